This is an optimization exercise on Yosys and OpenROAD, whose aim is small area, not a production implementation. At most, simulation tests tie the RTL to the original design; equivalence was not proved. Runs are listed by start time; runs that overlapped did not see each other's results, and the first one shown may already differ from the original design. The series may have gaps, and a smaller design here may also do less where the tests do not look. The RTL of runs 1 and 3 to 6 was laid out without a check of its function. Power and IR drop assume default switching activity.

$ cat design/flow/constraint.sdc
create_clock -name core_clock -period 10.0 [get_ports {CLK}]
set_input_delay 2.0000 -clock core_clock [delete_from_list [all_inputs] [get_ports {CLK}]]
set_output_delay 2.0000 -clock core_clock [all_outputs]
set_load 0.01 [all_outputs]
$ cat design/flow/design.v
`timescale 10 ps / 1ps
`timescale 1ps / 1ps
`timescale 10 ps / 1ps
module WROM64 ( WI ,WR ,ADDR );
	parameter nw=15;	
	input [5:0] ADDR ;
	wire [5:0] ADDR ;
	output [nw-1:0] WI ;
	wire [nw-1:0] WI ;
	output [nw-1:0] WR ;
	wire [nw-1:0] WR ;
	parameter signed  [15:0] c0 = 16'h7fff;  
	parameter signed  [15:0] s0 = 16'h0000;   
	parameter signed  [15:0] c1 = 16'h7f62;   
	parameter signed  [15:0] s1 = 16'h0c8c;   
	parameter signed  [15:0] c2 = 16'h7d8a;   
	parameter signed  [15:0] s2 = 16'h18f9 ;   
	parameter signed  [15:0] c3 = 16'h7a7d;   
	parameter signed  [15:0] s3 = 16'h2528;   
	parameter signed  [15:0] c4 = 16'h7642;   
	parameter signed  [15:0] s4 = 16'h30fc;   
	parameter signed  [15:0] c5 = 16'h70e3;   
	parameter signed  [15:0] s5 = 16'h3c57;   
	parameter signed  [15:0] c6 = 16'h6a6e;   
	parameter signed  [15:0] s6 = 16'h471d ;   
	parameter signed  [15:0] c7 = 16'h62f2;   
	parameter signed  [15:0] s7 = 16'h5134;   
	parameter signed  [15:0] c8 = 16'h5a82;   
	parameter[31:0] w0= {c0,-s0};   
	parameter[31:0] w1= {c1,-s1};
	parameter[31:0] w2= {c2,-s2};
	parameter[31:0] w3= {c3,-s3};
	parameter[31:0] w4= {c4,-s4};
	parameter[31:0] w5= {c5,-s5};
	parameter[31:0] w6= {c6,-s6};
	parameter[31:0] w7= {c7,-s7};
	parameter[31:0] w8= {c8,-c8};
	parameter[31:0] w9= {s7,-c7};
	parameter[31:0] w10= {s6,-c6};
	parameter[31:0] w12= {s4,-c4};
	parameter[31:0] w14= {s2,-c2};
	parameter[31:0] w15= {s1,-c1};
	parameter[31:0] w16= {s0,-c0};
	parameter[31:0] w18= {-s2, -c2};
	parameter[31:0] w20= {-s4, -c4};
	parameter[31:0] w21= {-s5, -c5};
	parameter[31:0] w24= {-c8, -c8};
	parameter[31:0] w25= {-c7, -s7};
	parameter[31:0] w28= {-c4, -s4};
	parameter[31:0] w30= {-c2, -s2};
	parameter[31:0] w35= {-c3, s3};
	parameter[31:0] w36= {-c4, s4};
	parameter[31:0] w42= {-s6, c6};
	parameter[31:0] w49= {s1, c1};
	reg [31:0] wf [0:63] ;	 
	integer	i;
	always@(ADDR) begin
			for( i =0; i<8; i=i+1) 	 wf[i] =w0;					
			for( i =8; i<63; i=i+8)  wf[i] =w0;					
			wf[9] =w1 ; wf[10] =w2 ;    wf[11] =w3 ;wf[12] =w4 ;
			wf[13] =w5 ;wf[14] =w6 ;   wf[15] =w7 ;
			wf[17] =w2 ;wf[18] =w4 ;   wf[19] =w6 ;wf[20] =w8 ;
			wf[21] =w10 ;wf[22] =w12 ;wf[23] =w14;
			wf[25] =w3 ;wf[26] =w6 ;   wf[27] =w9 ;wf[28] =w12 ;
			wf[29] =w15 ;wf[30] =w18 ;wf[31] =w21;
			wf[33] =w4 ;wf[34] =w8 ;	wf[35] =w12 ;wf[36] =w16 ;
			wf[37] =w20 ;wf[38] =w24 ;wf[39] =w28;
			wf[41] =w5 ;wf[42] =w10 ;	wf[43] =w15 ;wf[44] =w20 ;
			wf[45] =w25 ;wf[46] =w30 ;wf[47] =w35;
			wf[49] =w6 ;wf[50] =w12 ;	wf[51] =w18 ;wf[52] =w24 ;
			wf[53] =w30 ;wf[54] =w36 ;wf[55] =w42;
			wf[57] =w7 ;wf[58] =w14 ;	wf[59] =w21 ;wf[60] =w28 ;
			wf[61] =w35 ;wf[62] =w42 ;wf[63] =w49;
		end
	parameter[31:0] wi0= {c0,s0};   
	parameter[31:0] wi1= {c1,s1};
	parameter[31:0] wi2= {c2,s2};
	parameter[31:0] wi3= {c3,s3};
	parameter[31:0] wi4= {c4,s4};
	parameter[31:0] wi5= {c5,s5};
	parameter[31:0] wi6= {c6,s6};
	parameter[31:0] wi7= {c7,s7};
	parameter[31:0] wi8= {c8,c8};
	parameter[31:0] wi9= {s7,c7};
	parameter[31:0] wi10= {s6,c6};
	parameter[31:0] wi12= {s4,c4};
	parameter[31:0] wi14= {s2,c2};
	parameter[31:0] wi15= {s1,c1};
	parameter[31:0] wi16= {s0,c0};
	parameter[31:0] wi18= {-s2, c2};
	parameter[31:0] wi20= {-s4, c4};
	parameter[31:0] wi21= {-s5, c5};
	parameter[31:0] wi24= {-c8, c8};
	parameter[31:0] wi25= {-c7, s7};
	parameter[31:0] wi28= {-c4, s4};
	parameter[31:0] wi30= {-c2, s2};
	parameter[31:0] wi35= {-c3, -s3};
	parameter[31:0] wi36= {-c4, -s4};
	parameter[31:0] wi42= {-s6, -c6};
	parameter[31:0] wi49= {s1, -c1};		 
	reg [31:0] wb [0:63] ;	 
	always@(ADDR) begin
			for( i =0; i<8; i=i+1) 	 wb[i] =wi0;					
			for( i =8; i<63; i=i+8)  wb[i] =wi0;					
			wb[9] =wi1 ; wb[10] =wi2 ;    wb[11] =wi3 ;wb[12] =wi4 ;
			wb[13] =wi5 ;wb[14] =wi6 ;   wb[15] =wi7 ;
			wb[17] =wi2 ;wb[18] =wi4 ;   wb[19] =wi6 ;wb[20] =wi8 ;
			wb[21] =wi10 ;wb[22] =wi12 ;wb[23] =wi14;
			wb[25] =wi3 ;wb[26] =wi6 ;   wb[27] =wi9 ;wb[28] =wi12 ;
			wb[29] =wi15 ;wb[30] =wi18 ;wb[31] =wi21;
			wb[33] =wi4 ;wb[34] =wi8 ;	wb[35] =wi12 ;wb[36] =wi16 ;
			wb[37] =wi20 ;wb[38] =wi24 ;wb[39] =wi28;
			wb[41] =wi5 ;wb[42] =wi10 ;	wb[43] =wi15 ;wb[44] =wi20 ;
			wb[45] =wi25 ;wb[46] =wi30 ;wb[47] =wi35;
			wb[49] =wi6 ;wb[50] =wi12 ;	wb[51] =wi18 ;wb[52] =wi24 ;
			wb[53] =wi30 ;wb[54] =wi36 ;wb[55] =wi42;
			wb[57] =wi7 ;wb[58] =wi14 ;	wb[59] =wi21 ;wb[60] =wi28 ;
			wb[61] =wi35 ;wb[62] =wi42 ;wb[63] =wi49;
		end	  
	wire[31:0] reim;		
	assign reim = wb[ADDR];
	assign WR =reim[31:32-nw];
	assign WI=reim[15 :16-nw];
endmodule
`timescale 1 ns / 1 ps
`timescale 10 ps / 1ps
module RAM2x64C_1 ( CLK ,ED ,WE ,ODD ,ADDRW ,ADDRR ,DR ,DI ,DOR ,DOI );
	parameter nb=13;	
	output [nb-1:0] DOR ;
	wire [nb-1:0] DOR ;
	output [nb-1:0] DOI ;
	wire [nb-1:0] DOI ;
	input CLK ;
	wire CLK ;
	input ED ;
	wire ED ;
	input WE ;	      
	wire WE ;
	input ODD ;	   
	wire ODD ;
	input [5:0] ADDRW ;
	wire [5:0] ADDRW ;
	input [5:0] ADDRR ;
	wire [5:0] ADDRR ;
	input [nb-1:0] DR ;
	wire [nb-1:0] DR ;
	input [nb-1:0] DI ;
	wire [nb-1:0] DI ;	
	reg	oddd,odd2;
	always @( posedge CLK) begin  
			if (ED)	begin
					oddd<=ODD;
					odd2<=oddd;
				end
		end 
	wire [6:0] addrr2 = {ODD,ADDRR};
	wire [6:0] addrw2 = {~ODD,ADDRW};
	wire [2*nb-1:0] di= {DR,DI} ;	
	wire [2*nb-1:0] doi;	
	reg [2*nb-1:0] ram [127:0];
	reg [6:0] read_addra;
	always @(posedge CLK) begin
			if (ED)
				begin
					if (WE)
						ram[addrw2] <= di;
					read_addra <= addrr2;
				end
		end
	assign doi = ram[read_addra];				 
	assign	DOR=doi[2*nb-1:nb];		  
	assign	DOI=doi[nb-1:0];		  
endmodule
`timescale 1 ns / 1 ps
`timescale 10 ps / 1ps
module BUFRAM64C1 ( CLK ,RST ,ED ,START ,DR ,DI ,RDY ,DOR ,DOI );
	parameter nb=13;
	output RDY ;
	reg RDY ;
	output [nb-1:0] DOR ;
	wire [nb-1:0] DOR ;
	output [nb-1:0] DOI ;
	wire [nb-1:0] DOI ;
	input CLK ;
	wire CLK ;
	input RST ;
	wire RST ;
	input ED ;
	wire ED ;
	input START ;
	wire START ;
	input [nb-1:0] DR ;
	wire [nb-1:0] DR ;
	input [nb-1:0] DI ;
	wire [nb-1:0] DI ;
	wire odd, we;
	wire [5:0] addrw,addrr;
	reg [6:0] addr;
	reg [7:0] ct2;		 
	always @(posedge CLK)	 
		begin
			if (RST) begin
					addr<=6'b000000;
					ct2<= 7'b1000001;  
				RDY<=1'b0; end
			else if (START) begin 
					addr<=6'b000000;
					ct2<= 6'b000000;  
				RDY<=1'b0;end
			else if (ED)	begin
					RDY<=1'b0;
					addr<=addr+1; 
					if (ct2!=65) 
					ct2<=ct2+1;
					if (ct2==64) 
					RDY<=1'b1;
				end 
		end
assign	addrw=	addr[5:0];
assign	odd=addr[6];	   			 
assign	addrr={addr[2 : 0], addr[5 : 3]};	   
assign	we = ED;	  
	RAM2x64C_1 #(nb)	URAM(.CLK(CLK),.ED(ED),.WE(we),.ODD(odd),
	.ADDRW(addrw),	.ADDRR(addrr),
	.DR(DR),.DI(DI),
	.DOR(DOR),	.DOI(DOI));	   
endmodule
`timescale 1ps / 1ps  
`timescale 10 ps / 1ps
module FFT8 ( DOR ,DII ,RST ,ED ,CLK ,DOI ,START ,DIR ,RDY );
	parameter nb=13;	
	input ED ;
	wire ED ;
	input RST ;
	wire RST ;
	input CLK ;
	wire CLK ;
	input [nb-1:0] DII ;
	wire [nb-1:0] DII ;
	input START ;
	wire START ;
	input [nb-1:0] DIR ;
	wire [nb-1:0] DIR ;
	output [nb+2:0] DOI ;
	wire [nb+2:0] DOI ;
	output [nb+2:0] DOR ;
	wire [nb+2:0] DOR ;
	output RDY ;
	reg RDY ;		   
	reg [2:0] ct;  
	reg [3:0] ctd;  
	always @(   posedge CLK) begin	 
			if (RST)	begin
					ct<=0; 
					ctd<=15; 
				RDY<=0;  end
			else if (START)	  begin
					ct<=0; 
					ctd<=0;	
				RDY<=0;   end
			else if (ED) begin	
					RDY<=0; 
					ct<=ct+1;	
					if (ctd !=4'b1111)
						ctd<=ctd+1;		
					if (ctd==12 ) 
						RDY<=1;
				end 
		end	   
	reg signed	[nb-1: 0] dr,d1r,d2r,d3r,d4r,di,d1i,d2i,d3i,d4i;
	always @(posedge CLK)	   
		begin
			if (ED) 	begin
					dr<=DIR;  
					d1r<=dr;  
					d2r<=d1r;
					d3r<=d2r;
					d4r<=d3r;				
					di<=DII;  
					d1i<=di;  
					d2i<=d1i;
					d3i<=d2i;
					d4i<=d3i;				
				end
		end 	
	reg signed	[nb:0]	s1r,s2r,s1d1r,s1d2r,s1d3r,s2d1r,s2d2r,s2d3r;
	reg signed	[nb:0]	s1i,s2i,s1d1i,s1d2i,s1d3i,s2d1i,s2d2i,s2d3i;
	always @(posedge CLK)	begin		    
			if (ED && ((ct==5) || (ct==6) || (ct==7) || (ct==0))) begin
					s1r<=d4r + dr ;
					s1i<=d4i + di ;
					s2r<=d4r - dr ;
					s2i<= d4i - di;
				end	
			if	(ED)   begin
					s1d1r<=s1r;
					s1d2r<=s1d1r;	  
					s1d1i<=s1i;
					s1d2i<=s1d1i;	  
					if (ct==0 || ct==1)	 begin	   
							s1d3r<=s1d2r;
							s1d3i<=s1d2i;
						end
					if (ct==6 || ct==7 || ct==0) begin
							s2d1r<=s2r;
							s2d2r<=s2d1r;
							s2d1i<=s2i;
							s2d2i<=s2d1i;
						end		  
					if (ct==0) begin
							s2d3r<=s2d2r;
							s2d3i<=s2d2i;
						end 
				end
		end			  
	reg signed [nb+1:0]	s3r,s4r,s3d1r,s3d2r,s3d3r;
	reg signed [nb+1:0]	s3i,s4i,s3d1i,s3d2i,s3d3i;
	always @(posedge CLK)	begin		   
			if (ED)  
				case (ct) 
					0: begin s3r<=  s1d2r+s1r;	 	    
						s3i<= s1d2i+ s1i ;end  
					1: begin s3r<=  s1d3r - s1d1r;	 	  
						s3i<= s1d3i - s1d1i; end 
					2: begin s3r<= s1d3r +s1r;	 	  
						s3i<= s1d3i+ s1i ; end
					3: begin s3r<=  s1d3r - s1r;	 	 
						s3i<= s1d3i - s1i ; end
				endcase
			if	(ED) begin
					if (ct==1 || ct==2 || ct==3) begin
							s3d1r<=s3r;						 
							s3d1i<=s3i;
						end 
					if ( ct==2 || ct==3) begin
							s3d2r<=s3d1r;	  				 
							s3d3r<=s3d2r;				    
							s3d2i<=s3d1i;	  
							s3d3i<=s3d2i;
						end 
				end 		  
		end 		  		
	always @ (posedge CLK)	begin		   
			if (ED)	begin
					if (ct==1) begin
							s4r<= s2d2r + s2r;
						s4i<= s2d2i + s2i; end
					else if (ct==2) begin
							s4r<=s2d2r - s2r;
							s4i<= s2d2i - s2i;
						end 
				end 
		end 
	assign	em = ((ct==2 || ct==3 || ct==4)&& ED);
	wire signed [nb+1:0] m4m7r,m4m7i;
	MPU707 #(nb) UMR( .CLK(CLK),.EI(em),.DI(s4r),.DO(m4m7r));	  
	MPU707 #(nb) UMI( .CLK(CLK),.EI(em),.DI(s4i),	.DO(m4m7i));	  
	reg signed [nb+1:0]	sjr,sji, m6r,m6i;
	always @ (posedge CLK)	begin		    
			if (ED) begin	
					case  (ct) 
						3: begin sjr<= s2d1i;	                 
							sji<=0 - s2d1r; end
						4: begin sjr<= m4m7i;	 
							sji<=0 - m4m7r;end
						6: begin sjr<= s3i;		 
							sji<=0 - s3r;	  end
					endcase
					if (ct==4) begin
							m6r<=sjr;				  
							m6i<=sji;
						end
				end 
		end 	
	reg 	signed [nb+2:0]	s5r,s5d1r,s5d2r,q1r;
	reg 	signed [nb+2:0]	s5i,s5d1i,s5d2i,q1i;
	always @ (posedge CLK)		      
		if (ED)	  
			case  (ct) 
				5: begin q1r<=s2d3r +m4m7r ;	    
						q1i<=s2d3i +m4m7i ;	 
						s5r<=m6r + sjr;
					s5i<=m6i + sji; end
				6: begin 	s5r<=m6r - sjr;
						s5i<=m6i - sji;								  
						s5d1r<=s5r;
					s5d1i<=s5i; end
				7: begin	 s5r<=s2d3r - m4m7r;
						s5i<=s2d3i - m4m7i;	  
						s5d1r<=s5r;
						s5d1i<=s5i;
						s5d2r<=s5d1r;
						s5d2i<=s5d1i;
					end
			endcase
	reg 	signed [nb+3:0]	s6r,s6i	;
			always @ (posedge CLK)	begin		  
			if (ED)  
				case  (ct) 
					5: begin s6r<=s3d3r +s3d1r ;	   
						s6i<=s3d3i +s3d1i ;end	    
					6:  begin 
								s6r<=q1r + s5r ;	              
							s6i<=q1i + s5i ; end	 
						7:   begin 
								s6r<=s3d2r +sjr ;	          
							s6i<=s3d2i +sji ;	   end
					0:   begin 
								s6r<=s5r - s5d1r ;	                
							s6i<= s5i - s5d1i ;end	   
					1:begin	s6r<=s3d3r - s3d1r ;	     
						s6i<=s3d3i - s3d1i ; end
					2:   begin 
								s6r<=s5r + s5d1r ;	               
							s6i<=s5i + s5d1i ; end	   
					3:  begin 
								s6r<= s3d3r - sjr ;	         
							s6i<=s3d3i - sji ;	end
					4:   begin 
								s6r<= q1r - s5d2r ;	          
							s6i<=  q1i - s5d2i ;	end
				endcase
		end	  
	assign #1	DOR=s6r[nb+2:0];
	assign #1	DOI= s6i[nb+2:0];
endmodule
`timescale 10 ps / 1ps
module MPU707 ( CLK ,DO ,DI ,EI );
parameter nb=13; 
	input CLK ;
	wire CLK ;
	input [nb+1:0] DI ;
	wire signed [nb+1:0] DI ;
	input EI ;
	wire EI ;
	output [nb+1:0] DO ;
	reg [nb+1:0] DO ;	 
	reg signed [nb+5 :0] dx5;	 
	reg signed	[nb+2 : 0] dt;		   
	wire signed [nb+6 : 0]  dx5p; 
	wire  signed  [nb+6 : 0] dot;	
	always @(posedge CLK)
		begin
			if (EI) begin
					dx5<=DI+(DI <<2);	  
					dt<=DI;		  
					DO<=dot >>>4;	
				end 
		end		 
	assign   dot=	(dx5p+(dt>>>4)+(dx5>>>12));	    
		assign	dx5p=(dx5<<1)+(dx5>>>2);		 
endmodule
`timescale 1 ns / 1 ps		 
`timescale 10 ps / 1ps
module CNORM ( CLK ,ED ,START ,DR ,DI ,SHIFT ,OVF ,RDY ,DOR ,DOI );
	parameter nb=13;	
	output OVF ;
	reg OVF ;
	output RDY ;
	reg RDY ;
	output [nb+1:0] DOR ;
	wire [nb+1:0] DOR ;
	output [nb+1:0] DOI ;
	wire [nb+1:0] DOI ;
	input CLK ;
	wire CLK ;
	input ED ;
	wire ED ;
	input START ;
	wire START ;
	input [nb+2:0] DR ;
	wire [nb+2:0] DR ;
	input [nb+2:0] DI ;
	wire [nb+2:0] DI ;
	input [1:0] SHIFT ;
	wire [1:0] SHIFT ;
wire[nb+2:0]	 diri,diii;
assign diri = DR << SHIFT;
assign diii = DI << SHIFT;	 
reg [nb+2:0]	dir,dii;
    always @( posedge CLK )    begin
			if (ED)	  begin
					dir<=diri[nb+2:1];
     				dii<=diii[nb+2:1];
		end 
	end  
 always @( posedge CLK ) 	begin
		  	if (ED)	  begin
				RDY<=START;
				if (START) 
					OVF<=0;
				else   
					case (SHIFT) 
					2'b01 : OVF<= (DR[nb+2] != DR[nb+1]) || (DI[nb+2] != DI[nb+1]);
					2'b10 : OVF<= (DR[nb+2] != DR[nb+1]) || (DI[nb+2] != DI[nb+1]) ||
						(DR[nb+2] != DR[nb]) || (DI[nb+2] != DI[nb]);
					2'b11 : OVF<= (DR[nb+2] != DR[nb+1]) || (DI[nb+2] != DI[nb+1])||
						(DR[nb+2] != DR[nb]) || (DI[nb+2] != DI[nb]) ||
						(DR[nb+2] != DR[nb+1]) || (DI[nb-1] != DI[nb-1]);
					endcase						
				end
			end 
	assign DOR= dir;
	assign DOI= dii;
endmodule
`timescale 1ps / 1ps
`timescale 10 ps / 1ps
module ROTATOR64 (CLK ,RST,ED,START, DR,DI, DOR, DOI,RDY  );
	parameter nb=13;	
	parameter nw=15;	
	input RST ;
	wire RST ;
	input CLK ;
	wire CLK ;
	input ED ;  
	input [nb+1:0] DI;   
	wire [nb+1:0]  DI ;
	input [nb+1:0]  DR ;  
	input START ;		    
	wire START ;
	output [nb+1:0]  DOI ;  
	wire [nb+1:0]  DOI ;
	output [nb+1:0]  DOR ;  
	wire [nb+1:0]  DOR ;
	output RDY ;	    
	reg RDY ;		 
	reg [5:0] addrw;
	reg sd1,sd2;
	always	@( posedge CLK)	   
		begin
			if (RST) begin
					addrw<=0;
					sd1<=0;
					sd2<=0;
					RDY<=1'b0;
				end
			else if (START && ED)  begin
					addrw[5:0]<=0;
					sd1<=START;
					sd2<=0;		 
				end
			else if (ED) 	  begin
					addrw<=addrw+1; 
					sd1<=START;
					sd2<=sd1;
					RDY<=sd2;	 
				end
		end			  
		wire signed [nw-1:0] wr,wi;  
	WROM64 UROM( .ADDR(addrw),	.WR(wr),.WI(wi) );	
	reg signed [nb+1 : 0] drd,did;
	reg signed [nw-1 : 0] wrd,wid;
	wire signed [nw+nb+1 : 0] drri,drii,diri,diii;
	reg signed [nb+2:0] drr,dri,dir,dii,dwr,dwi;
	assign  	drri=drd*wrd;  
	assign	diri=did*wrd;  
	assign	drii=drd*wid;
	assign	diii=did*wid;  
	always @(posedge CLK)	  
		begin
			if (ED) begin	
					drd<=DR;
					did<=DI;
					wrd<=wr;
					wid<=wi;
					drr<=drri[nw+nb+1 :nw-1];  
					dri<=drii[nw+nb+1 : nw-1];
					dir<=diri[nw+nb+1 : nw-1];
					dii<=diii[nw+nb+1 : nw-1];
					dwr<=drr - dii;				
					dwi<=dri + dir;  
				end	 
		end 		
	assign DOR=dwr[nb+2:1];       
	assign DOI=dwi[nb+2 :1];
endmodule
`timescale 1 ns / 1 ps
`timescale 10 ps / 1ps
module USFFT64_2B ( CLK ,RST ,ED ,START ,SHIFT ,DR ,DI ,RDY ,OVF1 ,OVF2 ,ADDR ,DOR ,DOI );
	parameter nb=13;		  	 		 
	output RDY ;   			 
	wire RDY ;
	output OVF1 ;			 
	wire OVF1 ;
	output OVF2 ;			 
	wire OVF2 ;
	output [5:0] ADDR ;	 
	wire [5:0] ADDR ;
	output [nb+2:0] DOR ; 
	wire [nb+2:0] DOR ;	  
	output [nb+2:0] DOI ; 
	wire [nb+2:0] DOI ;
	input CLK ;        			 
	wire CLK ;
	input RST ;				 
	wire RST ;
	input ED ;					 
	wire ED ;
	input START ;  			 
	wire START ;			 	 
	input [3:0] SHIFT ;		 
	wire [3:0] SHIFT ;	   	 
	input [nb-1:0] DR ;		 
	wire [nb-1:0] DR ;	     
	input [nb-1:0] DI ;		 
	wire [nb-1:0] DI ;
	wire [nb-1:0] dr1,di1;
	wire [nb+1:0] dr3,di3,dr4,di4, dr5,di5 ;
	wire [nb+2:0] dr2,di2;
	wire [nb+4:0] dr6,di6; 	
	wire [nb+2:0] dr7,di7,dr8,di8;   
	wire rdy1,rdy2,rdy3,rdy4,rdy5,rdy6,rdy7,rdy8;			 
	reg [5:0] addri ;
	BUFRAM64C1 #(nb) U_BUF1(.CLK(CLK), .RST(RST), .ED(ED),	.START(START),
	.DR(DR),	.DI(DI),			.RDY(rdy1),	.DOR(dr1), .DOI(di1));	   
	FFT8 #(nb) U_FFT1(.CLK(CLK), .RST(RST), .ED(ED),
		.START(rdy1),.DIR(dr1),.DII(di1),
		.RDY(rdy2),	.DOR(dr2),.	DOI(di2));	
	wire	[1:0] shiftl=	 SHIFT[1:0]; 
	CNORM #(nb) U_NORM1( .CLK(CLK),	.ED(ED),   
		.START(rdy2),	 
		.DR(dr2),	.DI(di2),
		.SHIFT(shiftl),  
		.OVF(OVF1),
		.RDY(rdy3),
		.DOR(dr3),.DOI(di3));	
	ROTATOR64 U_MPU (.CLK(CLK),.RST(RST),.ED(ED),
		.START(rdy3),. DR(dr3),.DI(di3),
		.RDY(rdy4), .DOR(dr4),	.DOI(di4));
	BUFRAM64C1 #(nb+2) U_BUF2(.CLK(CLK),.RST(RST),.ED(ED),	 
		.START(rdy4),. DR(dr4),.DI(di4),
		.RDY(rdy5), .DOR(dr5),	.DOI(di5));	 
	FFT8 #(nb+2) U_FFT2(.CLK(CLK), .RST(RST), .ED(ED),
		.START(rdy5),. DIR(dr5),.DII(di5),
		.RDY(rdy6), .DOR(dr6),	.DOI(di6));
	wire	[1:0] shifth=	 SHIFT[3:2]; 
	CNORM #(nb+2) U_NORM2 ( .CLK(CLK),	.ED(ED),
		.START(rdy6),	 
		.DR(dr6),	.DI(di6),
		.SHIFT(shifth),  
		.OVF(OVF2),
		.RDY(rdy7),
		.DOR(dr7),	.DOI(di7));
		BUFRAM64C1  #(nb+3) 	Ubuf3(.CLK(CLK),.RST(RST),.ED(ED),	 
		.START(rdy7),. DR(dr7),.DI(di7),
		.RDY(rdy8), .DOR(dr8),	.DOI(di8));	 	
	always @(posedge CLK)	begin	 
			if (RST)
				addri<=6'b000000;
			else if (rdy8==1 )  
				addri<=6'b000000;
			else if (ED)
				addri<=addri+1; 
		end
		assign ADDR=  addri ;
	assign	DOR=dr8;
	assign	DOI=di8;
	assign	RDY=rdy8;	
endmodule
$ cat design/flow/run.sh
#!/bin/bash
# synth_recipe.tcl (not shown) runs the flow's synth.tcl, then flattens the netlist and writes it again
# the make line also repeats each setting of config.mk as NAME=value (left out here)
make -C /OpenROAD-flow-scripts/flow DESIGN_CONFIG=/design/flow/config.mk WORK_HOME=/design/flow/orfs CLKGATE_MAP_FILE= SYNTH_SCRIPT=/design/flow/synth_recipe.tcl finish
$ cat design/flow/config.mk
export PLATFORM = sky130hd
export DESIGN_NAME = USFFT64_2B
export DESIGN_NICKNAME = USFFT64_2B
export VERILOG_FILES = /design/flow/design.v
export SDC_FILE = /design/flow/constraint.sdc
export NUM_CORES = 4
export LEC_CHECK = 0
export CAP_MARGIN = 20
export CORE_MARGIN = 2
export CORE_UTILIZATION = 45
export PLACE_DENSITY = 0.55
export SLEW_MARGIN = 20
==> summary.txt, run 1 <==
Worst setup SP type flop; most frequent cells in the layout edfxtp_1 (13.23k), mux4_2 (3,746), inv_1 (1,603); outcome finished clean; Iteration-0 DRC Markers 33.34k; CTS Hold Bufs 0; Worst R2R Path Depth 22; # DRC 0; synth top area cells edfxtp_1 (69%), mux4_2 (15%), fa_1 (3.6%), ha_1 (2.8%), xnor2_1 (1.1%); Cell variety after synth 89; Port Buffers 74; CP Capture Type output pin; Seq pwr share 42.6%; Die Ht 1139 um; fin nets 33.96k; layout cell share with drive strength beyond 1 22.35%; fin crit period 8.028 ns; post-detail-place hpwl 977,400 um; initial antenna violation count 165; DR WL/cell 32.32 um; Placed Cells 47.26k; post-CTS setup-driven buffer insertion count 0; largest net degree at the start of global routing 137; f_max 0.1246 GHz; Post-Syn Instances 30.46k; Worst Path Arrival 6.03 ns; Max Cap Violations 0; Vias per Instance 5.948; Final Slew Violations 0; ANT nets after route 0; Hold Path Stages 0; Mapped Area 0.5799 mm^2; Final Hold Viols 0; htree depth 7; worst path required time 8.00 ns; combinational share of power 25.0%; Pleak 0.2141 uW; Sw Share 29.85%; Initial Util 45.05%; Final setup viols 0; vias in the first global route 303.6k; Die Area 1.298 mm^2; internal power 113,600 uW; switching pwr 48,370 uW; clk buf depth 6; Die Wd 1139 um; Core Region 1.287 mm^2; Final TNS setup 0 ns; Yosys reg bits 13.32k; clock power share 32.5%; Max rail drop VDD 0.9359 mV; Reg clk slew, reported paths 0.06 ns; worst min path class reg -> reg; Post-CTS Resized 0; DRT Pass-1 Iters 6; Synthesized Nets 32.84k; gr ovfl total 0; top-area cell type share of the netlist area 68.53%; Pwr Total 162,000 uW; Core Util, Final 50.80%; pre-CTS setup slack 2.021 ns; first-pass GRT wire length 2,287,000 um; TritonCTS Buffers 1,494; Syn-to-layout area delta 12.77%; leading area contributor after synthesis edfxtp_1; RSZ-0062 raised after global routing false; Tot GR Track Use 24.56%; relative slew slack 16.58%; FP Rows 417; commonest non-fill, non-tap cell in the layout edfxtp_1; CTS tree built; Post-synth EDFFs 13.23k; Worst-Skew Late Latency 1.32 ns; Routed WL 1,614,000 um; I/O pin total 75; GPL Wtd Cong 0.8682; Post-synth top flop edfxtp_1; fin crit share 80.28%; Async S/R FF share, synth 0%; Vias 297.0k; Slew @ Worst Pin 1.238 ns; Synth Warn # 21; PwrDens 247.8 mW/mm^2; final setup margin 1.972 ns; CTS root buf clkbuf_16; register area share after synthesis 68.83%; Crit Path Max Fanout 47; Avg Cell Area, Syn 19.04 um^2; Clock Sinks 13.32k; Layout fillers 103.6k; final setup skew 0.1153 ns; Post-Layout Cell Count 49.93k; Setup CP Type reg -> out
-- synthesized netlist by cell type, types with 107 or more instances --
cell / count
a21o_1: 170
a21oi_1: 822
a221oi_1: 109
and2_1: 446
buf_1: 175
clkbuf_1: 1051
edfxtp_1: 13230
fa_1: 1034
ha_1: 1315
inv_1: 1607
mux4_2: 3746
nand2_1: 1063
nand2b_1: 107
nand3_1: 195
nor2_1: 1395
nor2b_1: 149
nor3_1: 315
o21ai_0: 582
o21bai_1: 123
or3_1: 144
xnor2_1: 734
xor2_1: 408
-- worst max-delay path, stage by stage (launching register included) --
cell and delay (ns):
dfxtp_4 1.07, buf_12 0.44, buf_12 0.38, mux4_2 0.61, mux4_2 0.53, mux4_2 0.55
mux2_2 0.45, clkdlybuf4s50_1 0.54
-- routing by layer --
layer  track usage (%)  routed length (um)  vias to the layer above
li1                  -                   -                   123500
met1             35.56              688300                   161000
met2             39.62              771400                    10430
met3             3.608              109700                     2013
met4             6.158               43920                       30
met5                 0                 186                        -
-- stage by stage --
step / hold WS, ns / instance area [um^2]
finish: 0.4059 / 653900
global route: 0.3937 / 653800
CTS: 0.3884 / 653600
detailed placement: 0.4045 / 607600
global placement: 0.4006 / 607500
floorplan: 0.4003 / 579900
-- layout make-up --
class / instances / area [um^2] / share of cell area, %
clock inverters: 791 / 6948 / 1.063
multi-input cells: 14190 / 172800 / 26.43
flip-flops and latches: 13320 / 399100 / 61.04
repair buffers: 959 / 8329 / 1.274
well taps: 17180 / 21490 / 3.287
inverters: 1613 / 6061 / 0.9269
diodes: 60 / 150.1 / 0.02296
clock buffers: 1818 / 39000 / 5.965
-- path summary, 6_finish.rpt --
path / to / slack (ns) / from
max reg2reg: U_MPU.drr[14] / 2.11 / U_MPU.drd[14]
min reg2reg: U_FFT2.d2i[8] / 0.41 / U_FFT2.d1i[8]
max: DOI[10] / 1.97 / flop
min: U_FFT2.d2i[8] / 0.41 / U_FFT2.d1i[8]
-- logic make-up after synthesis --
family | after synthesis | share of synthesized area, %
buffers and inverters | 2945 | 1.929
xor gates and xnor gates | 1142 | 1.725
AOI/OAI and AO/OA | 2619 | 2.880
and+or+nand+nor | 4173 | 3.382
adders and majority gates | 2349 | 6.407
DFF | 13320 | 68.83
muxes | 3908 | 14.85
-- power by group through the flow --
stage / clock network [uW] / registers [uW] / logic [uW]
2_1_floorplan: 0 / 70900 / 26500
3_3_place_gp: 0 / 70100 / 40200
3_5_place_dp: 0 / 70200 / 40600
4_1_cts: 53600 / 69000 / 40900
5_1_grt: 55700 / 69000 / 45500
6_report: 52600 / 69000 / 40400
-- flip-flops by register name, summed over array words and instances (netlist names), 18 cells and up, named ones only --
signal	flops
U_FFT2.s6r	18
U_FFT2.q1i	18
U_FFT2.s5d2r	18
U_FFT2.s5i	18
U_FFT2.s5d1r	18
U_BUF2.URAM.ram	3840
U_FFT1.UMR.dx5	18
U_FFT2.s5r	18
U_FFT1.UMI.dx5	18
U_FFT2.s5d1i	18
U_FFT2.s5d2i	18
Ubuf3.URAM.ram	4096
U_FFT2.q1r	18
U_BUF1.URAM.ram	3328
U_FFT2.s6i	18
==> run 2, diff against run 1 <==
--- a/design/flow/design.v
+++ b/design/flow/design.v
@@ -126,51 +126,2 @@
 `timescale 10 ps / 1ps
-module RAM2x64C_1 ( CLK ,ED ,WE ,ODD ,ADDRW ,ADDRR ,DR ,DI ,DOR ,DOI );
-	parameter nb=13;	
-	output [nb-1:0] DOR ;
-	wire [nb-1:0] DOR ;
-	output [nb-1:0] DOI ;
-	wire [nb-1:0] DOI ;
-	input CLK ;
-	wire CLK ;
-	input ED ;
-	wire ED ;
-	input WE ;	      
-	wire WE ;
-	input ODD ;	   
-	wire ODD ;
-	input [5:0] ADDRW ;
-	wire [5:0] ADDRW ;
-	input [5:0] ADDRR ;
-	wire [5:0] ADDRR ;
-	input [nb-1:0] DR ;
-	wire [nb-1:0] DR ;
-	input [nb-1:0] DI ;
-	wire [nb-1:0] DI ;	
-	reg	oddd,odd2;
-	always @( posedge CLK) begin  
-			if (ED)	begin
-					oddd<=ODD;
-					odd2<=oddd;
-				end
-		end 
-	wire [6:0] addrr2 = {ODD,ADDRR};
-	wire [6:0] addrw2 = {~ODD,ADDRW};
-	wire [2*nb-1:0] di= {DR,DI} ;	
-	wire [2*nb-1:0] doi;	
-	reg [2*nb-1:0] ram [127:0];
-	reg [6:0] read_addra;
-	always @(posedge CLK) begin
-			if (ED)
-				begin
-					if (WE)
-						ram[addrw2] <= di;
-					read_addra <= addrr2;
-				end
-		end
-	assign doi = ram[read_addra];				 
-	assign	DOR=doi[2*nb-1:nb];		  
-	assign	DOI=doi[nb-1:0];		  
-endmodule
-`timescale 1 ns / 1 ps
-`timescale 10 ps / 1ps
 module BUFRAM64C1 ( CLK ,RST ,ED ,START ,DR ,DI ,RDY ,DOR ,DOI );
@@ -195,5 +146,3 @@
 	wire [nb-1:0] DI ;
-	wire odd, we;
-	wire [5:0] addrw,addrr;
-	reg [6:0] addr;
+	reg [5:0] addr;
 	reg [7:0] ct2;		 
@@ -218,10 +167,40 @@
 		end
-assign	addrw=	addr[5:0];
-assign	odd=addr[6];	   			 
-assign	addrr={addr[2 : 0], addr[5 : 3]};	   
-assign	we = ED;	  
-	RAM2x64C_1 #(nb)	URAM(.CLK(CLK),.ED(ED),.WE(we),.ODD(odd),
-	.ADDRW(addrw),	.ADDRR(addrr),
-	.DR(DR),.DI(DI),
-	.DOR(DOR),	.DOI(DOI));	   
+	localparam W = 2*nb;
+	localparam PAD = 13;
+	reg [W-1:0] pad [0:PAD-1];
+	reg [W-1:0] dla [0:27];
+	reg [W-1:0] dlb [0:13];
+	reg [W-1:0] dlc [0:6];
+	reg [W-1:0] ra, rb, rc;
+	wire [5:0] ia = addr - PAD;
+	wire [5:0] ib = addr - (PAD+29);
+	wire [5:0] ic = addr - (PAD+29+15);
+	wire sa = ia[5] & ~ia[2];
+	wire sb = ib[4] & ~ib[1];
+	wire sc = ic[3] & ~ic[0];
+	wire [W-1:0] xa = pad[PAD-1];
+	wire [W-1:0] oa = sa ? xa : dla[27];
+	wire [W-1:0] na = sa ? dla[27] : xa;
+	wire [W-1:0] ob = sb ? ra : dlb[13];
+	wire [W-1:0] nb_ = sb ? dlb[13] : ra;
+	wire [W-1:0] oc = sc ? rb : dlc[6];
+	wire [W-1:0] nc = sc ? dlc[6] : rb;
+	integer k;
+	always @(posedge CLK) begin
+			if (ED) begin
+					pad[0] <= {DR,DI};
+					for (k=1; k<PAD; k=k+1) pad[k] <= pad[k-1];
+					dla[0] <= na;
+					for (k=1; k<28; k=k+1) dla[k] <= dla[k-1];
+					ra <= oa;
+					dlb[0] <= nb_;
+					for (k=1; k<14; k=k+1) dlb[k] <= dlb[k-1];
+					rb <= ob;
+					dlc[0] <= nc;
+					for (k=1; k<7; k=k+1) dlc[k] <= dlc[k-1];
+					rc <= oc;
+				end
+		end
+	assign	DOR=rc[W-1:nb];
+	assign	DOI=rc[nb-1:0];
 endmodule
==> summary.txt, run 2 <==
Mapped Area 0.3291 mm^2; I/O pin total 75; Die Area 0.7381 mm^2; GPL Wtd Cong 0.8657; WHS Endpoint U_FFT1.d4i[2]; main combinational cell family by area after synthesis adder cells; htree depth 6; synth top area cells edfxtp_1 (70%), fa_1 (6.3%), ha_1 (5.0%), xnor2_1 (2.0%), inv_1 (1.9%); DRT Pass-1 Iters 7; register area share after synthesis 70.43%; Tot GR Track Use 17.28%; Final Slew Violations 0; Post-synth EDFFs 7,668; ANT nets after route 0; Post-synth top flop edfxtp_1; Routed WL 648,900 um; first-pass GRT wire length 992,100 um; Die Ht 859.1 um; Pleak 0.1360 uW; Core Region 0.7300 mm^2; most frequent cells in the layout edfxtp_1 (7,668), inv_1 (1,660), nand2_1 (1,577); CP Capture Type flop; vias in the first global route 163.9k; most frequent cells after synthesis edfxtp_1 (7,668), inv_1 (1,665), nand2_1 (1,584); worst path required time 10.83 ns; post-detail-place hpwl 437,300 um; fin nets 23.64k; Slew @ Worst Pin 1.396 ns; RSZ-0062 raised after global routing false; commonest non-fill, non-tap cell in the layout edfxtp_1; adder-cell area share of the yosys netlist 11.27%; FP Rows 314; f_max 0.1279 GHz; Vias 162.2k; Biggest register Ubuf3.dla; Final Hold Viols 0; Reg clk slew, reported paths 0.06 ns; Worst-Skew Late Latency 1.15 ns; Cell variety after synth 88; Avg Cell Area, Syn 15.92 um^2; CTS Hold Bufs 0; Initial Util 45.08%; Worst Path Arrival 8.64 ns; layout cell share with drive strength beyond 1 8.823%; Worst R2R Path Depth 25; Hold Startpoint U_FFT1.d3i[2]; Pwr Total 104,000 uW; post-CTS setup-driven buffer insertion count 0; reg2reg start U_MPU.drd[6]; largest net degree at the start of global routing 202; Post-Syn Instances 20.68k; relative slew slack 6.921%; worst min path class reg -> reg; Post-CTS Resized 0; Synth Area in Compound Gates 5.058%; Max Cap Violations 0; outcome finished clean; Synth Warn # 30; Max rail drop VDD 0.6810 mV; reg-to-reg endpoint U_MPU.drr[14]; Die Wd 859.1 um; Synthesized Nets 23.05k; Vias per Instance 5.137; Syn-to-layout area delta 11.92%; TritonCTS Buffers 796; CTS root buf clkbuf_16; PwrDens 282.3 mW/mm^2; Final TNS setup 0 ns; final setup skew 0.08975 ns; Simple-Gate Fraction of Synth Area 5.965%; gr ovfl total 0; fin crit share 78.16%; Top Registers Ubuf3.dla x896, U_BUF2.dla x840, U_BUF1.dla x728; top-area cell type share of the netlist area 69.97%; clk buf depth 4; Iteration-0 DRC Markers 13.48k; Synth Area in XOR/XNOR 3.008%; r2r setup slk 2.18 ns; Async S/R FF share, synth 0%; mux contribution to synthesized area 1.766%; DR WL/cell 20.55 um; Worst setup SP type flop; Setup CP Type reg -> reg; Yosys reg bits 7,744; max reg flops 896; initial antenna violation count 34; Clock Sinks 7,744; # DRC 0; most numerous cell in the Yosys netlist edfxtp_1; Crit Path Max Fanout 16; CTS tree built; Final setup viols 0; leading area contributor after synthesis edfxtp_1; Hold Path Stages 0; Port Buffers 74; fin crit period 7.816 ns
run 2: stage by stage:
stage	hold slack [ns]	util [%]	setup slack (ns)	std cells	instance area [um^2]
global placement	0.4001	46.87	1.954	30090	342100
detailed placement	0.4045	46.88	2.106	30090	342200
CTS	0.3546	50.43	2.085	31550	368100
finish	0.3666	50.45	2.184	31570	368300
global route	0.3563	50.45	1.767	31560	368300
floorplan	0.4003	-	2.093	20680	329100
run 2: cells by family (layout without fill, tap and decap cells):
| group | after synthesis | after routing |
|---|---|---|
| fa+ha+maj | 2344 | 2344 |
| buf+inv | 2188 | 3434 |
| other cells | 0 | 12 |
| mux | 473 | 473 |
| xor+xnor | 1130 | 1130 |
| simple gates | 4181 | 4181 |
| flops | 7744 | 7744 |
| compound gates | 2615 | 2615 |
run 2: area by class of cell:
class                   count  area, um^2
fillers                 60550      361700
flip-flops and latches   7744      231800
multi-input cells       10740       89340
clock buffers             968       20690
well taps                9638       12060
inverters                1671        6272
clock inverters           493        5246
repair buffers            302        2874
diodes                     12       30.03
run 2: how the worst max path moves through the flow:
stage	end	from	slack (ns)
after CTS	U_MPU.drr[13]	U_MPU.drd[3]	2.09
after detailed placement	U_MPU.drr[14]	U_MPU.drd[6]	2.11
after floorplan	U_FFT2.UMI.DO[0]	ED	2.09
final	U_MPU.drr[14]	U_MPU.drd[6]	2.18
after global routing	U_MPU.drr[13]	U_MPU.wrd[5]	1.77
after global placement	U_MPU.drr[14]	U_MPU.drd[6]	1.95
run 2: per-layer routing:
layer  vias up  global-route usage [%]  share of wire (%)
met5         -                       0             0.0020
met4         2                   5.392                3.4
met3      1089                   2.394                4.2
met2      2943                   28.16                 47
met1     81550                   24.28                 45
li1      76580                       -                  -
run 2: worst max-delay path, stage by stage, from the launching register on:
cell and delay (ns):
edfxtp_1 0.61, buf_4 0.30, and2_1 0.17, fa_1 0.51
inv_1 0.06, fa_1 0.54, inv_1 0.06, fa_1 0.50
inv_1 0.05, fa_1 0.48, inv_1 0.06, fa_1 0.53
inv_1 0.05, fa_1 0.52, inv_1 0.04, ha_1 0.30
a21oi_1 0.13, o21ai_0 0.13, a2111oi_1 0.83, o21a_1 0.33
o21ai_1 0.17, a221o_1 0.38, and2_1 0.20, a31oi_1 0.33
a21oi_1 0.13, xor2_1 0.16
run 2: power by group:
group / internal, uW / total [uW] / switching, uW
Clock: 16600 / 29300 / 12700
Sequential: 40500 / 41900 / 1480
Combinational: 14100 / 32700 / 18600
==> run 3, diff against run 2 <==
--- a/design/flow/design.v
+++ b/design/flow/design.v
@@ -128,2 +128,3 @@
 	parameter nb=13;
+	parameter PAD = 13;	 
 	output RDY ;
@@ -168,3 +169,2 @@
 	localparam W = 2*nb;
-	localparam PAD = 13;
 	reg [W-1:0] pad [0:PAD-1];
@@ -174,5 +174,5 @@
 	reg [W-1:0] ra, rb, rc;
-	wire [5:0] ia = addr - PAD;
-	wire [5:0] ib = addr - (PAD+29);
-	wire [5:0] ic = addr - (PAD+29+15);
+	wire [5:0] ia = addr - 13;
+	wire [5:0] ib = addr - (13+29);
+	wire [5:0] ic = addr - (13+29+15);
 	wire sa = ia[5] & ~ia[2];
@@ -248,184 +248,102 @@
 		end	   
-	reg signed	[nb-1: 0] dr,d1r,d2r,d3r,d4r,di,d1i,d2i,d3i,d4i;
-	always @(posedge CLK)	   
+	localparam W = nb+3;
+	function [W-1:0] radd;
+		input [W-1:0] x, y;
+		input c0;
+		reg c;
+		integer i;
 		begin
-			if (ED) 	begin
-					dr<=DIR;  
-					d1r<=dr;  
-					d2r<=d1r;
-					d3r<=d2r;
-					d4r<=d3r;				
-					di<=DII;  
-					d1i<=di;  
-					d2i<=d1i;
-					d3i<=d2i;
-					d4i<=d3i;				
+			c = c0;
+			for (i=0; i<W; i=i+1) begin
+					radd[i] = x[i] ^ y[i] ^ c;
+					c = (x[i] & y[i]) | (c & (x[i] ^ y[i]));
 				end
-		end 	
-	reg signed	[nb:0]	s1r,s2r,s1d1r,s1d2r,s1d3r,s2d1r,s2d2r,s2d3r;
-	reg signed	[nb:0]	s1i,s2i,s1d1i,s1d2i,s1d3i,s2d1i,s2d2i,s2d3i;
-	always @(posedge CLK)	begin		    
-			if (ED && ((ct==5) || (ct==6) || (ct==7) || (ct==0))) begin
-					s1r<=d4r + dr ;
-					s1i<=d4i + di ;
-					s2r<=d4r - dr ;
-					s2i<= d4i - di;
-				end	
-			if	(ED)   begin
-					s1d1r<=s1r;
-					s1d2r<=s1d1r;	  
-					s1d1i<=s1i;
-					s1d2i<=s1d1i;	  
-					if (ct==0 || ct==1)	 begin	   
-							s1d3r<=s1d2r;
-							s1d3i<=s1d2i;
-						end
-					if (ct==6 || ct==7 || ct==0) begin
-							s2d1r<=s2r;
-							s2d2r<=s2d1r;
-							s2d1i<=s2i;
-							s2d2i<=s2d1i;
-						end		  
-					if (ct==0) begin
-							s2d3r<=s2d2r;
-							s2d3i<=s2d2i;
-						end 
-				end
-		end			  
-	reg signed [nb+1:0]	s3r,s4r,s3d1r,s3d2r,s3d3r;
-	reg signed [nb+1:0]	s3i,s4i,s3d1i,s3d2i,s3d3i;
-	always @(posedge CLK)	begin		   
-			if (ED)  
-				case (ct) 
-					0: begin s3r<=  s1d2r+s1r;	 	    
-						s3i<= s1d2i+ s1i ;end  
-					1: begin s3r<=  s1d3r - s1d1r;	 	  
-						s3i<= s1d3i - s1d1i; end 
-					2: begin s3r<= s1d3r +s1r;	 	  
-						s3i<= s1d3i+ s1i ; end
-					3: begin s3r<=  s1d3r - s1r;	 	 
-						s3i<= s1d3i - s1i ; end
-				endcase
-			if	(ED) begin
-					if (ct==1 || ct==2 || ct==3) begin
-							s3d1r<=s3r;						 
-							s3d1i<=s3i;
-						end 
-					if ( ct==2 || ct==3) begin
-							s3d2r<=s3d1r;	  				 
-							s3d3r<=s3d2r;				    
-							s3d2i<=s3d1i;	  
-							s3d3i<=s3d2i;
-						end 
-				end 		  
-		end 		  		
-	always @ (posedge CLK)	begin		   
-			if (ED)	begin
-					if (ct==1) begin
-							s4r<= s2d2r + s2r;
-						s4i<= s2d2i + s2i; end
-					else if (ct==2) begin
-							s4r<=s2d2r - s2r;
-							s4i<= s2d2i - s2i;
-						end 
-				end 
-		end 
-	assign	em = ((ct==2 || ct==3 || ct==4)&& ED);
-	wire signed [nb+1:0] m4m7r,m4m7i;
-	MPU707 #(nb) UMR( .CLK(CLK),.EI(em),.DI(s4r),.DO(m4m7r));	  
-	MPU707 #(nb) UMI( .CLK(CLK),.EI(em),.DI(s4i),	.DO(m4m7i));	  
-	reg signed [nb+1:0]	sjr,sji, m6r,m6i;
-	always @ (posedge CLK)	begin		    
-			if (ED) begin	
-					case  (ct) 
-						3: begin sjr<= s2d1i;	                 
-							sji<=0 - s2d1r; end
-						4: begin sjr<= m4m7i;	 
-							sji<=0 - m4m7r;end
-						6: begin sjr<= s3i;		 
-							sji<=0 - s3r;	  end
-					endcase
-					if (ct==4) begin
-							m6r<=sjr;				  
-							m6i<=sji;
-						end
-				end 
-		end 	
-	reg 	signed [nb+2:0]	s5r,s5d1r,s5d2r,q1r;
-	reg 	signed [nb+2:0]	s5i,s5d1i,s5d2i,q1i;
-	always @ (posedge CLK)		      
-		if (ED)	  
-			case  (ct) 
-				5: begin q1r<=s2d3r +m4m7r ;	    
-						q1i<=s2d3i +m4m7i ;	 
-						s5r<=m6r + sjr;
-					s5i<=m6i + sji; end
-				6: begin 	s5r<=m6r - sjr;
-						s5i<=m6i - sji;								  
-						s5d1r<=s5r;
-					s5d1i<=s5i; end
-				7: begin	 s5r<=s2d3r - m4m7r;
-						s5i<=s2d3i - m4m7i;	  
-						s5d1r<=s5r;
-						s5d1i<=s5i;
-						s5d2r<=s5d1r;
-						s5d2i<=s5d1i;
+		end
+	endfunction
+	reg [2*nb-1:0] dl [0:7];
+	integer k;
+	always @(posedge CLK)
+		if (ED) begin
+				dl[0] <= {DIR, DII};
+				for (k=1; k<8; k=k+1) dl[k] <= dl[k-1];
+			end
+	wire signed [nb-1:0] inr = dl[3][2*nb-1:nb], ini = dl[3][nb-1:0];
+	wire signed [nb-1:0] xr = dl[7][2*nb-1:nb],  xi = dl[7][nb-1:0];
+	wire signed [W-1:0] sr = radd(xr, inr, 1'b0), si = radd(xi, ini, 1'b0);
+	wire signed [W-1:0] qr = radd(xr, ~inr, 1'b1), qi = radd(xi, ~ini, 1'b1);
+	reg signed [W-1:0] ar, ai, br, bi, m3r, m3i, m2r, m2i, ur, ui;
+	reg signed [W-1:0] d35r, d35i, v1r, v1i, v2r, v2i, zr, zi;
+	reg signed [nb:0] t4r, t4i;
+	reg signed [W-1:0] or_, oi;
+	wire signed [nb+1:0] mir = (ct==4) ? v2r[nb+1:0] : v1r[nb+1:0];
+	wire signed [nb+1:0] mii = (ct==4) ? v2i[nb+1:0] : v1i[nb+1:0];
+	wire signed [nb+1:0] mvr, mvi;
+	MPU707 #(nb) UMR( .DI(mir), .DO(mvr));
+	MPU707 #(nb) UMI( .DI(mii), .DO(mvi));
+	wire signed [W-1:0] wr = radd(ur, v1r, 1'b0), wi = radd(ui, v1i, 1'b0);
+	always @(posedge CLK) 
+		if (ED) 
+			case (ct)
+				0: begin
+						ar <= sr; ai <= si;								 
+						m3r <= qr; m3i <= qi;							 
+						or_ <= radd(v2r, ~ui, 1'b1); oi <= radd(v2i, ur, 1'b0);	 
+						v2r <= radd(v2r, ui, 1'b0); v2i <= radd(v2i, ~ur, 1'b1);	 
+					end
+				1: begin
+						br <= sr; bi <= si;								 
+						t4r <= qr; t4i <= qi;							 
+						or_ <= br; oi <= bi;							 
+					end
+				2: begin
+						ar <= radd(ar, sr, 1'b0); ai <= radd(ai, si, 1'b0);		 
+						m2r <= radd(ar, ~sr, 1'b1); m2i <= radd(ai, ~si, 1'b1);	 
+						ur <= qr; ui <= qi;								 
+						or_ <= v2r; oi <= v2i;							 
+					end
+				3: begin
+						br <= radd(br, sr, 1'b0); bi <= radd(bi, si, 1'b0);		 
+						d35r <= radd(br, ~sr, 1'b1); d35i <= radd(bi, ~si, 1'b1);
+						v1r <= radd(t4r, qr, 1'b0); v1i <= radd(t4i, qi, 1'b0);
+						v2r <= radd(t4r, ~qr, 1'b1); v2i <= radd(t4i, ~qi, 1'b1);
+						or_ <= d35r; oi <= d35i;						 
+					end
+				4: begin
+						v2r <= mvr; v2i <= mvi;							 
+						or_ <= zr; oi <= zi;							 
+					end
+				5: begin
+						or_ <= radd(ar, br, 1'b0); oi <= radd(ai, bi, 1'b0);		 
+						br <= radd(ar, ~br, 1'b1); bi <= radd(ai, ~bi, 1'b1);	 
+						v1r <= mvr; v1i <= mvi;							 
+						m3r <= radd(m3r, v2r, 1'b0); m3i <= radd(m3i, v2i, 1'b0);	 
+						v2r <= radd(m3r, ~v2r, 1'b1); v2i <= radd(m3i, ~v2i, 1'b1);	 
+					end
+				6: begin
+						or_ <= radd(m3r, wi, 1'b0); oi <= radd(m3i, ~wr, 1'b1);	 
+						zr <= radd(m3r, ~wi, 1'b1); zi <= radd(m3i, wr, 1'b0);	 
+						ur <= radd(ur, ~v1r, 1'b1); ui <= radd(ui, ~v1i, 1'b1);	 
+					end
+				7: begin
+						or_ <= radd(m2r, d35i, 1'b0); oi <= radd(m2i, ~d35r, 1'b1);	 
+						d35r <= radd(m2r, ~d35i, 1'b1); d35i <= radd(m2i, d35r, 1'b0);	 
 					end
 			endcase
-	reg 	signed [nb+3:0]	s6r,s6i	;
-			always @ (posedge CLK)	begin		  
-			if (ED)  
-				case  (ct) 
-					5: begin s6r<=s3d3r +s3d1r ;	   
-						s6i<=s3d3i +s3d1i ;end	    
-					6:  begin 
-								s6r<=q1r + s5r ;	              
-							s6i<=q1i + s5i ; end	 
-						7:   begin 
-								s6r<=s3d2r +sjr ;	          
-							s6i<=s3d2i +sji ;	   end
-					0:   begin 
-								s6r<=s5r - s5d1r ;	                
-							s6i<= s5i - s5d1i ;end	   
-					1:begin	s6r<=s3d3r - s3d1r ;	     
-						s6i<=s3d3i - s3d1i ; end
-					2:   begin 
-								s6r<=s5r + s5d1r ;	               
-							s6i<=s5i + s5d1i ; end	   
-					3:  begin 
-								s6r<= s3d3r - sjr ;	         
-							s6i<=s3d3i - sji ;	end
-					4:   begin 
-								s6r<= q1r - s5d2r ;	          
-							s6i<=  q1i - s5d2i ;	end
-				endcase
-		end	  
-	assign #1	DOR=s6r[nb+2:0];
-	assign #1	DOI= s6i[nb+2:0];
+	assign	DOR=or_;
+	assign	DOI=oi;
 endmodule
 `timescale 10 ps / 1ps
-module MPU707 ( CLK ,DO ,DI ,EI );
+module MPU707 ( DO ,DI );
 parameter nb=13; 
-	input CLK ;
-	wire CLK ;
 	input [nb+1:0] DI ;
 	wire signed [nb+1:0] DI ;
-	input EI ;
-	wire EI ;
 	output [nb+1:0] DO ;
-	reg [nb+1:0] DO ;	 
-	reg signed [nb+5 :0] dx5;	 
-	reg signed	[nb+2 : 0] dt;		   
+	wire [nb+1:0] DO ;	 
+	wire signed [nb+5 :0] dx5 = DI+(DI <<2);	  
+	wire signed	[nb+2 : 0] dt = DI;		   
 	wire signed [nb+6 : 0]  dx5p; 
 	wire  signed  [nb+6 : 0] dot;	
-	always @(posedge CLK)
-		begin
-			if (EI) begin
-					dx5<=DI+(DI <<2);	  
-					dt<=DI;		  
-					DO<=dot >>>4;	
-				end 
-		end		 
 	assign   dot=	(dx5p+(dt>>>4)+(dx5>>>12));	    
-		assign	dx5p=(dx5<<1)+(dx5>>>2);		 
+	assign	dx5p=(dx5<<1)+(dx5>>>2);		 
+	assign	DO=dot >>>4;	
 endmodule
@@ -527,27 +445,96 @@
 		end			  
-		wire signed [nw-1:0] wr,wi;  
-	WROM64 UROM( .ADDR(addrw),	.WR(wr),.WI(wi) );	
-	reg signed [nb+1 : 0] drd,did;
-	reg signed [nw-1 : 0] wrd,wid;
-	wire signed [nw+nb+1 : 0] drri,drii,diri,diii;
-	reg signed [nb+2:0] drr,dri,dir,dii,dwr,dwi;
-	assign  	drri=drd*wrd;  
-	assign	diri=did*wrd;  
-	assign	drii=drd*wid;
-	assign	diii=did*wid;  
-	always @(posedge CLK)	  
+	wire [5:0] addrn = (RST || START) ? 6'd0 : addrw + 1;
+	wire signed [nw-1:0] wrn,win;
+	WROM64 UROM( .ADDR(addrn),	.WR(wrn),.WI(win) );	
+	reg signed [nw-1:0] wrd,wid;  
+	always	@( posedge CLK)
+		if (RST || ED) begin
+				wrd <= wrn;
+				wid <= win;
+			end
+	localparam PW = nb+5;            
+	localparam FW = nw+nb+2;         
+	localparam HW = nb+3;            
+	function [6*FW-1:0] brows;
+		input signed [nb+1:0] x;
+		input signed [nb+3:0] x3;
+		input signed [nw-1:0] w;
+		reg [nw:0] we;
+		reg [FW-1:0] nk;
+		reg [PW-1:0] pp, m1, m2, m3, m4;
+		reg neg, s1, s2, s3, s4;
+		reg [3:0] g;
+		integer i;
+		begin
+			we = {w, 1'b0};
+			m1 = {{3{x[nb+1]}}, x};
+			m2 = {{2{x[nb+1]}}, x, 1'b0};
+			m3 = {x3[nb+3], x3};
+			m4 = {x[nb+1], x, 2'b00};
+			nk = 0;
+			for (i=0; i<nw/3; i=i+1) begin
+				g = we[3*i+3 -: 4];
+				neg = g[3];
+				s1 = (g==4'b0001)||(g==4'b0010)||(g==4'b1101)||(g==4'b1110);
+				s2 = (g==4'b0011)||(g==4'b0100)||(g==4'b1011)||(g==4'b1100);
+				s3 = (g==4'b0101)||(g==4'b0110)||(g==4'b1001)||(g==4'b1010);
+				s4 = (g==4'b0111)||(g==4'b1000);
+				pp = ({PW{s1}} & m1) | ({PW{s2}} & m2) | ({PW{s3}} & m3) | ({PW{s4}} & m4);
+				pp = pp ^ {PW{neg}};
+				brows[i*FW +: FW] = {{(FW-PW){1'b0}}, ~pp[PW-1], pp[PW-2:0]} << (3*i);
+				nk = nk | (neg << (3*i));
+			end
+			for (i=0; i<nw/3; i=i+1) 
+				nk = nk - ({{(FW-1){1'b0}},1'b1} << (3*i+PW-1));
+			brows[5*FW +: FW] = nk;
+		end
+	endfunction
+	function [2*FW-1:0] csa;
+		input [FW-1:0] a, b, c;
 		begin
-			if (ED) begin	
-					drd<=DR;
-					did<=DI;
-					wrd<=wr;
-					wid<=wi;
-					drr<=drri[nw+nb+1 :nw-1];  
-					dri<=drii[nw+nb+1 : nw-1];
-					dir<=diri[nw+nb+1 : nw-1];
-					dii<=diii[nw+nb+1 : nw-1];
-					dwr<=drr - dii;				
-					dwi<=dri + dir;  
-				end	 
-		end 		
+			csa[FW-1:0] = a ^ b ^ c;
+			csa[2*FW-1:FW] = ((a & b) | (a & c) | (b & c)) << 1;
+		end
+	endfunction
+	function [2*FW-1:0] bmul8;
+		input signed [nb+1:0] x;
+		input signed [nb+3:0] x3;
+		input signed [nw-1:0] w;
+		reg [6*FW-1:0] r;
+		reg [2*FW-1:0] l1a, l1b, l2, l3;
+		begin
+			r = brows(x, x3, w);
+			l1a = csa(r[0 +: FW], r[FW +: FW], r[2*FW +: FW]);
+			l1b = csa(r[3*FW +: FW], r[4*FW +: FW], r[5*FW +: FW]);
+			l2 = csa(l1a[0 +: FW], l1a[FW +: FW], l1b[0 +: FW]);
+			l3 = csa(l2[0 +: FW], l2[FW +: FW], l1b[FW +: FW]);
+			bmul8 = l3;
+		end
+	endfunction
+	wire signed [nb+1:0] drs = DR, dis = DI;
+	wire signed [nb+3:0] dr3 = drs + (drs <<< 1);
+	wire signed [nb+3:0] di3 = dis + (dis <<< 1);
+	wire [2*FW-1:0] prr = bmul8(drs, dr3, wrd);		 
+	wire [2*FW-1:0] pii = bmul8(dis, di3, wid);		 
+	wire [2*FW-1:0] pri = bmul8(drs, dr3, wid);		 
+	wire [2*FW-1:0] pir = bmul8(dis, di3, wrd);		 
+	wire [nw-1:0] lrr = prr[0 +: nw-1] + prr[FW +: nw-1];
+	wire [nw-1:0] lii = pii[0 +: nw-1] + pii[FW +: nw-1];
+	wire [nw-1:0] lri = pri[0 +: nw-1] + pri[FW +: nw-1];
+	wire [nw-1:0] lir = pir[0 +: nw-1] + pir[FW +: nw-1];
+	wire [HW-1:0] hrr_s = prr[nw-1 +: HW], hrr_c = prr[FW+nw-1 +: HW];
+	wire [HW-1:0] hii_s = pii[nw-1 +: HW], hii_c = pii[FW+nw-1 +: HW];
+	wire [HW-1:0] hri_s = pri[nw-1 +: HW], hri_c = pri[FW+nw-1 +: HW];
+	wire [HW-1:0] hir_s = pir[nw-1 +: HW], hir_c = pir[FW+nw-1 +: HW];
+	wire [HW-1:0] ra = hrr_s ^ hrr_c ^ ~hii_s;
+	wire [HW-1:0] rb = {((hrr_s & hrr_c) | (hrr_s & ~hii_s) | (hrr_c & ~hii_s)), lrr[nw-1]};
+	wire [HW-1:0] rc = ra ^ rb ^ ~hii_c;
+	wire [HW-1:0] rd = {((ra & rb) | (ra & ~hii_c) | (rb & ~hii_c)), ~lii[nw-1]};
+	wire [HW:0] rsum = {rc, 1'b1} + {rd, 1'b1};
+	wire [nb+2:0] dwr = rsum[HW:1];
+	wire [HW-1:0] ia = hri_s ^ hri_c ^ hir_s;
+	wire [HW-1:0] ib = {((hri_s & hri_c) | (hri_s & hir_s) | (hri_c & hir_s)), lri[nw-1]};
+	wire [HW-1:0] ic = ia ^ ib ^ hir_c;
+	wire [HW-1:0] id = {((ia & ib) | (ia & hir_c) | (ib & hir_c)), lir[nw-1]};
+	wire [nb+2:0] dwi = ic + id;
 	assign DOR=dwr[nb+2:1];       
@@ -608,3 +595,3 @@
 		.RDY(rdy4), .DOR(dr4),	.DOI(di4));
-	BUFRAM64C1 #(nb+2) U_BUF2(.CLK(CLK),.RST(RST),.ED(ED),	 
+	BUFRAM64C1 #(.nb(nb+2), .PAD(16)) U_BUF2(.CLK(CLK),.RST(RST),.ED(ED),	 
 		.START(rdy4),. DR(dr4),.DI(di4),
--- a/design/flow/config.mk
+++ b/design/flow/config.mk
@@ -10,2 +10,3 @@
 export CORE_UTILIZATION = 45
+export CTS_BUF_LIST = sky130_fd_sc_hd__clkbuf_4
 export PLACE_DENSITY = 0.55
==> summary.txt, run 3 <==
outcome finished clean; Synth Area in XOR/XNOR 1.873%; fin nets 20.58k; max reg flops 896; Final Slew Violations 0; Post-Syn Instances 16.85k; Cell variety after synth 104; Max Cap Violations 0; f_max 0.1052 GHz; final setup skew 0.2016 ns; Post-synth top flop edfxtp_1; r2r setup slk 0.50 ns; layout cell share with drive strength beyond 1 18.72%; Die Wd 815.8 um; TritonCTS Buffers 1,828; Most common cell on crit path fa_1; worst path required time 11.47 ns; Synth Warn # 28; CTS root buf clkbuf_4; Die Area 0.6655 mm^2; Mapped Area 0.2966 mm^2; Top Registers Ubuf3.dla x896, U_BUF2.dla x840, U_BUF1.dla x728; post-detail-place hpwl 410,200 um; most frequent cells after synthesis edfxtp_1 (7,094), inv_1 (1,588), fa_1 (1,556); initial antenna violation count 25; Tot GR Track Use 19.14%; Worst R2R Path Depth 26; main combinational cell family by area after synthesis adder cells; Biggest register Ubuf3.dla; GPL Wtd Cong 0.9069; Post-Layout Cell Count 28.44k; Avg Cell Area, Syn 17.60 um^2; reg2reg start U_FFT2.ur[0]; WHS Endpoint U_BUF1.dlb[3][15]; post-CTS setup-driven buffer insertion count 0; Hold Startpoint U_BUF1.dlb[2][15]; FP Rows 298; fin crit share 95.04%; commonest non-fill, non-tap cell in the layout edfxtp_1; Pleak 0.1222 uW; Syn-to-layout area delta 11.69%; Slowest cell on crit path fa_1; # DRC 0; met1 GRT Util 26.54%; Setup CP Type reg -> reg; Worst setup SP type flop; Port Buffers 74; adder-cell area share of the yosys netlist 12.68%; leading area contributor after synthesis edfxtp_1; DR WL/cell 22.28 um; Synth Area in Compound Gates 4.531%; Yosys reg bits 7,170; Max rail drop VDD 0.6610 mV; met2 Use GR 29.36%; vias in the first global route 150.9k; Iteration-0 DRC Markers 13.94k; most frequent cells in the layout edfxtp_1 (7,094), clkbuf_4 (2,637), inv_1 (1,585); hold slack final 0.2619 ns; Reg clk slew, reported paths 0.07 ns; synth top area cells edfxtp_1 (72%), fa_1 (11%), ha_1 (2.2%), inv_1 (2.0%), nand2_1 (1.6%); RSZ-0062 raised after global routing false; PwrDens 275.5 mW/mm^2; mux contribution to synthesized area 2.586%; CP Capture Type flop; Crit Path Max Fanout 4; register area share after synthesis 72.34%; Simple-Gate Fraction of Synth Area 3.163%; largest net degree at the start of global routing 201; top-area cell type share of the netlist area 71.83%; met3 Use GR 4.512%; Core Region 0.6577 mm^2; first-pass GRT wire length 955,700 um; clk buf depth 5; Vias 146.6k; origin of the worst setup path U_FFT2.ur[0]; Final Hold Viols 0; Routed WL 633,600 um; Final TNS setup 0 ns; htree depth 7; Die Ht 815.8 um; Final setup viols 0; CTS Hold Bufs 0; Hold Path Stages 0; busiest grt layer met2; Worst Path Arrival 10.98 ns; Initial Util 45.09%; Placed Cells 25.35k; Post-CTS Resized 0; gr ovfl total 0; Slew @ Worst Pin 1.209 ns; Async S/R FF share, synth 0%; Vias per Instance 5.156; Post-synth EDFFs 7,094; relative slew slack 18.93%; Clock Sinks 7,170; Worst-Skew Late Latency 1.80 ns; Synthesized Nets 18.96k; DRT Pass-1 Iters 13; reg-to-reg endpoint U_FFT2.oi[17]; I/O pin total 75; pre-CTS setup slack 0.4615 ns; fin crit period 9.504 ns; CTS tree built; final setup margin 0.4956 ns; most numerous cell in the Yosys netlist edfxtp_1; ANT nets after route 0; CP peak stage delay 0.60 ns; worst min path class reg -> reg
==> run 3: how the worst max path moves through the flow <==
stage                              endpoint  slack, ns  cells after the start
after floorplan               U_FFT2.bi[17]       1.04                     27
after global placement        U_FFT2.br[17]       0.55                     25
after detailed placement      U_FFT2.oi[17]       0.46                     26
after CTS                    U_FFT2.v1r[17]       0.47                     26
after global routing      U_BUF2.pad[0][28]       0.04                     36
final                         U_FFT2.oi[17]       0.50                     26
==> run 3: per-layer routing <==
layer,vias to the layer above,wire length (um)
li1,66170,-
met5,-,69
met2,4792,295100
met1,74400,276600
met3,1271,39490
met4,10,22410
==> run 3: power breakdown <==
part           leakage (uW)  internal, uW  switching, uW
Sequential           0.0697         36600           1230
Clock                0.0132         12400          11400
Combinational        0.0394         11000          18500
Total                 0.122         60100          31200
==> run 3: worst max-delay path, delay by kind of cell (launching register included) <==
family          cells  cell delay (ns)
simple gates        1             0.06
xor+xnor            1             0.16
buf+inv             4             0.28
compound gates      2             0.26
fa+ha+maj          18             8.04
flops               1             0.41
==> run 3: kinds of logic (layout without fill, tap and decap cells) <==
group                    Yosys count  after routing
AO/OA/AOI/OAI                   1943           1943
XOR/XNOR                         630            630
adder cells (fa/ha/maj)         2071           2071
buffers and inverters           2228           5082
flip-flops                      7170           7170
multiplexers                     652            652
other                              0             35
AND/OR/NAND/NOR                 2160           2160
==> run 3: layout make-up <==
cell class                      count  area, um^2
Fill cell                       55120      326500
Sequential cell                  7170      214600
Multi-Input combinational cell   7456       74040
Clock buffer                     2637       19800
Tap cell                         8700       10890
Inverter                         1594        5983
Timing Repair Buffer              428        3736
Clock inverter                    423        2153
Antenna cell                       35       87.58
==> run 3: metrics by stage <==
step | power, uW | area, um^2 | util [%]
after global routing | 97270 | 331200 | 50.36
after CTS | 92870 | 331100 | 50.34
after detailed placement | 68400 | 309200 | 47.00
after floorplan | 56510 | 296600 | -
after global placement | 68240 | 309200 | 47.00
final | 91260 | 331200 | 50.36
==> run 4, diff against run 3 <==
--- a/design/flow/design.v
+++ b/design/flow/design.v
@@ -273,4 +273,5 @@
 	wire signed [W-1:0] qr = radd(xr, ~inr, 1'b1), qi = radd(xi, ~ini, 1'b1);
-	reg signed [W-1:0] ar, ai, br, bi, m3r, m3i, m2r, m2i, ur, ui;
-	reg signed [W-1:0] d35r, d35i, v1r, v1i, v2r, v2i, zr, zi;
+	reg signed [nb+1:0] ar, ai, m2r, m2i, v1r, v1i;
+	reg signed [W-1:0] br, bi, m3r, m3i, ur, ui;
+	reg signed [W-1:0] d35r, d35i, v2r, v2i, zr, zi;
 	reg signed [nb:0] t4r, t4i;
--- a/design/flow/config.mk
+++ b/design/flow/config.mk
@@ -10,3 +10,5 @@
 export CORE_UTILIZATION = 45
-export CTS_BUF_LIST = sky130_fd_sc_hd__clkbuf_4
+export CTS_BUF_LIST = sky130_fd_sc_hd__clkbuf_16
+export CTS_CLUSTER_DIAMETER = 60
+export CTS_CLUSTER_SIZE = 30
 export PLACE_DENSITY = 0.55
==> summary.txt, run 4 <==
outcome finished clean; final setup skew 0.05580 ns; layout cell share with drive strength beyond 1 10.75%; most frequent cells after synthesis edfxtp_1 (7,082), fa_1 (1,536), inv_1 (1,503); Final TNS setup 0 ns; I/O pin total 75; hold slack final 0.3722 ns; Die Ht 814.6 um; Die Wd 814.6 um; Setup CP Type reg -> reg; first-pass GRT wire length 915,700 um; worst min path class reg -> reg; clk buf depth 4; Worst-Skew Late Latency 1.11 ns; max reg flops 896; Core Region 0.6544 mm^2; Cell variety after synth 106; worst path required time 10.87 ns; synth top area cells edfxtp_1 (72%), fa_1 (10%), ha_1 (2.2%), inv_1 (1.9%), nand2_1 (1.6%); Post-Syn Instances 16.86k; CP peak stage delay 0.57 ns; Biggest register Ubuf3.dla; post-detail-place hpwl 402,700 um; Clock Sinks 7,158; Final Hold Viols 0; Routed WL 608,600 um; relative slew slack 19.43%; largest delay contributor family on the critical path compound AO/OA/AOI/OAI gates; Top Registers Ubuf3.dla x896, U_BUF2.dla x840, U_BUF1.dla x728; CTS Hold Bufs 0; post-CTS setup-driven buffer insertion count 0; # DRC 0; Post-synth EDFFs 7,082; largest net degree at the start of global routing 203; Mapped Area 0.2957 mm^2; CP Capture Type flop; Port Buffers 74; Worst Path Buf+Inv 3; Max rail drop VDD 0.8464 mV; DRT Pass-1 Iters 14; Yosys reg bits 7,158; Final Slew Violations 0; initial antenna violation count 32; Worst setup SP type flop; Final setup viols 0; Initial Util 45.18%; Async S/R FF share, synth 0%; Layout fillers 53.93k; htree depth 6; commonest non-fill, non-tap cell in the layout edfxtp_1; CTS tree built; Pleak 0.1172 uW; fin nets 19.28k; vias in the first global route 140.7k; Vias per Instance 5.255; Max Cap Violations 0; register area share after synthesis 72.44%; most numerous cell in the Yosys netlist edfxtp_1; Vias 138.3k; CTS root buf clkbuf_16; f_max 0.1048 GHz; most frequent cells in the layout edfxtp_1 (7,082), fa_1 (1,536), inv_1 (1,515); leading area contributor after synthesis edfxtp_1; Syn-to-layout area delta 10.60%; Crit Path Max Fanout 12; Slew @ Worst Pin 1.196 ns; Worst Path Arrival 10.41 ns; DR WL/cell 23.13 um; fin crit period 9.538 ns; top-area cell type share of the netlist area 71.93%; Pwr Total 86,870 uW; Avg Cell Area, Syn 17.54 um^2; ANT nets after route 0; Seq pwr share 43.1%; Reg clk slew, reported paths 0.10 ns; Slowest cell on crit path fa_1; TritonCTS Buffers 521; Die Area 0.6635 mm^2; gr ovfl total 0; Synth Warn # 28; RSZ-0062 raised after global routing false; combinational share of power 30.7%; Synthesized Nets 18.95k; switching pwr 29,660 uW; PwrDens 265.7 mW/mm^2; clock power share 26.2%; internal power 57,220 uW; Iteration-0 DRC Markers 14.75k; Sw Share 34.14%; Tot GR Track Use 18.18%; FP Rows 297; GPL Wtd Cong 0.8991; Most common cell on crit path fa_1; fin crit share 95.38%; Post-synth top flop edfxtp_1
-- run 4: cell count changes after synthesis, moves of 28 or more --
cell / before / now
mux2i_1: 206 / 130
nand2_1: 1252 / 1280
inv_1: 1588 / 1503
a222oi_1: 289 / 239
o21ai_0: 539 / 605
nor2_1: 359 / 411
-- run 4: per-layer routing --
metal | vias up | GRT usage (%) | routed length [um]
met1 | 70730 | 25.00 | 259500
met2 | 3683 | 28.73 | 282300
met3 | 1376 | 2.748 | 31970
met4 | 8 | 8.619 | 34680
li1 | 62470 | - | -
met5 | - | 0.05746 | 82
-- run 4: cell families after synthesis --
logic type      count (synthesis)  share of synthesized area [%]
compound gates               2076                          4.801
xor+xnor                      627                          1.868
fa+ha+maj                    2057                          12.61
buf+inv                      2133                          2.715
flops                        7158                          72.44
mux                           578                          2.341
simple gates                 2226                          3.226
-- run 4: final cells by class --
cell class | count | area [um^2] | share of cell area [%]
tap | 8671 | 10850 | 3.318
sequential | 7158 | 214200 | 65.50
clock buffer | 536 | 13410 | 4.102
timing repair buffer | 441 | 3796 | 1.161
inverter | 1507 | 5657 | 1.730
clock inverter | 419 | 5197 | 1.589
antenna | 17 | 42.54 | 0.01301
multi-input combinational | 7564 | 73850 | 22.58
-- run 4: final timing paths --
check	cells after the start	startpoint	endpoint	slack, ns
worst max-delay path	34	U_NORM1.dii[1]	U_BUF2.pad[0][28]	0.46
worst min-delay path	0	U_FFT1.dl[4][16]	U_FFT1.dl[5][16]	0.37
worst max register to register	34	U_NORM1.dii[1]	U_BUF2.pad[0][28]	0.46
worst min register to register	0	U_FFT1.dl[4][16]	U_FFT1.dl[5][16]	0.37
-- run 4: power by group through the flow --
stage / combinational, uW / sequential [uW] / clock (uW)
after floorplan: 16500 / 37600 / 0
after global placement: 26100 / 38100 / 0
after detailed placement: 26400 / 38200 / 0
after CTS: 26600 / 37500 / 23600
after global routing: 29500 / 37700 / 24600
final: 26600 / 37400 / 22800
-- run 4: what timing repair did --
item | 4_1_cts | 5_1_grt
endpoints found under the setup margin | 0 | 1
hold endpoints to repair | 0 | 0
resized for setup | 0 | 1
-- run 4: worst reg2reg max path: cells and delay by family, from the launching register on --
family | cells | cell delay (ns)
AO/OA/AOI/OAI | 17 | 4.01
XOR/XNOR | 2 | 0.25
adder cells (fa/ha/maj) | 8 | 3.85
buffers and inverters | 3 | 0.36
flip-flops | 1 | 0.44
AND/OR/NAND/NOR | 4 | 0.42
-- run 4: per-stage QoR --
stage	util [%]	area (um^2)	instances	setup slack, ns
finish	49.97	327000	26310	0.4619
global route	49.96	327000	26300	0.008427
CTS	49.96	326900	26300	0.5153
detailed placement	47.12	308300	25340	0.5293
global placement	47.11	308300	25340	0.5142
floorplan	-	295700	16860	0.9782
==> run 5, diff against run 4 <==
--- a/design/flow/config.mk
+++ b/design/flow/config.mk
@@ -10,5 +10,5 @@
 export CORE_UTILIZATION = 45
-export CTS_BUF_LIST = sky130_fd_sc_hd__clkbuf_16
-export CTS_CLUSTER_DIAMETER = 60
-export CTS_CLUSTER_SIZE = 30
+export CTS_BUF_LIST = sky130_fd_sc_hd__clkbuf_8
+export CTS_CLUSTER_DIAMETER = 45
+export CTS_CLUSTER_SIZE = 16
 export PLACE_DENSITY = 0.55
==> summary.txt, run 5 <==
clk buf depth 4; DR WL/cell 22.92 um; cell area after layout 0.3264 mm^2; Routed WL 614,100 um; Slowest cell on crit path fa_1; top-area cell type share of the netlist area 71.93%; register area share after synthesis 72.44%; Setup CP Type reg -> reg; final setup skew 0.09318 ns; Initial Util 45.18%; Iteration-0 DRC Markers 14.77k; Die Wd 814.6 um; Cell variety after synth 106; most frequent cells after synthesis edfxtp_1 (7,082), fa_1 (1,536), inv_1 (1,503); pre-CTS setup slack 0.5293 ns; Vias per Instance 5.230; Reg clk slew, reported paths 0.08 ns; Biggest register Ubuf3.dla; relative slew slack 18.78%; GPL Wtd Cong 0.8991; Synth Warn # 28; Post-synth top flop edfxtp_1; Synthesized Nets 18.95k; met2 Use GR 28.81%; # DRC 0; fin crit share 96.19%; post-detail-place hpwl 402,700 um; htree depth 6; RSZ-0062 raised after global routing false; post-CTS setup-driven buffer insertion count 0; Clock Sinks 7,158; ANT nets after route 0; worst min path class reg -> reg; Post-Layout Cell Count 26.79k; FP Rows 297; Mapped Area 0.2957 mm^2; Tot GR Track Use 18.37%; CTS tree built; DRT Pass-1 Iters 13; worst path required time 11.07 ns; Final Slew Violations 0; CTS root buf clkbuf_8; first-pass GRT wire length 925,800 um; fin nets 19.54k; Vias 140.1k; layout cell share with drive strength beyond 1 12.73%; Placed Cells 25.34k; dpl cell area 0.3083 mm^2; Final Hold Viols 0; CTS Hold Bufs 0; met3 Use GR 3.149%; Async S/R FF share, synth 0%; I/O pin total 75; gr ovfl total 0; synth top area cells edfxtp_1 (72%), fa_1 (10%), ha_1 (2.2%), inv_1 (1.9%), nand2_1 (1.6%); Port Buffers 74; outcome finished clean; Pleak 0.1173 uW; most frequent cells in the layout edfxtp_1 (7,082), inv_1 (1,557), fa_1 (1,536); Crit Path Max Fanout 12; most numerous cell in the Yosys netlist edfxtp_1; vias in the first global route 143.8k; CP Capture Type flop; CP peak stage delay 0.57 ns; TritonCTS Buffers 775; Avg Cell Area, Syn 17.54 um^2; Slew @ Worst Pin 1.206 ns; Max rail drop VDD 0.8539 mV; initial antenna violation count 33; Die Area 0.6635 mm^2; hold slack final 0.3732 ns; commonest non-fill, non-tap cell in the layout edfxtp_1; Worst Path Arrival 10.69 ns; final setup margin 0.3812 ns; Worst setup SP type flop; Max Cap Violations 0; Post-CTS Resized 0; fin crit period 9.619 ns; Syn-to-layout area delta 10.38%; f_max 0.1040 GHz; busiest grt layer met2; Final TNS setup 0 ns; Final setup viols 0; Yosys reg bits 7,158; PwrDens 262.9 mW/mm^2; largest net degree at the start of global routing 203; max reg flops 896; Die Ht 814.6 um; Most common cell on crit path fa_1; Post-synth EDFFs 7,082; leading area contributor after synthesis edfxtp_1; met1 GRT Util 24.96%; Post-Syn Instances 16.86k; Core Region 0.6544 mm^2; Top Registers Ubuf3.dla x896, U_BUF2.dla x840, U_BUF1.dla x728; Worst-Skew Late Latency 1.36 ns
## run 5: cell count changes in the layout (fill, tap and decap cells not counted), moves of 28 or more
| cell | before | now |
|---|---|---|
| inv_1 | 1515 | 1557 |
| inv_8 | 46 | 74 |
| inv_6 | 65 | 109 |
| clkbuf_8 | 0 | 787 |
| bufinv_16 | 23 | 82 |
| clkinv_4 | 20 | 63 |
| clkinv_2 | 40 | 73 |
| clkbuf_16 | 536 | 0 |
## run 5: logic make-up after synthesis
group	after synthesis	synth area share, %
flip-flops	7158	72.44
AND/OR/NAND/NOR	2226	3.226
buffers and inverters	2133	2.715
AO/OA/AOI/OAI	2076	4.801
adder cells (fa/ha/maj)	2057	12.61
XOR/XNOR	627	1.868
multiplexers	578	2.341
## run 5: cell type report
class / instances / area [um^2]
clock buffers: 787 / 10830
flip-flops and latches: 7158 / 214200
clock inverters: 644 / 7138
diodes: 17 / 42.54
well taps: 8671 / 10850
inverters: 1507 / 5657
multi-input cells: 7564 / 73850
repair buffers: 441 / 3796
fillers: 54370 / 328000
## run 5: path summary, 6_finish.rpt
| check | startpoint | end | slack, ns | depth (start not counted) |
|---|---|---|---|---|
| min | U_FFT1.dl[6][4] | U_FFT1.dl[7][4] | 0.37 | 0 |
| min reg2reg | U_FFT1.dl[6][4] | U_FFT1.dl[7][4] | 0.37 | 0 |
| max reg2reg | U_NORM1.dii[1] | U_BUF2.pad[0][28] | 0.38 | 34 |
| max | U_NORM1.dii[1] | U_BUF2.pad[0][28] | 0.38 | 34 |
## run 5: critical path: cells and delay by family, from the launching register on
kind	cells	cell delay [ns]
XOR/XNOR	2	0.25
AO/OA/AOI/OAI	17	4.04
AND/OR/NAND/NOR	4	0.42
adder cells (fa/ha/maj)	8	3.84
flip-flops	1	0.45
buffers and inverters	3	0.35
## run 5: layer usage
| metal | vias up | part of all wire (%) |
|---|---|---|
| li1 | 63040 | - |
| met5 | - | 0.023 |
| met4 | 16 | 5.9 |
| met1 | 71520 | 42 |
| met2 | 3978 | 46 |
| met3 | 1542 | 5.7 |
## run 5: power breakdown
part / internal [uW] / switching, uW
Clock: 10100 / 11600
Combinational: 9750 / 16800
Sequential: 36300 / 1130
## run 5: stage by stage
step	utilization, %	total power, uW
after CTS	49.86	86760
after global placement	47.11	64260
after floorplan	-	54090
after global routing	49.87	90980
after detailed placement	47.12	64550
final	49.87	85810
==> run 6, diff against run 5 <==
--- a/design/flow/design.v
+++ b/design/flow/design.v
@@ -230,2 +230,4 @@
 	reg [3:0] ctd;  
+	reg [7:0] ph;  
+	reg [7:0] pa, pb;  
 	always @(   posedge CLK) begin	 
@@ -233,2 +235,5 @@
 					ct<=0; 
+					ph<=8'b00000001;
+					pa<=8'b00000001;
+					pb<=8'b00000001;
 					ctd<=15; 
@@ -237,2 +242,5 @@
 					ct<=0; 
+					ph<=8'b00000001;
+					pa<=8'b00000001;
+					pb<=8'b00000001;
 					ctd<=0;	
@@ -242,2 +250,5 @@
 					ct<=ct+1;	
+					ph<={ph[6:0],ph[7]};
+					pa<={pa[6:0],pa[7]};
+					pb<={pb[6:0],pb[7]};
 					if (ctd !=4'b1111)
@@ -262,2 +273,45 @@
 	endfunction
+	localparam LW = W/2;
+	function [W-1:0] cadd;
+		input [W-1:0] x, y;
+		input c0;
+		reg c, c1h, c0h;
+		reg [W-1:0] s0, s1;
+		integer i;
+		begin
+			c = c0;
+			for (i=0; i<LW; i=i+1) begin
+					cadd[i] = x[i] ^ y[i] ^ c;
+					c = (x[i] & y[i]) | (c & (x[i] ^ y[i]));
+				end
+			c0h = 1'b0; c1h = 1'b1;
+			for (i=LW; i<W; i=i+1) begin
+					s0[i] = x[i] ^ y[i] ^ c0h;
+					c0h = (x[i] & y[i]) | (c0h & (x[i] ^ y[i]));
+					s1[i] = x[i] ^ y[i] ^ c1h;
+					c1h = (x[i] & y[i]) | (c1h & (x[i] ^ y[i]));
+					cadd[i] = c ? s1[i] : s0[i];
+				end
+		end
+	endfunction
+	function [W-1:0] add3;
+		input [W-1:0] x, y, z;
+		begin
+			add3 = cadd(x ^ y ^ z, {(x & y) | (x & z) | (y & z), 1'b0}, 1'b0);
+		end
+	endfunction
+	function [W-1:0] add3c;		 
+		input [W-1:0] x, y, z;
+		begin
+			add3c = cadd(x ^ y ^ z, {(x & y) | (x & z) | (y & z), 1'b1}, 1'b0);
+		end
+	endfunction
+	function [W-1:0] sub3;
+		input [W-1:0] x, y, z;
+		reg [W-1:0] ny, nz;
+		begin
+			ny = ~y; nz = ~z;
+			sub3 = cadd(x ^ ny ^ nz, {(x & ny) | (x & nz) | (ny & nz), 1'b1}, 1'b1);
+		end
+	endfunction
 	reg [2*nb-1:0] dl [0:7];
@@ -271,4 +325,2 @@
 	wire signed [nb-1:0] xr = dl[7][2*nb-1:nb],  xi = dl[7][nb-1:0];
-	wire signed [W-1:0] sr = radd(xr, inr, 1'b0), si = radd(xi, ini, 1'b0);
-	wire signed [W-1:0] qr = radd(xr, ~inr, 1'b1), qi = radd(xi, ~ini, 1'b1);
 	reg signed [nb+1:0] ar, ai, m2r, m2i, v1r, v1i;
@@ -278,4 +330,4 @@
 	reg signed [W-1:0] or_, oi;
-	wire signed [nb+1:0] mir = (ct==4) ? v2r[nb+1:0] : v1r[nb+1:0];
-	wire signed [nb+1:0] mii = (ct==4) ? v2i[nb+1:0] : v1i[nb+1:0];
+	wire signed [nb+1:0] mir = ph[4] ? v2r : v1r;
+	wire signed [nb+1:0] mii = ph[4] ? v2i : v1i;
 	wire signed [nb+1:0] mvr, mvi;
@@ -283,31 +335,45 @@
 	MPU707 #(nb) UMI( .DI(mii), .DO(mvi));
-	wire signed [W-1:0] wr = radd(ur, v1r, 1'b0), wi = radd(ui, v1i, 1'b0);
+	wire signed [W-1:0] par = pa[5] ? ar : pa[6] ? ur : pa[7] ? m2r : xr;
+	wire signed [W-1:0] pai = pa[5] ? ai : pa[6] ? ui : pa[7] ? m2i : xi;
+	wire signed [W-1:0] rar = pa[5] ? br : pa[6] ? v1r : pa[7] ? d35i : inr;
+	wire signed [W-1:0] rai = pa[5] ? bi : pa[6] ? v1i : pa[7] ? d35r : ini;
+	wire signed [W-1:0] sar = cadd(par, rar, 1'b0), sai = cadd(pai, rai, 1'b0);
+	wire signed [W-1:0] dar = cadd(par, ~rar, 1'b1), dai = cadd(pai, ~rai, 1'b1);
+	wire signed [W-1:0] pbr = pb[2] ? ar : pb[3] ? br : (pb[5] | pb[6]) ? m3r : v2r;
+	wire signed [W-1:0] pbi = pb[2] ? ai : pb[3] ? bi : (pb[5] | pb[6]) ? m3i : v2i;
+	wire signed [W-1:0] rbr = (pb[2] | pb[3]) ? xr : pb[5] ? v2r : ui;
+	wire signed [W-1:0] rbi = (pb[2] | pb[3]) ? xi : pb[5] ? v2i : ur;
+	wire signed [W-1:0] qbr = (pb[2] | pb[3]) ? inr : pb[6] ? v1i : $signed({W{1'b0}});
+	wire signed [W-1:0] qbi = (pb[2] | pb[3]) ? ini : pb[6] ? v1r : $signed({W{1'b0}});
+	wire signed [W-1:0] sbr = add3(pbr, rbr, qbr), sbi = add3(pbi, rbi, qbi);
+	wire signed [W-1:0] dbr = sub3(pbr, rbr, qbr), dbi = sub3(pbi, rbi, qbi);
+	wire signed [W-1:0] v1nr = add3c(t4r, xr, ~inr), v1ni = add3c(t4i, xi, ~ini);	 
+	wire signed [W-1:0] v2nr = add3c(t4r, ~xr, inr), v2ni = add3c(t4i, ~xi, ini);	 
 	always @(posedge CLK) 
-		if (ED) 
-			case (ct)
-				0: begin
-						ar <= sr; ai <= si;								 
-						m3r <= qr; m3i <= qi;							 
-						or_ <= radd(v2r, ~ui, 1'b1); oi <= radd(v2i, ur, 1'b0);	 
-						v2r <= radd(v2r, ui, 1'b0); v2i <= radd(v2i, ~ur, 1'b1);	 
-					end
-				1: begin
-						br <= sr; bi <= si;								 
-						t4r <= qr; t4i <= qi;							 
+		if (ED) begin
+				if (ph[0]) begin
+						ar <= sar; ai <= sai;							 
+						m3r <= dar; m3i <= dai;							 
+						or_ <= dbr; oi <= sbi;							 
+						v2r <= sbr; v2i <= dbi;							 
+					end
+				if (ph[1]) begin
+						br <= sar; bi <= sai;							 
+						t4r <= dar; t4i <= dai;							 
 						or_ <= br; oi <= bi;							 
 					end
-				2: begin
-						ar <= radd(ar, sr, 1'b0); ai <= radd(ai, si, 1'b0);		 
-						m2r <= radd(ar, ~sr, 1'b1); m2i <= radd(ai, ~si, 1'b1);	 
-						ur <= qr; ui <= qi;								 
+				if (ph[2]) begin
+						ar <= sbr; ai <= sbi;							 
+						m2r <= dbr; m2i <= dbi;							 
+						ur <= dar; ui <= dai;							 
 						or_ <= v2r; oi <= v2i;							 
 					end
-				3: begin
-						br <= radd(br, sr, 1'b0); bi <= radd(bi, si, 1'b0);		 
-						d35r <= radd(br, ~sr, 1'b1); d35i <= radd(bi, ~si, 1'b1);
-						v1r <= radd(t4r, qr, 1'b0); v1i <= radd(t4i, qi, 1'b0);
-						v2r <= radd(t4r, ~qr, 1'b1); v2i <= radd(t4i, ~qi, 1'b1);
+				if (ph[3]) begin
+						br <= sbr; bi <= sbi;							 
+						d35r <= dbr; d35i <= dbi;						 
+						v1r <= v1nr; v1i <= v1ni;						 
+						v2r <= v2nr; v2i <= v2ni;						 
 						or_ <= d35r; oi <= d35i;						 
 					end
-				4: begin
+				if (ph[4]) begin
 						v2r <= mvr; v2i <= mvi;							 
@@ -315,19 +381,19 @@
 					end
-				5: begin
-						or_ <= radd(ar, br, 1'b0); oi <= radd(ai, bi, 1'b0);		 
-						br <= radd(ar, ~br, 1'b1); bi <= radd(ai, ~bi, 1'b1);	 
+				if (ph[5]) begin
+						or_ <= sar; oi <= sai;							 
+						br <= dar; bi <= dai;							 
 						v1r <= mvr; v1i <= mvi;							 
-						m3r <= radd(m3r, v2r, 1'b0); m3i <= radd(m3i, v2i, 1'b0);	 
-						v2r <= radd(m3r, ~v2r, 1'b1); v2i <= radd(m3i, ~v2i, 1'b1);	 
+						m3r <= sbr; m3i <= sbi;							 
+						v2r <= dbr; v2i <= dbi;							 
 					end
-				6: begin
-						or_ <= radd(m3r, wi, 1'b0); oi <= radd(m3i, ~wr, 1'b1);	 
-						zr <= radd(m3r, ~wi, 1'b1); zi <= radd(m3i, wr, 1'b0);	 
-						ur <= radd(ur, ~v1r, 1'b1); ui <= radd(ui, ~v1i, 1'b1);	 
-					end
-				7: begin
-						or_ <= radd(m2r, d35i, 1'b0); oi <= radd(m2i, ~d35r, 1'b1);	 
-						d35r <= radd(m2r, ~d35i, 1'b1); d35i <= radd(m2i, d35r, 1'b0);	 
+				if (ph[6]) begin
+						or_ <= sbr; oi <= dbi;							 
+						zr <= dbr; zi <= sbi;							 
+						ur <= dar; ui <= dai;							 
+					end
+				if (ph[7]) begin
+						or_ <= sar; oi <= dai;							 
+						d35r <= dar; d35i <= sai;						 
 					end
-			endcase
+			end
 	assign	DOR=or_;
==> summary.txt, run 6 <==
Most common cell on crit path fa_1; dpl cell area 0.3043 mm^2; Worst R2R Path Depth 24; synth top area cells edfxtp_1 (73%), fa_1 (6.2%), mux2_2 (2.3%), ha_1 (2.1%), nand2_1 (1.7%); I/O pin total 75; Tot GR Track Use 18.81%; Cell variety after synth 99; Hold Path Stages 0; Clock Sinks 7,200; PwrDens 266.1 mW/mm^2; Biggest register Ubuf3.dla; most frequent cells in the layout edfxtp_1 (7,082), inv_1 (1,349), nand2_1 (1,331); Final Slew Violations 0; CTS root buf clkbuf_8; post-CTS setup-driven buffer insertion count 0; # DRC 0; most frequent cells after synthesis edfxtp_1 (7,082), nand2_1 (1,335), inv_1 (1,287); Worst-Skew Late Latency 1.32 ns; worst path required time 11.04 ns; r2r setup slk 0.38 ns; Worst Path Buf+Inv 0; layout cell share with drive strength beyond 1 13.21%; gr ovfl total 0; Max Cap Violations 0; CP Capture Type flop; post-detail-place hpwl 402,200 um; Port Buffers 74; Setup CP Type reg -> reg; RSZ-0062 raised after global routing false; fin nets 19.33k; Post-synth EDFFs 7,082; max reg flops 896; Final setup viols 0; Max rail drop VDD 0.5599 mV; register area share after synthesis 73.60%; outcome finished clean; CP Depth 24; FP Rows 295; Die Area 0.6557 mm^2; clk buf depth 4; GPL Wtd Cong 0.9121; final setup skew 0.1061 ns; f_max 0.1039 GHz; top-area cell type share of the netlist area 72.79%; Die Wd 809.8 um; hold slack final 0.3428 ns; Layout fillers 54.06k; Final TNS setup 0 ns; worst min path class reg -> reg; commonest non-fill, non-tap cell in the layout edfxtp_1; fin crit share 96.22%; Pwr Total 85,530 uW; initial antenna violation count 19; Top Registers Ubuf3.dla x896, U_BUF2.dla x840, U_BUF1.dla x728; critical path cell sequence mux2i_1 > nor2_1 > a21oi_1 > o21ai_0 > ha_1 > fa_1 > fa_1 > fa_1 > fa_1 > fa_1 > fa_1 > fa_1 > fa_1 > mux2i_1 > fa_1 > fa_1 > fa_1 > fa_1 > fa_1 > fa_1 > fa_1 > xor2_1 > a21oi_1 > o21ai_0; Final Hold Viols 0; Routed WL 629,500 um; Post-Syn Instances 17.47k; Syn-to-layout area delta 10.01%; Reg clk slew, reported paths 0.09 ns; Async S/R FF share, synth 0%; relative slew slack 20.75%; Slew @ Worst Pin 1.189 ns; DRT Pass-1 Iters 12; Vias per Instance 5.313; vias in the first global route 144.3k; Post-CTS Resized 0; Yosys reg bits 7,200; cell area after layout 0.3214 mm^2; ANT nets after route 0; Worst Path Arrival 10.66 ns; pre-CTS setup slack 0.4516 ns; fin crit period 9.622 ns; CP peak stage delay 0.54 ns; TritonCTS Buffers 746; Mapped Area 0.2922 mm^2; Initial Util 45.23%; Core Region 0.6459 mm^2; Avg Cell Area, Syn 16.72 um^2; htree depth 6; leading area contributor after synthesis edfxtp_1; final setup margin 0.3785 ns; Worst setup SP type flop; Synth Warn # 28; CTS tree built; DR WL/cell 23.19 um; CTS Hold Bufs 0; Slowest cell on crit path dfxtp_4; Pleak 0.1151 uW; most numerous cell in the Yosys netlist edfxtp_1; Vias 144.2k; largest delay contributor family on the critical path adder cells; Iteration-0 DRC Markers 15.02k; first-pass GRT wire length 937,200 um; Crit Path Max Fanout 17; largest net degree at the start of global routing 191; Synthesized Nets 18.90k; Post-synth top flop edfxtp_1; Die Ht 809.8 um
-- run 6: power by group --
part / switching [uW] / total [uW] / internal (uW)
Sequential: 1250 / 38300 / 37100
Clock: 11400 / 20900 / 9460
Combinational: 16000 / 26300 / 10200
-- run 6: cell type report --
cell class / count / area, um^2 / area share (%)
Antenna cell: 16 / 40.04 / 0.01246
Tap cell: 8613 / 10780 / 3.353
Clock buffer: 750 / 10320 / 3.212
Clock inverter: 616 / 6611 / 2.057
Multi-Input combinational cell: 8193 / 69650 / 21.67
Sequential cell: 7200 / 215100 / 66.93
Inverter: 1293 / 4853 / 1.510
Timing Repair Buffer: 467 / 4041 / 1.257
-- run 6: final timing paths --
kind | from | end
worst max-delay path | U_FFT2.pa[7] | U_FFT2.oi[17]
worst min-delay path | U_BUF2.rc[22] | U_FFT2.dl[0][22]
worst max register to register | U_FFT2.pa[7] | U_FFT2.oi[17]
worst min register to register | U_BUF2.rc[22] | U_FFT2.dl[0][22]
-- run 6: stage by stage --
step	util, %	instances
after floorplan	-	17470
after CTS	49.74	27130
after detailed placement	47.12	25760
final	49.76	27150
after global routing	49.75	27140
after global placement	47.12	25760
-- run 6: cells by family (layout without fill, tap and decap cells) --
logic type      after synthesis  after routing  share of synthesized area (%)
compound gates             2478           2478                          5.633
xor+xnor                    606            606                          1.817
fa+ha+maj                  1397           1397                          8.316
buf+inv                    2079           3126                          2.677
flops                      7200           7200                          73.60
mux                        1045           1045                          4.048
other cells                   0             16                              0
simple gates               2667           2667                          3.910
-- run 6: per-layer routing --
metal,wire (um),global-route usage (%),vias to the layer above
met1,281600,27.20,73210
met3,38060,3.046,1214
met4,23660,6.595,2
li1,-,-,65290
met2,286100,29.14,4526
met5,13,0,-
-- run 6: worst reg2reg max path, cell delays in order, from the launching register on --
cell     delay, ns
dfxtp_4       0.54
mux2i_1       0.25
nor2_1        0.05
a21oi_1       0.12
o21ai_0       0.17
ha_1          0.29
fa_1          0.46
fa_1          0.48
fa_1          0.48
fa_1          0.48
fa_1          0.50
fa_1          0.47
fa_1          0.47
fa_1          0.52
mux2i_1       0.18
fa_1          0.48
fa_1          0.47
fa_1          0.48
fa_1          0.48
fa_1          0.48
fa_1          0.49
fa_1          0.46
xor2_1        0.23
a21oi_1       0.19
o21ai_0       0.10
==> run 7, diff against run 6 <==
--- a/design/flow/design.v
+++ b/design/flow/design.v
@@ -296,22 +296,2 @@
 	endfunction
-	function [W-1:0] add3;
-		input [W-1:0] x, y, z;
-		begin
-			add3 = cadd(x ^ y ^ z, {(x & y) | (x & z) | (y & z), 1'b0}, 1'b0);
-		end
-	endfunction
-	function [W-1:0] add3c;		 
-		input [W-1:0] x, y, z;
-		begin
-			add3c = cadd(x ^ y ^ z, {(x & y) | (x & z) | (y & z), 1'b1}, 1'b0);
-		end
-	endfunction
-	function [W-1:0] sub3;
-		input [W-1:0] x, y, z;
-		reg [W-1:0] ny, nz;
-		begin
-			ny = ~y; nz = ~z;
-			sub3 = cadd(x ^ ny ^ nz, {(x & ny) | (x & nz) | (ny & nz), 1'b1}, 1'b1);
-		end
-	endfunction
 	reg [2*nb-1:0] dl [0:7];
@@ -343,10 +323,6 @@
 	wire signed [W-1:0] pbi = pb[2] ? ai : pb[3] ? bi : (pb[5] | pb[6]) ? m3i : v2i;
-	wire signed [W-1:0] rbr = (pb[2] | pb[3]) ? xr : pb[5] ? v2r : ui;
-	wire signed [W-1:0] rbi = (pb[2] | pb[3]) ? xi : pb[5] ? v2i : ur;
-	wire signed [W-1:0] qbr = (pb[2] | pb[3]) ? inr : pb[6] ? v1i : $signed({W{1'b0}});
-	wire signed [W-1:0] qbi = (pb[2] | pb[3]) ? ini : pb[6] ? v1r : $signed({W{1'b0}});
-	wire signed [W-1:0] sbr = add3(pbr, rbr, qbr), sbi = add3(pbi, rbi, qbi);
-	wire signed [W-1:0] dbr = sub3(pbr, rbr, qbr), dbi = sub3(pbi, rbi, qbi);
-	wire signed [W-1:0] v1nr = add3c(t4r, xr, ~inr), v1ni = add3c(t4i, xi, ~ini);	 
-	wire signed [W-1:0] v2nr = add3c(t4r, ~xr, inr), v2ni = add3c(t4i, ~xi, ini);	 
+	wire signed [W-1:0] rbr = (pb[2] | pb[3]) ? sar : pb[5] ? v2r : pb[6] ? sai : ui;
+	wire signed [W-1:0] rbi = (pb[2] | pb[3]) ? sai : pb[5] ? v2i : pb[6] ? sar : ur;
+	wire signed [W-1:0] sbr = cadd(pbr, rbr, 1'b0), sbi = cadd(pbi, rbi, 1'b0);
+	wire signed [W-1:0] dbr = cadd(pbr, ~rbr, 1'b1), dbi = cadd(pbi, ~rbi, 1'b1);
 	always @(posedge CLK) 
@@ -373,4 +349,4 @@
 						d35r <= dbr; d35i <= dbi;						 
-						v1r <= v1nr; v1i <= v1ni;						 
-						v2r <= v2nr; v2i <= v2ni;						 
+						v1r <= cadd(t4r, dar, 1'b0); v1i <= cadd(t4i, dai, 1'b0);	 
+						v2r <= cadd(t4r, ~dar, 1'b1); v2i <= cadd(t4i, ~dai, 1'b1);	 
 						or_ <= d35r; oi <= d35i;						 
==> summary.txt, run 7 <==
most numerous cell in the Yosys netlist edfxtp_1; reg2reg start U_FFT2.pa[6]; Biggest register Ubuf3.dla; Worst R2R Path Depth 39; Cell variety after synth 105; leading area contributor after synthesis edfxtp_1; Final TNS setup 0 ns; Final Slew Violations 0; CTS root buf clkbuf_8; Hold Startpoint U_BUF2.dlb[8][24]; most frequent cells after synthesis edfxtp_1 (7,082), nand2_1 (1,320), inv_1 (969); Die Wd 801.0 um; CP peak stage delay 0.52 ns; outcome finished clean; Clock Sinks 7,200; clk buf depth 4; Tot GR Track Use 18.30%; worst path required time 11.03 ns; htree depth 6; Async S/R FF share, synth 0%; relative slew slack 19.69%; Max rail drop VDD 0.7183 mV; Post-synth top flop edfxtp_1; FP Rows 292; f_max 0.1042 GHz; Placed Cells 25.08k; fin crit share 95.94%; Avg Cell Area, Syn 16.87 um^2; Vias 141.6k; CP Capture Type flop; Post-Syn Instances 16.95k; CTS tree built; DRT Pass-1 Iters 13; DR WL/cell 22.88 um; Final setup viols 0; vias in the first global route 139.5k; Setup CP Type reg -> reg; Max Cap Violations 0; first-pass GRT wire length 900,900 um; Worst setup SP type flop; PwrDens 245.9 mW/mm^2; fin crit period 9.594 ns; largest net degree at the start of global routing 210; Die Ht 801.0 um; top-area cell type share of the netlist area 74.39%; Worst Path Arrival 10.63 ns; Final Hold Viols 0; initial antenna violation count 15; Port Buffers 74; max reg flops 896; Worst-Skew Late Latency 1.34 ns; Slowest cell on crit path fa_1; Initial Util 45.18%; gr ovfl total 0; Routed WL 604,100 um; reg-to-reg endpoint U_FFT2.or_[16]; Yosys reg bits 7,200; Crit Path Max Fanout 6; Top Registers Ubuf3.dla x896, U_BUF2.dla x840, U_BUF1.dla x728; r2r setup slk 0.41 ns; GPL Wtd Cong 0.8900; TritonCTS Buffers 724; final setup skew 0.1118 ns; worst min path class reg -> reg; Layout fillers 52.82k; post-detail-place hpwl 378,500 um; Synth Warn # 28; Core Region 0.6328 mm^2; commonest non-fill, non-tap cell in the layout edfxtp_1; Post-Layout Cell Count 26.40k; Slew @ Worst Pin 1.205 ns; hold slack final 0.3611 ns; Synthesized Nets 18.15k; # DRC 0; Die Area 0.6416 mm^2; register area share after synthesis 75.22%; Vias per Instance 5.362; Most common cell on crit path fa_1; Reg clk slew, reported paths 0.09 ns; layout cell share with drive strength beyond 1 13.37%; ANT nets after route 0; Iteration-0 DRC Markers 15.79k; I/O pin total 75; Pleak 0.1108 uW; fin nets 18.63k; Syn-to-layout area delta 10.14%; Hold Path Stages 0; synth top area cells edfxtp_1 (74%), fa_1 (4.7%), ha_1 (2.2%), mux2_2 (1.9%), nand2_1 (1.7%); WHS Endpoint U_BUF2.dlb[9][24]; Core Util, Final 49.75%; Post-synth EDFFs 7,082; most frequent cells in the layout edfxtp_1 (7,082), nand2_1 (1,317), inv_1 (1,017); Mapped Area 0.2859 mm^2
==> run 7: cell types whose count changed in the layout (fill, tap and decap cells not counted), moves of 34 or more <==
cell	before	now
and2_1	71	24
a21oi_1	680	750
clkinv_2	54	88
o21a_1	34	78
inv_1	1349	1017
nand3_1	132	90
fa_1	908	654
a211oi_1	99	210
a22oi_1	91	55
o211a_1	62	13
buf_4	364	427
mux2_2	592	495
==> run 7: per-stage QoR <==
step                instance area, um^2  setup WS (ns)  total power (uW)
finish                           314800         0.4058             77410
CTS                              314600        0.06409             78300
global route                     314800     -0.0005622             81560
global placement                 298400      -0.004902             57290
floorplan                        285900        0.01507             50260
detailed placement               298400        0.07949             57590
==> run 7: critical path: cells and delay by family (launching register included) <==
| family | cells | cell delay, ns |
|---|---|---|
| fa+ha+maj | 17 | 6.51 |
| simple gates | 5 | 0.37 |
| compound gates | 9 | 1.16 |
| buf+inv | 6 | 0.52 |
| mux | 2 | 0.30 |
| flops | 1 | 0.41 |
==> run 7: worst max path at each step <==
stage / slack (ns) / startpoint / end / cells past startpoint
2_1_floorplan: 0.02 / U_FFT2.pa[7] / U_FFT2.or_[16] / 41
4_1_cts: 0.06 / U_FFT2.pa[7] / U_FFT2.or_[16] / 37
6_report: 0.41 / U_FFT2.pa[6] / U_FFT2.or_[16] / 39
5_1_grt: -0.0006 / U_FFT2.pa[7] / U_FFT2.oi[16] / 42
3_3_place_gp: -0.005 / U_FFT2.pa[7] / U_FFT2.or_[16] / 37
3_5_place_dp: 0.08 / U_FFT2.pa[7] / U_FFT2.or_[16] / 37
==> run 7: per-layer routing <==
layer | vias up | share of wire (%) | track usage (%)
met5 | - | 0.0056 | 0
met4 | 4 | 3.9 | 6.638
met3 | 1188 | 5.9 | 2.797
met2 | 4392 | 46 | 28.27
met1 | 71660 | 45 | 26.58
li1 | 64320 | - | -
==> run 7: report_power, final <==
part,internal (uW),switching (uW),total (uW),leakage (uW)
Combinational,7460,12000,19500,0.0326
Sequential,36500,969,37500,0.0699
Clock,9330,11100,20400,0.00831
==> run 7: cells by family after synthesis <==
kind of cell	after synthesis	synth area share (%)
xor+xnor	593	1.845
mux	950	3.767
simple gates	2644	3.949
buf+inv	1758	2.314
fa+ha+maj	1169	6.881
flops	7200	75.22
compound gates	2633	6.024
==> run 7: area by class of cell <==
| cell class | count | area, um^2 | share of cell area, % |
|---|---|---|---|
| Antenna cell | 13 | 32.53 | 0.01033 |
| Clock buffer | 736 | 10130 | 3.217 |
| Clock inverter | 571 | 6111 | 1.941 |
| Inverter | 977 | 3667 | 1.165 |
| Multi-Input combinational cell | 7989 | 64710 | 20.55 |
| Sequential cell | 7200 | 215100 | 68.32 |
| Tap cell | 8379 | 10480 | 3.330 |
| Timing Repair Buffer | 535 | 4598 | 1.460 |
==> run 7: timing repair <==
action	in CTS	in global routing
resized for setup	0	42
setup endpoints to repair	0	10
hold buffers	0	0
buffers inserted	0	5
==> run 8, diff against run 7 <==
--- a/design/flow/design.v
+++ b/design/flow/design.v
@@ -308,3 +308,2 @@
 	reg signed [W-1:0] d35r, d35i, v2r, v2i, zr, zi;
-	reg signed [nb:0] t4r, t4i;
 	reg signed [W-1:0] or_, oi;
@@ -337,3 +336,3 @@
 						br <= sar; bi <= sai;							 
-						t4r <= dar; t4i <= dai;							 
+						v1r <= dar; v1i <= dai;							 
 						or_ <= br; oi <= bi;							 
@@ -349,4 +348,4 @@
 						d35r <= dbr; d35i <= dbi;						 
-						v1r <= cadd(t4r, dar, 1'b0); v1i <= cadd(t4i, dai, 1'b0);	 
-						v2r <= cadd(t4r, ~dar, 1'b1); v2i <= cadd(t4i, ~dai, 1'b1);	 
+						v1r <= cadd(v1r, dar, 1'b0); v1i <= cadd(v1i, dai, 1'b0);	 
+						v2r <= cadd(v1r, ~dar, 1'b1); v2i <= cadd(v1i, ~dai, 1'b1);	 
 						or_ <= d35r; oi <= d35i;						 
--- a/design/flow/config.mk
+++ b/design/flow/config.mk
@@ -11,4 +11,4 @@
 export CTS_BUF_LIST = sky130_fd_sc_hd__clkbuf_8
-export CTS_CLUSTER_DIAMETER = 45
-export CTS_CLUSTER_SIZE = 16
+export CTS_CLUSTER_DIAMETER = 40
+export CTS_CLUSTER_SIZE = 20
 export PLACE_DENSITY = 0.55
==> summary.txt, run 8 <==
commonest non-fill, non-tap cell in the layout edfxtp_1; layout cell share with drive strength beyond 1 15.13%; largest net degree at the start of global routing 210; Core Util, Final 50.48%; DRT Pass-1 Iters 12; Top Registers Ubuf3.dla x896, U_BUF2.dla x840, U_BUF1.dla x728; htree depth 6; worst path required time 11.11 ns; post-detail-place hpwl 379,100 um; Worst Path Arrival 10.83 ns; Worst-Skew Late Latency 1.35 ns; Final Hold Viols 0; Syn-to-layout area delta 11.98%; fin crit period 9.721 ns; Final setup viols 0; RSZ-0062 raised after global routing true; Reg clk slew, reported paths 0.09 ns; most frequent cells in the layout edfxtp_1 (7,022), nand2_1 (1,449), inv_1 (1,063); Mapped Area 0.2846 mm^2; clock power share 28.3%; Die Ht 799.3 um; Post-synth top flop edfxtp_1; Sw Share 32.89%; combinational share of power 27.7%; final setup margin 0.2786 ns; outcome finished clean; Post-Layout Cell Count 26.98k; Worst setup SP type flop; Iteration-0 DRC Markers 15.64k; Async S/R FF share, synth 0%; Synthesized Nets 18.34k; Pleak 0.1134 uW; CTS Hold Bufs 0; CP peak stage delay 0.45 ns; DR WL/cell 22.48 um; final setup skew 0.1329 ns; Setup CP Type reg -> reg; f_max 0.1029 GHz; Cell variety after synth 100; Routed WL 606,500 um; Synth Warn # 28; Yosys reg bits 7,140; Core Region 0.6313 mm^2; vias in the first global route 142.1k; pre-CTS setup slack -0.06973 ns; Port Buffers 74; Vias 143.1k; PwrDens 265.3 mW/mm^2; initial antenna violation count 11; Slowest cell on crit path fa_2; switching pwr 27,810 uW; Pwr Total 84,550 uW; clk buf depth 4; Max rail drop VDD 0.6527 mV; FP Rows 292; CTS tree built; Die Wd 799.3 um; internal power 56,740 uW; Max Cap Violations 0; leading area contributor after synthesis edfxtp_1; most numerous cell in the Yosys netlist edfxtp_1; Seq pwr share 44.0%; worst min path class reg -> reg; relative slew slack 19.82%; Die Area 0.6388 mm^2; TritonCTS Buffers 885; max reg flops 896; most frequent cells after synthesis edfxtp_1 (7,022), nand2_1 (1,452), inv_1 (1,027); Biggest register Ubuf3.dla; Initial Util 45.08%; Post-Syn Instances 17.14k; first-pass GRT wire length 907,100 um; gr ovfl total 0; register area share after synthesis 74.92%; Final Slew Violations 0; synth top area cells edfxtp_1 (74%), fa_1 (4.7%), ha_1 (2.2%), nand2_1 (1.9%), mux2_2 (1.8%); CP Capture Type flop; ANT nets after route 0; top-area cell type share of the netlist area 74.09%; Avg Cell Area, Syn 16.61 um^2; Post-synth EDFFs 7,022; Placed Cells 25.28k; fin nets 19.00k; Crit Path Max Fanout 6; Tot GR Track Use 18.58%; Vias per Instance 5.306; # DRC 0; fin crit share 97.21%; GPL Wtd Cong 0.8880; Most common cell on crit path fa_1; CTS root buf clkbuf_8; I/O pin total 75; Slew @ Worst Pin 1.203 ns; Clock Sinks 7,140
[run 8: cell types whose count changed in the layout (fill, tap and decap cells not counted), moves of 51 or more]
cell | before | now
clkbuf_8 | 736 | 887
nand2_1 | 1317 | 1449
inv_6 | 84 | 147
edfxtp_1 | 7082 | 7022
a21oi_1 | 750 | 802
buf_4 | 427 | 478
[run 8: cell type report]
| cell class | instances | area [um^2] |
|---|---|---|
| Tap cell | 8379 | 10480 |
| Multi-Input combinational cell | 8143 | 64870 |
| Antenna cell | 10 | 25.02 |
| Fill cell | 52430 | 312600 |
| Timing Repair Buffer | 591 | 5075 |
| Sequential cell | 7140 | 213300 |
| Clock inverter | 792 | 8860 |
| Clock buffer | 887 | 12210 |
| Inverter | 1033 | 3880 |
[run 8: per-stage QoR]
step	hold WS (ns)	setup TNS (ns)	cell area, um^2
final	0.3079	0	318700
after global routing	0.2969	-0.09204	318700
after CTS	0.2969	0	318400
after detailed placement	0.4045	-0.09432	297400
after global placement	0.4000	-0.1669	297400
after floorplan	0.4003	0	284600
[run 8: power by group through the flow]
stage	Combinational, uW	Sequential [uW]	Clock [uW]
6_report	23400	37200	23900
5_1_grt	25800	37400	25900
3_3_place_gp	23200	37900	0
2_1_floorplan	14900	37300	0
3_5_place_dp	23400	37900	0
4_1_cts	23500	37300	24800
[run 8: kinds of logic after synthesis]
logic type / count (synthesis) / share of synthesized area [%]
xor+xnor: 591 / 1.846
compound gates: 2728 / 6.226
buf+inv: 1852 / 2.452
mux: 887 / 3.555
simple gates: 2768 / 4.092
flops: 7140 / 74.92
fa+ha+maj: 1169 / 6.912
[run 8: final timing paths]
kind         slack [ns]         startpoint  cells past startpoint                 to
max                0.28       U_FFT2.pa[7]                     37      U_FFT2.br[17]
min                0.31  U_BUF2.pad[2][25]                      0  U_BUF2.pad[3][25]
max reg2reg        0.28       U_FFT2.pa[7]                     37      U_FFT2.br[17]
min reg2reg        0.31  U_BUF2.pad[2][25]                      0  U_BUF2.pad[3][25]
[run 8: what timing repair did]
action	CTS	global route
buffers inserted	0	3
pin swaps	0	6
endpoints found under the setup margin	2	11
gates cloned	0	0
gates resized for setup	2	47
[run 8: critical path, delay by kind of cell (launching register included)]
kind | cells | cell delay, ns
adder cells (fa/ha/maj) | 17 | 6.14
AND/OR/NAND/NOR | 3 | 0.26
multiplexers | 2 | 0.48
flip-flops | 1 | 0.40
buffers and inverters | 5 | 0.68
XOR/XNOR | 3 | 0.60
AO/OA/AOI/OAI | 7 | 0.93
[run 8: metal layers]
metal	GRT usage [%]	vias to the layer above	routed length, um
met4	7.096	6	24750
met2	28.94	4272	277200
li1	-	65340	-
met1	26.40	72210	269600
met5	0	-	40
met3	3.085	1306	34920
==> run 9, diff against run 8 <==
--- a/design/flow/design.v
+++ b/design/flow/design.v
@@ -308,2 +308,3 @@
 	reg signed [W-1:0] d35r, d35i, v2r, v2i, zr, zi;
+	reg signed [nb:0] t4r, t4i;
 	reg signed [W-1:0] or_, oi;
@@ -336,3 +337,3 @@
 						br <= sar; bi <= sai;							 
-						v1r <= dar; v1i <= dai;							 
+						t4r <= dar; t4i <= dai;							 
 						or_ <= br; oi <= bi;							 
@@ -348,4 +349,4 @@
 						d35r <= dbr; d35i <= dbi;						 
-						v1r <= cadd(v1r, dar, 1'b0); v1i <= cadd(v1i, dai, 1'b0);	 
-						v2r <= cadd(v1r, ~dar, 1'b1); v2i <= cadd(v1i, ~dai, 1'b1);	 
+						v1r <= cadd(t4r, dar, 1'b0); v1i <= cadd(t4i, dai, 1'b0);	 
+						v2r <= cadd(t4r, ~dar, 1'b1); v2i <= cadd(t4i, ~dai, 1'b1);	 
 						or_ <= d35r; oi <= d35i;						 
--- a/design/flow/config.mk
+++ b/design/flow/config.mk
@@ -11,4 +11,4 @@
 export CTS_BUF_LIST = sky130_fd_sc_hd__clkbuf_8
-export CTS_CLUSTER_DIAMETER = 40
-export CTS_CLUSTER_SIZE = 20
+export CTS_CLUSTER_DIAMETER = 35
+export CTS_CLUSTER_SIZE = 22
 export PLACE_DENSITY = 0.55
==> summary.txt, run 9 <==
CP peak stage delay 0.51 ns; reg-to-reg endpoint U_FFT2.or_[16]; Reg clk slew, reported paths 0.07 ns; TritonCTS Buffers 1,242; relative slew slack 20.75%; Cell variety after synth 105; Vias 145.1k; register area share after synthesis 75.22%; Biggest register Ubuf3.dla; first-pass GRT wire length 920,100 um; Final Slew Violations 0; hold slack final 0.3032 ns; Hold Path Stages 0; f_max 0.1034 GHz; leading area contributor after synthesis edfxtp_1; internal power 60,170 uW; Final Hold Viols 0; gr ovfl total 0; area of the multi-input gates 0.06471 mm^2; layout cell share with drive strength beyond 1 16.84%; Pwr Total 85,960 uW; r2r setup slk 0.33 ns; Async S/R FF share, synth 0%; outcome finished clean; fin crit period 9.668 ns; Top Registers Ubuf3.dla x896, U_BUF2.dla x840, U_BUF1.dla x728; post-detail-place hpwl 378,500 um; commonest non-fill, non-tap cell in the layout edfxtp_1; Worst R2R Path Depth 39; Seq pwr share 43.7%; Core Region 0.6328 mm^2; reg2reg start U_FFT2.pa[7]; ANT nets after route 0; top-area cell type share of the netlist area 74.39%; Die Wd 801.0 um; PwrDens 264.1 mW/mm^2; Worst Path Arrival 10.72 ns; Most common cell on crit path fa_1; dpl cell area 0.2984 mm^2; htree depth 7; clock power share 33.7%; combinational share of power 22.7%; Syn-to-layout area delta 13.88%; fin crit share 96.68%; Synthesized Nets 18.15k; Synth Warn # 28; most frequent cells after synthesis edfxtp_1 (7,082), nand2_1 (1,320), inv_1 (969); Storage cell area 0.2151 mm^2; switching pwr 25,790 uW; largest net degree at the start of global routing 210; Sw Share 30.01%; DRT Pass-1 Iters 11; FP Rows 292; Die Ht 801.0 um; Pleak 0.1163 uW; Vias per Instance 5.320; fin nets 19.15k; CTS root buf clkbuf_8; worst path required time 11.05 ns; Iteration-0 DRC Markers 15.64k; GPL Wtd Cong 0.8900; Setup CP Type reg -> reg; Max Cap Violations 0; Crit Path Max Fanout 6; Worst setup SP type flop; Hold Startpoint U_BUF2.dla[13][16]; CP Capture Type flop; Tot GR Track Use 18.92%; I/O pin total 75; most numerous cell in the Yosys netlist edfxtp_1; # DRC 0; Mapped Area 0.2859 mm^2; initial antenna violation count 13; worst min path class reg -> reg; Max rail drop VDD 0.6720 mV; final setup skew 0.1483 ns; max reg flops 896; Die Area 0.6416 mm^2; Clock Sinks 7,200; Port Buffers 74; Initial Util 45.18%; Layout fillers 52.21k; Worst-Skew Late Latency 1.39 ns; clk buf depth 5; CTS tree built; Slew @ Worst Pin 1.189 ns; vias in the first global route 144.5k; RSZ-0062 raised after global routing true; DR WL/cell 22.56 um; Routed WL 615,200 um; cell area after layout 0.3255 mm^2; WHS Endpoint U_BUF2.dla[14][16]; Slowest cell on crit path fa_1; synth top area cells edfxtp_1 (74%), fa_1 (4.7%), ha_1 (2.2%), mux2_2 (1.9%), nand2_1 (1.7%); Post-Syn Instances 16.95k; most frequent cells in the layout edfxtp_1 (7,082), nand2_1 (1,317), clkbuf_8 (1,265); CTS Hold Bufs 0; Yosys reg bits 7,200; Avg Cell Area, Syn 16.87 um^2; Post-synth EDFFs 7,082; Final setup viols 0; Post-synth top flop edfxtp_1
## run 9: cell types whose count changed in the layout (fill, tap and decap cells not counted), moves of 30 or more
cell | previous run | this run
nor2_1 | 777 | 734
buf_4 | 478 | 430
inv_8 | 93 | 47
edfxtp_1 | 7022 | 7082
clkinv_8 | 55 | 6
nand2_1 | 1449 | 1317
mux2_2 | 463 | 495
inv_6 | 147 | 113
clkinv_2 | 80 | 143
a21oi_1 | 802 | 751
bufinv_16 | 85 | 149
mux2i_1 | 368 | 398
clkbuf_8 | 887 | 1265
clkinv_1 | 61 | 114
## run 9: repair_timing
item | 4_1_cts | 5_1_grt
gates resized for setup | 0 | 42
buffers inserted | 0 | 7
endpoints found under the setup margin | 0 | 12
## run 9: layout make-up
type	instances	area share, %
Multi-Input combinational cell	7989	19.88
Timing Repair Buffer	538	1.422
Antenna cell	16	0.01230
Clock buffer	1265	5.348
Clock inverter	908	2.916
Sequential cell	7200	66.08
Inverter	977	1.127
Tap cell	8379	3.221
## run 9: critical path, delay by kind of cell, from the launching register on
kind            cells  cell delay [ns]
fa+ha+maj          17             6.51
compound gates     10             1.36
buf+inv             5             0.43
flops               1             0.40
simple gates        5             0.34
mux                 2             0.31
## run 9: cell families after synthesis
family / Yosys count / share of synthesized area [%]
AO/OA/AOI/OAI: 2633 / 6.024
XOR/XNOR: 593 / 1.845
adder cells (fa/ha/maj): 1169 / 6.881
buffers and inverters: 1758 / 2.314
flip-flops: 7200 / 75.22
multiplexers: 950 / 3.767
AND/OR/NAND/NOR: 2644 / 3.949
## run 9: how the worst max path moves through the flow
stage | cells past startpoint | start | endpoint
2_1_floorplan | 41 | U_FFT2.pa[7] | U_FFT2.or_[16]
3_5_place_dp | 37 | U_FFT2.pa[7] | U_FFT2.or_[16]
6_report | 39 | U_FFT2.pa[7] | U_FFT2.or_[16]
4_1_cts | 37 | U_FFT2.pa[7] | U_FFT2.or_[16]
3_3_place_gp | 37 | U_FFT2.pa[7] | U_FFT2.or_[16]
5_1_grt | 39 | U_FFT2.pa[7] | U_FFT2.or_[16]
## run 9: metrics by stage
step	TNS (ns)	std cells	utilization [%]	setup WS, ns
3_5_place_dp	0	25080	47.15	0.07949
6_report	0	27270	51.44	0.3317
5_1_grt	-0.06885	27260	51.44	-0.04535
3_3_place_gp	-0.004902	25080	47.15	-0.004902
2_1_floorplan	0	16950	-	0.01507
4_1_cts	0	27250	51.40	0.02144
## run 9: per-layer routing
metal	track usage [%]	vias to the layer above	wire length (um)
met5	0	-	34
met4	8.560	4	26010
met3	3.864	1480	37920
met2	28.58	4883	279200
met1	26.68	72960	272000
li1	-	65770	-
## run 9: power by group through the flow
stage	Clock [uW]	Sequential [uW]	Combinational [uW]
2_1_floorplan	0	37600	12600
3_3_place_gp	0	38200	19100
3_5_place_dp	0	38200	19400
4_1_cts	29900	37600	19500
5_1_grt	31200	37700	21600
6_report	29000	37500	19500
==> run 10, diff against run 9 <==
--- a/design/flow/design.v
+++ b/design/flow/design.v
@@ -308,3 +308,2 @@
 	reg signed [W-1:0] d35r, d35i, v2r, v2i, zr, zi;
-	reg signed [nb:0] t4r, t4i;
 	reg signed [W-1:0] or_, oi;
@@ -337,3 +336,3 @@
 						br <= sar; bi <= sai;							 
-						t4r <= dar; t4i <= dai;							 
+						v1r <= dar; v1i <= dai;							 
 						or_ <= br; oi <= bi;							 
@@ -349,4 +348,4 @@
 						d35r <= dbr; d35i <= dbi;						 
-						v1r <= cadd(t4r, dar, 1'b0); v1i <= cadd(t4i, dai, 1'b0);	 
-						v2r <= cadd(t4r, ~dar, 1'b1); v2i <= cadd(t4i, ~dai, 1'b1);	 
+						v1r <= cadd(v1r, dar, 1'b0); v1i <= cadd(v1i, dai, 1'b0);	 
+						v2r <= cadd(v1r, ~dar, 1'b1); v2i <= cadd(v1i, ~dai, 1'b1);	 
 						or_ <= d35r; oi <= d35i;						 
--- a/design/flow/config.mk
+++ b/design/flow/config.mk
@@ -11,4 +11,4 @@
 export CTS_BUF_LIST = sky130_fd_sc_hd__clkbuf_8
-export CTS_CLUSTER_DIAMETER = 35
-export CTS_CLUSTER_SIZE = 22
+export CTS_CLUSTER_DIAMETER = 45
+export CTS_CLUSTER_SIZE = 16
 export PLACE_DENSITY = 0.55
==> summary.txt, run 10 <==
outcome finished clean; Syn-to-layout area delta 10.31%; htree depth 6; largest net degree at the start of global routing 210; leading area contributor after synthesis edfxtp_1; f_max 0.1029 GHz; TritonCTS Buffers 727; Crit Path Max Fanout 6; Core Util, Final 49.73%; I/O pin total 75; worst path required time 11.04 ns; WHS Endpoint U_BUF2.pad[4][7]; Final Slew Violations 0; RSZ-0062 raised after global routing true; max reg flops 896; Worst R2R Path Depth 41; GPL Wtd Cong 0.8880; Top Registers Ubuf3.dla x896, U_BUF2.dla x840, U_BUF1.dla x728; Die Wd 799.3 um; CTS tree built; CTS Hold Bufs 0; Metal-1 WL 269,200 um; Slowest cell on crit path fa_1; first-pass GRT wire length 901,400 um; gr ovfl total 0; r2r setup slk 0.28 ns; Post-synth EDFFs 7,022; Port Buffers 74; CP peak stage delay 0.56 ns; Core Region 0.6313 mm^2; routed wl met3 34,400 um; Post-Syn Instances 17.14k; Pleak 0.1112 uW; Mapped Area 0.2846 mm^2; Pwr Total 80,840 uW; Hold Path Stages 0; Post-synth top flop edfxtp_1; vias in the first global route 140.2k; Initial Util 45.08%; Layout fillers 52.70k; commonest non-fill, non-tap cell in the layout edfxtp_1; Most common cell on crit path fa_2; FP Rows 292; reg2reg start U_FFT2.pa[7]; Hold Startpoint U_BUF2.pad[3][7]; Die Ht 799.3 um; Reg clk slew, reported paths 0.09 ns; Biggest register Ubuf3.dla; Max rail drop VDD 0.6542 mV; Max Cap Violations 0; Synth Warn # 28; synth top area cells edfxtp_1 (74%), fa_1 (4.7%), ha_1 (2.2%), nand2_1 (1.9%), mux2_2 (1.8%); post-detail-place hpwl 379,100 um; DR WL/cell 22.67 um; Clock Sinks 7,140; Worst-Skew Late Latency 1.33 ns; Vias 141.8k; ANT nets after route 0; initial antenna violation count 15; Final Hold Viols 0; Vias per Instance 5.325; layout cell share with drive strength beyond 1 13.36%; Avg Cell Area, Syn 16.61 um^2; PwrDens 257.5 mW/mm^2; # DRC 0; reg-to-reg endpoint U_FFT2.or_[16]; Routed WL 603,600 um; Async S/R FF share, synth 0%; relative slew slack 21.96%; most numerous cell in the Yosys netlist edfxtp_1; most frequent cells after synthesis edfxtp_1 (7,022), nand2_1 (1,452), inv_1 (1,027); final setup skew 0.1585 ns; Slew @ Worst Pin 1.171 ns; Yosys reg bits 7,140; fin crit period 9.721 ns; Worst Path Arrival 10.76 ns; Setup CP Type reg -> reg; Die Area 0.6388 mm^2; CTS root buf clkbuf_8; fin crit share 97.21%; Worst setup SP type flop; Cell variety after synth 100; most frequent cells in the layout edfxtp_1 (7,022), nand2_1 (1,449), inv_1 (1,089); met2 WL 276,600 um; Tot GR Track Use 18.47%; DRT Pass-1 Iters 12; worst min path class reg -> reg; Synthesized Nets 18.34k; fin nets 18.84k; CP Capture Type flop; Final setup viols 0; register area share after synthesis 74.92%; top-area cell type share of the netlist area 74.09%; Top Layer Used met5; Iteration-0 DRC Markers 15.39k; clk buf depth 4
-- run 10: area by class of cell --
cell class	instances	area [um^2]	share of cell area, %
sequential	7140	213300	67.94
multi-input combinational	8143	64860	20.66
tap	8379	10480	3.339
clock buffer	738	10160	3.235
clock inverter	585	6181	1.969
timing repair buffer	592	5075	1.616
inverter	1033	3880	1.236
antenna	11	27.53	0.008767
-- run 10: per-stage QoR --
stage	hold WS (ns)	setup WS, ns	area [um^2]	std cells	setup TNS, ns
2_1_floorplan	0.4003	0.007733	284600	17140	0
3_3_place_gp	0.4000	-0.1154	297400	25280	-0.1669
3_5_place_dp	0.4045	-0.06973	297400	25280	-0.09432
4_1_cts	0.2816	0.03914	313700	26600	0
5_1_grt	0.3110	-0.06488	313900	26610	-0.07656
6_report	0.3176	0.2790	314000	26620	0
-- run 10: worst max path at each step --
stage,depth (start not counted),startpoint,endpoint,slack (ns)
floorplan,46,U_FFT2.pa[7],U_FFT2.oi[16],0.008
global placement,39,U_FFT2.pa[7],U_FFT2.or_[16],-0.12
detailed placement,38,U_FFT2.pa[7],U_FFT2.or_[16],-0.07
CTS,39,U_FFT2.pa[7],U_FFT2.or_[16],0.04
global route,41,U_FFT2.pa[7],U_FFT2.or_[16],-0.06
finish,41,U_FFT2.pa[7],U_FFT2.or_[16],0.28
-- run 10: where the power goes --
part	total, uW	switching (uW)	internal, uW
registers	37200	973	36200
logic	23400	14300	9070
clock network	20300	11000	9210
total	80800	26300	54500
-- run 10: logic make-up after synthesis --
logic type	after synthesis	synth area share, %
muxes	887	3.555
buffers and inverters	1852	2.452
DFF	7140	74.92
AOI/OAI and AO/OA	2728	6.226
xor gates and xnor gates	591	1.846
adders and majority gates	1169	6.912
and+or+nand+nor	2768	4.092
-- run 10: worst max-delay path, delay by kind of cell (launching register included) --
| kind | cells | cell delay (ns) |
|---|---|---|
| buf+inv | 5 | 0.54 |
| fa+ha+maj | 17 | 6.15 |
| simple gates | 5 | 0.38 |
| compound gates | 11 | 1.43 |
| flops | 1 | 0.40 |
| mux | 2 | 0.36 |
| xor+xnor | 1 | 0.18 |
-- run 10: per-layer routing --
layer	track usage, %	vias to the layer above
met5	0	-
met4	6.676	4
met3	2.907	1207
met2	28.93	4234
met1	26.39	71560
li1	-	64750
-- run 10: timing repair --
| item | CTS | global route |
|---|---|---|
| resized for setup | 2 | 48 |
| setup endpoints to repair | 1 | 8 |
| gates cloned | 0 | 0 |
| hold endpoints to repair | 0 | 0 |
| pin swaps | 0 | 7 |
| buffers inserted | 0 | 4 |
==> run 11, diff against run 10 <==
--- a/design/flow/config.mk
+++ b/design/flow/config.mk
@@ -7,2 +7,3 @@
 export LEC_CHECK = 0
+export ABC_CLOCK_PERIOD_IN_PS = 10000
 export CAP_MARGIN = 20
==> summary.txt, run 11 <==
TritonCTS Buffers 727; Async S/R FF share, synth 0%; Hold Startpoint U_BUF2.pad[3][7]; synth top area cells edfxtp_1 (74%), fa_1 (4.7%), ha_1 (2.2%), nand2_1 (1.9%), mux2_2 (1.8%); CP Capture Type flop; fin nets 18.84k; clk buf depth 4; Worst setup SP type flop; Sw Share 32.58%; internal power 54,500 uW; Placed Cells 25.28k; Storage cell area 0.2133 mm^2; Reg clk slew, reported paths 0.09 ns; Synthesized Nets 18.34k; area of the multi-input gates 0.06486 mm^2; Yosys reg bits 7,140; Worst Path Arrival 10.76 ns; Vias 141.8k; Syn-to-layout area delta 10.31%; most frequent cells in the layout edfxtp_1 (7,022), nand2_1 (1,449), inv_1 (1,089); Tot GR Track Use 18.47%; ANT nets after route 0; outcome finished clean; Final setup viols 0; Max Cap Violations 0; first-pass GRT wire length 901,400 um; Layout fillers 52.70k; PwrDens 257.5 mW/mm^2; Mapped Area 0.2846 mm^2; worst path required time 11.04 ns; FP Rows 292; Final TNS setup 0 ns; Worst-Skew Late Latency 1.33 ns; Vias per Instance 5.325; CTS tree built; Avg Cell Area, Syn 16.61 um^2; switching pwr 26,340 uW; Final Slew Violations 0; # DRC 0; register area share after synthesis 74.92%; Seq pwr share 46.0%; vias in the first global route 140.2k; Setup CP Type reg -> reg; Pleak 0.1112 uW; Cell variety after synth 100; final setup skew 0.1585 ns; Biggest register Ubuf3.dla; Crit Path Max Fanout 6; fin crit period 9.721 ns; Post-Layout Cell Count 26.62k; commonest non-fill, non-tap cell in the layout edfxtp_1; Final Hold Viols 0; CP peak stage delay 0.56 ns; most numerous cell in the Yosys netlist edfxtp_1; combinational share of power 28.9%; clock power share 25.1%; CTS Hold Bufs 0; pre-CTS setup slack -0.06973 ns; leading area contributor after synthesis edfxtp_1; GPL Wtd Cong 0.8880; RSZ-0062 raised after global routing true; final setup margin 0.2790 ns; DR WL/cell 22.67 um; Core Region 0.6313 mm^2; top-area cell type share of the netlist area 74.09%; Die Area 0.6388 mm^2; gr ovfl total 0; Clock Sinks 7,140; Iteration-0 DRC Markers 15.39k; reg2reg start U_FFT2.pa[7]; origin of the worst setup path U_FFT2.pa[7]; worst min path class reg -> reg; Synth Warn # 28; largest net degree at the start of global routing 210; relative slew slack 21.96%; Slowest cell on crit path fa_1; I/O pin total 75; Initial Util 45.08%; Routed WL 603,600 um; initial antenna violation count 15; htree depth 6; Die Wd 799.3 um; DRT Pass-1 Iters 12; f_max 0.1029 GHz; fin crit share 97.21%; layout cell share with drive strength beyond 1 13.36%; hold slack final 0.3176 ns; Max rail drop VDD 0.6542 mV; post-detail-place hpwl 379,100 um; Top Registers Ubuf3.dla x896, U_BUF2.dla x840, U_BUF1.dla x728; Post-Syn Instances 17.14k; CTS root buf clkbuf_8; Post-synth top flop edfxtp_1; Slew @ Worst Pin 1.171 ns; Core Util, Final 49.73%; Most common cell on crit path fa_2; Die Ht 799.3 um; Post-synth EDFFs 7,022; Port Buffers 74; most frequent cells after synthesis edfxtp_1 (7,022), nand2_1 (1,452), inv_1 (1,027); max reg flops 896
==> run 11: worst max-delay path, delay by kind of cell (launching register included) <==
kind                     cells  cell delay, ns
adder cells (fa/ha/maj)     17            6.15
AO/OA/AOI/OAI               11            1.43
buffers and inverters        5            0.54
flip-flops                   1            0.40
AND/OR/NAND/NOR              5            0.38
multiplexers                 2            0.36
XOR/XNOR                     1            0.18
==> run 11: repair_timing <==
| item | in CTS | in global routing |
|---|---|---|
| endpoints found under the setup margin | 1 | 8 |
| resized for setup | 2 | 48 |
| setup buffers | 0 | 4 |
| pin swaps | 0 | 7 |
==> run 11: final timing paths <==
path	slack, ns	cells past startpoint	end
setup / recovery	0.28	41	U_FFT2.or_[16]
hold / removal	0.32	0	U_BUF2.pad[4][7]
setup reg to reg	0.28	41	U_FFT2.or_[16]
hold reg to reg	0.32	0	U_BUF2.pad[4][7]
==> run 11: area by class of cell <==
cell class,count,share of cell area [%]
inverters,1033,1.236
flip-flops and latches,7140,67.94
repair buffers,592,1.616
diodes,11,0.008767
well taps,8379,3.339
clock buffers,738,3.235
multi-input cells,8143,20.66
clock inverters,585,1.969
==> run 11: kinds of logic after synthesis <==
group,count (synthesis),share of synthesized area (%)
xor+xnor,591,1.846
fa+ha+maj,1169,6.912
mux,887,3.555
flops,7140,74.92
compound gates,2728,6.226
simple gates,2768,4.092
buf+inv,1852,2.452
==> run 11: routing by layer <==
metal  GRT usage (%)  vias up  part of all wire (%)
met1           26.39    71560                    45
li1                -    64750                     -
met2           28.93     4234                    46
met5               0        -                0.0046
met3           2.907     1207                   5.7
met4           6.676        4                   3.9
==> run 11: power by group through the flow <==
stage | registers (uW) | clock network [uW] | logic [uW]
global placement | 37900 | 0 | 23200
CTS | 37300 | 21100 | 23500
detailed placement | 37900 | 0 | 23400
floorplan | 37300 | 0 | 14900
global route | 37400 | 22100 | 25800
finish | 37200 | 20300 | 23400
==> run 11: through the flow <==
step	total power [uW]	instance area (um^2)
after floorplan	52240	284600
after global placement	61060	297400
after detailed placement	61300	297400
after CTS	81870	313700
after global routing	85370	313900
final	80840	314000
==> run 12, diff against run 11 <==
--- a/design/flow/config.mk
+++ b/design/flow/config.mk
@@ -7,6 +7,5 @@
 export LEC_CHECK = 0
-export ABC_CLOCK_PERIOD_IN_PS = 10000
 export CAP_MARGIN = 20
 export CORE_MARGIN = 2
-export CORE_UTILIZATION = 45
+export CORE_UTILIZATION = 55
 export CTS_BUF_LIST = sky130_fd_sc_hd__clkbuf_8
@@ -14,3 +13,3 @@
 export CTS_CLUSTER_SIZE = 16
-export PLACE_DENSITY = 0.55
+export PLACE_DENSITY = 0.65
 export SLEW_MARGIN = 20
==> summary.txt, run 12 <==
Core Util, Final 59.83%; gr ovfl total 0; I/O pin total 75; synth top area cells edfxtp_1 (74%), fa_1 (4.7%), ha_1 (2.2%), nand2_1 (1.9%), mux2_2 (1.8%); Worst-Skew Late Latency 1.28 ns; Async S/R FF share, synth 0%; CTS root buf clkbuf_8; Clock Sinks 7,140; layout cell share with drive strength beyond 1 12.07%; Mapped Area 0.2846 mm^2; Syn-to-layout area delta 8.535%; vias in the first global route 137.6k; Simple-Gate Fraction of Synth Area 4.092%; Worst Path Arrival 10.66 ns; ANT nets after route 0; clock power share 22.6%; htree depth 6; Max Cap Violations 0; combinational share of power 30.4%; Placed Cells 23.76k; Vias 141.3k; fin nets 18.71k; relative slew slack 19.30%; Storage cell area 0.2133 mm^2; first-pass GRT wire length 854,800 um; worst min path class reg -> reg; Post-synth EDFFs 7,022; worst path required time 11.02 ns; area of the multi-input gates 0.06487 mm^2; Synthesized Nets 18.34k; Die Ht 723.4 um; Max rail drop VDD 0.5960 mV; r2r setup slk 0.37 ns; GPL Wtd Cong 0.9361; Avg Cell Area, Syn 16.61 um^2; initial antenna violation count 14; most numerous cell in the Yosys netlist edfxtp_1; CTS tree built; most frequent cells in the layout edfxtp_1 (7,022), nand2_1 (1,449), inv_1 (1,076); Tot GR Track Use 21.48%; Final setup viols 0; most frequent cells after synthesis edfxtp_1 (7,022), nand2_1 (1,452), inv_1 (1,027); WHS Endpoint U_FFT2.dl[1][19]; fin crit share 96.34%; Port Buffers 74; # DRC 0; largest net degree at the start of global routing 218; Slew @ Worst Pin 1.210 ns; Post-Syn Instances 17.14k; Final Slew Violations 0; main combinational cell family by area after synthesis adder cells; commonest non-fill, non-tap cell in the layout edfxtp_1; Synth Area in XOR/XNOR 1.846%; leading area contributor after synthesis edfxtp_1; Pwr Total 79,080 uW; f_max 0.1038 GHz; post-detail-place hpwl 356,300 um; Routed WL 570,900 um; mux contribution to synthesized area 3.555%; Worst setup SP type flop; final setup skew 0.08976 ns; fin crit period 9.634 ns; Slowest cell on crit path fa_2; Sw Share 32.45%; Pleak 0.1095 uW; Core Region 0.5163 mm^2; DRT Pass-1 Iters 13; FP Rows 264; Cell variety after synth 100; max reg flops 896; reg-to-reg endpoint U_FFT2.br[17]; Hold Startpoint U_FFT2.dl[0][19]; Post-Layout Cell Count 24.87k; Seq pwr share 47.1%; TritonCTS Buffers 655; internal power 53,420 uW; Yosys reg bits 7,140; reg2reg start U_FFT2.pa[7]; Hold Path Stages 0; CP Capture Type flop; PwrDens 256.0 mW/mm^2; Post-synth top flop edfxtp_1; Most common cell on crit path fa_1; Initial Util 55.13%; switching pwr 25,660 uW; outcome finished clean; register area share after synthesis 74.92%; Biggest register Ubuf3.dla; Crit Path Max Fanout 5; Layout fillers 38.12k; adder-cell area share of the yosys netlist 6.912%; clk buf depth 4; Final TNS setup 0 ns; CP peak stage delay 0.45 ns; Die Area 0.5232 mm^2; DR WL/cell 22.95 um; Synth Area in Compound Gates 6.226%; Die Wd 723.4 um; Setup CP Type reg -> reg; Synth Warn # 28; Top Registers Ubuf3.dla x896, U_BUF2.dla x840, U_BUF1.dla x728; Vias per Instance 5.682; Reg clk slew, reported paths 0.09 ns; Worst R2R Path Depth 36; top-area cell type share of the netlist area 74.09%; Final Hold Viols 0; Iteration-0 DRC Markers 16.83k
[run 12: what timing repair did]
| item | CTS | global route |
|---|---|---|
| hold buffers | 0 | 0 |
| endpoints found under the setup margin | 3 | 12 |
| gates resized for setup | 3 | 54 |
| pin swaps | 0 | 7 |
| setup buffers | 0 | 5 |
| gates cloned | 0 | 0 |
[run 12: power by group through the flow]
| stage | sequential, uW | combinational, uW | clock, uW |
|---|---|---|---|
| global placement | 37800 | 23900 | 0 |
| detailed placement | 37900 | 24100 | 0 |
| finish | 37200 | 24000 | 17900 |
| CTS | 37300 | 24200 | 18500 |
| floorplan | 37300 | 14900 | 0 |
| global route | 37400 | 26500 | 19500 |
[run 12: how the worst max path moves through the flow]
| stage | from | endpoint | slack [ns] | depth (start not counted) |
|---|---|---|---|---|
| after detailed placement | U_FFT2.pa[7] | U_FFT2.or_[16] | -0.09 | 39 |
| after global routing | U_FFT2.pa[7] | U_FFT2.br[17] | -0.002 | 35 |
| after floorplan | U_FFT2.pa[7] | U_FFT2.oi[16] | 0.008 | 46 |
| after global placement | U_FFT2.pa[7] | U_FFT2.or_[16] | -0.13 | 39 |
| after CTS | U_FFT2.pa[7] | U_FFT2.oi[16] | 0.0001 | 42 |
| final | U_FFT2.pa[7] | U_FFT2.br[17] | 0.37 | 36 |
[run 12: area by class of cell]
class | instances | share of cell area, %
Timing Repair Buffer | 537 | 1.538
Multi-Input combinational cell | 8143 | 21.00
Antenna cell | 6 | 0.004861
Tap cell | 6916 | 2.801
Inverter | 1033 | 1.256
Clock inverter | 429 | 1.386
Clock buffer | 665 | 2.963
Sequential cell | 7140 | 69.05
[run 12: layer usage]
layer  up-vias  GRT usage (%)  share of wire, %
li1      64290              -                 -
met1     70550          31.40                44
met2      5128          32.50                45
met3      1340          3.679               7.1
met4        12          8.669               4.4
met5         -              0             0.015
[run 12: worst max-delay path, delay by kind of cell (launching register included)]
family / cells / cell delay, ns
adders and majority gates: 16 / 6.37
buffers and inverters: 7 / 0.78
AOI/OAI and AO/OA: 6 / 0.77
muxes: 2 / 0.44
DFF: 1 / 0.38
xor gates and xnor gates: 2 / 0.37
and+or+nand+nor: 3 / 0.27
[run 12: cells by family after synthesis]
logic type                 after synthesis
DFF                                   7140
and+or+nand+nor                       2768
AOI/OAI and AO/OA                     2728
buffers and inverters                 1852
adders and majority gates             1169
muxes                                  887
xor gates and xnor gates               591
[run 12: metrics by stage]
step | cell area [um^2] | worst slack, ns | hold slack, ns
2_1_floorplan | 284600 | 0.007733 | 0.4003
3_3_place_gp | 295100 | -0.1270 | 0.4002
3_5_place_dp | 295100 | -0.09350 | 0.4045
4_1_cts | 308500 | 0.0001421 | 0.3659
5_1_grt | 308900 | -0.002045 | 0.3827
6_report | 308900 | 0.3663 | 0.3710

[re-timing with driven ports]
No port has a modelled driver above. Below, the same layouts with a new extraction and two added sets of constraints.
Step 1 sets driving cells, clkbuf_16 on the clock port and buf_2 on the other inputs (assumed; they add their load-dependent delay and slew).
Step 2, shift: input delay + t, output delay - t, t = (earliest + latest rising clock arrival at the registers) / 2. This alone moves slack from input paths to output paths.
a / b / c = no drivers / after step 1 / after step 2; a / b = the first two.
| run | t (ns) | setup WS [ns] | hold WS [ns] | worst data-port slew with drivers (ns) | cell pins on the clock port's net |
|---|---|---|---|---|---|
| run 1 | 1.433 | 1.972 / 1.807 / 2.110 | 0.406 / 0.406 / 0.406 | 0.97 | 1 |
| run 2 | 1.239 | 2.184 / 2.184 / 2.184 | 0.367 / 0.367 / 0.367 | 0.29 | 1 |
| run 3 | 1.869 | 0.496 / 0.496 / 0.496 | 0.262 / 0.262 / 0.262 | 0.28 | 1 |
| run 4 | 1.228 | 0.462 / 0.462 / 0.462 | 0.372 / 0.372 / 0.372 | 0.23 | 1 |
| run 5 | 1.462 | 0.381 / 0.381 / 0.381 | 0.373 / 0.373 / 0.373 | 0.24 | 1 |
| run 6 | 1.397 | 0.378 / 0.378 / 0.378 | 0.343 / 0.343 / 0.343 | 0.29 | 1 |
| run 7 | 1.407 | 0.406 / 0.406 / 0.406 | 0.361 / 0.361 / 0.361 | 0.10 | 1 |
| run 8 | 1.414 | 0.279 / 0.279 / 0.279 | 0.308 / 0.308 / 0.308 | 0.15 | 1 |
| run 9 | 1.431 | 0.332 / 0.332 / 0.332 | 0.303 / 0.303 / 0.303 | 0.11 | 1 |
| run 10 | 1.389 | 0.279 / 0.279 / 0.279 | 0.318 / 0.318 / 0.318 | 0.16 | 1 |
| run 11 | 1.389 | 0.279 / 0.279 / 0.279 | 0.318 / 0.318 / 0.318 | 0.16 | 1 |
| run 12 | 1.361 | 0.366 / 0.366 / 0.366 | 0.371 / 0.371 / 0.371 | 0.09 | 1 |
After both steps every run listed still meets setup and hold.
